From an optimization exercise on the open Yosys and OpenROAD flow, aimed at small area; shortcuts taken in it are not production practice.
RTL that was checked went through simulation tests only; none was proved equivalent to the original.
Order is by start time. A run may have started before the one above it ended, and the first run may already hold edits.
Not every run is shown, and edits may drop behaviour that the tests do not exercise.
The RTL of runs 4 and 5 was laid out without a check of its function.

`flow/design.v`:
```
module ALU(input [31:0] val_A, input [31:0] val_B, input [2:0] ALU_op, output [31:0] ALU_out, output [31:0] flags);
  reg [31:0] out1;
  reg [31:0] out2;
  assign ALU_out = out1;
  assign flags = out2;
  always_comb begin
    out2 = 32'd0;
    case (ALU_op)
      3'b000: begin  
        out1 = $signed(val_A) + $signed(val_B);
        out2[28] = ((val_A[31] & val_B[31] & ~out1[31]) | (~val_A[31] & ~val_B[31] & out1[31]));
        out2[27:0] = 0;  
        out2[31:29] = 0;  
      end
      3'b001: begin  
        out1 = $signed(val_A) - $signed(val_B);
        out2[28] = ((val_A[31] ^ val_B[31] & out1[31]) != val_A[31]);
        out2[27:0] = 0;  
        out2[31:29] = 0;  
      end
      3'b010: begin  
        out1 = val_A & val_B;
        out2 = 0;
      end
      3'b011: begin  
        out1 = val_A | val_B;
        out2 = 0;
      end
      3'b110: begin  
        out1 = ~val_B;
        out2 = 0;
      end
      3'b111: begin  
        out1 = val_A ^ val_B;
        out2 = 0;
      end
      default: begin
        out1 = val_A;
        out2 = 0;
      end
    endcase
    out2[31] = out1[31];  
    out2[30] = (out1 == 0) ? 1'd1 : 1'd0;
  end
endmodule: ALU
module shifter(input [31:0] shift_in, input [1:0] shift_op, input [31:0] shift_amt, output [31:0] shift_out);
  reg[31:0] out1;
  assign shift_out = out1;
  always_comb begin
    case (shift_op)
      2'b00: begin   
        out1 <= shift_in << shift_amt;
      end
      2'b01: begin  
        out1 <= shift_in >> shift_amt;
      end
      2'b10: begin  
        out1 <= $signed(shift_in) >>> shift_amt;
      end
      2'b11: begin  
        out1 <= (shift_in >> shift_amt) | (shift_in << ($bits(shift_in) - shift_amt));
      end
      default:;
    endcase
  end
endmodule: shifter
module regfile(
    input clk, 
    input [31:0] w_data1, 
    input [3:0] w_addr1, 
    input w_en1,
    input [31:0] w_data_ldr, 
    input [3:0] w_addr_ldr, 
    input w_en_ldr,
    input [3:0] A_addr, 
    input [3:0] B_addr, 
    input [3:0] shift_addr, 
    input [3:0] str_addr,
    output [31:0] A_data, 
    output [31:0] B_data, 
    output [31:0] shift_data, 
    output [31:0] str_data,
    input [1:0] sel_pc, 
    input load_pc, 
    input [6:0] start_pc, 
    input [6:0] dp_pc,
    output [6:0] pc_out,
    input en_status,
    input [31:0] status_in,
    output [31:0] status_out,
    output [31:0] reg_output, 
    input [3:0] reg_addr
);
    reg [31:0] registeres[0:14];
    reg [6:0] pc_register;
    reg [31:0] status_reg;
    assign status_out = status_reg;
    wire [6:0] pc_in;
    assign A_data = (A_addr == 4'd15) ? 32'd0 : registeres[A_addr];
    assign B_data = (B_addr == 4'd15) ? 32'd0 : registeres[B_addr];
    assign shift_data = (shift_addr == 4'd15) ? 32'd0 : registeres[shift_addr];
    assign str_data = (str_addr == 4'd15) ? 32'd0 : registeres[str_addr];
    assign pc_out = pc_register;
    assign pc_in = pc_out + 7'd1;
    assign reg_output = (reg_addr == 4'd15)? pc_register : registeres[reg_addr];  
    integer i;
    always_ff @(posedge clk) begin
        for (i = 0; i < 15; i = i + 1) begin
            if (w_en_ldr == 1'b1 && w_addr_ldr == i[3:0]) begin
                registeres[i] <= w_data_ldr;
            end else if (w_en1 == 1'b1 && w_addr1 == i[3:0]) begin
                registeres[i] <= w_data1;
            end
        end
    end
    always_ff @(posedge clk) begin
        if (load_pc == 1'b1) begin
            case (sel_pc)
                2'b01: begin
                    pc_register <= start_pc;
                end
                2'b11: begin
                    pc_register <= dp_pc;
                end
                default: pc_register <= pc_in;
            endcase
        end
    end
    always_ff @(posedge clk) begin
        if (en_status == 1'b1) begin
            status_reg <= status_in;
        end
    end
endmodule: regfile
module idecoder(
    input [31:0] instr,      
    output [3:0] cond,       
    output [6:0] opcode,     
    output en_status,        
    output [3:0] rn,         
    output [3:0] rd,         
    output [3:0] rs,         
    output [3:0] rm,         
    output [1:0] shift_op,   
    output [4:0] imm5,       
    output [11:0] imm12,     
    output [31:0] imm_branch,     
    output P,
    output U,
    output W
);
    reg en_status_reg;
    reg [1:0] shift_op_reg;
    reg [3:0] cond_reg, rn_reg, rd_reg, rs_reg, rm_reg;
    reg [6:0] opcode_reg;
    reg [4:0] imm5_reg;
    reg [11:0] imm12_reg;
    reg signed [31:0] imm_branch_reg;
    assign en_status = en_status_reg;
    assign shift_op = shift_op_reg;
    assign cond = cond_reg;
    assign rn = rn_reg;
    assign rd = rd_reg;
    assign rs = rs_reg;
    assign rm = rm_reg;
    assign opcode = opcode_reg;
    assign imm5 = imm5_reg;
    assign imm12 = imm12_reg;
    assign imm_branch = imm_branch_reg;
    assign type_I = instr[25];
    assign type_RS = instr[4];
    assign P = instr[24];
    assign U = instr[23];
    assign W = instr[21];
    always_comb begin
        cond_reg = instr[31:28];
        rn_reg = instr[19:16];
        rd_reg = instr[15:12];
        rs_reg = instr[11:8];
        rm_reg = instr[3:0];
        shift_op_reg = instr[6:5];
        imm5_reg = instr[11:7];
        imm12_reg = instr[11:0];
        imm_branch_reg = {{8{instr[23]}}, instr[23:0]};     
        en_status_reg = instr[20];
        case (instr[27:26])
            2'b00: begin  
                if(instr[27:21] == 7'b0011001) begin  
                    opcode_reg = 7'b0100000; 
                end else if(instr[27:21] == 7'b0001000) begin  
                    opcode_reg = 7'b0101010;
                end else if(instr[27:21] == 7'b0001001) begin  
                    if(instr[5] == 1'b0) begin  
                        opcode_reg = 7'b1001001;
                    end else begin  
                        opcode_reg = 7'b1001011;
                    end
                end else begin
                    if(type_I) begin
                        case(instr[24:21])
                            4'b0100: begin  
                                opcode_reg = 7'b0001000;
                            end
                            4'b0010: begin  
                                opcode_reg = 7'b0001001;
                            end
                            4'b1010: begin  
                                opcode_reg = 7'b0001010;
                            end
                            4'b0000: begin  
                                opcode_reg = 7'b0001011;
                            end
                            4'b1100: begin  
                                opcode_reg = 7'b0001100;
                            end
                            4'b0001: begin  
                                opcode_reg = 7'b0001101;
                            end
                            4'b1101: begin  
                                opcode_reg = 7'b0000000;
                            end
                            default: begin  
                                opcode_reg = 7'b0100000;
                            end
                        endcase
                    end else if(type_RS) begin
                        case(instr[24:21])
                            4'b0100: begin  
                                opcode_reg = 7'b0111000;
                            end
                            4'b0010: begin  
                                opcode_reg = 7'b0111001;
                            end
                            4'b1010: begin  
                                opcode_reg = 7'b0111010;
                            end
                            4'b0000: begin  
                                opcode_reg = 7'b0111011;
                            end
                            4'b1100: begin  
                                opcode_reg = 7'b0111100;
                            end
                            4'b0001: begin  
                                opcode_reg = 7'b0111101;
                            end
                            4'b1101: begin  
                                opcode_reg = 7'b0110000;
                            end
                            default: begin  
                                opcode_reg = 7'b0100000;
                            end
                        endcase
                    end else begin
                        case(instr[24:21])
                            4'b0100: begin  
                                opcode_reg = 7'b0011000;
                            end
                            4'b0010: begin  
                                opcode_reg = 7'b0011001;
                            end
                            4'b1010: begin  
                                opcode_reg = 7'b0011010;
                            end
                            4'b0000: begin  
                                opcode_reg = 7'b0011011;
                            end
                            4'b1100: begin  
                                opcode_reg = 7'b0011100;
                            end
                            4'b0001: begin  
                                opcode_reg = 7'b0011101;
                            end
                            4'b1101: begin  
                                opcode_reg = 7'b0010000;
                            end
                            default: begin  
                                opcode_reg = 7'b0100000;
                            end
                        endcase
                    end 
                end
            end
            2'b10: begin  
                if(instr[25:24] == 4'b10) begin
                    case(instr[31:28])
                        default: begin  
                            opcode_reg = 7'b1001000;
                        end
                    endcase
                end else begin  
                    opcode_reg = 7'b1001010;
                end
            end
            2'b01: begin  
                opcode_reg = {4'b0000, P, U, W};
                if (instr[20] == 1'b1) begin  
                    case (instr[25])
                    1'b0: begin      
                        if (instr[19:16] == 4'b1111) begin
                            opcode_reg[6:3] = 4'b1000;
                        end else begin   
                            opcode_reg[6:3] = 4'b1100;
                        end
                    end
                    default: begin
                        opcode_reg[6:3] = 4'b1101;
                    end
                    endcase
                end else begin  
                    case (instr[25])
                    1'b0: begin      
                        opcode_reg[6:3] = 4'b1110;
                    end
                    default: begin
                        opcode_reg[6:3] = 4'b1111; 
                    end
                    endcase
                end
                end
            default: begin  
                opcode_reg = 7'b0100000;
            end
        endcase
    end
endmodule: idecoder
module datapath(
    input clk, 
    input [31:0] LR_in, 
    input [1:0] sel_w_addr1,
    input [3:0] rd_memory_unit, 
    input [3:0] rn_memory_unit, 
    input w_en1, 
    input [3:0] w_addr_ldr, 
    input w_en_ldr,
    input [31:0] w_data_ldr, 
    input [3:0] A_addr, 
    input [3:0] B_addr, 
    input [3:0] shift_addr, 
    input [3:0] str_addr,
    input [1:0] sel_pc, 
    input load_pc, 
    input [6:0] start_pc, 
    input [6:0] pc_execute_unit,
    input [1:0] sel_A_in, 
    input [1:0] sel_B_in, 
    input [1:0] sel_shift_in,
    input en_A, 
    input en_B, 
    input [31:0] shift_imm, 
    input sel_shift,
    input [1:0] shift_op, 
    input en_S,
    input sel_A, 
    input sel_B, 
    input sel_branch_imm, 
    input sel_pre_indexed, 
    input [31:0] imm12, 
    input [31:0] imm_branch,
    input [2:0] ALU_op, 
    input en_status,
    output [31:0] datapath_out, 
    output [31:0] status_out, 
    output [31:0] str_data, 
    output [6:0] PC,
    output [31:0] reg_output, 
    input [3:0] reg_addr
);
    wire [31:0] A_data, B_data, shift_data;
    reg [31:0] w_data1;
    reg [3:0] w_addr1;
    wire [6:0] pc_out;
    wire [31:0] reg_output_rf;
    assign PC = pc_out;
    assign reg_output = reg_output_rf;
    wire [31:0] shift_out;
    wire [31:0] val_A, val_B, ALU_out, shift_amt, status_in, imm_data;
    reg [31:0] A_in, B_in, shift_in;
    reg [31:0] A_reg, B_reg, S_reg, status_out_reg;
    assign status_out = status_out_reg;
    regfile regfile(
        .clk(clk), 
        .w_data1(w_data1), 
        .w_addr1(w_addr1), 
        .w_en1(w_en1),
        .w_data_ldr(w_data_ldr), 
        .w_addr_ldr(w_addr_ldr), 
        .w_en_ldr(w_en_ldr), 
        .A_addr(A_addr), 
        .B_addr(B_addr), 
        .shift_addr(shift_addr), 
        .str_addr(str_addr),
        .A_data(A_data), 
        .B_data(B_data), 
        .shift_data(shift_data), 
        .str_data(str_data), 
        .sel_pc(sel_pc), 
        .load_pc(load_pc), 
        .start_pc(start_pc), 
        .dp_pc(ALU_out[6:0]),
        .pc_out(pc_out),
        .en_status(en_status),
        .status_in(status_in),
        .status_out(status_out_reg),
        .reg_output(reg_output_rf), 
        .reg_addr(reg_addr)
    );
    shifter shifter(
        .shift_in(B_reg), 
        .shift_op(shift_op), 
        .shift_amt(S_reg), 
        .shift_out(shift_out)
    );
    ALU alu(
        .val_A(val_A), 
        .val_B(val_B), 
        .ALU_op(ALU_op), 
        .ALU_out(ALU_out), 
        .flags(status_in)
    );
    assign datapath_out = (sel_pre_indexed == 1'b1) ? val_A : ALU_out;
    assign val_A = (sel_A == 1'b1) ? 31'b0 : A_reg;
    assign val_B = (sel_B == 1'b1) ? imm_data : shift_out; 
    assign imm_data = (sel_branch_imm == 1'b1) ? imm_branch : imm12;
    assign shift_amt = (sel_shift == 1'b1) ? shift_in: shift_imm;
    always_comb begin
        case (sel_w_addr1)
        2'b01: w_data1 = LR_in;
        default: w_data1 = ALU_out;
        endcase
    end
    always_comb begin
        case (sel_w_addr1)
        2'b00: w_addr1 = rd_memory_unit;
        2'b01: w_addr1 = 4'd14;
        2'b10: w_addr1 = rn_memory_unit;
        default: w_addr1 = rd_memory_unit;
        endcase
    end
    always_comb begin
        case (sel_A_in)
            2'b00: A_in = A_data;
            2'b01: A_in = ALU_out;
            2'b10: A_in = w_data_ldr;
            2'b11: A_in = {25'd0, pc_execute_unit};
            default: A_in = A_data;
        endcase
    end
    always_comb begin
        case (sel_B_in)
            2'b00: B_in = B_data;
            2'b01: B_in = ALU_out;
            2'b10: B_in = w_data_ldr;
            2'b11: B_in = val_B;
            default: B_in = B_data;
        endcase
    end
    always_comb begin
        case (sel_shift_in)
            2'b00: shift_in = shift_data;
            2'b01: shift_in = ALU_out;
            2'b10: shift_in = w_data_ldr;
            2'b11: shift_in = 32'b0;
            default: shift_in = shift_data;
        endcase
    end
    always_ff @(posedge clk) begin
        if (en_A == 1'b1) begin
            A_reg <= A_in;
        end
    end
    always_ff @(posedge clk) begin
        if (en_B == 1'b1) begin
            B_reg <= B_in;
        end
    end
    always_ff @(posedge clk) begin
        if (en_S == 1'b1) begin
            S_reg <= shift_amt;
        end
    end
endmodule: datapath
module fetch_pipeline_unit(
    input clk,
    input rst_n,
    input branch_in,
    input [6:0] pc_in,
    output branch_value,
    output [6:0] pc_out
);
reg branch_value_reg;
reg [6:0] pc_reg;
assign branch_value = branch_value_reg;
assign pc_out = pc_reg;
always_ff @( posedge clk or negedge rst_n) begin
    if (~rst_n) begin
        branch_value_reg <= 1'b1;  
    end else begin
        branch_value_reg <= branch_in;
    end
end
always_ff @( posedge clk or negedge rst_n) begin
    if (~rst_n) begin
        pc_reg <= 7'd0;
    end else begin
        pc_reg <= pc_in;
    end
end
endmodule: fetch_pipeline_unit
module fetch_unit(
    input clk,
    input rst_n,
    input branch_in,
    input [6:0] pc_in,
    output branch_value,
    output [6:0] pc_out
);
fetch_pipeline_unit fetch_pipeline_unit(
    .clk(clk),
    .rst_n(rst_n),
    .branch_in(branch_in),
    .pc_in(pc_in),
    .branch_value(branch_value),
    .pc_out(pc_out)
);
endmodule: fetch_unit
module fetch_wait_unit(
    input clk,
    input rst_n,
    input branch_in,
    input [6:0] pc_in,
    output branch_value,
    output [6:0] pc_out
);
fetch_pipeline_unit fetch_pipeline_unit(
    .clk(clk),
    .rst_n(rst_n),
    .branch_in(branch_in),
    .pc_in(pc_in),
    .branch_value(branch_value),
    .pc_out(pc_out)
);
endmodule: fetch_wait_unit
module decoder_pipeline_unit(
    input clk,
    input rst_n,
    input [6:0] pc_in,
    input [31:0] instr_in,
    output [31:0] instr_out,
    output [6:0] pc_out,
    output [6:0] opcode_decode_unit
);
assign instr_out = instr_in;
assign pc_out = pc_in;
idecoder decoder(
    .instr(instr_in),
    .cond(),
    .opcode(opcode_decode_unit),
    .en_status(),
    .rn(),
    .rd(),
    .rs(),
    .rm(),
    .shift_op(),
    .imm5(),
    .imm12(),
    .imm_branch(),
    .P(),
    .U(),
    .W()
);
endmodule: decoder_pipeline_unit
module decoder_unit(
    input clk,
    input rst_n,
    input [6:0] pc_in,
    input [31:0] instr_in,
    output [31:0] instr_out,
    output [6:0] pc_out,
    output [6:0] opcode_decode_unit
);
decoder_pipeline_unit decoder_pipeline_unit(
    .clk(clk),
    .rst_n(rst_n),
    .pc_in(pc_in),
    .instr_in(instr_in),
    .instr_out(instr_out),
    .pc_out(pc_out),
    .opcode_decode_unit(opcode_decode_unit)
);
endmodule: decoder_unit
module execute_pipeline_unit(
    input clk,
    input rst_n,
    input [31:0] instr_in,
    input branch_in,
    input sel_stall,
    input [6:0] pc_in,
    output [3:0] cond,       
    output [6:0] opcode,     
    output [3:0] rn,         
    output [3:0] rs,         
    output [3:0] rm,         
    output [4:0] imm5,       
    output branch_value,
    output [31:0] instr_output,
    output [6:0] pc_out
);
localparam [31:0] NOP = 32'b1110_00110010_0000_11110000_00000000;
reg [31:0] instr_reg;
reg branch_value_reg;
wire [3:0] cond_out, rn_out, rs_out, rm_out;
wire [4:0] imm5_out;
wire [6:0] opcode_out;
wire [31:0] instr_decoder_in;
reg [6:0] pc_reg;
assign cond = cond_out;
assign opcode = opcode_out;
assign rn = rn_out; 
assign rs = rs_out;
assign rm = rm_out;
assign imm5 = imm5_out;
assign branch_value = branch_value_reg;
assign instr_output = instr_decoder_in;
assign pc_out = pc_reg; 
idecoder decoder(
    .instr(instr_decoder_in),
    .cond(cond_out),
    .opcode(opcode_out),
    .en_status(),
    .rn(rn_out),
    .rd(),
    .rs(rs_out),
    .rm(rm_out),
    .shift_op(),
    .imm5(imm5_out),
    .imm12(),
    .imm_branch(),
    .P(),
    .U(),
    .W()
);
assign instr_decoder_in = instr_reg;
always_ff @( posedge clk or negedge rst_n) begin
    if (~rst_n) begin
        instr_reg <= NOP;
    end else begin
        if (sel_stall == 1'b0) begin
            instr_reg <= instr_in;
        end
    end
end
always_ff @( posedge clk or negedge rst_n) begin
    if (~rst_n) begin
        branch_value_reg <= 0;
    end else begin
        if (sel_stall == 1'b1) begin
            branch_value_reg <= branch_value_reg;
        end else begin
            branch_value_reg <= branch_in;
        end
    end
end
always_ff @( posedge clk or negedge rst_n) begin
    if (~rst_n) begin
        pc_reg <= 7'd0;
    end else begin
        pc_reg <= pc_in;
    end
end
endmodule: execute_pipeline_unit
module execute_unit(
    input clk,
    input rst_n,
    input [31:0] instr_in,
    input branch_in,
    input [6:0] pc_in,
    output [6:0] opcode,     
    output [3:0] rn,         
    output [3:0] rs,         
    output [3:0] rm,         
    output [4:0] imm5,       
    output branch_value,
    output [31:0] instr_output,
    output [6:0] pc_out,
    input [3:0] rn_memory,                   
    input [3:0] rd_memory,                   
    input [6:0] opcode_memory,               
    input [1:0] sel_w_addr1_memory,                
    input [3:0] rt_memory_wait,              
    input [6:0] opcode_memory_wait,          
    input [3:0] rt_writeback,                
    input [6:0] opcode_writeback,            
    output [1:0] sel_A_in,
    output [1:0] sel_B_in,
    output [1:0] sel_shift_in,
    output sel_shift,
    output en_A,
    output en_B,
    output en_S,
    output stall_pc
);
localparam [6:0] opcode_NOP = 7'b0100000;
localparam [31:0] instr_NOP = 32'b1110_00110010_0000_11110000_00000000;
reg [1:0] sel_A_in_reg;
reg [1:0] sel_B_in_reg;
reg [1:0] sel_shift_in_reg;
reg sel_shift_reg;
reg en_A_reg;
reg en_B_reg;
reg en_S_reg;
reg stall_pc_reg;
assign sel_A_in = sel_A_in_reg;
assign sel_B_in = sel_B_in_reg;
assign sel_shift_in = sel_shift_in_reg;
assign sel_shift = sel_shift_reg;
assign en_A = en_A_reg;
assign en_B = en_B_reg;
assign en_S = en_S_reg;
assign stall_pc = stall_pc_reg;
wire [3:0] cond_out;
wire [6:0] opcode_out;
wire [3:0] rn_out;
wire [3:0] rs_out;
wire [3:0] rm_out;
wire [4:0] imm5_out;
wire branch_value_out;
wire [31:0] instr_out;
assign opcode = opcode_out;
assign rn = rn_out;
assign rs = rs_out;
assign rm = rm_out;
assign imm5 = imm5_out;
assign branch_value = branch_value_out;
assign instr_output = (stall_pc_reg == 1'b1)? instr_NOP : instr_out;    
execute_pipeline_unit execute_pipeline_unit(
    .clk(clk),
    .rst_n(rst_n),
    .instr_in(instr_in),
    .branch_in(branch_in),
    .sel_stall(stall_pc_reg),
    .pc_in(pc_in),
    .cond(cond_out),
    .opcode(opcode_out),
    .rn(rn_out),
    .rs(rs_out),  
    .rm(rm_out),
    .imm5(imm5_out),
    .branch_value(branch_value_out),
    .instr_output(instr_out),
    .pc_out(pc_out)
);
always_comb begin
    sel_A_in_reg = 2'b00;
    sel_B_in_reg = 2'b00;
    sel_shift_in_reg = 2'b00;
    sel_shift_reg = 1'b0;
    en_A_reg = 1'b0;
    en_B_reg = 1'b0;
    en_S_reg = 1'b0;     
    stall_pc_reg = 1'b0;
    if (opcode_out != opcode_NOP && ((!opcode_out[6] && opcode_out[3:0] != 4'b0000) || opcode_out[6:5] == 2'b11)) begin      
        if (opcode_memory != opcode_NOP                                                                                      
            && ((sel_w_addr1_memory == 2'b10 && rn_out == rn_memory)                                                         
            || (!opcode_memory[6] && rn_out == rd_memory))) begin                                                            
            sel_A_in_reg = 2'b01;     
        end else if (opcode_writeback != opcode_NOP                                                                         
            && (opcode_writeback[6:4] == 3'b110 || opcode_writeback[6:3] == 4'b1000)                                         
            && (rt_writeback == rn_out)) begin                                                                              
            sel_A_in_reg = 2'b10;     
        end
    end
    if ((!opcode_out[6] && opcode_out[4]) || (opcode_out[6:5] == 2'b11 && opcode_out[3]) || (opcode_out[6:2] == 5'b10010 && opcode_out[0])) begin    
        if (opcode_memory != opcode_NOP 
            && ((sel_w_addr1_memory == 2'b10 && rm_out == rn_memory)
            || (!opcode_memory[6] && rm_out == rd_memory))) begin
            sel_B_in_reg = 2'b01;     
        end else if (opcode_writeback != opcode_NOP                                                                    
            && (opcode_writeback[6:4] == 3'b110 || opcode_writeback[6:3] == 4'b1000)                                   
            && (rt_writeback == rm_out)) begin                                                                         
            sel_B_in_reg = 2'b10;     
        end
    end
    if (opcode_out[6:4] == 3'b011) begin
        if (opcode_memory != opcode_NOP
            && ((sel_w_addr1_memory == 2'b10 && rs_out == rn_memory) 
            || (!opcode_memory[6] && rs_out == rd_memory))) begin
            sel_shift_in_reg = 2'b01;    
        end else if (opcode_writeback != opcode_NOP                                                                    
            && (opcode_writeback[6:4] == 3'b110 || opcode_writeback[6:3] == 4'b1000)                                   
            && (rt_writeback == rs_out)) begin                                                                         
            sel_shift_in_reg = 2'b10;     
        end
    end
    if ((opcode_out != opcode_NOP && ((!opcode_out[6] && opcode_out[3:0] != 4'b0000) || opcode_out[6:5] == 2'b11)                                
            && (((opcode_memory[6:4] == 3'b110 || opcode_memory[6:3] == 4'b1000) && rd_memory == rn_out)                                         
                || ((opcode_memory_wait[6:4] == 3'b110 || opcode_memory_wait[6:3] == 4'b1000) && rt_memory_wait == rn_out)))                     
        || (((!opcode_out[6] && opcode_out[4]) || (opcode_out[6:5] == 2'b11 && opcode_out[3]) || (opcode_out[6:2] == 5'b10010 && opcode_out[0]))   
            && (((opcode_memory[6:4] == 3'b110 || opcode_memory[6:3] == 4'b1000) && rd_memory == rm_out)                                         
                || ((opcode_memory_wait[6:4] == 3'b110 || opcode_memory_wait[6:3] == 4'b1000) && rt_memory_wait == rm_out)))                     
        || ((opcode_out[6:4] == 3'b011)                                                                                                          
            && (((opcode_memory[6:4] == 3'b110 || opcode_memory[6:3] == 4'b1000) && rd_memory == rs_out)                                         
                || ((opcode_memory_wait[6:4] == 3'b110 || opcode_memory_wait[6:3] == 4'b1000) && rt_memory_wait == rs_out)))) begin              
        stall_pc_reg = 1'b1;             
    end
    if (opcode_out[6] == 0 && opcode_out[5:4] != 2'b10 && cond_out != 4'b1111)  begin
        if (opcode_out[4] == 1'b1) begin
            sel_shift_reg = opcode_out[5];
        end
        if (opcode_out[3] == 1'b1) begin
            en_A_reg = 1'b1;
        end
        if (opcode_out[4] == 1'b1) begin
            en_B_reg = 1'b1;
        end
        if (opcode_out[4] == 1'b1) begin
            en_S_reg = 1'b1;
        end
    end else if (opcode_out[6:5] == 2'b11 || opcode_out[6:3] == 4'b1000) begin  
        if (opcode_out[3] == 1'b0) begin
            if (opcode_out[6:4] == 3'b100) begin  
                sel_A_in_reg = 2'b11;        
            end  
            en_A_reg = 1'b1;
        end else begin   
            en_A_reg = 1'b1;
            en_B_reg = 1'b1;
            en_S_reg = 1'b1;
        end
    end else if (opcode_out[6:3] == 4'b1001) begin   
        if (opcode[0] == 1'b0) begin
            sel_A_in_reg = 2'b11;
        end
        sel_shift_reg = 1'b1;
        sel_shift_in_reg = 2'b11;
        if (opcode[0] == 1'b0) begin
            en_A_reg = 1'b1;
        end
        if (opcode_out[0] == 1'b1) begin
            en_B_reg = 1'b1;
        end
        en_S_reg = 1'b1;
    end
end
endmodule: execute_unit
module memory_pipeline_unit(
    input clk,
    input rst_n,
    input [31:0] instr_in,
    input branch_ref,
    input branch_in,
    input [6:0] pc_in,
    output [3:0] cond,       
    output [6:0] opcode,     
    output en_status,        
    output [3:0] rn,         
    output [3:0] rd,         
    output [1:0] shift_op,   
    output [11:0] imm12,     
    output [31:0] imm_branch,     
    output P,
    output U,
    output W,
    output [31:0] instr_output,
    output [6:0] pc_out
);
localparam [31:0] NOP = 32'b1110_00110010_0000_11110000_00000000;
reg [31:0] instr_reg;
reg branch_value_reg;
wire [3:0] cond_out, rn_out, rd_out, rs_out, rm_out;
wire [1:0] shift_op_out;
wire [4:0] imm5_out;
wire [11:0] imm12_out;
wire [31:0] imm_branch_out;
wire P_out, U_out, W_out;
wire en_status_out;
wire [6:0] opcode_out;
wire [31:0] instr_decoder_in;
reg [6:0] pc_reg;
assign cond = cond_out;
assign opcode = opcode_out;
assign en_status = en_status_out;
assign rn = rn_out; 
assign rd = rd_out;
assign shift_op = shift_op_out;
assign imm12 = imm12_out;
assign imm_branch = imm_branch_out;
assign P = P_out;
assign U = U_out;
assign W = W_out;
assign instr_output = instr_decoder_in;
assign pc_out = pc_reg;
idecoder decoder(
    .instr(instr_decoder_in),
    .cond(cond_out),
    .opcode(opcode_out),
    .en_status(en_status_out),
    .rn(rn_out),
    .rd(rd_out),
    .rs(),
    .rm(),
    .shift_op(shift_op_out),
    .imm5(),
    .imm12(imm12_out),
    .imm_branch(imm_branch_out),
    .P(P_out),
    .U(U_out),
    .W(W_out)
);
assign instr_decoder_in = (branch_ref == branch_value_reg) ? instr_reg : NOP;
always_ff @( posedge clk or negedge rst_n) begin
    if (~rst_n) begin
        instr_reg <= NOP;
    end else begin
        instr_reg <= instr_in;
    end
end
always_ff @( posedge clk or negedge rst_n) begin
    if (~rst_n) begin
        branch_value_reg <= 0;
    end else begin
        branch_value_reg <= branch_in;
    end
end
always_ff @( posedge clk or negedge rst_n) begin
    if (~rst_n) begin
        pc_reg <= 7'd0;
    end else begin
        pc_reg <= pc_in;
    end
end
endmodule: memory_pipeline_unit
module memory_unit(
    input clk,
    input rst_n,
    input [31:0] instr_in,
    input branch_in,
    input [6:0] pc_in,
    output [3:0] cond,       
    output [6:0] opcode,     
    output [3:0] rn,         
    output [3:0] rd,         
    output [1:0] shift_op,   
    output [11:0] imm12,     
    output [31:0] imm_branch,     
    output [31:0] instr_output,
    output [6:0] pc_out,
    input [31:0] status_reg,
    output [1:0] sel_pc,
    output sel_branch_imm,
    output sel_A,
    output sel_B,
    output [2:0] ALU_op,
    output sel_pre_indexed,
    output en_status,
    output [1:0] sel_w_addr1,
    output w_en1,
    output mem_w_en,
    output is_halt,
    output branch_ref_global
);
wire [3:0] cond_decoded;
wire [6:0] opcode_decoded;
wire en_status_decoded;
wire [3:0] rn_out;
wire [3:0] rd_out;
wire [1:0] shift_op_out;
wire [11:0] imm12_out;
wire [31:0] imm_branch_out;
wire P;
wire U;
wire W;
wire [31:0] instr_out;
assign cond = cond_decoded;
assign opcode = opcode_decoded;
assign rn = rn_out;
assign rd = rd_out;
assign shift_op = shift_op_out;
assign imm12 = imm12_out;
assign imm_branch = imm_branch_out;
assign instr_output = instr_out;
reg branch_ref_new;
assign branch_ref_global = branch_ref_new;
reg branch_ref_global_reg;
reg [1:0] sel_pc_reg;
reg sel_branch_imm_reg;
reg sel_A_reg;
reg sel_B_reg;
reg [2:0] ALU_op_reg;
reg en_status_reg;
reg sel_pre_indexed_reg;
reg [1:0] sel_w_addr1_reg;
reg w_en1_reg;
reg mem_w_en_reg;
reg is_halt_reg;
assign sel_pc = sel_pc_reg;
assign sel_branch_imm = sel_branch_imm_reg;
assign sel_A = sel_A_reg;
assign sel_B = sel_B_reg;
assign ALU_op = ALU_op_reg;
assign en_status = en_status_reg;
assign sel_pre_indexed = sel_pre_indexed_reg;
assign sel_w_addr1 = sel_w_addr1_reg;
assign w_en1 = w_en1_reg;
assign mem_w_en = mem_w_en_reg;
assign is_halt = is_halt_reg;
wire N;
wire Z;
wire C;
wire V;
assign N = status_reg[31];
assign Z = status_reg[30];
assign C = status_reg[29];
assign V = status_reg[28];
localparam [2:0] ADD = 3'b000;
localparam [2:0] SUB = 3'b001;
localparam [2:0] AND = 3'b010;
localparam [2:0] ORR = 3'b011;
localparam [2:0] XOR = 3'b111;
localparam [3:0] CMP = 4'b1010;  
localparam [6:0] HALT = 7'b0101010;
memory_pipeline_unit memory_pipeline_unit(
    .clk(clk),
    .rst_n(rst_n),
    .instr_in(instr_in),
    .branch_ref(branch_ref_global_reg),
    .branch_in(branch_in),
    .pc_in(pc_in),
    .cond(cond_decoded),
    .opcode(opcode_decoded),
    .en_status(en_status_decoded),
    .rn(rn_out),
    .rd(rd_out),
    .shift_op(shift_op_out),
    .imm12(imm12_out),
    .imm_branch(imm_branch_out),
    .P(P),
    .U(U),
    .W(W),
    .instr_output(instr_out),
    .pc_out(pc_out)
);
always_ff @(posedge clk or negedge rst_n) begin
    if (~rst_n) begin
        branch_ref_global_reg <= 1'b0;
    end else begin
        branch_ref_global_reg <= branch_ref_new;
    end
end
always_comb begin
    sel_pc_reg = 2'b00;
    sel_branch_imm_reg = 1'b0;
    sel_A_reg = 1'b0;
    sel_B_reg = 1'b0;
    ALU_op_reg = 3'b000;
    sel_pre_indexed_reg = 1'b0;
    en_status_reg = 1'b0;
    sel_w_addr1_reg = 2'b00;
    w_en1_reg = 1'b0;
    mem_w_en_reg = 1'b0;
    is_halt_reg = 1'b0;
    branch_ref_new = branch_ref_global_reg;
    if (opcode[6] == 0 && opcode[5:4] != 2'b10 && cond_decoded != 4'b1111)  begin
        if (opcode[3] == 1'b0) begin
            sel_A_reg = 1'b1;
        end  
        if (opcode[4] == 1'b0) begin
            sel_B_reg = 1'b1;
        end  
        case (opcode[2:0])
            3'b000: ALU_op_reg = ADD;
            3'b001: ALU_op_reg = SUB;
            3'b010: ALU_op_reg = SUB;
            3'b011: ALU_op_reg = AND;
            3'b100: ALU_op_reg = ORR;
            3'b101: ALU_op_reg = XOR;
            default: ALU_op_reg = ADD;
        endcase
        en_status_reg = en_status_decoded;
        if (opcode[3:0] != CMP) begin
            w_en1_reg = 1'b1;
        end
        mem_w_en_reg = 1'b0;
    end else if (opcode[6:5] == 2'b11 || opcode[6:3] == 4'b1000) begin  
        sel_A_reg = 1'b0;
        sel_pre_indexed_reg = P;
        if (opcode[3] == 1'b1) begin
            sel_B_reg = 1'b0;
        end else begin
            sel_B_reg = 1'b1;
        end
        case (U)
        1'b0: ALU_op_reg = SUB;
        default: ALU_op_reg = ADD;
        endcase
        en_status_reg = en_status_decoded;
        if (W) begin
            sel_w_addr1_reg = 2'b10;
        end  
        w_en1_reg = W;
        if (opcode[4] == 1'b1) begin     
            mem_w_en_reg = 1'b1;
        end  
    end else if (opcode[6:3] == 4'b1001) begin   
        if ((cond_decoded == 4'b0000 && Z) || 
            (cond_decoded == 4'b0001 && ~Z) || 
            (cond_decoded == 4'b0010 && C) || 
            (cond_decoded == 4'b0011 && ~C) || 
            (cond_decoded == 4'b0100 && N) || 
            (cond_decoded == 4'b0101 && ~N) || 
            (cond_decoded == 4'b0110 && V) || 
            (cond_decoded == 4'b0111 && ~V) || 
            (cond_decoded == 4'b1000 && C && ~Z) || 
            (cond_decoded == 4'b1001 && ~C || Z) || 
            (cond_decoded == 4'b1010 && N == V) || 
            (cond_decoded == 4'b1011 && N != V) || 
            (cond_decoded == 4'b1100 && (~Z && (N == V))) || 
            (cond_decoded == 4'b1101 && (Z || (N != V))) || 
            (cond_decoded == 4'b1110)) begin
            sel_pc_reg = 2'b11;
            branch_ref_new = ~branch_ref_global_reg;
        end else begin
            sel_pc_reg = 2'b00;
        end
        if (opcode[0] == 1'b1) begin
            sel_A_reg = 1'b1;
        end
        if (opcode[0] == 1'b1) begin
            sel_B_reg = 1'b0;
        end else begin
            sel_B_reg = 1'b1;
            sel_branch_imm_reg = 1'b1;
        end
        if (opcode[1] == 1'b1) begin
            sel_w_addr1_reg = 2'b01;
            w_en1_reg = 1'b1;
        end
    end else if (opcode == HALT) begin
        sel_pc_reg = 2'b01;
        is_halt_reg = 1'b1;
        branch_ref_new = ~branch_ref_global_reg;
    end
end
endmodule: memory_unit
module memory_wait_pipeline_unit(
    input clk,
    input rst_n,
    input [31:0] instr_in,
    input [6:0] pc_in,
    output [3:0] rt,
    output [6:0] opcode,
    output [31:0] instr_output,
    output [6:0] pc_out
);
localparam [31:0] NOP = 32'b1110_00110010_0000_11110000_00000000;
reg [31:0] instr_reg;
wire [3:0] rt_out;
wire [6:0] opcode_out;
reg [6:0] pc_reg;
assign instr_output = instr_reg;
assign rt = rt_out;
assign opcode = opcode_out;
assign pc_out = pc_reg;
idecoder decoder(
    .instr(instr_reg),
    .cond(),
    .opcode(opcode_out),
    .en_status(),
    .rn(),
    .rd(rt_out),
    .rs(),
    .rm(),
    .shift_op(),
    .imm5(),
    .imm12(),
    .imm_branch(),
    .P(),
    .U(),
    .W()
);
always_ff @( posedge clk or negedge rst_n) begin
    if (~rst_n) begin
        instr_reg <= NOP;
    end else begin
        instr_reg <= instr_in;
    end
end
always_ff @( posedge clk or negedge rst_n) begin
    if (~rst_n) begin
        pc_reg <= 7'd0;
    end else begin
        pc_reg <= pc_in;
    end
end
endmodule: memory_wait_pipeline_unit
module memory_wait_unit(
    input clk,
    input rst_n,
    input [31:0] instr_in,
    input [6:0] pc_in,
    output [3:0] rt,
    output [6:0] opcode,
    output [31:0] instr_output,
    output [6:0] pc_out
);
wire [31:0] instr_out;
wire [3:0] rt_out;
wire [6:0] opcode_out;
assign instr_output = instr_out;
assign rt = rt_out;
assign opcode = opcode_out;
memory_wait_pipeline_unit memory_wait_pipeline_unit(
    .clk(clk),
    .rst_n(rst_n),
    .instr_in(instr_in),
    .pc_in(pc_in),
    .rt(rt_out),
    .opcode(opcode_out),
    .instr_output(instr_out),
    .pc_out(pc_out)
);
endmodule: memory_wait_unit
module writeback_pipeline_unit(
    input clk,
    input rst_n,
    input [31:0] instr_in,
    input [6:0] pc_in,
    output [3:0] rt,         
    output [6:0] opcode,     
    output [6:0] pc_out
);
localparam [31:0] NOP = 32'b1110_00110010_0000_11110000_00000000;
reg [31:0] instr_reg;
reg [6:0] pc_reg;
assign pc_out = pc_reg;
wire [6:0] opcode_out;
wire [3:0] rt_out;
wire [31:0] instr_decoder_in;
assign rt = rt_out;
assign opcode = opcode_out;
idecoder decoder(
    .instr(instr_decoder_in),
    .cond(),
    .opcode(opcode_out),
    .en_status(),
    .rn(),
    .rd(rt_out),
    .rs(),
    .rm(),
    .shift_op(),
    .imm5(),
    .imm12(),
    .imm_branch(),
    .P(),
    .U(),
    .W()
);
assign instr_decoder_in = instr_reg;
always_ff @( posedge clk or negedge rst_n) begin
    if (~rst_n) begin
        instr_reg <= NOP;
    end else begin
        instr_reg <= instr_in;
    end
end
always_ff @( posedge clk or negedge rst_n) begin
    if (~rst_n) begin
        pc_reg <= 7'd0;
    end else begin
        pc_reg <= pc_in;
    end
end
endmodule: writeback_pipeline_unit
module ldr_writeback_unit(
    input clk,
    input rst_n,
    input [31:0] instr_in,
    input [6:0] pc_in,
    output [3:0] rt,
    output [6:0] opcode,
    output w_en_ldr,
    output [6:0] pc_out
);
wire [3:0] rt_out;
wire [6:0] opcode_out;
assign rt = rt_out;
assign opcode = opcode_out;
reg w_en_ldr_reg;
assign w_en_ldr = w_en_ldr_reg;
writeback_pipeline_unit writeback_pipeline_unit(
    .clk(clk),
    .rst_n(rst_n),
    .instr_in(instr_in),
    .pc_in(pc_in),
    .rt(rt_out),
    .opcode(opcode_out),
    .pc_out(pc_out)
);
always_comb begin
    w_en_ldr_reg = 1'b0;
    if (opcode_out[6:4] == 3'b110 || opcode_out[6:3] == 4'b1000) begin
        w_en_ldr_reg = 1'b1;
    end
end
endmodule: ldr_writeback_unit
module controller(
    input clk, 
    input rst_n,
    input [31:0] instr_in,
    input [31:0] status_reg,
    input [6:0] pc_in,
    output [6:0] pc_fetch_unit,
    output [6:0] opcode_fetch_unit,
    output [6:0] pc_fetch_wait_unit,
    output [6:0] opcode_fetch_wait_unit,
    output [6:0] pc_decode_unit,
    output [6:0] opcode_decode_unit,
    output [6:0] pc_execute_unit,
    output [6:0] opcode_execute_unit,
    output [3:0] rn_execute_unit,
    output [3:0] rm_execute_unit,
    output [3:0] rs_execute_unit,
    output [4:0] imm5_execute_unit,
    output [1:0] sel_A_in,
    output [1:0] sel_B_in,
    output [1:0] sel_shift_in,
    output sel_shift,
    output en_A,
    output en_B,
    output en_S,
    output load_pc,
    output [3:0] cond_memory_unit,                       
    output [6:0] pc_memory_unit,
    output [6:0] opcode_memory_unit,
    output [3:0] rn_memory_unit,
    output [3:0] rd_memory_unit,
    output [1:0] shift_op_memory_unit,
    output [11:0] imm12_memory_unit,
    output [31:0] imm_branch_memory_unit,
    output [1:0] sel_pc,
    output sel_branch_imm,
    output sel_A,
    output sel_B,
    output [2:0] ALU_op,
    output sel_pre_indexed,
    output en_status,
    output [1:0] sel_w_addr1,
    output w_en1,
    output mem_w_en,
    output [6:0] start_pc,
    output [6:0] pc_memory_wait_unit,
    output [6:0] opcode_memory_wait_unit,
    output [6:0] pc_writeback_unit,
    output [6:0] opcode_writeback_unit,
    output w_en_ldr,
    output [3:0] rt_writeback_unit
);
    reg cpu_stopped;
    wire [6:0] pc_fetch_unit_out;
    assign pc_fetch_unit = pc_fetch_unit_out;
    assign opcode_fetch_unit = 7'b0100000;
    wire branch_value_fetch_unit;
    wire [6:0] pc_fetch_wait_unit_out;
    assign pc_fetch_wait_unit = pc_fetch_wait_unit_out;
    assign opcode_fetch_wait_unit = 7'b0100000;
    wire branch_value_fetch_wait_unit;
    wire [6:0] pc_decode_unit_out;
    wire [31:0] instr_decode_unit;
    wire [6:0] opcode_decode_unit_out;
    assign pc_decode_unit = pc_decode_unit_out;
    assign opcode_decode_unit = opcode_decode_unit_out;      
    wire [6:0] opcode_execute_unit_out;
    wire [3:0] rn_execute_unit_out;
    wire [3:0] rs_execute_unit_out;
    wire [3:0] rm_execute_unit_out;
    wire [4:0] imm5_execute_unit_out;
    wire branch_value_execute_unit;
    wire [31:0] instr_execute_unit;
    wire [6:0] pc_execute_unit_out;
    assign opcode_execute_unit = opcode_execute_unit_out;
    assign rn_execute_unit = rn_execute_unit_out;
    assign rs_execute_unit = rs_execute_unit_out;
    assign rm_execute_unit = rm_execute_unit_out;
    assign imm5_execute_unit = imm5_execute_unit_out;
    assign pc_execute_unit = pc_execute_unit_out;
    wire [1:0] sel_A_in_out;
    wire [1:0] sel_B_in_out;
    wire [1:0] sel_shift_in_out;
    wire sel_shift_out;
    wire en_A_out;
    wire en_B_out;
    wire en_S_out;
    wire stall_pc;
    assign sel_A_in = sel_A_in_out;
    assign sel_B_in = sel_B_in_out;
    assign sel_shift_in = sel_shift_in_out;
    assign sel_shift = sel_shift_out;
    assign en_A = en_A_out;
    assign en_B = en_B_out;
    assign en_S = en_S_out;
    assign load_pc = (cpu_stopped == 1'b1) ? 1'b0 : ~stall_pc;
    wire [3:0] cond_memory_unit_out;
    wire [6:0] opcode_memory_unit_out;
    wire [3:0] rn_memory_unit_out;
    wire [3:0] rd_memory_unit_out;
    wire [1:0] shift_op_memory_unit_out;
    wire [11:0] imm12_memory_unit_out;
    wire [31:0] imm_branch_memory_unit_out;
    wire branch_value_memory_unit;
    wire [31:0] instr_memory_unit;
    wire [6:0] pc_memory_unit_out;
    assign cond_memory_unit = cond_memory_unit_out;
    assign opcode_memory_unit = opcode_memory_unit_out;
    assign rn_memory_unit = rn_memory_unit_out;
    assign rd_memory_unit = rd_memory_unit_out;
    assign shift_op_memory_unit = shift_op_memory_unit_out;
    assign imm12_memory_unit = imm12_memory_unit_out;
    assign imm_branch_memory_unit = imm_branch_memory_unit_out;
    assign pc_memory_unit = pc_memory_unit_out;
    reg [1:0] sel_pc_out;
    wire [1:0] sel_pc_memory_unit_out;   
    wire sel_branch_imm_out;
    wire sel_A_out;
    wire sel_B_out;
    wire [2:0] ALU_op_out;
    wire sel_pre_indexed_out;
    wire en_status_out;
    wire [1:0] sel_w_addr1_out;
    wire w_en1_out;
    wire mem_w_en_out;
    wire is_halt;
    reg [6:0] start_pc_out;
    assign sel_pc = sel_pc_out;
    assign sel_branch_imm = sel_branch_imm_out;
    assign sel_A = sel_A_out;
    assign sel_B = sel_B_out;
    assign ALU_op = ALU_op_out;
    assign sel_pre_indexed = sel_pre_indexed_out;
    assign en_status = en_status_out;
    assign sel_w_addr1 = sel_w_addr1_out;
    assign w_en1 = w_en1_out;
    assign mem_w_en = mem_w_en_out;
    assign start_pc_out = (is_halt == 1'b1) ? pc_memory_unit_out : 7'd0;
    assign start_pc = start_pc_out;
    reg branch_ref_global;
    wire [3:0] rt_memory_wait_unit;
    wire [6:0] opcode_memory_wait_unit_out;
    wire [31:0] instr_memory_wait_unit;
    wire [6:0] pc_memory_wait_unit_out;
    assign opcode_memory_wait_unit = opcode_memory_wait_unit_out;
    assign pc_memory_wait_unit = pc_memory_wait_unit_out;
    wire [3:0] rt_writeback_unit_out;
    wire [6:0] opcode_writeback_unit_out;
    wire [6:0] pc_writeback_unit_out;
    assign rt_writeback_unit = rt_writeback_unit_out;
    assign opcode_writeback_unit = opcode_writeback_unit_out;
    assign pc_writeback_unit = pc_writeback_unit_out;
    wire w_en_ldr_out;
    assign w_en_ldr = w_en_ldr_out;
    fetch_unit fetch_unit(
        .clk(clk),
        .rst_n(rst_n),
        .pc_in(pc_in),
        .branch_in(branch_ref_global),
        .branch_value(branch_value_fetch_unit),
        .pc_out(pc_fetch_unit_out)
    );
    fetch_wait_unit fetch_wait_unit(
        .clk(clk),
        .rst_n(rst_n),
        .branch_in(branch_value_fetch_unit),
        .pc_in(pc_fetch_unit_out),
        .branch_value(branch_value_fetch_wait_unit),
        .pc_out(pc_fetch_wait_unit_out)
    );
    decoder_unit decoder_unit(
        .clk(clk),
        .rst_n(rst_n),
        .instr_in(instr_in),
        .pc_in(pc_fetch_wait_unit_out),
        .instr_out(instr_decode_unit),
        .pc_out(pc_decode_unit_out),
        .opcode_decode_unit(opcode_decode_unit_out)
    );
    execute_unit execute_unit(
        .clk(clk),
        .rst_n(rst_n),
        .instr_in(instr_decode_unit),
        .pc_in(pc_decode_unit_out),              
        .branch_in(branch_value_fetch_wait_unit),
        .opcode(opcode_execute_unit_out),
        .rn(rn_execute_unit_out),
        .rs(rs_execute_unit_out),
        .rm(rm_execute_unit_out),
        .imm5(imm5_execute_unit_out),
        .branch_value(branch_value_execute_unit),
        .instr_output(instr_execute_unit),
        .pc_out(pc_execute_unit_out),
        .rn_memory(rn_memory_unit_out),
        .rd_memory(rd_memory_unit_out),
        .opcode_memory(opcode_memory_unit_out),
        .sel_w_addr1_memory(sel_w_addr1_out),
        .rt_memory_wait(rt_memory_wait_unit),
        .opcode_memory_wait(opcode_memory_wait_unit_out),
        .rt_writeback(rt_writeback_unit_out),
        .opcode_writeback(opcode_writeback_unit_out),
        .sel_A_in(sel_A_in_out),
        .sel_B_in(sel_B_in_out),
        .sel_shift_in(sel_shift_in_out),
        .sel_shift(sel_shift_out),
        .en_A(en_A_out),
        .en_B(en_B_out),
        .en_S(en_S_out),
        .stall_pc(stall_pc)
    );
    memory_unit memory_unit(
        .clk(clk),
        .rst_n(rst_n),
        .instr_in(instr_execute_unit),
        .branch_in(branch_value_execute_unit),
        .pc_in(pc_execute_unit_out),
        .cond(cond_memory_unit_out),
        .opcode(opcode_memory_unit_out),
        .rn(rn_memory_unit_out),
        .rd(rd_memory_unit_out),
        .shift_op(shift_op_memory_unit_out),
        .imm12(imm12_memory_unit_out),
        .imm_branch(imm_branch_memory_unit_out),
        .instr_output(instr_memory_unit),
        .pc_out(pc_memory_unit_out),
        .status_reg(status_reg),
        .sel_pc(sel_pc_memory_unit_out),
        .sel_branch_imm(sel_branch_imm_out),
        .sel_A(sel_A_out),
        .sel_B(sel_B_out),
        .ALU_op(ALU_op_out),
        .sel_pre_indexed(sel_pre_indexed_out),
        .en_status(en_status_out),
        .sel_w_addr1(sel_w_addr1_out),
        .w_en1(w_en1_out),
        .mem_w_en(mem_w_en_out),
        .is_halt(is_halt),
        .branch_ref_global(branch_ref_global)
    );
    memory_wait_unit memory_wait_unit(
        .clk(clk),
        .rst_n(rst_n),
        .instr_in(instr_memory_unit),
        .pc_in(pc_memory_unit_out),
        .rt(rt_memory_wait_unit),
        .opcode(opcode_memory_wait_unit_out),
        .instr_output(instr_memory_wait_unit),
        .pc_out(pc_memory_wait_unit_out)
    );
    ldr_writeback_unit ldr_writeback_unit(
        .clk(clk),
        .rst_n(rst_n),
        .instr_in(instr_memory_wait_unit),
        .pc_in(pc_memory_wait_unit_out),
        .rt(rt_writeback_unit_out),
        .opcode(opcode_writeback_unit_out),
        .w_en_ldr(w_en_ldr_out),
        .pc_out(pc_writeback_unit_out)
    );
    reg [1:0] state;
    reg [1:0] next_state;
    localparam load_pc_start = 2'b00;
    localparam run_cpu = 2'b01;
    localparam stop_cpu = 2'b10;
    always_ff @(posedge clk or negedge rst_n) begin
        if (rst_n == 1'b0) begin
            state <= load_pc_start;
        end else begin
            state <= next_state;
        end
    end
    always_comb begin
        if (is_halt == 1'b1) begin
            next_state <= stop_cpu;
        end else begin
            case (state)
                load_pc_start: begin
                    next_state <= run_cpu;
                end
                run_cpu: begin
                    next_state <= run_cpu;
                end
                stop_cpu: begin
                    next_state <= stop_cpu;
                end
                default: begin
                    next_state <= stop_cpu;
                end
            endcase
        end
    end
    always_comb begin
        case (state)
            load_pc_start: begin
                sel_pc_out <= 2'b01;
                cpu_stopped <= 1'b0;
            end
            stop_cpu: begin
                sel_pc_out <= sel_pc_memory_unit_out;
                cpu_stopped <= 1'b1;
            end
            default: begin
                sel_pc_out <= sel_pc_memory_unit_out;
                cpu_stopped <= 1'b0;
            end
        endcase
    end
endmodule: controller
module cpu (
    input clk, 
    input rst_n, 
    input [31:0] instr, 
    input [31:0] ram_data2, 
    output mem_w_en, 
    output [6:0] ram_addr2, 
    output [31:0] ram_in2,
    output [31:0] status, 
    output [6:0] pc, 
    output load_pc,
    output [6:0] pc_fetch_unit,
    output [6:0] pc_fetch_wait_unit,
    output [6:0] pc_decode_unit,
    output [6:0] pc_execute_unit,
    output [6:0] pc_memory_unit,
    output [6:0] pc_memory_wait_unit,
    output [6:0] pc_writeback_unit,
    output [6:0] opcode_fetch_unit,
    output [6:0] opcode_fetch_wait_unit,
    output [6:0] opcode_decode_unit,
    output [6:0] opcode_execute_unit,
    output [6:0] opcode_memory_unit,
    output [6:0] opcode_memory_wait_unit,
    output [6:0] opcode_writeback_unit,
    output [31:0] reg_output, 
    input [3:0] reg_addr
);
    wire [31:0] status_out;
    wire [31:0] datapath_out;
    wire [31:0] str_data;
    wire [6:0] pc_out;
    wire [31:0] reg_output_out;
    assign status = status_out;
    assign pc = pc_out;
    assign ram_addr2 = datapath_out[6:0];
    assign ram_in2 = str_data;
    assign reg_output = reg_output_out;
    reg [6:0] start_pc;
    wire [6:0] pc_fetch_unit_out;
    wire [6:0] opcode_fetch_unit_out;
    assign pc_fetch_unit = pc_fetch_unit_out;
    assign opcode_fetch_unit = opcode_fetch_unit_out;
    wire [6:0] pc_fetch_wait_unit_out;
    wire [6:0] opcode_fetch_wait_unit_out;
    assign pc_fetch_wait_unit = pc_fetch_wait_unit_out;
    assign opcode_fetch_wait_unit = opcode_fetch_wait_unit_out;
    wire [6:0] pc_decode_unit_out;
    wire [6:0] opcode_decode_unit_out;
    assign pc_decode_unit = pc_decode_unit_out;
    assign opcode_decode_unit = opcode_decode_unit_out;
    wire [3:0] rn, rm, rs;
    wire [4:0] imm5;
    wire [1:0] sel_A_in, sel_B_in, sel_shift_in;
    wire sel_shift, en_A, en_B, en_S;
    wire [6:0] pc_execute_unit_out;
    wire [6:0] opcode_execute_unit_out;
    assign pc_execute_unit = pc_execute_unit_out;
    assign opcode_execute_unit = opcode_execute_unit_out;
    wire [3:0] cond;
    wire [6:0] pc_memory_unit_out;
    wire [6:0] opcode_memory_unit_out;
    wire [3:0] rd;
    wire [3:0] rn_memory_unit;
    wire [1:0] shift_op;
    wire [11:0] imm12;
    wire [31:0] imm_branch;
    wire [1:0] sel_pc;
    wire load_pc_out, sel_branch_imm, sel_A, sel_B;
    wire [2:0] ALU_op;
    wire sel_pre_indexed, en_status;
    wire [1:0] sel_w_addr1;
    wire w_en1, mem_w_en_out;
    assign load_pc = load_pc_out;
    assign pc_memory_unit = pc_memory_unit_out;
    assign opcode_memory_unit = opcode_memory_unit_out;
    wire [6:0] pc_memory_wait_unit_out;
    wire [6:0] opcode_memory_wait_unit_out;
    assign pc_memory_wait_unit = pc_memory_wait_unit_out;
    assign opcode_memory_wait_unit = opcode_memory_wait_unit_out;
    wire w_en_ldr;
    wire [6:0] pc_writeback_unit_out;
    wire [6:0] opcode_writeback_unit_out;
    assign pc_writeback_unit = pc_writeback_unit_out;
    assign opcode_writeback_unit = opcode_writeback_unit_out;
    assign mem_w_en = mem_w_en_out;
    wire [3:0] rt;
    wire [3:0] rt_writeback_unit;
    assign rt = rd;
    datapath datapath(
        .clk(clk),
        .LR_in(ram_data2),
        .sel_w_addr1(sel_w_addr1),
        .rd_memory_unit(rd),
        .rn_memory_unit(rn_memory_unit),
        .w_en1(w_en1),
        .w_addr_ldr(rt_writeback_unit),    
        .w_en_ldr(w_en_ldr),
        .w_data_ldr(ram_data2),   
        .A_addr(rn),
        .B_addr(rm),
        .shift_addr(rs),
        .str_addr(rt),
        .sel_pc(sel_pc),
        .load_pc(load_pc_out),
        .start_pc(start_pc),
        .pc_execute_unit(pc_execute_unit_out),
        .sel_A_in(sel_A_in),
        .sel_B_in(sel_B_in),
        .sel_shift_in(sel_shift_in),
        .en_A(en_A),
        .en_B(en_B),
        .shift_imm({27'd0, imm5}),
        .sel_shift(sel_shift),
        .shift_op(shift_op),
        .en_S(en_S),
        .sel_A(sel_A),
        .sel_B(sel_B),
        .sel_branch_imm(sel_branch_imm),
        .sel_pre_indexed(sel_pre_indexed),
        .imm12({20'd0, imm12}),
        .imm_branch(imm_branch),
        .ALU_op(ALU_op),
        .en_status(en_status),
        .datapath_out(datapath_out),
        .status_out(status_out),
        .str_data(str_data),
        .PC(pc_out),
        .reg_output(reg_output_out), 
        .reg_addr(reg_addr)
    );
    controller controller(
        .clk(clk),
        .rst_n(rst_n),
        .instr_in(instr),
        .status_reg(status_out),
        .pc_in(pc_out),
        .pc_fetch_unit(pc_fetch_unit_out),
        .opcode_fetch_unit(opcode_fetch_unit_out),
        .pc_fetch_wait_unit(pc_fetch_wait_unit_out),
        .opcode_fetch_wait_unit(opcode_fetch_wait_unit_out),
        .pc_decode_unit(pc_decode_unit_out),
        .opcode_decode_unit(opcode_decode_unit_out),
        .pc_execute_unit(pc_execute_unit_out),
        .opcode_execute_unit(opcode_execute_unit_out),
        .rn_execute_unit(rn),
        .rm_execute_unit(rm),
        .rs_execute_unit(rs),
        .imm5_execute_unit(imm5),
        .sel_A_in(sel_A_in),
        .sel_B_in(sel_B_in),
        .sel_shift_in(sel_shift_in),
        .sel_shift(sel_shift),
        .en_A(en_A),
        .en_B(en_B),
        .en_S(en_S),
        .load_pc(load_pc_out),
        .cond_memory_unit(cond),
        .pc_memory_unit(pc_memory_unit_out),
        .opcode_memory_unit(opcode_memory_unit_out),
        .rn_memory_unit(rn_memory_unit),
        .rd_memory_unit(rd),
        .shift_op_memory_unit(shift_op),
        .imm12_memory_unit(imm12),
        .imm_branch_memory_unit(imm_branch),
        .sel_pc(sel_pc),
        .sel_branch_imm(sel_branch_imm),
        .sel_A(sel_A),
        .sel_B(sel_B),
        .ALU_op(ALU_op),
        .sel_pre_indexed(sel_pre_indexed),
        .en_status(en_status),
        .sel_w_addr1(sel_w_addr1),
        .w_en1(w_en1),
        .mem_w_en(mem_w_en_out),
        .start_pc(start_pc),
        .pc_memory_wait_unit(pc_memory_wait_unit_out),
        .opcode_memory_wait_unit(opcode_memory_wait_unit_out),
        .pc_writeback_unit(pc_writeback_unit_out),
        .opcode_writeback_unit(opcode_writeback_unit_out),
        .w_en_ldr(w_en_ldr),
        .rt_writeback_unit(rt_writeback_unit)
    );
endmodule: cpu
module instruction_queue(
    input clk,
    input rst_n,
    input [31:0] instr_in,
    input is_enqueue,
    output [31:0] instr_out,
    output is_empty
);
reg [31:0] q1_reg, q2_reg;
reg q1_filled_reg, q2_filled_reg;
wire sel_q1;
assign sel_q1 = q1_filled_reg & ~q2_filled_reg;
assign instr_out = (sel_q1 == 1'b1) ? q1_reg : q2_reg;
assign is_empty = ~(q1_filled_reg | q2_filled_reg);
always_ff@(posedge clk or negedge rst_n) begin
    if (~rst_n) begin
        q1_reg <= 32'h0;
        q1_filled_reg <= 1'b0;
    end else begin
        q1_reg <= instr_in;
        q1_filled_reg <= 1'b1;
        q1_filled_reg <= is_enqueue;
    end
end
always_ff@(posedge clk or negedge rst_n) begin
    if (~rst_n) begin
        q2_reg <= 32'h0;
        q2_filled_reg <= 1'b0;
    end else begin
        q2_reg <= q1_reg;
        q2_filled_reg <= q1_filled_reg & (is_enqueue | ~sel_q1);
    end
end
endmodule: instruction_queue
module arm_pipe_top (
    input clk,
    input rst_n,
    output [6:0] imem_addr,
    input [31:0] imem_rdata,
    output dmem_we,
    output [6:0] dmem_addr,
    output [31:0] dmem_wdata,
    input [31:0] dmem_rdata,
    output [31:0] status,
    input [3:0] reg_addr,
    output [31:0] reg_output
);
    wire load_pc;
    wire [31:0] instr_queued;
    wire is_empty;
    wire [31:0] instr_in;
    assign instr_in = (is_empty) ? imem_rdata : instr_queued;
    cpu cpu(
        .clk(clk),
        .rst_n(rst_n),
        .instr(instr_in),
        .ram_data2(dmem_rdata),
        .mem_w_en(dmem_we),
        .ram_addr2(dmem_addr),
        .ram_in2(dmem_wdata),
        .status(status),
        .pc(imem_addr),
        .load_pc(load_pc),
        .pc_fetch_unit(),
        .pc_fetch_wait_unit(),
        .pc_decode_unit(),
        .pc_execute_unit(),
        .pc_memory_unit(),
        .pc_memory_wait_unit(),
        .pc_writeback_unit(),
        .opcode_fetch_unit(),
        .opcode_fetch_wait_unit(),
        .opcode_decode_unit(),
        .opcode_execute_unit(),
        .opcode_memory_unit(),
        .opcode_memory_wait_unit(),
        .opcode_writeback_unit(),
        .reg_output(reg_output),
        .reg_addr(reg_addr)
    );
    instruction_queue instruction_queue(
        .clk(clk),
        .rst_n(rst_n),
        .instr_in(imem_rdata),
        .is_enqueue(~load_pc),
        .instr_out(instr_queued),
        .is_empty(is_empty)
    );
endmodule
```
`flow/constraint.sdc`:
```
create_clock -name core_clock -period 15.0 [get_ports {clk}]
set_input_delay 3.0000 -clock core_clock [delete_from_list [all_inputs] [get_ports {clk}]]
set_output_delay 3.0000 -clock core_clock [all_outputs]
set_load 0.01 [all_outputs]
```
`flow/config.mk`:
```
export PLATFORM = sky130hd
export DESIGN_NAME = arm_pipe_top
export DESIGN_NICKNAME = arm_pipe_top
export VERILOG_FILES = /design/flow/design.v
export SDC_FILE = /design/flow/constraint.sdc
export NUM_CORES = 4
export LEC_CHECK = 0
export CAP_MARGIN = 20
export CELL_PAD_IN_SITES_DETAIL_PLACEMENT = 2
export CELL_PAD_IN_SITES_GLOBAL_PLACEMENT = 2
export CORE_MARGIN = 2
export CORE_UTILIZATION = 30
export PLACE_DENSITY = 0.5
export SLEW_MARGIN = 20
```
`flow/run.sh`:
```
#!/bin/bash
# synth_recipe.tcl (not shown) runs the flow's synth.tcl, then flattens the netlist and writes it again
# the make line also repeats each setting of config.mk as NAME=value (left out here)
make -C /OpenROAD-flow-scripts/flow DESIGN_CONFIG=/design/flow/config.mk WORK_HOME=/design/flow/orfs CLKGATE_MAP_FILE= SYNTH_SCRIPT=/design/flow/synth_recipe.tcl finish
```
==> results of run 1 <==
==> layout by cell type, fill, tap and decap left out, drive strengths merged, types with 172 or more instances in the layout <==
cell,n
nor3,195
inv,172
nand4,192
buf,287
a222oi,181
o21ai,587
a22oi,825
nand2,725
edfxtp,586
nor2,787
nand3,222
a21oi,658
==> through the flow <==
stage | setup slack (ns) | area [um^2] | hold WS [ns] | cells | utilization, %
finish | 3.07 | 69300 | 0.324 | 9903 | 34.6
floorplan | 4.85 | 60600 | 0.331 | 7318 | -
global route | 2.37 | 69200 | 0.331 | 9882 | 34.6
global placement | 3.99 | 65600 | 0.332 | 9679 | 32.8
detailed placement | 3.88 | 65700 | 0.336 | 9683 | 32.8
CTS | 3.07 | 69200 | 0.328 | 9875 | 34.6
==> worst reg2reg max path, delay by kind of cell (launching register included) <==
kind	cells	cell delay, ns
DFF	1	0.52
buffers and inverters	4	1.18
and+or+nand+nor	12	3.96
xor gates and xnor gates	1	0.14
AOI/OAI and AO/OA	10	3.22
adders and majority gates	2	1.05
==> routing by layer <==
layer / GRT usage [%] / routed length, um
met5: 0.163 / 265
met4: 31.0 / 39100
met3: 14.7 / 53700
met2: 64.3 / 196000
met1: 52.9 / 174000
==> kinds of logic (layout without fill, tap and decap cells) <==
logic type               count (synthesis)  in the layout  share of synthesized area, %
multiplexers                           164            164                          3.11
flip-flops                             785            785                          37.4
adder cells (fa/ha/maj)                119            119                          2.49
XOR/XNOR                                87             87                          1.27
buffers and inverters                  887            790                          5.77
AO/OA/AOI/OAI                         2861           2861                          32.1
AND/OR/NAND/NOR                       2386           2386                          17.8
other                                    1             55                       0.00620
==> worst max path at each step <==
stage                                                                 from            to  slack, ns
final                     cpu.controller.memory_unit.branch_ref_global_reg  dmem_addr[6]       3.07
after CTS                                            cpu.datapath.S_reg[7]  dmem_addr[6]       3.07
after global routing      cpu.controller.memory_unit.branch_ref_global_reg  dmem_addr[6]       2.37
after detailed placement                             cpu.datapath.S_reg[7]  dmem_addr[6]       3.88
after global placement                               cpu.datapath.S_reg[7]  dmem_addr[6]       3.99
after floorplan                                      cpu.datapath.S_reg[1]  dmem_addr[6]       4.85
==> final cells by class <==
class                      count  area (um^2)  share of cell area [%]
clock buffer                 129         2740                    3.95
sequential                   785        22600                    32.7
inverter                     164          616                   0.889
antenna                       26         65.1                  0.0939
timing repair buffer         434         3690                    5.33
clock inverter                63          713                    1.03
tap                         2656         3320                    4.80
multi-input combinational   5646        35500                    51.3
==> results by group, run 1 <==
Route
  • Drt drc: 0
  • Per-cell routed wire length: 46.8 um
  • DRT Pass-1 Iters: 13
  • DRT antenna net count: 0
  • DRT iter0 DRCs: ~11000
  • Total wire length: about 460000 um
  • Routed vias/inst: 7.32
  • Via Count: 72500

Setup path
  • CP Capture Type: output pin
  • CP max FO: 32
  • Crit Path Class: reg -> out
  • Crit path buf inv count: 6
  • Worst reg2reg path endpoint: cpu.datapath.regfile.status_reg[30]
  • WP depth: 27
  • Slowest-stage cell, CP: ha_1
  • R2R depth: 29
  • Worst EP arrival: just under 9 ns
  • R2R Path Start: cpu.controller.memory_unit.branch_ref_global_reg
  • Crit-path leading delay family: compound AO/OA/AOI/OAI gates
  • Flop2flop setup slack: approximately 4.6 ns
  • CP dominant cell by count: nor2_1
  • Crit-path max cell delay: between 0.6 and 0.7 ns
  • Critical Path RT: roughly 12 ns
  • Startpoint types: flop

GRT
  • GRT Residual Overflow: 0
  • Initial antenna violation count: 29
  • Largest net degree at the start of global routing: 99
  • Vias in the first global route: about 70000
  • GRT Total Usage: 43.6%
  • First-pass GRT wire length: slightly above 600000 um

Cells and area
  • Fillers: approximately 22000
  • Synthesis-to-layout area growth: 14.6%
  • Fraction of layout cells with a size suffix above 1: 11.0%
  • Max reg flops: 480
  • Most flops, register: cpu.datapath.regfile.registeres
  • Final net count: 7322

Clock tree
  • Clock transition at path regs: ~0.07 ns
  • CTS HTree Levels: 3
  • Root Buffer: clkbuf_16
  • CTS Hold Bufs: 0
  • CTS buffer count: slightly above 100
  • Clk Latency, worst-skew pair: around 0.8 ns
  • CTS tree: built
  • CTS sink cnt: about 790
  • Post CTS Setup Buffer Count: 0
  • Cts repair resizes: 0
  • Clock buffer depth: 3

Yosys
  • Synth unique cells: about 110
  • Top cells by instance count after synthesis: a22oi_1 (825), nor2_1 (784), nand2_1 (725)
  • Synth area leaders: edfxtp_1 (29%), a22oi_1 (10%), dfrtp_1 (6.7%)
  • Mapped Area: just over 60000 um^2
  • FFs w/ async S/R, synth: approximately 25%
  • Biggest area consumer among synthesized cells: edfxtp_1
  • Yosys warning count: 19
  • Post-synth EDFFs: about 590
  • FF+latch count, synth: about 790
  • Main synth FF type: edfxtp_1
  • Syn Area/Cell: ~8.3 um^2
  • Syn Inst Count: 7290
  • Post-synth top area share: just under 30%
  • Top-count cell post-synth: a22oi_1
  • Sequential area share after synthesis: a little under two fifths

Place
  • Port Buffers: around 150
  • GP Congestion: approximately 0.97
  • HPWL after detailed placement: between 200000 and 300000 um

Floorplan
  • Initial Util: a little under a third
  • Placeable Area: roughly 200000 um^2
  • Rows: about 160
  • DIE WIDTH: 453 um
  • Die ar.: roughly 210000 um^2
  • Die Span Y: 453 um
  • IO Pins: between 150 and 200

Timing
  • Unrepaired setup endpoints after global routing: false
  • Fmax: roughly 84 MHz
  • Setup violators final: 0
  • Worst clock skew: between 0.06 and 0.07 ns
  • Final Hold Vio Count: 0
  • Worst relative slew slack: 11.0%
  • Worst-Margin Slew: 1.33 ns
  • Fin. max-slew vios: 0
  • Period utilization: between 70% and 80%
  • Setup TNS: 0 ns
  • Period minus WS final: about 12 ns

Flow run
  • Max-cap viol count: 0

Hold path
  • Hold crit path type: reg -> reg
  • Hold path depth: 0

Run status
  • Status: complete, no violations
Power of run 1 is left out: the tool's default activity adds up to more than one toggle a clock period on the data nets, which glitch-free logic cannot reach.
==> run 2: changes to the inputs <==
==> flow/design.v (replaced) <==
module arm_pipe_top (
    input clk,
    input rst_n,
    output [6:0] imem_addr,
    input [31:0] imem_rdata,
    output dmem_we,
    output [6:0] dmem_addr,
    output [31:0] dmem_wdata,
    input [31:0] dmem_rdata,
    output [31:0] status,
    input [3:0] reg_addr,
    output [31:0] reg_output
);
    localparam [6:0] OP_NOP  = 7'b0100000;
    localparam [6:0] OP_HALT = 7'b0101010;
    function automatic [6:0] dec_op(input [31:0] i);
        reg [3:0] o4;
        reg ok;
        begin
            dec_op = OP_NOP;
            case (i[27:26])
                2'b00: begin
                    if (i[27:21] == 7'b0011001) dec_op = OP_NOP;
                    else if (i[27:21] == 7'b0001000) dec_op = OP_HALT;
                    else if (i[27:21] == 7'b0001001) dec_op = i[5] ? 7'b1001011 : 7'b1001001;
                    else begin
                        ok = 1'b1;
                        case (i[24:21])
                            4'b0100: o4 = 4'b1000;
                            4'b0010: o4 = 4'b1001;
                            4'b1010: o4 = 4'b1010;
                            4'b0000: o4 = 4'b1011;
                            4'b1100: o4 = 4'b1100;
                            4'b0001: o4 = 4'b1101;
                            4'b1101: o4 = 4'b0000;
                            default: begin o4 = 4'b0000; ok = 1'b0; end
                        endcase
                        if (!ok) dec_op = OP_NOP;
                        else if (i[25]) dec_op = {3'b000, o4};
                        else if (i[4]) dec_op = {3'b011, o4};
                        else dec_op = {3'b001, o4};
                    end
                end
                2'b10: dec_op = (i[25:24] == 2'b10) ? 7'b1001000 : 7'b1001010;
                2'b01: begin
                    if (i[20]) begin
                        if (i[25]) dec_op = {4'b1101, i[24], i[23], i[21]};
                        else if (i[19:16] == 4'b1111) dec_op = {4'b1000, i[24], i[23], i[21]};
                        else dec_op = {4'b1100, i[24], i[23], i[21]};
                    end else begin
                        dec_op = {i[25] ? 4'b1111 : 4'b1110, i[24], i[23], i[21]};
                    end
                end
                default: dec_op = OP_NOP;
            endcase
        end
    endfunction
    function automatic is_ldr_op(input [6:0] o);
        is_ldr_op = (o[6:4] == 3'b110) || (o[6:3] == 4'b1000);
    endfunction
    reg st_run, st_stop;                 
    reg [6:0] pc;                        
    reg bv_f, bv_fw;                     
    reg [6:0] pc_f, pc_fw;
    reg [31:0] q1, q2;                   
    reg q1f, q2f;
    reg [31:0] instr_e;                  
    reg nop_e, bv_e;
    reg [6:0] pc_e;
    reg [31:0] instr_m;                  
    reg nop_m, bv_m, bref;
    reg [6:0] pc_m;
    reg ldr_w, ldr_b;                    
    reg [3:0] rt_w, rt_b;
    reg [31:0] A_reg, B_reg;             
    reg [5:0] S_amt;                     
    reg S_big;                           
    reg [31:0] SD;                       
    reg fN, fZ, fV;                      
    reg [31:0] rf [0:14];
    wire sel_q1 = q1f & ~q2f;
    wire is_empty = ~(q1f | q2f);
    wire [31:0] instr_d = is_empty ? imem_rdata : (sel_q1 ? q1 : q2);
    wire v_m = (bref == bv_m) & ~nop_m;
    wire [6:0] op_m = v_m ? dec_op(instr_m) : OP_NOP;
    wire [3:0] cond_m = instr_m[31:28];
    wire [3:0] rn_m = instr_m[19:16];
    wire [3:0] rd_m = instr_m[15:12];
    wire [1:0] shop_m = v_m ? instr_m[6:5] : 2'b00;
    wire P_m = instr_m[24], U_m = instr_m[23], W_m = instr_m[21], Sb_m = instr_m[20];
    reg [1:0] sel_pc_m;
    reg sel_bimm, sel_A, sel_B, sel_pre;
    reg [2:0] alu_op;
    reg en_status;
    reg [1:0] sel_w1;
    reg w_en1, mem_we, is_halt, bref_new;
    wire bc_taken =
        (cond_m == 4'b0000 && fZ) ||
        (cond_m == 4'b0001 && ~fZ) ||
        (cond_m == 4'b0011) ||
        (cond_m == 4'b0100 && fN) ||
        (cond_m == 4'b0101 && ~fN) ||
        (cond_m == 4'b0110 && fV) ||
        (cond_m == 4'b0111 && ~fV) ||
        (cond_m == 4'b1001) || fZ ||
        (cond_m == 4'b1010 && fN == fV) ||
        (cond_m == 4'b1011 && fN != fV) ||
        (cond_m == 4'b1100 && (~fZ && (fN == fV))) ||
        (cond_m == 4'b1101 && (fZ || (fN != fV))) ||
        (cond_m == 4'b1110);
    always @* begin
        sel_pc_m = 2'b00;
        sel_bimm = 1'b0;
        sel_A = 1'b0;
        sel_B = 1'b0;
        alu_op = 3'b000;
        sel_pre = 1'b0;
        en_status = 1'b0;
        sel_w1 = 2'b00;
        w_en1 = 1'b0;
        mem_we = 1'b0;
        is_halt = 1'b0;
        bref_new = bref;
        if (op_m[6] == 1'b0 && op_m[5:4] != 2'b10 && cond_m != 4'b1111) begin
            sel_A = ~op_m[3];
            sel_B = ~op_m[4];
            case (op_m[2:0])
                3'b001, 3'b010: alu_op = 3'b001;
                3'b011: alu_op = 3'b010;
                3'b100: alu_op = 3'b011;
                3'b101: alu_op = 3'b111;
                default: alu_op = 3'b000;
            endcase
            en_status = Sb_m;
            w_en1 = (op_m[3:0] != 4'b1010);
        end else if (op_m[6:5] == 2'b11 || op_m[6:3] == 4'b1000) begin
            sel_pre = P_m;
            sel_B = ~op_m[3];
            alu_op = U_m ? 3'b000 : 3'b001;
            en_status = Sb_m;
            if (W_m) sel_w1 = 2'b10;
            w_en1 = W_m;
            mem_we = op_m[4];
        end else if (op_m[6:3] == 4'b1001) begin
            if (bc_taken) begin
                sel_pc_m = 2'b11;
                bref_new = ~bref;
            end
            sel_A = op_m[0];
            sel_B = ~op_m[0];
            sel_bimm = ~op_m[0];
            if (op_m[1]) begin
                sel_w1 = 2'b01;
                w_en1 = 1'b1;
            end
        end else if (op_m == OP_HALT) begin
            sel_pc_m = 2'b01;
            is_halt = 1'b1;
            bref_new = ~bref;
        end
    end
    wire [31:0] Bs = B_reg;
    wire s_ge32 = S_big | S_amt[5];
    wire s_ror0 = S_big | (S_amt[5] & (S_amt[4:0] != 5'd0));
    wire signed [31:0] Bsg = B_reg;
    wire [31:0] asr_out = Bsg >>> S_amt[4:0];
    reg [31:0] shift_out;
    always @* begin
        case (shop_m)
            2'b00: shift_out = s_ge32 ? 32'd0 : (Bs << S_amt[4:0]);
            2'b01: shift_out = s_ge32 ? 32'd0 : (Bs >> S_amt[4:0]);
            2'b10: shift_out = s_ge32 ? {32{Bs[31]}} : asr_out;
            default: shift_out = s_ror0 ? 32'd0 : ((Bs >> S_amt[4:0]) | (Bs << (6'd32 - {1'b0, S_amt[4:0]})));
        endcase
    end
    wire [31:0] imm_data = sel_bimm ? {{8{instr_m[23]}}, instr_m[23:0]} : {20'd0, instr_m[11:0]};
    wire [31:0] val_A = sel_A ? 32'd0 : A_reg;
    wire [31:0] val_B = sel_B ? imm_data : shift_out;
    reg [31:0] alu_out;
    reg alu_v;
    always @* begin
        alu_v = 1'b0;
        case (alu_op)
            3'b000: begin
                alu_out = val_A + val_B;
                alu_v = (val_A[31] & val_B[31] & ~alu_out[31]) | (~val_A[31] & ~val_B[31] & alu_out[31]);
            end
            3'b001: begin
                alu_out = val_A - val_B;
                alu_v = val_B[31] & alu_out[31];
            end
            3'b010: alu_out = val_A & val_B;
            3'b011: alu_out = val_A | val_B;
            default: alu_out = val_A ^ val_B;
        endcase
    end
    wire alu_z = (alu_out == 32'd0);
    wire [3:0] w_addr1 = (sel_w1 == 2'b01) ? 4'd14 : (sel_w1 == 2'b10) ? rn_m : rd_m;
    wire [31:0] w_data1 = (sel_w1 == 2'b01) ? dmem_rdata : alu_out;
    integer k;
    always @(posedge clk) begin
        for (k = 0; k < 15; k = k + 1) begin
            if (ldr_b && rt_b == k[3:0]) rf[k] <= dmem_rdata;
            else if (w_en1 && w_addr1 == k[3:0]) rf[k] <= w_data1;
        end
    end
    wire [6:0] op_e = nop_e ? OP_NOP : dec_op(instr_e);
    wire [3:0] cond_e = instr_e[31:28];
    wire [3:0] rn_e = instr_e[19:16];
    wire [3:0] rm_e = instr_e[3:0];
    wire [3:0] rs_e = instr_e[11:8];
    wire [3:0] rd_e = instr_e[15:12];
    wire [4:0] imm5_e = instr_e[11:7];
    wire uses_rn = (op_e != OP_NOP) && ((!op_e[6] && op_e[3:0] != 4'b0000) || op_e[6:5] == 2'b11);
    wire uses_rm = (!op_e[6] && op_e[4]) || (op_e[6:5] == 2'b11 && op_e[3]) || (op_e[6:2] == 5'b10010 && op_e[0]);
    wire uses_rs = (op_e[6:4] == 3'b011);
    wire mem_ok = (op_m != OP_NOP);
    wire fwd_alu_n = mem_ok && ((sel_w1 == 2'b10 && rn_e == rn_m) || (!op_m[6] && rn_e == rd_m));
    wire fwd_alu_m = mem_ok && ((sel_w1 == 2'b10 && rm_e == rn_m) || (!op_m[6] && rm_e == rd_m));
    wire fwd_alu_s = mem_ok && ((sel_w1 == 2'b10 && rs_e == rn_m) || (!op_m[6] && rs_e == rd_m));
    wire fwd_ldr_n = ldr_b && (rt_b == rn_e);
    wire fwd_ldr_m = ldr_b && (rt_b == rm_e);
    wire fwd_ldr_s = ldr_b && (rt_b == rs_e);
    wire ldr_m = is_ldr_op(op_m);
    wire stall = (uses_rn && ((ldr_m && rd_m == rn_e) || (ldr_w && rt_w == rn_e)))
              || (uses_rm && ((ldr_m && rd_m == rm_e) || (ldr_w && rt_w == rm_e)))
              || (uses_rs && ((ldr_m && rd_m == rs_e) || (ldr_w && rt_w == rs_e)));
    reg [1:0] sel_A_in, sel_B_in, sel_s_in;
    reg sel_shift, en_A, en_B, en_S;
    always @* begin
        sel_A_in = 2'b00;
        sel_B_in = 2'b00;
        sel_s_in = 2'b00;
        sel_shift = 1'b0;
        en_A = 1'b0;
        en_B = 1'b0;
        en_S = 1'b0;
        if (uses_rn) sel_A_in = fwd_alu_n ? 2'b01 : fwd_ldr_n ? 2'b10 : 2'b00;
        if (uses_rm) sel_B_in = fwd_alu_m ? 2'b01 : fwd_ldr_m ? 2'b10 : 2'b00;
        if (uses_rs) sel_s_in = fwd_alu_s ? 2'b01 : fwd_ldr_s ? 2'b10 : 2'b00;
        if (op_e[6] == 1'b0 && op_e[5:4] != 2'b10 && cond_e != 4'b1111) begin
            if (op_e[4]) sel_shift = op_e[5];
            en_A = op_e[3];
            en_B = op_e[4];
            en_S = op_e[4];
        end else if (op_e[6:5] == 2'b11 || op_e[6:3] == 4'b1000) begin
            if (op_e[3] == 1'b0) begin
                if (op_e[6:4] == 3'b100) sel_A_in = 2'b11;
                en_A = 1'b1;
            end else begin
                en_A = 1'b1;
                en_B = 1'b1;
                en_S = 1'b1;
            end
        end else if (op_e[6:3] == 4'b1001) begin
            if (op_e[0] == 1'b0) begin
                sel_A_in = 2'b11;
                en_A = 1'b1;
            end
            sel_shift = 1'b1;
            sel_s_in = 2'b11;
            en_S = 1'b1;
            en_B = op_e[0];
        end
    end
    wire is_str_e = (op_e[6:5] == 2'b11) && op_e[4];
    wire [3:0] s_addr = is_str_e ? rd_e : rs_e;
    wire [31:0] A_data = (rn_e == 4'd15) ? 32'd0 : rf[rn_e];
    wire [31:0] B_data = (rm_e == 4'd15) ? 32'd0 : rf[rm_e];
    wire [31:0] S_data = (s_addr == 4'd15) ? 32'd0 : rf[s_addr];
    reg [31:0] A_in, B_in, S_in;
    always @* begin
        case (sel_A_in)
            2'b00: A_in = A_data;
            2'b01: A_in = alu_out;
            2'b10: A_in = dmem_rdata;
            default: A_in = {25'd0, pc_e};
        endcase
        case (sel_B_in)
            2'b01: B_in = alu_out;
            2'b10: B_in = dmem_rdata;
            default: B_in = B_data;
        endcase
        case (sel_s_in)
            2'b00: S_in = S_data;
            2'b01: S_in = alu_out;
            2'b10: S_in = dmem_rdata;
            default: S_in = 32'd0;
        endcase
    end
    wire [31:0] shift_amt = sel_shift ? S_in : {27'd0, imm5_e};
    wire [31:0] SD_next = (s_addr == 4'd15) ? 32'd0 :
                          (ldr_b && rt_b == s_addr) ? dmem_rdata :
                          (w_en1 && w_addr1 == s_addr) ? w_data1 : S_data;
    always @(posedge clk) begin
        if (en_A) A_reg <= A_in;
        if (en_B) B_reg <= B_in;
        if (en_S) begin
            S_amt <= shift_amt[5:0];
            S_big <= |shift_amt[31:6];
        end
        SD <= SD_next;
        if (en_status) begin
            fN <= alu_out[31];
            fZ <= alu_z;
            fV <= alu_v;
        end
        rt_w <= rd_m;
        rt_b <= rt_w;
    end
    wire load_pc = ~st_stop & ~stall;
    wire [1:0] sel_pc = st_run ? sel_pc_m : 2'b01;
    wire [6:0] start_pc = is_halt ? pc_m : 7'd0;
    always @(posedge clk) begin
        if (load_pc) begin
            case (sel_pc)
                2'b01: pc <= start_pc;
                2'b11: pc <= alu_out[6:0];
                default: pc <= pc + 7'd1;
            endcase
        end
    end
    always @(posedge clk or negedge rst_n) begin
        if (~rst_n) begin
            st_run <= 1'b0;
            st_stop <= 1'b0;
            bv_f <= 1'b1;
            bv_fw <= 1'b1;
            pc_f <= 7'd0;
            pc_fw <= 7'd0;
            q1f <= 1'b0;
            q2f <= 1'b0;
            nop_e <= 1'b1;
            bv_e <= 1'b0;
            pc_e <= 7'd0;
            nop_m <= 1'b1;
            bv_m <= 1'b0;
            pc_m <= 7'd0;
            bref <= 1'b0;
            ldr_w <= 1'b0;
            ldr_b <= 1'b0;
        end else begin
            st_run <= 1'b1;
            st_stop <= st_stop | is_halt;
            bv_f <= bref_new;
            bv_fw <= bv_f;
            pc_f <= pc;
            pc_fw <= pc_f;
            q1f <= ~load_pc;
            q2f <= q1f & (~load_pc | ~sel_q1);
            if (~stall) begin
                nop_e <= 1'b0;
                bv_e <= bv_fw;
            end
            pc_e <= pc_fw;
            nop_m <= stall | nop_e;
            bv_m <= bv_e;
            pc_m <= pc_e;
            bref <= bref_new;
            ldr_w <= ldr_m;
            ldr_b <= ldr_w;
        end
    end
    always @(posedge clk) begin
        q1 <= imem_rdata;
        q2 <= q1;
        if (~stall) instr_e <= instr_d;
        instr_m <= instr_e;
    end
    assign imem_addr = pc;
    assign dmem_we = mem_we;
    assign dmem_addr = sel_pre ? val_A[6:0] : alu_out[6:0];
    assign dmem_wdata = SD;
    assign status = {fN, fZ, 1'b0, fV, 28'd0};
    assign reg_output = (reg_addr == 4'd15) ? {25'd0, pc} : rf[reg_addr];
endmodule
==> run 2 against run 1 <==
Compared with the run above: still clean on timing, DRC and antenna; routed wire length fell by 14%; clock skew rose by 0.0019 ns; maximum frequency rose by 5.3%; area after synthesis fell by 8.5%; synthesized cell count fell by 11%; die area fell by 8.4%; clock-buffer cell count fell by 5; utilization rose by 0.30 points; cell count fell by 9.5%; sequential cell count fell by 15; critical path type unchanged; highest routed layer unchanged.
==> results by group, run 2 <==
Run status
  • Status: complete, no violations (unchanged)

Route
  • Via Count: 62800 (was 72500)
  • Drt drc: 0 (unchanged)
  • DRT antenna net count: 0 (unchanged)
  • Per-cell routed wire length: 44.4 um (was 46.8 um)
  • DRT Pass-1 Iters: 10 (was 13)
  • Routed vias/inst: 7.01 (was 7.32)
  • Total wire length: 398000 um (was 463000 um)
  • DRT iter0 DRCs: 10000 (was 11400)

Place
  • GP Congestion: 0.950 (was 0.969)
  • Placed Area: 60600 um^2 (was 65700 um^2)
  • Port Buffers: 151 (unchanged)
  • HPWL after detailed placement: 264000 um (was 298000 um)

Cells and area
  • Final net count: 6590 (was 7322)
  • Commonest non-fill, non-tap cell in the layout: nand2_1 (was a22oi_1)
  • Fraction of layout cells with a size suffix above 1: 11.2% (was 11.0%)
  • Most flops, register: rf (was cpu.datapath.regfile.registeres)
  • Max reg flops: 480 (unchanged)
  • Most frequent cells in the layout: nand2_1 (723), a22oi_1 (679), o21ai_0 (638), edfxtp_1 (593), a21oi_1 (495) (was a22oi_1 (824), nor2_1 (727), nand2_1 (721), a21oi_1 (649), edfxtp_1 (586))
  • Synthesis-to-layout area growth: 15.6% (was 14.6%)
  • Final instance area: 63900 um^2 (was 69300 um^2)

Yosys
  • Mapped Area: 55300 um^2 (was 60500 um^2)
  • Top-count cell post-synth: nand2_1 (was a22oi_1)
  • Synth area leaders: edfxtp_1 (32%), a22oi_1 (9.2%), o21ai_0 (5.9%) (was edfxtp_1 (29%), a22oi_1 (10%), dfrtp_1 (6.7%))
  • Post-synth EDFFs: 593 (was 586)
  • Biggest area consumer among synthesized cells: edfxtp_1 (unchanged)
  • Post-synth top area share: 32.2% (was 29.1%)
  • Yosys warning count: 2 (was 19)
  • Top cells by instance count after synthesis: nand2_1 (726), a22oi_1 (679), o21ai_0 (657) (was a22oi_1 (825), nor2_1 (784), nand2_1 (725))
  • FFs w/ async S/R, synth: 5.32% (was 25.4%)
  • FF+latch count, synth: 770 (was 785)
  • Main synth FF type: edfxtp_1 (unchanged)
  • Syn Area/Cell: 8.53 um^2 (was 8.29 um^2)
  • Synth unique cells: 104 (was 108)
  • Syn Inst Count: 6485 (was 7290)
  • Sequential area share after synthesis: 39.0% (was 37.4%)

Clock tree
  • CTS buffer count: 96 (was 102)
  • CTS Hold Bufs: 0 (unchanged)
  • Clk Latency, worst-skew pair: 0.79 ns (was 0.80 ns)
  • Cts repair resizes: 0 (unchanged)
  • CTS sink cnt: 770 (was 785)
  • Clock transition at path regs: 0.06 ns (was 0.07 ns)
  • Post CTS Setup Buffer Count: 0 (unchanged)
  • CTS tree: built (unchanged)
  • Clock buffer depth: 3 (unchanged)
  • CTS HTree Levels: 3 (unchanged)
  • Root Buffer: clkbuf_16 (unchanged)

Floorplan
  • Rows: 157 (was 164)
  • Initial Util: 30.2% (about the same)
  • DIE WIDTH: 433 um (was 453 um)
  • Die ar.: 188000 um^2 (was 205000 um^2)
  • Placeable Area: 183000 um^2 (was 200000 um^2)
  • Die Span Y: 433 um (was 453 um)
  • IO Pins: 181 (unchanged)

Setup path
  • Crit-path max cell delay: 0.77 ns (was 0.69 ns)
  • Slowest-stage cell, CP: o31ai_1 (was ha_1)
  • Worst reg2reg path endpoint: S_big (was cpu.datapath.regfile.status_reg[30])
  • Crit Path Class: reg -> out (unchanged)
  • CP max FO: 22 (was 32)
  • R2R depth: 25 (was 29)
  • Critical Path RT: 12.00 ns (about the same)
  • Startpoint types: flop (unchanged)
  • Worst EP arrival: 8.32 ns (was 8.93 ns)
  • Crit-path cells: inv_1, ha_1, nor2b_1, and4_1, o21a_1, a41oi_1, o21ai_1, nor2_1, o32ai_1, nand2b_1, o31ai_1, ha_1, nor2_1, o311ai_0, nand2_1, a2bb2oi_1, o2111ai_1, o21ai_0, o21ai_0, clkdlybuf4s50_1
  • R2R Path Start: instr_m[26] (was cpu.controller.memory_unit.branch_ref_global_reg)
  • Flop2flop setup slack: 5.16 ns (was 4.63 ns)
  • Crit path buf inv count: 2 (was 6)
  • Crit-path leading delay family: compound AO/OA/AOI/OAI gates (unchanged)
  • CP Capture Type: output pin (unchanged)

Timing
  • Worst relative slew slack: 10.7% (was 11.0%)
  • Worst clock skew: 0.0639 ns (was 0.0620 ns)
  • Hold WS: 0.341 ns (was 0.324 ns)
  • Worst-Margin Slew: 1.33 ns (about the same)
  • Unrepaired setup endpoints after global routing: false (unchanged)
  • Period utilization: 75.5% (was 79.5%)
  • Period minus WS final: 11.32 ns (was 11.93 ns)
  • Fmax: 88.3 MHz (was 83.8 MHz)
  • Fin. max-slew vios: 0 (unchanged)
  • Setup violators final: 0 (unchanged)
  • Final Hold Vio Count: 0 (unchanged)
  • Setup TNS: 0 ns (unchanged)

GRT
  • Initial antenna violation count: 35 (was 29)
  • Vias in the first global route: 61600 (was 70900)
  • First-pass GRT wire length: 536000 um (was 622000 um)
  • Largest net degree at the start of global routing: 67 (was 99)
  • GRT Total Usage: 41.1% (was 43.6%)
  • GRT Residual Overflow: 0 (unchanged)

Flow run
  • Max-cap viol count: 0 (unchanged)

Hold path
  • Hold crit path type: reg -> reg (unchanged)
  • Hold path depth: 0 (unchanged)
  • Worst Hold Launch: pc_fw[2]
  • Worst Hold End: pc_e[2]
-- run 2: cell types whose count changed after synthesis, moves of 32 or more --
| cell | change |
|---|---|
| a222oi_1 | -53 |
| nor3_1 | -78 |
| dfstp_2 | -32 |
| a22oi_1 | -146 |
| nor2_1 | -278 |
| dfrtp_1 | -126 |
| a21oi_1 | -154 |
| nand4_1 | -64 |
| clkbuf_1 | -98 |
| mux2i_1 | +64 |
| o21ai_0 | +80 |
| dfxtp_1 | +136 |
-- run 2: per-layer routing --
metal	up-vias	GRT usage, %	wire, um
li1	24700	-	-
met1	32400	51.4	154000
met2	4370	62.9	173000
met3	1330	11.9	42400
met4	18	24.0	28000
met5	-	0.364	198
-- run 2: per-stage QoR --
step / utilization, % / setup WS [ns] / std cells
after global placement: 33.0 / 4.73 / 8772
after global routing: 34.9 / 3.06 / 8954
after CTS: 34.9 / 3.72 / 8953
after floorplan: - / 6.76 / 6514
after detailed placement: 33.1 / 4.52 / 8775
final: 34.9 / 3.68 / 8963
-- run 2: worst register-to-register path, stage by stage (launching register included) --
cell and delay [ns]:
dfxtp_1 0.35, inv_1 0.09, ha_1 0.30, nor2b_1 0.46, and4_1 0.28, o21a_1 0.46
a41oi_1 0.19, o21ai_1 0.61, nor2_1 0.09, o32ai_1 0.35, nand2b_1 0.61, o31ai_1 0.78
ha_1 0.43, nor3_1 0.16, o21ai_1 0.12, a2111oi_0 0.63, o32ai_1 0.35, o31a_1 0.37
o31a_1 0.31, o31a_1 0.29, o31ai_1 0.49, a2111oi_0 0.20, a211oi_1 0.34, and2_1 0.97
and4b_1 0.32, nor2_1 0.05
-- run 2: cell families (layout without fill, tap and decap cells) --
family	Yosys count	after routing	share of synthesized area (%)
fa+ha+maj	110	110	2.52
flops	770	770	39.0
other cells	2	40	0.0136
buf+inv	792	768	5.84
compound gates	2561	2561	30.9
simple gates	1928	1928	15.7
xor+xnor	79	79	1.25
mux	243	243	4.79
-- run 2: how the worst max path moves through the flow --
stage | startpoint | end | slack [ns] | cells after the start
after floorplan | S_amt[1] | dmem_addr[6] | 6.76 | 26
after global placement | instr_m[26] | dmem_addr[6] | 4.73 | 20
after detailed placement | instr_m[26] | dmem_addr[6] | 4.52 | 20
after CTS | instr_m[26] | dmem_addr[6] | 3.72 | 20
after global routing | instr_m[26] | dmem_addr[6] | 3.06 | 20
final | instr_m[26] | dmem_addr[6] | 3.68 | 20
-- run 2: final cells by class --
cell class	instances	area, um^2
inverters	136	510
fillers	20400	119000
diodes	9	22.5
multi-input cells	4952	31600
flip-flops and latches	770	21600
well taps	2464	3080
repair buffers	454	3820
clock buffers	124	2650
clock inverters	54	637
Power of run 2 is not shown: the default activity estimate is doubtful for this run.
==> run 3: changes to the inputs <==
==> flow/flow/run.sh (new file) <==
#!/bin/bash
set -euo pipefail
here=$(pwd)
rm -rf "$here/scripts_area"
cp -r "$FLOW_HOME/scripts" "$here/scripts_area"
cp "$here/flow/abc.script" "$here/scripts_area/abc_speed.script"
bash standard.sh SCRIPTS_DIR="$here/scripts_area" finish > "$here/flow_make.log" 2>&1
==> flow/flow/abc.script (new file) <==
strash
&get -n
&fraig -x
&put
scorr
dc2
strash
dch -f
dc2
strash
&get -n
&dch -f
&nf
&put
==> flow/standard.sh (new file) <==
#!/bin/bash
# synth_recipe.tcl (not shown) runs the flow's synth.tcl, then flattens the netlist and writes it again
# the make line also repeats each setting of config.mk as NAME=value (left out here)
make -C /OpenROAD-flow-scripts/flow DESIGN_CONFIG=/design/flow/config.mk WORK_HOME=/design/flow/orfs CLKGATE_MAP_FILE= SYNTH_SCRIPT=/design/flow/synth_recipe.tcl "${@:-finish}"
removed: flow/run.sh
==> run 3 against run 2 <==
Compared with the run above: utilization up 1.6 points; die area down 11%; worst setup slack better by 0.21 ns; non-clock buffer count down 36; sequential cell count unchanged; area after synthesis down 11%; final area down 6.9%; routed wire length down 7.7%; sequential share of layout area up 2.5 points; clock skew down 0.0016 ns; register-to-register slack worse by 1.3 ns; highest routed layer unchanged.
==> results by group, run 3 <==
Clock tree
  • Cts repair resizes: 0 (unchanged)
  • Clock buffer depth: 3 (unchanged)
  • CTS HTree Levels: 3 (unchanged)
  • CTS buffer count: 95 (was 96)
  • Root Buffer: clkbuf_16 (unchanged)
  • CTS tree: built (unchanged)
  • Clk Latency, worst-skew pair: 0.77 ns (was 0.79 ns)
  • CTS sink cnt: 770 (unchanged)
  • Clock transition at path regs: 0.06 ns (about the same)
  • Post CTS Setup Buffer Count: 0 (unchanged)
  • CTS Hold Bufs: 0 (unchanged)

GRT
  • Largest net degree at the start of global routing: 92 (was 67)
  • Met3 Usage GRT: 10.3% (was 11.9%)
  • First-pass GRT wire length: 497000 um (was 536000 um)
  • Initial antenna violation count: 20 (was 35)
  • GRT Total Usage: 42.2% (was 41.1%)
  • Vias in the first global route: 58700 (was 61600)
  • M1 GR Usage: 53.5% (was 51.4%)
  • GRT Residual Overflow: 0 (unchanged)
  • GR peak layer: met2 (unchanged)
  • Met2 Resource Use GR: 63.1% (was 62.9%)

Timing
  • Unrepaired setup endpoints after global routing: false (unchanged)
  • Setup TNS: 0 ns (unchanged)
  • Fmax: 90.0 MHz (was 88.3 MHz)
  • Setup violators final: 0 (unchanged)
  • Worst relative slew slack: 15.6% (was 10.7%)
  • Final worst slack: 3.89 ns (was 3.68 ns)
  • Worst clock skew: 0.0624 ns (was 0.0639 ns)
  • Worst-Margin Slew: 1.25 ns (was 1.33 ns)
  • Period utilization: 74.1% (was 75.5%)
  • Final Hold Vio Count: 0 (unchanged)
  • Fin. max-slew vios: 0 (unchanged)
  • Period minus WS final: 11.11 ns (was 11.32 ns)

Run status
  • Status: complete, no violations (unchanged)

Route
  • DRT Pass-1 Iters: 10 (unchanged)
  • Drt drc: 0 (unchanged)
  • DRT antenna net count: 0 (unchanged)
  • Via Count: 59600 (was 62800)
  • Per-cell routed wire length: 44.5 um (was 44.4 um)
  • Routed vias/inst: 7.22 (was 7.01)
  • DRT iter0 DRCs: 11300 (was 10000)
  • Total wire length: 367000 um (was 398000 um)

Hold path
  • Worst Hold End: instr_m[6] (was pc_e[2])
  • Worst Hold Launch: instr_e[6] (was pc_fw[2])
  • Hold path depth: 0 (unchanged)
  • Hold crit path type: reg -> reg (unchanged)

Yosys
  • Synth area leaders: edfxtp_1 (36%), a21oi_1 (6.7%), o21ai_0 (6.7%) (was edfxtp_1 (32%), a22oi_1 (9.2%), o21ai_0 (5.9%))
  • Sequential area share after synthesis: 43.7% (was 39.0%)
  • Main synth FF type: edfxtp_1 (unchanged)
  • FFs w/ async S/R, synth: 5.32% (unchanged)
  • Post-synth top area share: 36.1% (was 32.2%)
  • Post-synth EDFFs: 593 (unchanged)
  • Syn Inst Count: 5479 (was 6485)
  • Top cells by instance count after synthesis: nand2_1 (696), a21oi_1 (664), o21ai_0 (657) (was nand2_1 (726), a22oi_1 (679), o21ai_0 (657))
  • Yosys warning count: 2 (unchanged)
  • Syn Area/Cell: 8.99 um^2 (was 8.53 um^2)
  • FF+latch count, synth: 770 (unchanged)
  • Synth unique cells: 67 (was 104)
  • Biggest area consumer among synthesized cells: edfxtp_1 (unchanged)
  • Mapped Area: 49300 um^2 (was 55300 um^2)
  • Top-count cell post-synth: nand2_1 (unchanged)

Setup path
  • Crit-path max cell delay: 0.62 ns (was 0.77 ns)
  • Worst reg2reg path endpoint: fZ (was S_big)
  • Worst EP arrival: 11.65 ns (was 8.32 ns)
  • R2R Path Start: S_amt[0] (was instr_m[26])
  • CP max FO: 22 (unchanged)
  • CP dominant cell by count: o21ai_0
  • CP Capture Type: flop (was output pin)
  • R2R depth: 45 (was 25)
  • Crit Path Class: reg -> reg (was reg -> out)
  • Flop2flop setup slack: 3.89 ns (was 5.16 ns)
  • Startpoint types: flop (unchanged)
  • Critical Path RT: 15.55 ns (was 12.00 ns)
  • Slowest-stage cell, CP: clkinv_1 (was o31ai_1)

Floorplan
  • DIE WIDTH: 409 um (was 433 um)
  • Die Span Y: 409 um (was 433 um)
  • Initial Util: 30.2% (about the same)
  • Rows: 148 (was 157)
  • Placeable Area: 163000 um^2 (was 183000 um^2)
  • IO Pins: 181 (unchanged)
  • Die ar.: 168000 um^2 (was 188000 um^2)

Place
  • Pre-CTS setup slack: 4.06 ns (was 4.52 ns)
  • Port Buffers: 151 (unchanged)
  • GP Congestion: 0.952 (was 0.950)
  • HPWL after detailed placement: 233000 um (was 264000 um)

Cells and area
  • Most flops, register: rf (unchanged)
  • Most frequent cells in the layout: nand2_1 (691), a21oi_1 (662), o21ai_0 (648), edfxtp_1 (593), nor2_1 (481) (was nand2_1 (723), a22oi_1 (679), o21ai_0 (638), edfxtp_1 (593), a21oi_1 (495))
  • Final net count: 6171 (was 6590)
  • Synthesis-to-layout area growth: 20.8% (was 15.6%)
  • Max reg flops: 480 (unchanged)
  • Post-layout util: 36.5% (was 34.9%)
  • Fraction of layout cells with a size suffix above 1: 9.03% (was 11.2%)
  • Commonest non-fill, non-tap cell in the layout: nand2_1 (unchanged)

Flow run
  • Max-cap viol count: 0 (unchanged)
[run 3: critical path: cells and delay by family (launching register included)]
kind	cells	cell delay (ns)
buffers and inverters	2	0.74
adders and majority gates	4	1.63
AOI/OAI and AO/OA	30	5.59
and+or+nand+nor	9	2.61
DFF	1	0.35
[run 3: metal layers]
layer / vias to the layer above / part of all wire [%]
met5: - / 0.030
met4: 16 / 8.6
met3: 1503 / 11
met2: 4660 / 42
met1: 30200 / 38
li1: 23100 / -
[run 3: worst max path at each step]
stage                  start   endpoint  slack [ns]  depth (start not counted)
finish              S_amt[0]         fZ        3.89                         45
global placement    S_amt[1]     SD[30]        4.16                         42
global route        S_amt[0]         fZ        2.89                         45
CTS                 S_amt[1]         fZ        4.00                         42
floorplan           S_amt[1]  rf[7][30]        3.41                         43
detailed placement  S_amt[1]         fZ        4.06                         40
[run 3: logic make-up (layout without fill, tap and decap cells)]
| group | count (synthesis) | after routing | share of synthesized area, % |
|---|---|---|---|
| DFF | 770 | 770 | 43.7 |
| other | 2 | 39 | 0.0152 |
| and+or+nand+nor | 1697 | 1697 | 14.9 |
| buffers and inverters | 225 | 788 | 1.96 |
| AOI/OAI and AO/OA | 2548 | 2548 | 34.1 |
| adders and majority gates | 110 | 110 | 2.82 |
| muxes | 63 | 63 | 1.30 |
| xor gates and xnor gates | 64 | 64 | 1.14 |
[run 3: layout make-up]
| cell class | instances | area (um^2) |
|---|---|---|
| Multi-Input combinational cell | 4513 | 27800 |
| Fill cell | 18100 | 103000 |
| Sequential cell | 770 | 21600 |
| Inverter | 193 | 724 |
| Tap cell | 2175 | 2720 |
| Clock buffer | 127 | 2670 |
| Timing Repair Buffer | 418 | 3510 |
| Clock inverter | 50 | 523 |
| Antenna cell | 8 | 20.0 |
[run 3: per-stage QoR]
stage                     std cells  hold slack [ns]  area [um^2]
after global routing           8246            0.353        59500
final                          8254            0.340        59500
after global placement         8067            0.328        56300
after detailed placement       8067            0.336        56300
after CTS                      8244            0.342        59500
after floorplan                5508            0.323        49400
Power of run 3 is not shown: the default activity estimate is doubtful for this run.
==> run 4: changes to the inputs <==
--- a/flow/design.v
+++ b/flow/design.v
@@ -163,18 +163,38 @@
     wire s_ge32 = S_big | S_amt[5];
     wire s_ror0 = S_big | (S_amt[5] & (S_amt[4:0] != 5'd0));
-    wire signed [31:0] Bsg = B_reg;
-    wire [31:0] asr_out = Bsg >>> S_amt[4:0];
+    wire sh_lsl = (shop_m == 2'b00);
+    wire sh_asr = (shop_m == 2'b10);
+    wire sh_ror = (shop_m == 2'b11);
+    wire [4:0] rot_n = sh_lsl ? (5'd0 - S_amt[4:0]) : S_amt[4:0];
+    wire [31:0] rot0 = rot_n[0] ? {Bs[0], Bs[31:1]} : Bs;
+    wire [31:0] rot1 = rot_n[1] ? {rot0[1:0], rot0[31:2]} : rot0;
+    wire [31:0] rot2 = rot_n[2] ? {rot1[3:0], rot1[31:4]} : rot1;
+    wire [31:0] rot3 = rot_n[3] ? {rot2[7:0], rot2[31:8]} : rot2;
+    wire [31:0] rot4 = rot_n[4] ? {rot3[15:0], rot3[31:16]} : rot3;
+    wire sh_fill = sh_asr & Bs[31];
+    wire sh_big = sh_ror ? s_ror0 : s_ge32;
+    reg [31:0] therm;                    
     reg [31:0] shift_out;
+    integer si;
     always @* begin
-        case (shop_m)
-            2'b00: shift_out = s_ge32 ? 32'd0 : (Bs << S_amt[4:0]);
-            2'b01: shift_out = s_ge32 ? 32'd0 : (Bs >> S_amt[4:0]);
-            2'b10: shift_out = s_ge32 ? {32{Bs[31]}} : asr_out;
-            default: shift_out = s_ror0 ? 32'd0 : ((Bs >> S_amt[4:0]) | (Bs << (6'd32 - {1'b0, S_amt[4:0]})));
-        endcase
+        for (si = 0; si < 32; si = si + 1) therm[si] = (S_amt[4:0] <= si);
+        for (si = 0; si < 32; si = si + 1)
+            shift_out[si] = (~sh_big & (sh_ror | (sh_lsl ? therm[si] : therm[31-si]))) ? rot4[si] : sh_fill;
     end
     wire [31:0] imm_data = sel_bimm ? {{8{instr_m[23]}}, instr_m[23:0]} : {20'd0, instr_m[11:0]};
     wire [31:0] val_A = sel_A ? 32'd0 : A_reg;
     wire [31:0] val_B = sel_B ? imm_data : shift_out;
+    wire alu_sub = (alu_op == 3'b001);
+    wire [31:0] add_b = val_B ^ {32{alu_sub}};
+    wire [32:0] add_c;
+    wire [31:0] add_s;
+    assign add_c[0] = alu_sub;
+    genvar ga;
+    generate
+        for (ga = 0; ga < 32; ga = ga + 1) begin : g_add
+            assign add_s[ga] = val_A[ga] ^ add_b[ga] ^ add_c[ga];
+            assign add_c[ga+1] = (val_A[ga] & add_b[ga]) | (add_c[ga] & (val_A[ga] ^ add_b[ga]));
+        end
+    endgenerate
     reg [31:0] alu_out;
     reg alu_v;
@@ -183,10 +203,10 @@
         case (alu_op)
             3'b000: begin
-                alu_out = val_A + val_B;
-                alu_v = (val_A[31] & val_B[31] & ~alu_out[31]) | (~val_A[31] & ~val_B[31] & alu_out[31]);
+                alu_out = add_s;
+                alu_v = (val_A[31] & val_B[31] & ~add_s[31]) | (~val_A[31] & ~val_B[31] & add_s[31]);
             end
             3'b001: begin
-                alu_out = val_A - val_B;
-                alu_v = val_B[31] & alu_out[31];
+                alu_out = add_s;
+                alu_v = val_B[31] & add_s[31];
             end
             3'b010: alu_out = val_A & val_B;
@@ -198,11 +218,15 @@
     wire [3:0] w_addr1 = (sel_w1 == 2'b01) ? 4'd14 : (sel_w1 == 2'b10) ? rn_m : rd_m;
     wire [31:0] w_data1 = (sel_w1 == 2'b01) ? dmem_rdata : alu_out;
-    integer k;
-    always @(posedge clk) begin
-        for (k = 0; k < 15; k = k + 1) begin
-            if (ldr_b && rt_b == k[3:0]) rf[k] <= dmem_rdata;
-            else if (w_en1 && w_addr1 == k[3:0]) rf[k] <= w_data1;
+    wire [14:0] wl, ww, wh;
+    genvar gi;
+    generate
+        for (gi = 0; gi < 15; gi = gi + 1) begin : g_rf
+            assign wl[gi] = ldr_b & (rt_b == gi);
+            assign ww[gi] = w_en1 & (w_addr1 == gi) & ~wl[gi];
+            assign wh[gi] = ~(wl[gi] | ww[gi]);
+            always @(posedge clk)
+                rf[gi] <= ({32{wl[gi]}} & dmem_rdata) | ({32{ww[gi]}} & w_data1) | ({32{wh[gi]}} & rf[gi]);
         end
-    end
+    endgenerate
     wire [6:0] op_e = nop_e ? OP_NOP : dec_op(instr_e);
     wire [3:0] cond_e = instr_e[31:28];
==> flow/flow/run.sh (replaced) <==
#!/bin/bash
# The standard layout (standard.sh), with three changes to how it is made:
#  - ABC maps the logic with an area-oriented script (flow/abc.script) instead
#    of the delay-oriented one, without buffering or sizing at synthesis;
#    placement and CTS repair still fix slew, capacitance and timing;
#  - port buffers use the smallest buffer cell;
#  - CTS does not insert dummy loads.
set -euo pipefail
here=$(pwd)
rm -rf "$here/scripts_area"
cp -r "$FLOW_HOME/scripts" "$here/scripts_area"
cp "$here/flow/abc.script" "$here/scripts_area/abc_speed.script"
bash standard.sh SCRIPTS_DIR="$here/scripts_area" \
  BUFFER_PORTS_ARGS="-buffer_cell sky130_fd_sc_hd__buf_1" \
  CTS_ARGS="-sink_clustering_enable -repair_clock_nets -dont_use_dummy_load" \
  finish > "$here/flow_make.log" 2>&1
==> flow/flow/abc.script (replaced) <==
strash
&get -n
&fraig -x
&put
scorr
dc2
strash
dch -f
dc2
strash
&get -n
&dch -f
&nf -R 2000 -a
&put
==> run 4 against run 3 <==
Compared with the run above: still clean; non-clock buffer count rose by 58; worst setup slack worse by 3.5 ns; die area is 11% lower; critical path type unchanged.
==> results by group, run 4 <==
Clock tree
  • CTS buffer count: 95 (unchanged)
  • CTS Hold Bufs: 0 (unchanged)
  • Clk Latency, worst-skew pair: 0.77 ns (about the same)
  • CTS tree: built (unchanged)
  • CTS sink cnt: 770 (unchanged)
  • Root Buffer: clkbuf_16 (unchanged)
  • CTS HTree Levels: 3 (unchanged)
  • Clock transition at path regs: 0.06 ns (about the same)
  • Clock buffer depth: 3 (unchanged)

Timing
  • Period utilization: 97.1% (was 74.1%)
  • Unrepaired setup endpoints after global routing: false (unchanged)
  • Setup violators final: 0 (unchanged)
  • Worst-Margin Slew: 1.29 ns (was 1.25 ns)
  • Final Hold Vio Count: 0 (unchanged)
  • Worst clock skew: 0.117 ns (was 0.0624 ns)
  • Worst relative slew slack: 13.8% (was 15.6%)
  • Fmax: 68.6 MHz (was 90.0 MHz)
  • Period minus WS final: 14.57 ns (was 11.11 ns)
  • Fin. max-slew vios: 0 (unchanged)
  • Hold WS: 0.316 ns (was 0.340 ns)

Run status
  • Status: complete, no violations (unchanged)

Cells and area
  • Fin cells: 7377 (was 8254)
  • Commonest non-fill, non-tap cell in the layout: a222oi_1 (was nand2_1)
  • Fillers: 16200 (was 18100)
  • Final net count: 5620 (was 6171)
  • Most frequent cells in the layout: a222oi_1 (712), dfxtp_1 (614), clkinv_1 (607), a21oi_1 (326) (was nand2_1 (691), a21oi_1 (662), o21ai_0 (648), edfxtp_1 (593), nor2_1 (481))
  • Synthesis-to-layout area growth: 19.9% (was 20.8%)
  • Max reg flops: 480 (unchanged)
  • Final instance area: 52800 um^2 (was 59500 um^2)
  • Fraction of layout cells with a size suffix above 1: 11.3% (was 9.03%)
  • Most flops, register: rf (unchanged)

Yosys
  • Top-count cell post-synth: a222oi_1 (was nand2_1)
  • Syn Area/Cell: 9.04 um^2 (was 8.99 um^2)
  • Sequential area share after synthesis: 38.1% (was 43.7%)
  • Mapped Area: 44000 um^2 (was 49300 um^2)
  • Synth unique cells: 66 (was 67)
  • Syn Inst Count: 4872 (was 5479)
  • Biggest area consumer among synthesized cells: dfxtp_1 (was edfxtp_1)
  • Synth area leaders: dfxtp_1 (28%), a222oi_1 (16%), edfxtp_1 (7.7%) (was edfxtp_1 (36%), a21oi_1 (6.7%), o21ai_0 (6.7%))
  • Main synth FF type: dfxtp_1 (was edfxtp_1)
  • FF+latch count, synth: 770 (unchanged)
  • Post-synth EDFFs: 113 (was 593)
  • Top cells by instance count after synthesis: a222oi_1 (712), dfxtp_1 (616), clkinv_1 (612) (was nand2_1 (696), a21oi_1 (664), o21ai_0 (657))
  • Yosys warning count: 2 (unchanged)
  • FFs w/ async S/R, synth: 5.32% (unchanged)
  • Post-synth top area share: 28.0% (was 36.1%)

GRT
  • Vias in the first global route: 56000 (was 58700)
  • M1 GR Usage: 56.2% (was 53.5%)
  • GR peak layer: met2 (unchanged)
  • Largest net degree at the start of global routing: 54 (was 92)
  • Initial antenna violation count: 31 (was 20)
  • GRT Residual Overflow: 0 (unchanged)
  • GRT Total Usage: 46.5% (was 42.2%)
  • First-pass GRT wire length: 487000 um (was 497000 um)
  • Met3 Usage GRT: 19.3% (was 10.3%)
  • Met2 Resource Use GR: 65.8% (was 63.1%)

Setup path
  • Critical Path RT: 15.53 ns (was 15.55 ns)
  • Worst EP arrival: 15.10 ns (was 11.65 ns)
  • CP max FO: 11 (was 22)
  • CP dominant cell by count: fa_2 (was o21ai_0)
  • Startpoint types: flop (unchanged)
  • Crit-path max cell delay: 0.40 ns (was 0.62 ns)
  • Crit Path Class: reg -> reg (unchanged)
  • CP Capture Type: flop (unchanged)
  • Slowest-stage cell, CP: dfrtp_1 (was clkinv_1)

Place
  • Placed Area: 50200 um^2 (was 56300 um^2)
  • HPWL after detailed placement: 215000 um (was 233000 um)
  • GP Congestion: 0.928 (was 0.952)
  • Placed cell count: 7254 (was 8067)
  • Port Buffers: 151 (unchanged)

Floorplan
  • Die ar.: 150000 um^2 (was 168000 um^2)
  • Rows: 140 (was 148)
  • Placeable Area: 146000 um^2 (was 163000 um^2)
  • Initial Util: 30.2% (about the same)
  • Die Span Y: 387 um (was 409 um)
  • IO Pins: 181 (unchanged)
  • DIE WIDTH: 387 um (was 409 um)

Route
  • DRT iter0 DRCs: 15000 (was 11300)
  • Total wire length: 364000 um (was 367000 um)
  • Via Count: 58000 (was 59600)
  • Drt drc: 0 (unchanged)
  • DRT antenna net count: 0 (unchanged)
  • Per-cell routed wire length: 49.4 um (was 44.5 um)
  • DRT Pass-1 Iters: 14 (was 10)
  • Routed vias/inst: 7.86 (was 7.22)

Flow run
  • Max-cap viol count: 0 (unchanged)

Hold path
  • Hold crit path type: reg -> reg (unchanged)
run 4: repair_timing:
action	CTS	global route
setup endpoints to repair	16	54
setup buffers	4	4
pin swaps	0	1
resized for setup	1	21
run 4: per-layer routing:
layer | vias to the layer above | wire length (um)
met4 | 28 | 32000
met1 | 29400 | 133000
met3 | 1744 | 51900
met5 | - | 422
li1 | 21400 | -
met2 | 5427 | 147000
run 4: worst paths after layout:
path / startpoint / to / slack, ns / cells after the start
worst max-delay path: bref / SD[31] / 0.43 / 58
worst min-delay path: pc_f[0] / pc_fw[0] / 0.32 / 0
worst max register to register: bref / SD[31] / 0.43 / 58
worst min register to register: pc_f[0] / pc_fw[0] / 0.32 / 0
max in group asynchronous: rst_n / pc_m[2] / 11.96 / 1
min in group asynchronous: rst_n / pc_m[1] / 2.40 / 1
run 4: critical path: cells and delay by family, from the launching register on:
family	cells	cell delay, ns
adder cells (fa/ha/maj)	30	9.73
AO/OA/AOI/OAI	8	1.53
buffers and inverters	7	0.85
multiplexers	4	0.74
XOR/XNOR	4	0.63
AND/OR/NAND/NOR	5	0.47
flip-flops	1	0.40
run 4: area by class of cell:
class	instances	area (um^2)	share of cell area, %
clock buffers	95	2380	4.50
diodes	20	50.0	0.0948
well taps	1917	2400	4.54
inverters	612	2300	4.36
multi-input cells	3487	25900	49.0
repair buffers	476	3060	5.79
flip-flops and latches	770	16800	31.7
run 4: per-stage QoR:
step           setup slack [ns]  utilization (%)  TNS, ns
3_3_place_gp              0.184             34.4        0
6_report                  0.429             36.2        0
2_1_floorplan             -1.74                -  -139.83
5_1_grt                  0.0277             36.2        0
4_1_cts                  0.0732             36.1        0
3_5_place_dp            -0.0577             34.5   -0.633
run 4: cells by family (layout without fill, tap and decap cells):
group	after synthesis	after routing	share of synthesized area [%]
AO/OA/AOI/OAI	2164	2164	38.5
AND/OR/NAND/NOR	1023	1023	10.6
flip-flops	770	770	38.1
buffers and inverters	644	1183	5.76
adder cells (fa/ha/maj)	108	108	3.58
multiplexers	83	83	1.94
XOR/XNOR	78	78	1.55
other	2	51	0.0171
Power of run 4 is left out: the tool's default activity adds up to more than one toggle a clock period on the data nets, which glitch-free logic cannot reach.
==> run 5: changes to the inputs <==
--- a/flow/config.mk
+++ b/flow/config.mk
@@ -6,9 +6,10 @@
 export NUM_CORES = 4
 export LEC_CHECK = 0
-export CAP_MARGIN = 20
+export CAP_MARGIN = 0
 export CELL_PAD_IN_SITES_DETAIL_PLACEMENT = 2
 export CELL_PAD_IN_SITES_GLOBAL_PLACEMENT = 2
 export CORE_MARGIN = 2
 export CORE_UTILIZATION = 30
+export CTS_BUF_LIST = sky130_fd_sc_hd__clkbuf_8
 export PLACE_DENSITY = 0.5
-export SLEW_MARGIN = 20
+export SLEW_MARGIN = 0
==> run 5 against run 4 <==
Compared with the run above: the layout now fails its checks (capacitance limit, slew limit); final area is essentially flat; critical path depth is the same; routed wire length is essentially flat; die area is the same; via count shrank 0.23%; area after synthesis is the same; register-to-register slack gained 0.07 ns; utilization is essentially flat; sequential cell count is the same; non-clock buffer count is the same.
==> results by group, run 5 <==
Timing
  • Period minus WS final: 14.50 ns (was 14.57 ns)
  • Setup violators final: 0 (unchanged)
  • Unrepaired setup endpoints after global routing: false (unchanged)
  • Hold WS: 0.338 ns (was 0.316 ns)
  • Worst-Margin Slew: 1.57 ns (was 1.29 ns)
  • Final worst slack: 0.498 ns (was 0.429 ns)
  • Worst relative slew slack: -4.81% (was 13.8%)
  • Fmax: 69.0 MHz (was 68.6 MHz)
  • Fin. max-slew vios: 24 (was 0)
  • Worst clock skew: 0.0868 ns (was 0.117 ns)
  • Period utilization: 96.7% (was 97.1%)
  • Final Hold Vio Count: 0 (unchanged)

GRT
  • GRT Residual Overflow: 0 (unchanged)
  • Largest net degree at the start of global routing: 54 (unchanged)
  • First-pass GRT wire length: 487000 um (about the same)
  • Vias in the first global route: 55700 (was 56000)
  • GRT Total Usage: 46.4% (was 46.5%)
  • Initial antenna violation count: 33 (was 31)

Setup path
  • Startpoint types: flop (unchanged)
  • Slowest-stage cell, CP: or3_1 (was dfrtp_1)
  • CP Capture Type: flop (unchanged)
  • Worst EP arrival: 15.05 ns (was 15.10 ns)
  • Crit Path Class: reg -> reg (unchanged)
  • CP dominant cell by count: fa_2 (unchanged)
  • Flop2flop setup slack: 0.50 ns (was 0.43 ns)
  • CP max FO: 8 (was 11)
  • Crit-path max cell delay: 0.41 ns (was 0.40 ns)
  • Critical Path RT: 15.54 ns (was 15.53 ns)

Clock tree
  • CTS tree: built (unchanged)
  • CTS HTree Levels: 3 (unchanged)
  • CTS sink cnt: 770 (unchanged)
  • Clock transition at path regs: 0.06 ns (about the same)
  • Root Buffer: clkbuf_16 (unchanged)
  • Clock buffer depth: 3 (unchanged)
  • Clk Latency, worst-skew pair: 0.76 ns (was 0.77 ns)
  • CTS buffer count: 97 (was 95)
  • CTS Hold Bufs: 0 (unchanged)

Floorplan
  • DIE WIDTH: 387 um (unchanged)
  • Rows: 140 (unchanged)
  • Placeable Area: 146000 um^2 (unchanged)
  • IO Pins: 181 (unchanged)
  • Die Span Y: 387 um (unchanged)
  • Die ar.: 150000 um^2 (unchanged)
  • Initial Util: 30.2% (unchanged)

Yosys
  • Top cells by instance count after synthesis: a222oi_1 (712), dfxtp_1 (616), clkinv_1 (612) (unchanged)
  • Post-Synth Adder-Cell Area: 3.58% (unchanged)
  • FF+latch count, synth: 770 (unchanged)
  • Top-count cell post-synth: a222oi_1 (unchanged)
  • Mapped Area: 44000 um^2 (unchanged)
  • Synth Area in Compound Gates: 38.5% (unchanged)
  • Syn Inst Count: 4872 (unchanged)
  • FFs w/ async S/R, synth: 5.32% (unchanged)
  • Synth unique cells: 66 (unchanged)
  • Post-synth top area share: 28.0% (unchanged)
  • Post-Synth XOR/XNOR Area: 1.55% (unchanged)
  • Sequential area share after synthesis: 38.1% (unchanged)
  • Synth area leaders: dfxtp_1 (28%), a222oi_1 (16%), edfxtp_1 (7.7%) (unchanged)
  • Mux share of post-synthesis cell area: 1.94% (unchanged)
  • Post-synth EDFFs: 113 (unchanged)
  • Biggest area consumer among synthesized cells: dfxtp_1 (unchanged)
  • Syn Area/Cell: 9.04 um^2 (unchanged)
  • Main combinational cell family by area after synthesis: compound AO/OA/AOI/OAI gates (unchanged)
  • Yosys warning count: 2 (unchanged)
  • Simple-gate share of the synthesized area: 10.6% (unchanged)
  • Main synth FF type: dfxtp_1 (unchanged)

Run status
  • Layout check faults: capacitance limit, slew limit
  • Status: complete, but fails checks (was complete, no violations)

Route
  • DRT iter0 DRCs: 14700 (was 15000)
  • DRT Pass-1 Iters: 15 (was 14)
  • Per-cell routed wire length: 49.3 um (was 49.4 um)
  • WL met1: 133000 um (about the same)
  • WL met2: 146000 um (was 147000 um)
  • Via Count: 57900 (was 58000)
  • Routed vias/inst: 7.84 (was 7.86)
  • DRT antenna net count: 0 (unchanged)
  • Drt drc: 0 (unchanged)
  • Total wire length: 364000 um (about the same)
  • Met3 WL: 51500 um (was 51900 um)
  • Uppermost layer routed: met5 (unchanged)

Flow run
  • Max-cap viol count: 2 (was 0)

Cells and area
  • Fillers: 16200 (about the same)
  • Final net count: 5622 (was 5620)
  • Commonest non-fill, non-tap cell in the layout: a222oi_1 (unchanged)
  • Max reg flops: 480 (unchanged)
  • Synthesis-to-layout area growth: 20.0% (was 19.9%)
  • Fraction of layout cells with a size suffix above 1: 11.3% (about the same)
  • Most frequent cells in the layout: a222oi_1 (712), dfxtp_1 (614), clkinv_1 (607), a21oi_1 (327), nand2_1 (323) (was a222oi_1 (712), dfxtp_1 (614), clkinv_1 (607), a21oi_1 (326))
  • Most flops, register: rf (unchanged)

Place
  • GP Congestion: 0.928 (unchanged)
  • Port Buffers: 151 (unchanged)
  • Pre-CTS setup slack: -0.00854 ns (was -0.0577 ns)
  • HPWL after detailed placement: 214000 um (was 215000 um)

Hold path
  • Hold crit path type: reg -> reg (unchanged)
run 5: final cells by class:
class                      count  area [um^2]  share of cell area (%)
clock buffer                  97         2430                    4.59
inverter                     612         2300                    4.36
multi-input combinational   3487        25900                    48.9
antenna                       26         65.1                   0.123
sequential                   770        16800                    31.7
tap                         1917         2400                    4.54
timing repair buffer         476         3040                    5.75
run 5: metrics by stage:
| step | cells | cell area [um^2] | TNS, ns | utilization (%) |
|---|---|---|---|---|
| floorplan | 4901 | 44300 | -139.83 | - |
| global placement | 7253 | 50200 | 0 | 34.4 |
| detailed placement | 7253 | 50200 | -0.0117 | 34.4 |
| CTS | 7354 | 52700 | 0 | 36.1 |
| global route | 7361 | 52800 | 0 | 36.2 |
| finish | 7385 | 52800 | 0 | 36.3 |
run 5: timing repair:
| action | 4_1_cts | 5_1_grt |
|---|---|---|
| gates resized for setup | 1 | 19 |
| buffers inserted | 4 | 5 |
| endpoints found under the setup margin | 16 | 52 |
| pin swaps | 0 | 2 |
run 5: cell families after synthesis:
group / Yosys count
simple gates: 1023
compound gates: 2164
buf+inv: 644
flops: 770
other cells: 2
fa+ha+maj: 108
mux: 83
xor+xnor: 78
run 5: critical path: cells and delay by family, from the launching register on:
kind	cells	cell delay, ns
xor gates and xnor gates	3	0.41
adders and majority gates	30	9.68
AOI/OAI and AO/OA	9	1.36
buffers and inverters	5	0.52
DFF	1	0.33
and+or+nand+nor	11	2.04
run 5: final timing paths:
check / startpoint / cells past startpoint / end
worst max-delay path: instr_m[21] / 58 / SD[31]
worst min-delay path: pc_fw[6] / 0 / pc_e[6]
worst max register to register: instr_m[21] / 58 / SD[31]
worst min register to register: pc_fw[6] / 0 / pc_e[6]
max in group asynchronous: rst_n / 1 / bv_m
min in group asynchronous: rst_n / 1 / q2f
run 5: per-layer routing:
layer | track usage (%) | vias up
met5 | 0.0319 | -
met4 | 33.2 | 26
met3 | 19.8 | 1774
met2 | 65.5 | 5386
met1 | 56.2 | 29300
li1 | - | 21400
Power of run 5 is left out for the same reason.
==> run 6: changes to the inputs <==
--- a/flow/design.v
+++ b/flow/design.v
@@ -69,5 +69,6 @@
     reg [6:0] pc_e;
     reg [31:0] instr_m;                  
-    reg nop_m, bv_m, bref;
+    reg pm_selA, pm_selB, pm_sub;        
+    reg v_m, bref;                       
     reg [6:0] pc_m;
     reg ldr_w, ldr_b;                    
@@ -82,5 +83,4 @@
     wire is_empty = ~(q1f | q2f);
     wire [31:0] instr_d = is_empty ? imem_rdata : (sel_q1 ? q1 : q2);
-    wire v_m = (bref == bv_m) & ~nop_m;
     wire [6:0] op_m = v_m ? dec_op(instr_m) : OP_NOP;
     wire [3:0] cond_m = instr_m[31:28];
@@ -90,5 +90,5 @@
     wire P_m = instr_m[24], U_m = instr_m[23], W_m = instr_m[21], Sb_m = instr_m[20];
     reg [1:0] sel_pc_m;
-    reg sel_bimm, sel_A, sel_B, sel_pre;
+    reg sel_bimm, sel_pre;
     reg [2:0] alu_op;
     reg en_status;
@@ -112,6 +112,4 @@
         sel_pc_m = 2'b00;
         sel_bimm = 1'b0;
-        sel_A = 1'b0;
-        sel_B = 1'b0;
         alu_op = 3'b000;
         sel_pre = 1'b0;
@@ -123,6 +121,4 @@
         bref_new = bref;
         if (op_m[6] == 1'b0 && op_m[5:4] != 2'b10 && cond_m != 4'b1111) begin
-            sel_A = ~op_m[3];
-            sel_B = ~op_m[4];
             case (op_m[2:0])
                 3'b001, 3'b010: alu_op = 3'b001;
@@ -136,5 +132,4 @@
         end else if (op_m[6:5] == 2'b11 || op_m[6:3] == 4'b1000) begin
             sel_pre = P_m;
-            sel_B = ~op_m[3];
             alu_op = U_m ? 3'b000 : 3'b001;
             en_status = Sb_m;
@@ -147,6 +142,4 @@
                 bref_new = ~bref;
             end
-            sel_A = op_m[0];
-            sel_B = ~op_m[0];
             sel_bimm = ~op_m[0];
             if (op_m[1]) begin
@@ -183,7 +176,9 @@
     end
     wire [31:0] imm_data = sel_bimm ? {{8{instr_m[23]}}, instr_m[23:0]} : {20'd0, instr_m[11:0]};
+    wire sel_A = v_m & pm_selA;
+    wire sel_B = v_m & pm_selB;
     wire [31:0] val_A = sel_A ? 32'd0 : A_reg;
     wire [31:0] val_B = sel_B ? imm_data : shift_out;
-    wire alu_sub = (alu_op == 3'b001);
+    wire alu_sub = v_m & pm_sub;
     wire [31:0] add_b = val_B ^ {32{alu_sub}};
     wire [32:0] add_c;
@@ -217,14 +212,16 @@
     wire alu_z = (alu_out == 32'd0);
     wire [3:0] w_addr1 = (sel_w1 == 2'b01) ? 4'd14 : (sel_w1 == 2'b10) ? rn_m : rd_m;
-    wire [31:0] w_data1 = (sel_w1 == 2'b01) ? dmem_rdata : alu_out;
-    wire [14:0] wl, ww, wh;
+    wire w1_lr = (sel_w1 == 2'b01);      
+    wire [14:0] wl, ww, wr, wa, wh;
     genvar gi;
     generate
         for (gi = 0; gi < 15; gi = gi + 1) begin : g_rf
             assign wl[gi] = ldr_b & (rt_b == gi);
-            assign ww[gi] = w_en1 & (w_addr1 == gi) & ~wl[gi];
+            assign ww[gi] = w_en1 & (w_addr1 == gi);
+            assign wr[gi] = wl[gi] | (ww[gi] & w1_lr);
+            assign wa[gi] = ww[gi] & ~w1_lr & ~wl[gi];
             assign wh[gi] = ~(wl[gi] | ww[gi]);
             always @(posedge clk)
-                rf[gi] <= ({32{wl[gi]}} & dmem_rdata) | ({32{ww[gi]}} & w_data1) | ({32{wh[gi]}} & rf[gi]);
+                rf[gi] <= ({32{wr[gi]}} & dmem_rdata) | ({32{wa[gi]}} & alu_out) | ({32{wh[gi]}} & rf[gi]);
         end
     endgenerate
@@ -288,4 +285,21 @@
         end
     end
+    reg pe_selA, pe_selB, pe_sub;
+    always @* begin
+        pe_selA = 1'b0;
+        pe_selB = 1'b0;
+        pe_sub = 1'b0;
+        if (op_e[6] == 1'b0 && op_e[5:4] != 2'b10 && cond_e != 4'b1111) begin
+            pe_selA = ~op_e[3];
+            pe_selB = ~op_e[4];
+            pe_sub = (op_e[2:0] == 3'b001) || (op_e[2:0] == 3'b010);
+        end else if (op_e[6:5] == 2'b11 || op_e[6:3] == 4'b1000) begin
+            pe_selB = ~op_e[3];
+            pe_sub = ~instr_e[23];
+        end else if (op_e[6:3] == 4'b1001) begin
+            pe_selA = op_e[0];
+            pe_selB = ~op_e[0];
+        end
+    end
     wire is_str_e = (op_e[6:5] == 2'b11) && op_e[4];
     wire [3:0] s_addr = is_str_e ? rd_e : rs_e;
@@ -314,7 +328,11 @@
     end
     wire [31:0] shift_amt = sel_shift ? S_in : {27'd0, imm5_e};
-    wire [31:0] SD_next = (s_addr == 4'd15) ? 32'd0 :
-                          (ldr_b && rt_b == s_addr) ? dmem_rdata :
-                          (w_en1 && w_addr1 == s_addr) ? w_data1 : S_data;
+    wire sd_l = ldr_b && (rt_b == s_addr);
+    wire sd_w = w_en1 && (w_addr1 == s_addr);
+    wire sd_ok = (s_addr != 4'd15);
+    wire sd_r = sd_ok & (sd_l | (sd_w & w1_lr));
+    wire sd_a = sd_ok & sd_w & ~w1_lr & ~sd_l;
+    wire sd_h = ~(sd_l | sd_w);
+    wire [31:0] SD_next = ({32{sd_r}} & dmem_rdata) | ({32{sd_a}} & alu_out) | ({32{sd_h}} & S_data);
     always @(posedge clk) begin
         if (en_A) A_reg <= A_in;
@@ -331,4 +349,7 @@
         end
         rt_w <= rd_m;
+        pm_selA <= pe_selA;
+        pm_selB <= pe_selB;
+        pm_sub <= pe_sub;
         rt_b <= rt_w;
     end
@@ -358,6 +379,5 @@
             bv_e <= 1'b0;
             pc_e <= 7'd0;
-            nop_m <= 1'b1;
-            bv_m <= 1'b0;
+            v_m <= 1'b0;
             pc_m <= 7'd0;
             bref <= 1'b0;
@@ -378,6 +398,5 @@
             end
             pc_e <= pc_fw;
-            nop_m <= stall | nop_e;
-            bv_m <= bv_e;
+            v_m <= (bref_new == bv_e) & ~stall & ~nop_e;
             pc_m <= pc_e;
             bref <= bref_new;
==> flow/flow/run.sh (replaced) <==
#!/bin/bash
# The standard layout (standard.sh), with these changes to how it is made:
#  - ABC maps the logic with an area-oriented script (flow/abc.script) instead
#    of the delay-oriented one, without buffering or sizing at synthesis;
#    placement, CTS and global-route repair still fix slew, capacitance and timing;
#  - port buffers use the smallest buffer cell (every port is still buffered);
#  - CTS clusters more sinks per buffer and inserts no dummy loads.
set -euo pipefail
here=$(pwd)
rm -rf "$here/scripts_area"
cp -r "$FLOW_HOME/scripts" "$here/scripts_area"
cp "$here/flow/abc.script" "$here/scripts_area/abc_speed.script"
bash standard.sh SCRIPTS_DIR="$here/scripts_area" \
  BUFFER_PORTS_ARGS="-buffer_cell sky130_fd_sc_hd__buf_1" \
  CTS_ARGS="-sink_clustering_enable -repair_clock_nets -dont_use_dummy_load -sink_clustering_size 25 -sink_clustering_max_diameter 80" \
  finish > "$here/flow_make.log" 2>&1
--- a/flow/config.mk
+++ b/flow/config.mk
@@ -6,10 +6,9 @@
 export NUM_CORES = 4
 export LEC_CHECK = 0
-export CAP_MARGIN = 0
+export CAP_MARGIN = 20
 export CELL_PAD_IN_SITES_DETAIL_PLACEMENT = 2
 export CELL_PAD_IN_SITES_GLOBAL_PLACEMENT = 2
 export CORE_MARGIN = 2
 export CORE_UTILIZATION = 30
-export CTS_BUF_LIST = sky130_fd_sc_hd__clkbuf_8
 export PLACE_DENSITY = 0.5
-export SLEW_MARGIN = 0
+export SLEW_MARGIN = 20
==> run 6 against run 5 <==
Compared with the run above: now clean on timing, DRC and antenna; clock-buffer cell count shrank 29; maximum frequency grew 1.1%; final area shrank 2.0%; area after synthesis is 0.55% lower; synthesized cell count is 4.3% higher; critical endpoint is now A_reg[31]; hold slack worse by 0.0022 ns; first-iteration DRC count shrank 7.7%; worst setup slack gained 0.15 ns; global-route usage is 0.45 points higher; critical path depth rose by 5.
==> results by group, run 6 <==
Cells and area
  • Most frequent cells in the layout: nand2_1 (1056), a22oi_1 (684), dfxtp_1 (619), a222oi_1 (461), clkinv_1 (284) (was a222oi_1 (712), dfxtp_1 (614), clkinv_1 (607), a21oi_1 (327), nand2_1 (323))
  • Synthesis-to-layout area growth: 18.2% (was 20.0%)
  • Final net count: 5764 (was 5622)
  • Max reg flops: 480 (unchanged)
  • Most flops, register: rf (unchanged)
  • Fraction of layout cells with a size suffix above 1: 9.92% (was 11.3%)
  • Commonest non-fill, non-tap cell in the layout: nand2_1 (was a222oi_1)

Floorplan
  • Rows: 140 (unchanged)
  • Placeable Area: 145000 um^2 (was 146000 um^2)
  • Die ar.: 149000 um^2 (was 150000 um^2)
  • DIE WIDTH: 386 um (was 387 um)
  • Die Span Y: 386 um (was 387 um)
  • IO Pins: 181 (unchanged)
  • Initial Util: 30.2% (about the same)

Clock tree
  • CTS tree: built (unchanged)
  • CTS buffer count: 68 (was 97)
  • CTS Hold Bufs: 0 (unchanged)
  • CTS sink cnt: 772 (was 770)
  • Root Buffer: clkbuf_16 (unchanged)
  • Clock buffer depth: 3 (unchanged)
  • Clock transition at path regs: 0.10 ns (was 0.06 ns)
  • Clk Latency, worst-skew pair: 0.74 ns (was 0.76 ns)
  • CTS HTree Levels: 3 (unchanged)

Yosys
  • Top-count cell post-synth: nand2_1 (was a222oi_1)
  • Sequential area share after synthesis: 38.3% (was 38.1%)
  • Post-synth EDFFs: 113 (unchanged)
  • Post-Synth Adder-Cell Area: 3.60% (was 3.58%)
  • Post-Synth XOR/XNOR Area: 1.56% (was 1.55%)
  • Yosys warning count: 2 (unchanged)
  • Main synth FF type: dfxtp_1 (unchanged)
  • Top cells by instance count after synthesis: nand2_1 (1062), a22oi_1 (684), dfxtp_1 (619) (was a222oi_1 (712), dfxtp_1 (616), clkinv_1 (612))
  • Syn Inst Count: 5083 (was 4872)
  • Main combinational cell family by area after synthesis: compound AO/OA/AOI/OAI gates (unchanged)
  • Biggest area consumer among synthesized cells: dfxtp_1 (unchanged)
  • FF+latch count, synth: 772 (was 770)
  • Syn Area/Cell: 8.62 um^2 (was 9.04 um^2)
  • Mapped Area: 43800 um^2 (was 44000 um^2)
  • Synth Area in Compound Gates: 35.9% (was 38.5%)
  • Mux share of post-synthesis cell area: 1.19% (was 1.94%)
  • Post-synth top area share: 28.3% (was 28.0%)
  • Synth unique cells: 58 (was 66)
  • Synth area leaders: dfxtp_1 (28%), a22oi_1 (12%), a222oi_1 (11%) (was dfxtp_1 (28%), a222oi_1 (16%), edfxtp_1 (7.7%))
  • FFs w/ async S/R, synth: 5.18% (was 5.32%)
  • Simple-gate share of the synthesized area: 16.4% (was 10.6%)

Route
  • Routed vias/inst: 7.65 (was 7.84)
  • DRT Pass-1 Iters: 11 (was 15)
  • Via Count: 57600 (was 57900)
  • DRT iter0 DRCs: 13600 (was 14700)
  • Per-cell routed wire length: 48.2 um (was 49.3 um)
  • DRT antenna net count: 0 (unchanged)
  • Drt drc: 0 (unchanged)
  • Total wire length: 363000 um (was 364000 um)

Setup path
  • Slowest-stage cell, CP: fa_1 (was or3_1)
  • CP max FO: 24 (was 8)
  • CP dominant cell by count: fa_2 (unchanged)
  • CP Capture Type: flop (unchanged)
  • Critical Path RT: 15.39 ns (was 15.54 ns)
  • Worst EP arrival: 14.74 ns (was 15.05 ns)
  • Crit-path max cell delay: 0.43 ns (was 0.41 ns)
  • Startpoint types: flop (unchanged)
  • Crit Path Class: reg -> reg (unchanged)

Place
  • GP Congestion: 0.930 (was 0.928)
  • HPWL after detailed placement: 211000 um (was 214000 um)
  • Port Buffers: 151 (unchanged)

GRT
  • Vias in the first global route: 55200 (was 55700)
  • Initial antenna violation count: 34 (was 33)
  • First-pass GRT wire length: 482000 um (was 487000 um)
  • Largest net degree at the start of global routing: 54 (unchanged)
  • GRT Total Usage: 46.9% (was 46.4%)
  • GRT Residual Overflow: 0 (unchanged)

Hold path
  • Hold crit path type: reg -> reg (unchanged)

Timing
  • Period utilization: 95.7% (was 96.7%)
  • Worst-Margin Slew: 1.38 ns (was 1.57 ns)
  • Period minus WS final: 14.35 ns (was 14.50 ns)
  • Fmax: 69.7 MHz (was 69.0 MHz)
  • Worst clock skew: 0.0924 ns (was 0.0868 ns)
  • Worst relative slew slack: 7.13% (was -4.81%)
  • Fin. max-slew vios: 0 (was 24)
  • Setup violators final: 0 (unchanged)
  • Unrepaired setup endpoints after global routing: false (unchanged)
  • Final Hold Vio Count: 0 (unchanged)
  • Setup TNS: 0 ns (unchanged)

Run status
  • Status: complete, no violations (was complete, but fails checks)

Flow run
  • Max-cap viol count: 0 (was 2)
run 6: through the flow:
stage	std cells	hold slack [ns]	worst slack [ns]	utilization, %	cell area [um^2]
after global routing	7502	0.343	0.0165	35.6	51700
final	7522	0.336	0.651	35.7	51800
after floorplan	5112	0.323	0.0230	-	44000
after CTS	7492	0.334	0.0482	35.5	51500
after detailed placement	7424	0.337	0.113	34.3	49800
after global placement	7424	0.334	0.316	34.3	49800
run 6: logic make-up (layout without fill, tap and decap cells):
logic type                 after synthesis  in the layout
DFF                                    772            772
buffers and inverters                  321            791
other                                    2             52
muxes                                   50             50
xor gates and xnor gates                78             78
and+or+nand+nor                       1700           1700
AOI/OAI and AO/OA                     2052           2054
adders and majority gates              108            108
run 6: path summary, 6_finish.rpt:
path	from	end	slack, ns	cells past startpoint
setup / recovery	instr_m[6]	A_reg[31]	0.65	63
hold / removal	q1[1]	q2[1]	0.34	0
setup reg to reg	instr_m[6]	A_reg[31]	0.65	63
hold reg to reg	q1[1]	q2[1]	0.34	0
max in group asynchronous	rst_n	v_m	12.15	2
min in group asynchronous	rst_n	pc_m[2]	2.36	2
run 6: final cells by class:
type / count / area [um^2]
clock buffer: 68 / 1700
antenna: 21 / 52.6
multi-input combinational: 4021 / 27000
sequential: 772 / 16800
tap: 1917 / 2400
fill: 16400 / 93400
timing repair buffer: 434 / 2790
inverter: 289 / 1090
run 6: timing repair:
| item | CTS | global route |
|---|---|---|
| endpoints found under the setup margin | 0 | 30 |
| gates resized for setup | 0 | 10 |
| buffers inserted | 0 | 4 |
run 6: routing by layer:
layer / track usage [%] / share of wire [%] / up-vias
li1: - / - / 21500
met2: 65.7 / 40 / 5237
met4: 33.0 / 8.4 / 42
met3: 19.5 / 14 / 1658
met1: 57.5 / 37 / 29100
met5: 1.30 / 0.18 / -
run 6: worst max-delay path, delay by kind of cell (launching register included):
family	cells	cell delay (ns)
adders and majority gates	30	8.99
buffers and inverters	14	1.47
DFF	1	0.36
xor gates and xnor gates	4	0.66
AOI/OAI and AO/OA	12	2.16
and+or+nand+nor	3	0.38
Power of run 6 is not shown: the default activity estimate is doubtful for this run.
==> run 7: changes to the inputs <==
--- a/flow/flow/run.sh
+++ b/flow/flow/run.sh
@@ -13,4 +13,4 @@
 bash standard.sh SCRIPTS_DIR="$here/scripts_area" \
   BUFFER_PORTS_ARGS="-buffer_cell sky130_fd_sc_hd__buf_1" \
-  CTS_ARGS="-sink_clustering_enable -repair_clock_nets -dont_use_dummy_load -sink_clustering_size 25 -sink_clustering_max_diameter 80" \
+  CTS_ARGS="-sink_clustering_enable -repair_clock_nets -dont_use_dummy_load -buf_list sky130_fd_sc_hd__clkbuf_8 -sink_clustering_size 16 -sink_clustering_max_diameter 50" \
   finish > "$here/flow_make.log" 2>&1
==> run 7 against run 6 <==
Compared with the run above: still clean; via count increased by 0.55%; sequential cell count unchanged; final area decreased by 0.15%; die area unchanged; hold slack got worse by 0.010 ns; critical endpoint is now S_big; largest cell class unchanged.
==> results by group, run 7 <==
Floorplan
  • Placeable Area: 145000 um^2 (unchanged)
  • Initial Util: 30.2% (unchanged)
  • Die Span Y: 386 um (unchanged)
  • DIE WIDTH: 386 um (unchanged)
  • Die ar.: 149000 um^2 (unchanged)
  • Rows: 140 (unchanged)
  • IO Pins: 181 (unchanged)

Timing
  • Worst relative slew slack: 10.4% (was 7.13%)
  • Setup TNS: 0 ns (unchanged)
  • Unrepaired setup endpoints after global routing: false (unchanged)
  • Fmax: 69.4 MHz (was 69.7 MHz)
  • Final Hold Vio Count: 0 (unchanged)
  • Period minus WS final: 14.41 ns (was 14.35 ns)
  • Worst-Margin Slew: 1.33 ns (was 1.38 ns)
  • Setup violators final: 0 (unchanged)
  • Period utilization: 96.1% (was 95.7%)
  • Fin. max-slew vios: 0 (unchanged)
  • Worst clock skew: 0.120 ns (was 0.0924 ns)

Place
  • HPWL after detailed placement: 211000 um (unchanged)
  • GP Congestion: 0.930 (unchanged)
  • Port Buffers: 151 (unchanged)
  • Placed Area: 49800 um^2 (unchanged)

Hold path
  • Worst Hold Launch: q1[10] (was q1[1])
  • Hold crit path type: reg -> reg (unchanged)
  • Worst Hold End: q2[10] (was q2[1])
  • Hold path depth: 0 (unchanged)

Clock tree
  • Clk Latency, worst-skew pair: 0.92 ns (was 0.74 ns)
  • CTS HTree Levels: 3 (unchanged)
  • Clock buffer depth: 3 (unchanged)
  • Clock transition at path regs: 0.10 ns (about the same)
  • CTS tree: built (unchanged)
  • Root Buffer: clkbuf_8 (was clkbuf_16)
  • CTS Hold Bufs: 0 (unchanged)
  • CTS sink cnt: 772 (unchanged)
  • CTS buffer count: 118 (was 68)

Yosys
  • Yosys warning count: 2 (unchanged)
  • Top cells by instance count after synthesis: nand2_1 (1062), a22oi_1 (684), dfxtp_1 (619) (unchanged)
  • Post-synth top area share: 28.3% (unchanged)
  • Biggest area consumer among synthesized cells: dfxtp_1 (unchanged)
  • Sequential area share after synthesis: 38.3% (unchanged)
  • FFs w/ async S/R, synth: 5.18% (unchanged)
  • FF+latch count, synth: 772 (unchanged)
  • Main synth FF type: dfxtp_1 (unchanged)
  • Syn Inst Count: 5083 (unchanged)
  • Mapped Area: 43800 um^2 (unchanged)
  • Top-count cell post-synth: nand2_1 (unchanged)
  • Syn Area/Cell: 8.62 um^2 (unchanged)
  • Post-synth EDFFs: 113 (unchanged)
  • Synth area leaders: dfxtp_1 (28%), a22oi_1 (12%), a222oi_1 (11%) (unchanged)
  • Synth unique cells: 58 (unchanged)

Cells and area
  • Final net count: 5816 (was 5764)
  • Fraction of layout cells with a size suffix above 1: 10.8% (was 9.92%)
  • Most frequent cells in the layout: nand2_1 (1056), a22oi_1 (684), dfxtp_1 (619), a222oi_1 (461), clkinv_1 (284) (unchanged)
  • Fillers: 16500 (was 16400)
  • Post-layout util: 35.6% (was 35.7%)
  • Max reg flops: 480 (unchanged)
  • Most flops, register: rf (unchanged)
  • Final instance area: 51700 um^2 (was 51800 um^2)
  • Synthesis-to-layout area growth: 18.0% (was 18.2%)
  • Commonest non-fill, non-tap cell in the layout: nand2_1 (unchanged)

Setup path
  • Crit-path max cell delay: 0.43 ns (about the same)
  • Crit-path leading delay family: adder cells (unchanged)
  • R2R Path Start: instr_m[6] (unchanged)
  • Worst EP arrival: 15.12 ns (was 14.74 ns)
  • R2R depth: 65 (was 63)
  • CP max FO: 19 (was 24)
  • Crit Path Class: reg -> reg (unchanged)
  • Flop2flop setup slack: 0.59 ns (was 0.65 ns)
  • Critical Path RT: 15.71 ns (was 15.39 ns)
  • CP Capture Type: flop (unchanged)
  • Slowest-stage cell, CP: dfxtp_1 (was fa_1)
  • CP dominant cell by count: fa_2 (unchanged)
  • Startpoint types: flop (unchanged)
  • Worst reg2reg path endpoint: S_big (was A_reg[31])
  • Crit path buf inv count: 12 (was 14)

GRT
  • Vias in the first global route: 55500 (was 55200)
  • Met2 Resource Use GR: 66.1% (was 65.7%)
  • GRT Total Usage: 47.0% (was 46.9%)
  • First-pass GRT wire length: 483000 um (was 482000 um)
  • Largest net degree at the start of global routing: 54 (unchanged)
  • M1 GR Usage: 57.7% (was 57.5%)
  • GR peak layer: met2 (unchanged)
  • GRT Residual Overflow: 0 (unchanged)
  • Met3 Usage GRT: 19.7% (was 19.5%)
  • Initial antenna violation count: 38 (was 34)

Route
  • Per-cell routed wire length: 48.0 um (was 48.2 um)
  • DRT antenna net count: 0 (unchanged)
  • Via Count: 57900 (was 57600)
  • Routed vias/inst: 7.64 (was 7.65)
  • Total wire length: 364000 um (was 363000 um)
  • DRT Pass-1 Iters: 14 (was 11)
  • DRT iter0 DRCs: 14100 (was 13600)
  • Drt drc: 0 (unchanged)

Flow run
  • Max-cap viol count: 0 (unchanged)

Run status
  • Status: complete, no violations (unchanged)
[run 7: changes by cell type in the layout (fill, tap and decap cells not counted)]
cell,previous run,this run
clkbuf_8,0,118
clkbuf_16,68,0
buf_4,273,277
buf_12,6,3
diode_2,21,24
buf_16,0,1
buf_6,3,2
clkbuf_4,0,1
nor4_1,21,22
nor4_2,10,9
o21ai_0,206,205
o21ai_2,24,25
[run 7: cells by family (layout without fill, tap and decap cells)]
group / Yosys count / after routing / share of synthesized area, %
AND/OR/NAND/NOR: 1700 / 1700 / 16.4
multiplexers: 50 / 50 / 1.19
AO/OA/AOI/OAI: 2052 / 2054 / 35.9
XOR/XNOR: 78 / 78 / 1.56
buffers and inverters: 321 / 843 / 3.03
adder cells (fa/ha/maj): 108 / 108 / 3.60
other: 2 / 55 / 0.0171
flip-flops: 772 / 772 / 38.3
[run 7: metal layers]
metal	part of all wire, %	vias to the layer above
met2	40	5227
met1	37	29300
li1	-	21600
met5	0.10	-
met4	8.3	30
met3	14	1713
[run 7: worst max path at each step]
| stage | slack [ns] | cells after the start | to | start |
|---|---|---|---|---|
| floorplan | 0.02 | 62 | S_big | S_amt[0] |
| global placement | 0.32 | 61 | S_big | instr_m[6] |
| detailed placement | 0.11 | 59 | S_big | instr_m[6] |
| CTS | 0.11 | 59 | S_big | instr_m[6] |
| global route | 0.007 | 60 | S_big | S_amt[0] |
| finish | 0.59 | 65 | S_big | instr_m[6] |
[run 7: stage by stage]
step	hold WS (ns)	setup slack (ns)	instances
6_report	0.325	0.591	7577
5_1_grt	0.324	0.00705	7554
4_1_cts	0.329	0.108	7542
3_5_place_dp	0.337	0.113	7424
3_3_place_gp	0.334	0.316	7424
2_1_floorplan	0.323	0.0230	5112
[run 7: timing repair]
action / in CTS / in global routing
resized for setup: 0 / 10
endpoints found under the setup margin: 0 / 25
setup buffers: 0 / 4
[run 7: cell type report]
class,count,area [um^2],share of cell area [%]
diodes,24,60.1,0.116
inverters,289,1090,2.11
flip-flops and latches,772,16800,32.5
multi-input cells,4021,27000,52.1
well taps,1917,2400,4.64
repair buffers,436,2780,5.38
clock buffers,118,1620,3.14
Power of run 7 is not shown: the default activity estimate is doubtful for this run.
==> run 8: changes to the inputs <==
--- a/flow/design.v
+++ b/flow/design.v
@@ -171,5 +171,5 @@
     integer si;
     always @* begin
-        for (si = 0; si < 32; si = si + 1) therm[si] = (S_amt[4:0] <= si);
+        therm = 32'hffffffff << S_amt[4:0];
         for (si = 0; si < 32; si = si + 1)
             shift_out[si] = (~sh_big & (sh_ror | (sh_lsl ? therm[si] : therm[31-si]))) ? rot4[si] : sh_fill;
@@ -378,7 +378,5 @@
             nop_e <= 1'b1;
             bv_e <= 1'b0;
-            pc_e <= 7'd0;
             v_m <= 1'b0;
-            pc_m <= 7'd0;
             bref <= 1'b0;
             ldr_w <= 1'b0;
@@ -397,7 +395,5 @@
                 bv_e <= bv_fw;
             end
-            pc_e <= pc_fw;
             v_m <= (bref_new == bv_e) & ~stall & ~nop_e;
-            pc_m <= pc_e;
             bref <= bref_new;
             ldr_w <= ldr_m;
@@ -410,4 +406,6 @@
         if (~stall) instr_e <= instr_d;
         instr_m <= instr_e;
+        pc_e <= pc_fw;
+        pc_m <= pc_e;
     end
     assign imem_addr = pc;
--- a/flow/flow/run.sh
+++ b/flow/flow/run.sh
@@ -13,4 +13,4 @@
 bash standard.sh SCRIPTS_DIR="$here/scripts_area" \
   BUFFER_PORTS_ARGS="-buffer_cell sky130_fd_sc_hd__buf_1" \
-  CTS_ARGS="-sink_clustering_enable -repair_clock_nets -dont_use_dummy_load -buf_list sky130_fd_sc_hd__clkbuf_8 -sink_clustering_size 16 -sink_clustering_max_diameter 50" \
+  CTS_ARGS="-sink_clustering_enable -repair_clock_nets -dont_use_dummy_load -sink_clustering_size 25 -sink_clustering_max_diameter 80" \
   finish > "$here/flow_make.log" 2>&1
==> flow/flow/abc.script (replaced) <==
strash
&get -n
&fraig -x
&put
scorr
dc2
strash
dch -f
dc2
strash
&get -n
&synch2
&nf -R 2000
&put
strash
&get -n
&synch2
&nf -R 2000
&put
strash
&get -n
&synch2
&nf -R 2000
&put
--- a/flow/config.mk
+++ b/flow/config.mk
@@ -10,5 +10,5 @@
 export CELL_PAD_IN_SITES_GLOBAL_PLACEMENT = 2
 export CORE_MARGIN = 2
-export CORE_UTILIZATION = 30
-export PLACE_DENSITY = 0.5
+export CORE_UTILIZATION = 45
+export PLACE_DENSITY = 0.6
 export SLEW_MARGIN = 20
==> run 8 against run 7 <==
Compared with the run above: the run now fails in 5_1_grt; area after synthesis is 2.7% lower; synthesized cell count is 7.3% lower.
==> results by group, run 8 <==
Clock tree
  • CTS HTree Levels: 2 (was 3)
  • CTS Hold Bufs: 0 (unchanged)
  • Root Buffer: clkbuf_16 (was clkbuf_8)
  • CTS buffer count: 46 (was 118)
  • CTS sink cnt: 772 (unchanged)
  • Clock buffer depth: 3 (unchanged)

Yosys
  • Mapped Area: 42600 um^2 (was 43800 um^2)
  • Top-count cell post-synth: a22oi_1 (was nand2_1)
  • Top cells by instance count after synthesis: a22oi_1 (842), o21ai_0 (685), dfxtp_1 (633) (was nand2_1 (1062), a22oi_1 (684), dfxtp_1 (619))
  • Post-synth EDFFs: 113 (unchanged)
  • Post-synth top area share: 29.7% (was 28.3%)
  • Main synth FF type: dfxtp_1 (unchanged)
  • Mux share of post-synthesis cell area: 2.35% (was 1.19%)
  • FFs w/ async S/R, synth: 3.37% (was 5.18%)
  • Synth unique cells: 60 (was 58)
  • Synth Area in Compound Gates: 40.3% (was 35.9%)
  • Synth area leaders: dfxtp_1 (30%), a22oi_1 (15%), o21ai_0 (8.0%) (was dfxtp_1 (28%), a22oi_1 (12%), a222oi_1 (11%))
  • Syn Area/Cell: 9.04 um^2 (was 8.62 um^2)
  • Syn Inst Count: 4711 (was 5083)
  • Main combinational cell family by area after synthesis: compound AO/OA/AOI/OAI gates (unchanged)
  • Biggest area consumer among synthesized cells: dfxtp_1 (unchanged)
  • Simple-gate share of the synthesized area: 10.8% (was 16.4%)
  • Sequential area share after synthesis: 39.2% (was 38.3%)
  • FF+latch count, synth: 772 (unchanged)
  • Post-Synth Adder-Cell Area: 3.70% (was 3.60%)
  • Post-Synth XOR/XNOR Area: 2.10% (was 1.56%)
  • Yosys warning count: 2 (unchanged)

Place
  • Placed cell count: 6357 (was 7424)
  • GP Congestion: 1.06 (was 0.930)
  • HPWL after detailed placement: 194000 um (was 211000 um)
  • Port Buffers: 151 (unchanged)

Floorplan
  • Initial Util: 45.5% (was 30.2%)
  • IO Pins: 181 (unchanged)
  • Die Span Y: 312 um (was 386 um)
  • DIE WIDTH: 312 um (was 386 um)
  • Rows: 112 (was 140)

Timing
  • Worst_ep kind: sequential cell input
  • Worst_ep grt: B_reg[31]$_DFFE_PP_/D

GRT
  • Largest net degree at the start of global routing: ~50
  • GRT Residual Overflow: 33
  • GRT Total Usage: around 83%

Run status
  • Status: stopped before the end (was complete, no violations)
  • Run Error: [ERROR GRT-0232] Routing congestion too high. Check the congestion heatmap in the GUI.
  • Failed at: 5_1_grt
-- run 8: changes by cell type after synthesis, moves of 25 or more --
cell / previous run / this run
xor2_1: 34 / 59
nand3_1: 109 / 139
mux2i_1: 32 / 82
a222oi_1: 461 / 243
o21ai_0: 252 / 685
a22oi_1: 684 / 842
nand2_1: 1062 / 367
clkinv_1: 289 / 102
-- run 8: kinds of logic after synthesis --
kind of cell	count (synthesis)
AOI/OAI and AO/OA	2472
xor gates and xnor gates	102
adders and majority gates	108
buffers and inverters	134
DFF	772
muxes	98
other	2
and+or+nand+nor	1023
-- run 8: worst max path at each step --
stage               startpoint     to  slack (ns)  cells after the start
CTS                 instr_m[5]  S_big        0.04                     55
global placement           v_m  S_big        0.55                     54
detailed placement         v_m  S_big       -0.36                     53
floorplan             S_amt[0]  S_big        0.02                     53
-- run 8: repair_timing --
| item | 4_1_cts |
|---|---|
| pin swaps | 1 |
| setup endpoints to repair | 24 |
| resized for setup | 19 |
| endpoints found under the hold margin | 0 |
| cloned | 2 |
| setup buffers | 5 |
-- run 8: per-stage QoR --
stage	worst slack [ns]	area, um^2	hold WS, ns	util [%]	setup TNS (ns)
CTS	0.0378	48800	0.343	52.1	0
floorplan	0.0171	42900	0.323	-	0
global placement	0.552	47500	0.328	50.7	0
detailed placement	-0.356	47500	0.334	50.7	-1.16
-- run 8: routing by layer --
metal | GRT overflow | GRT usage, %
met4 | 12 | 78.2
met1 | 3 | 84.8
met3 | 11 | 72.7
met5 | 1 | 49.5
met2 | 6 | 93.8
==> run 9: changes to the inputs <==
--- a/flow/config.mk
+++ b/flow/config.mk
@@ -10,5 +10,5 @@
 export CELL_PAD_IN_SITES_GLOBAL_PLACEMENT = 2
 export CORE_MARGIN = 2
-export CORE_UTILIZATION = 45
-export PLACE_DENSITY = 0.6
+export CORE_UTILIZATION = 30
+export PLACE_DENSITY = 0.5
 export SLEW_MARGIN = 20
==> run 9 against run 8 <==
Compared with the run above: now clean on timing, DRC and antenna; synthesized cell count is the same; area after synthesis unchanged.
==> results by group, run 9 <==
Yosys
  • Post-synth EDFFs: 113 (unchanged)
  • Syn Area/Cell: 9.04 um^2 (unchanged)
  • FFs w/ async S/R, synth: 3.37% (unchanged)
  • Main synth FF type: dfxtp_1 (unchanged)
  • Biggest area consumer among synthesized cells: dfxtp_1 (unchanged)
  • Syn Inst Count: 4711 (unchanged)
  • Post-synth top area share: 29.7% (unchanged)
  • Synth area leaders: dfxtp_1 (30%), a22oi_1 (15%), o21ai_0 (8.0%) (unchanged)
  • FF+latch count, synth: 772 (unchanged)
  • Mapped Area: 42600 um^2 (unchanged)
  • Top cells by instance count after synthesis: a22oi_1 (842), o21ai_0 (685), dfxtp_1 (633) (unchanged)
  • Synth unique cells: 60 (unchanged)
  • Sequential area share after synthesis: 39.2% (unchanged)
  • Top-count cell post-synth: a22oi_1 (unchanged)
  • Yosys warning count: 2 (unchanged)

Flow run
  • Max-cap viol count: 0

Place
  • GP Congestion: 0.938 (was 1.06)
  • HPWL after detailed placement: 204000 um (was 194000 um)
  • Port Buffers: 151 (unchanged)
  • Placed cell count: 7014 (was 6357)
  • Placed Area: 48500 um^2 (was 47500 um^2)

Setup path
  • Worst EP arrival: 14.87 ns
  • R2R depth: 53
  • R2R Path Start: S_amt[1]
  • CP max FO: 34
  • Critical Path RT: about 15 ns
  • Setup crit end: S_big
  • Slowest-stage cell, CP: edfxtp_1
  • Critical path startpoint: S_amt[1]
  • CP Capture Type: flop
  • Startpoint types: flop
  • CP dominant cell by count: fa_2
  • Crit Path Class: reg -> reg
  • Flop2flop setup slack: between 0.5 and 0.6 ns
  • Crit-path max cell delay: between 0.4 and 0.5 ns
  • Worst reg2reg path endpoint: S_big

Route
  • Total wire length: 355000 um
  • Via Count: about 56000
  • Drt drc: 0
  • Routed vias/inst: 7.83
  • DRT Pass-1 Iters: 11
  • Per-cell routed wire length: 50.0 um
  • DRT iter0 DRCs: 12700
  • DRT antenna net count: 0

Cells and area
  • Final instance area: 50300 um^2
  • Final net count: approximately 5400
  • Most flops, register: rf
  • Multi-input gate area: 26500 um^2
  • Fin cells: 7102
  • Post-layout util: 35.6%
  • Most frequent cells in the layout: a22oi_1 (842), o21ai_0 (655), dfxtp_1 (633), nand2_1 (362), buf_4 (268)
  • Synthesis-to-layout area growth: 18.0%
  • Fraction of layout cells with a size suffix above 1: about a tenth
  • Register area: 16700 um^2
  • Fillers: 15800
  • Commonest non-fill, non-tap cell in the layout: a22oi_1
  • Max reg flops: 480

GRT
  • Vias in the first global route: about 53000
  • Initial antenna violation count: 52
  • First-pass GRT wire length: roughly 470000 um
  • GRT Residual Overflow: 0
  • Largest net degree at the start of global routing: 36
  • GRT Total Usage: a little under half

Clock tree
  • CTS Hold Bufs: 0 (unchanged)
  • CTS sink cnt: 772 (unchanged)
  • CTS HTree Levels: 3 (was 2)
  • Clk Latency, worst-skew pair: around 0.75 ns
  • Root Buffer: clkbuf_16 (unchanged)
  • CTS buffer count: 67 (was 46)
  • Clock buffer depth: 3 (unchanged)
  • Clock transition at path regs: roughly 0.080 ns
  • CTS tree: built

Floorplan
  • Die ar.: 145000 um^2
  • Die Span Y: 381 um (was 312 um)
  • DIE WIDTH: 381 um (was 312 um)
  • Placeable Area: between 100000 and 150000 um^2
  • IO Pins: 181 (unchanged)
  • Initial Util: 30.2% (was 45.5%)
  • Rows: 138 (was 112)

Timing
  • Setup violators final: 0
  • Worst relative slew slack: about a tenth
  • Fmax: 69.1 MHz
  • Worst-Margin Slew: 1.34 ns
  • Final Hold Vio Count: 0
  • Period minus WS final: 14.47 ns
  • Period utilization: between 90% and 100%
  • Worst clock skew: 0.106 ns
  • Fin. max-slew vios: 0
  • Hold WS: 0.324 ns

Hold path
  • Hold crit path type: reg -> reg

Run status
  • Status: complete, no violations (was stopped before the end)
[run 9: cell counts after synthesis]
Identical to the previous run, type by type.
[run 9: through the flow]
stage,setup slack (ns),setup TNS [ns]
3_3_place_gp,0.291,0
2_1_floorplan,0.0171,0
3_5_place_dp,-0.0180,-0.0180
4_1_cts,0.0171,0
5_1_grt,-0.0342,-0.0431
6_report,0.527,0
[run 9: cell families after synthesis]
group                    count (synthesis)  share of synthesized area, %
AO/OA/AOI/OAI                         2472                          40.3
XOR/XNOR                               102                          2.10
adder cells (fa/ha/maj)                108                          3.70
buffers and inverters                  134                          1.46
flip-flops                             772                          39.2
multiplexers                            98                          2.35
other                                    2                        0.0176
AND/OR/NAND/NOR                       1023                          10.8
[run 9: what timing repair did]
item,4_1_cts,5_1_grt
resized for setup,0,7
pin swaps,1,1
endpoints found under the setup margin,1,23
setup buffers,0,6
gates cloned,0,1
[run 9: layout make-up]
cell class	instances	share of cell area, %
Antenna cell	13	0.0647
Clock buffer	67	3.33
Sequential cell	772	33.2
Tap cell	1890	4.70
Timing Repair Buffer	423	5.22
Multi-Input combinational cell	3835	52.7
Inverter	102	0.779
[run 9: worst max-delay path, delay by kind of cell (launching register included)]
kind	cells	cell delay (ns)
XOR/XNOR	4	0.74
multiplexers	3	0.66
flip-flops	1	0.41
AO/OA/AOI/OAI	6	1.22
buffers and inverters	5	0.62
AND/OR/NAND/NOR	4	0.47
adder cells (fa/ha/maj)	31	10.03
[run 9: worst min path at each step]
| stage | startpoint | end | slack [ns] | depth (start not counted) |
|---|---|---|---|---|
| 3_3_place_gp | pc_fw[4] | pc_e[4] | 0.32 | 0 |
| 4_1_cts | pc_fw[0] | pc_e[0] | 0.32 | 0 |
| 6_report | pc_fw[0] | pc_e[0] | 0.32 | 0 |
| 2_1_floorplan | instr_e[6] | instr_m[6] | 0.32 | 0 |
| 5_1_grt | pc_fw[0] | pc_e[0] | 0.32 | 0 |
| 3_5_place_dp | pc_fw[5] | pc_e[5] | 0.33 | 0 |
[run 9: per-layer routing]
metal / wire [um] / track usage (%)
met1: 130000 / 57.4
met2: 140000 / 65.8
met3: 53500 / 20.5
met4: 30500 / 31.3
met5: 655 / 0.562
Power of run 9 is not shown: the default activity estimate is doubtful for this run.
==> run 10: changes to the inputs <==
--- a/flow/flow/run.sh
+++ b/flow/flow/run.sh
@@ -5,5 +5,5 @@
 #    placement, CTS and global-route repair still fix slew, capacitance and timing;
 #  - port buffers use the smallest buffer cell (every port is still buffered);
-#  - CTS clusters more sinks per buffer and inserts no dummy loads.
+#  - CTS uses clkbuf_8 with small sink clusters and inserts no dummy loads.
 set -euo pipefail
 here=$(pwd)
@@ -13,4 +13,4 @@
 bash standard.sh SCRIPTS_DIR="$here/scripts_area" \
   BUFFER_PORTS_ARGS="-buffer_cell sky130_fd_sc_hd__buf_1" \
-  CTS_ARGS="-sink_clustering_enable -repair_clock_nets -dont_use_dummy_load -sink_clustering_size 25 -sink_clustering_max_diameter 80" \
+  CTS_ARGS="-sink_clustering_enable -repair_clock_nets -dont_use_dummy_load -buf_list sky130_fd_sc_hd__clkbuf_8 -sink_clustering_size 16 -sink_clustering_max_diameter 50" \
   finish > "$here/flow_make.log" 2>&1
--- a/flow/config.mk
+++ b/flow/config.mk
@@ -10,5 +10,5 @@
 export CELL_PAD_IN_SITES_GLOBAL_PLACEMENT = 2
 export CORE_MARGIN = 2
-export CORE_UTILIZATION = 30
+export CORE_UTILIZATION = 33
 export PLACE_DENSITY = 0.5
 export SLEW_MARGIN = 20
==> run 10 against run 9 <==
Compared with the run above: non-clock buffer count fell by 8; still clean; sequential share of layout area rose by 0.35 points; maximum frequency fell by 0.74%; clock skew rose by 0.034 ns; global-route usage rose by 3.3 points; critical path depth rose by 2; worst setup slack got worse by 0.11 ns; area after synthesis did not move; sequential cell count did not move; final area fell by 1.0%.
==> results by group, run 10 <==
Yosys
  • Biggest area consumer among synthesized cells: dfxtp_1 (unchanged)
  • Synth unique cells: 60 (unchanged)
  • Yosys warning count: 2 (unchanged)
  • Syn Area/Cell: 9.04 um^2 (unchanged)
  • Post-synth EDFFs: 113 (unchanged)
  • Syn Inst Count: 4711 (unchanged)
  • Sequential area share after synthesis: 39.2% (unchanged)
  • Post-synth top area share: 29.7% (unchanged)
  • Synth area leaders: dfxtp_1 (30%), a22oi_1 (15%), o21ai_0 (8.0%) (unchanged)
  • Main synth FF type: dfxtp_1 (unchanged)
  • Top-count cell post-synth: a22oi_1 (unchanged)
  • FF+latch count, synth: 772 (unchanged)
  • Mapped Area: 42600 um^2 (unchanged)
  • Top cells by instance count after synthesis: a22oi_1 (842), o21ai_0 (685), dfxtp_1 (633) (unchanged)
  • FFs w/ async S/R, synth: 3.37% (unchanged)

Clock tree
  • Clock buffer depth: 3 (unchanged)
  • CTS tree: built (unchanged)
  • Clk Latency, worst-skew pair: 0.93 ns (was 0.75 ns)
  • CTS sink cnt: 772 (unchanged)
  • Root Buffer: clkbuf_8 (was clkbuf_16)
  • CTS HTree Levels: 3 (unchanged)
  • CTS buffer count: 108 (was 67)
  • Clock transition at path regs: 0.09 ns (was 0.08 ns)

Place
  • Placed cell count: 6777 (was 7014)
  • HPWL after detailed placement: 199000 um (was 204000 um)
  • Port Buffers: 151 (unchanged)
  • Pre-CTS setup slack: 0.231 ns (was -0.0180 ns)
  • Placed Area: 48100 um^2 (was 48500 um^2)
  • GP Congestion: 0.964 (was 0.938)

Route
  • Routed vias/inst: 8.17 (was 7.83)
  • Drt drc: 0 (unchanged)
  • DRT Pass-1 Iters: 13 (was 11)
  • DRT antenna net count: 0 (unchanged)
  • Per-cell routed wire length: 49.7 um (was 50.0 um)
  • Total wire length: 344000 um (was 355000 um)
  • Via Count: 56600 (was 55600)
  • DRT iter0 DRCs: 13100 (was 12700)

Timing
  • Fin. max-slew vios: 0 (unchanged)
  • Setup violators final: 0 (unchanged)
  • Period utilization: 97.2% (was 96.5%)
  • Fmax: 68.6 MHz (was 69.1 MHz)
  • Final worst slack: 0.419 ns (was 0.527 ns)
  • Worst-Margin Slew: 1.38 ns (was 1.34 ns)
  • Worst relative slew slack: 7.26% (was 10.2%)
  • Final Hold Vio Count: 0 (unchanged)
  • Period minus WS final: 14.58 ns (was 14.47 ns)
  • Worst clock skew: 0.140 ns (was 0.106 ns)

Cells and area
  • Commonest non-fill, non-tap cell in the layout: a22oi_1 (unchanged)
  • Fin cells: 6925 (was 7102)
  • Synthesis-to-layout area growth: 16.8% (was 18.0%)
  • Final instance area: 49800 um^2 (was 50300 um^2)
  • Most flops, register: rf (unchanged)
  • Most frequent cells in the layout: a22oi_1 (842), o21ai_0 (661), dfxtp_1 (633), nand2_1 (362), buf_4 (262) (was a22oi_1 (842), o21ai_0 (655), dfxtp_1 (633), nand2_1 (362), buf_4 (268))
  • Final net count: 5411 (was 5379)
  • Max reg flops: 480 (unchanged)
  • Fraction of layout cells with a size suffix above 1: 10.7% (was 10.2%)
  • Post-layout util: 38.9% (was 35.6%)

Floorplan
  • Die Span Y: 363 um (was 381 um)
  • Die ar.: 132000 um^2 (was 145000 um^2)
  • Placeable Area: 128000 um^2 (was 141000 um^2)
  • DIE WIDTH: 363 um (was 381 um)
  • Rows: 131 (was 138)
  • IO Pins: 181 (unchanged)
  • Initial Util: 33.3% (was 30.2%)

Setup path
  • Slowest-stage cell, CP: edfxtp_1 (unchanged)
  • Crit Path Class: reg -> reg (unchanged)
  • WP depth: 55 (was 53)
  • CP dominant cell by count: fa_2 (unchanged)
  • Worst EP arrival: 15.13 ns (was 14.87 ns)
  • CP Capture Type: flop (unchanged)
  • Crit-path max cell delay: 0.41 ns (about the same)
  • CP max FO: 28 (was 34)
  • Critical Path RT: 15.55 ns (was 15.40 ns)
  • Crit path buf inv count: 7 (was 5)
  • Startpoint types: flop (unchanged)
  • Crit-path leading delay family: adder cells (unchanged)
  • R2R depth: 55 (was 53)

Run status
  • Status: complete, no violations (unchanged)

GRT
  • Vias in the first global route: 54100 (was 53300)
  • GRT Total Usage: 50.2% (was 46.9%)
  • Largest net degree at the start of global routing: 36 (unchanged)
  • GRT Residual Overflow: 0 (unchanged)
  • Initial antenna violation count: 37 (was 52)
  • First-pass GRT wire length: 460000 um (was 473000 um)

Flow run
  • Max-cap viol count: 0 (unchanged)

Hold path
  • Hold path depth: 0 (unchanged)
  • Hold crit path type: reg -> reg (unchanged)
run 10: layout make-up:
cell class | instances | area, um^2
fillers | 14200 | 78100
multi-input cells | 3834 | 26400
flip-flops and latches | 772 | 16700
repair buffers | 415 | 2580
well taps | 1662 | 2080
clock buffers | 108 | 1490
inverters | 102 | 392
diodes | 32 | 80.1
run 10: per-layer routing:
layer  global-route usage, %  routed length, um  share of wire, %
met5                    1.63                477              0.14
met1                    59.0             123000                36
met4                    36.5              31200               9.1
met2                    69.7             136000                39
met3                    25.1              54100                16
run 10: worst paths after layout:
| check | from | to | slack (ns) |
|---|---|---|---|
| min in group asynchronous | rst_n | st_stop | 2.20 |
| max reg2reg | S_amt[0] | S_big | 0.42 |
| min reg2reg | q1[14] | q2[14] | 0.32 |
| max in group asynchronous | rst_n | v_m | 12.22 |
| max | S_amt[0] | S_big | 0.42 |
| min | q1[14] | q2[14] | 0.32 |
run 10: cells by family (layout without fill, tap and decap cells):
kind of cell / count (synthesis) / after routing / synth area share [%]
other cells: 2 / 63 / 0.0176
flops: 772 / 772 / 39.2
buf+inv: 134 / 625 / 1.46
mux: 98 / 98 / 2.35
compound gates: 2472 / 2472 / 40.3
fa+ha+maj: 108 / 108 / 3.70
simple gates: 1023 / 1023 / 10.8
xor+xnor: 102 / 102 / 2.10
run 10: stage by stage:
stage / hold WS, ns / TNS (ns)
2_1_floorplan: 0.323 / 0
4_1_cts: 0.322 / 0
3_5_place_dp: 0.330 / 0
3_3_place_gp: 0.325 / 0
6_report: 0.324 / 0
5_1_grt: 0.316 / -0.0335
run 10: what timing repair did:
action,CTS,global route
setup buffers,0,8
hold buffers,0,0
setup endpoints to repair,0,21
resized for setup,0,1
run 10: worst register-to-register path, delay by kind of cell, from the launching register on:
family	cells	cell delay (ns)
AO/OA/AOI/OAI	6	1.00
flip-flops	1	0.41
adder cells (fa/ha/maj)	31	10.03
XOR/XNOR	1	0.18
multiplexers	3	0.60
AND/OR/NAND/NOR	7	0.98
buffers and inverters	7	1.09
Power of run 10 is not shown: the default activity estimate is doubtful for this run.

==> what the ideal ports hide <==
In the flow no input, the clock included, has a driving cell. The finished layouts below were timed again as built, in two steps.
Step 1 sets driving cells, clkbuf_16 on the clock port and buf_2 on the other inputs (assumed; they add their load-dependent delay and slew).
Step 2 adds t to the input delays and takes it off the output delays; t is the mean of the earliest and latest rising clock arrival at the registers after step 1. Input paths then give back, and output paths get back, about the clock's delay inside the block.
Three values: ideal, step 1, step 2; two values: the first two.
run | t, ns | setup slack, ns | worst hold slack (ns) | slew at the worst register clock pin (ns)
run 1 | 0.854 | 3.073 / 2.990 / 3.844 | 0.324 / 0.324 / 0.324 | 0.07 / 0.07
run 2 | 0.842 | 3.678 / 3.589 / 4.431 | 0.341 / 0.341 / 0.341 | 0.07 / 0.07
run 3 | 0.826 | 3.892 / 3.892 / 3.892 | 0.340 / 0.340 / 0.340 | 0.07 / 0.07
run 4 | 0.797 | 0.429 / 0.429 / 0.429 | 0.316 / 0.316 / 0.316 | 0.07 / 0.07
run 5 | 0.798 | 0.498 / 0.498 / 0.498 | 0.338 / 0.338 / 0.338 | 0.07 / 0.07
run 6 | 0.773 | 0.651 / 0.651 / 0.651 | 0.336 / 0.336 / 0.336 | 0.10 / 0.10
run 7 | 0.941 | 0.591 / 0.591 / 0.591 | 0.325 / 0.325 / 0.325 | 0.10 / 0.10
run 9 | 0.784 | 0.527 / 0.527 / 0.527 | 0.324 / 0.324 / 0.324 | 0.10 / 0.10
run 10 | 0.940 | 0.419 / 0.419 / 0.419 | 0.324 / 0.324 / 0.324 | 0.11 / 0.11
